Context: an optimization exercise on an open-source flow, tuned for a short achievable clock period and few clock cycles. The choices shown serve that exercise and are no tape-out recipe. RTL that was checked went through simulation tests only; none was proved equivalent to the original. The runs stand in the order in which they began. Some may have run side by side, so a run need not build on the results above it, and the first need not be the original design. The series may have gaps, and a smaller design here may also do less where the tests do not look. For runs 1 and 3, only the layout was checked, not whether the RTL still works. No activity file was given, so power comes from the tool's default toggle rates.

File: design/flow/run.sh
#!/bin/bash
# synth_recipe.tcl (not shown) runs the flow's synth.tcl, then flattens the netlist and writes it again
# the make line also repeats each setting of config.mk as NAME=value (left out here)
make -C /OpenROAD-flow-scripts/flow DESIGN_CONFIG=/design/flow/config.mk WORK_HOME=/design/flow/orfs CLKGATE_MAP_FILE= SYNTH_SCRIPT=/design/flow/synth_recipe.tcl finish
File: design/flow/constraint.sdc
create_clock -name core_clock -period 14.0 [get_ports {CLK}]
set_input_delay 2.8000 -clock core_clock [delete_from_list [all_inputs] [get_ports {CLK}]]
set_output_delay 2.8000 -clock core_clock [all_outputs]
set_load 0.01 [all_outputs]
File: design/flow/config.mk
export PLATFORM = sky130hd
export DESIGN_NAME = CPU
export DESIGN_NICKNAME = CPU
export VERILOG_FILES = /design/flow/design.v
export SDC_FILE = /design/flow/constraint.sdc
export NUM_CORES = 4
export LEC_CHECK = 0
export CAP_MARGIN = 20
export CORE_MARGIN = 2
export CORE_UTILIZATION = 40
export SLEW_MARGIN = 20
File: design/flow/design.v
module ALU (
   	FOUT, C, Z, S, V,
   	ABUS, BBUS, FSEL, CIN
   	) ;
   	input  [15:0] ABUS,BBUS;           
   	input [3:0] 	 FSEL;	              
   	input         CIN;                 
   	output [15:0] FOUT;                
   	output 	 C,Z,S,V;             
   	reg [15:0] 	 FOUT;
   	reg 		 C,Z,S,V;
	reg [16:0]	 TMP;
	always@(*)
	begin
		case (FSEL)
			4'b0000 : 	begin
						TMP = ABUS;					 
						C = 1'b0; V = 1'b0;
					end
			4'b0001 : 	begin
						TMP = ABUS + 1;					 
						if (ABUS == 16'hFFFF) begin
							C = 1'b1; 
							V = 1'b0;
						end
						else if (ABUS == 16'h7FFF) begin
							V = 1'b1;
							C = 1'b0;
						end
						else begin
							V = 1'b0;
							C = 1'b0;
						end
					end
			4'b0010 : 	begin
						TMP = ABUS - 1;					 
						if (ABUS == 16'h0000) begin
							C = 1'b1;
							V = 1'b0;
						end
						else if (ABUS == 16'h8000) begin
							V = 1'b1;
							C = 1'b0;
						end
						else begin
							V = 1'b0;
							C = 1'b0;
						end
					end
			4'b0011 : 	begin
						TMP = ABUS + BBUS + CIN;			 
						C = TMP[16];
						V = ((!(ABUS[15]^BBUS[15])) && (TMP[15]^BBUS[15]));
					end
			4'b0100 : 	begin
						TMP = ABUS - BBUS - CIN; 			 
						C = TMP[16];
						V = ((!(ABUS[15]^!BBUS[15])) && (TMP[15]^!BBUS[15]));
					end
			4'b0101 : 	begin
						TMP = ABUS & BBUS;				 
						V = 1'b0; C = 1'b0;
					end
			4'b0110 : 	begin
						TMP = ABUS | BBUS;				 
						V = 1'b0; C = 1'b0;
					end
			4'b0111 : 	begin
						TMP = ABUS ^ BBUS;				 
						V = 1'b0; C = 1'b0;
					end
			4'b1000 : 	begin
						TMP = ~ABUS;					 
						V = 1'b0; C = 1'b0;
					end
			4'b1001 : 	begin
						C = ABUS[15]; TMP = {ABUS[14:0],1'b0};		 
						if (ABUS[15] ^ ABUS[14])
							V = 1'b1;
						else
							V = 1'b0;
					end
			4'b1010 : 	begin
						C = ABUS[0]; TMP = ABUS[15:1];			 
						if (ABUS[15] == 1'b1)
							V = 1'b1;
						else
							V = 1'b0;
					end
			4'b1011 : 	begin
						if (ABUS == 16'hFFFF) 				 
							TMP = 16'h0000;
						else
							TMP = {ABUS[15],ABUS[15:1]};
						C = ABUS[0]; V = 1'b0;
					end
			4'b1100 : 	begin
						TMP = {ABUS[14:0],CIN}; C = ABUS[15];		 
						if (ABUS[15] ^ ABUS[14])
							V = 1'b1;
						else
							V = 1'b0;
					end
			4'b1101 : 	begin
						TMP = {CIN,ABUS[15:1]}; C = ABUS[0];		 
						if (ABUS[15] ^ CIN)
							V = 1'b1;
						else
							V = 1'b0;
					end
			4'b1110 : 	begin
						TMP = {ABUS[7:0],ABUS[15:8]};			 
						C = 1'b0; V = 1'b0;
					end
			4'b1111 :	begin
						TMP = BBUS;					 
						C = 1'b0; V = 1'b0;
					end
		endcase
		if (TMP[15:0] == 16'h0000) begin
			Z = 1'b1;
			S = 1'b0;
		end
		else if (TMP[15] == 1'b1) begin
			S = 1'b1;
			Z = 1'b0;
		end
		else begin
			S = 1'b0;
			Z = 1'b0;
		end
		FOUT = TMP[15:0];
	end
endmodule  
module REGFILE (
   ABUS, BBUS,
   ASEL, BSEL, DSEL, DIN, RIN, CLK, RST
   );
   input [2:0]   ASEL,BSEL,DSEL;
   input [15:0]  DIN,RIN;
   output [15:0] ABUS,BBUS;
   input 	 CLK;
   input 	 RST;
reg [15:0] ABUS, BBUS;	
reg [15:0] R [1:7];		 
integer i;			 
always @(posedge CLK or negedge RST)
begin
	if (RST == 1'b0) begin
		for(i = 1; i < 8; i = i + 1)
			R[i] <= 16'h0000;
	end
	else if(DSEL != 0)
		R[DSEL] <= RIN;
end
always @(*)
begin
	if(ASEL == 0)
		ABUS = DIN;
	else
		ABUS = R[ASEL];
	if(BSEL == 0)
		BBUS = DIN;
	else
		BBUS = R[BSEL];
end
endmodule  
module MICROCODE_ROM (ADDR_in,ROM_out);
   input  [10:0] ADDR_in;
   output [44:0] ROM_out;
   reg    [44:0] ROM_out_r;
   assign ROM_out = ROM_out_r;
   always @(ADDR_in)
     begin
        case(ADDR_in)
          11'h0: ROM_out_r = 45'b111_000_111_0001_0000_0_0000_0000000000000000_0000100;  
          11'h1: ROM_out_r = 45'b000_000_000_0000_0000_0_0000_0000000000000000_0000001;  
          11'h2: ROM_out_r = 45'b000_000_000_0000_0000_0_0000_0000000000000000_0001001;  
          11'h3: ROM_out_r = 45'b000_000_000_0000_0000_1_0001_0000000000000000_0000000;  
          11'h8: ROM_out_r = 45'b000_000_000_0000_1111_0_0001_0000000000000000_0010000;  
          11'h10: ROM_out_r = 45'b000_000_000_0001_1111_0_0001_0000000000000000_0010000;  
          11'h18: ROM_out_r = 45'b000_000_000_0010_1111_0_0001_0000000000000000_0010000;  
          11'h20: ROM_out_r = 45'b000_000_000_0011_1111_0_0001_0000000000000000_0010000;  
          11'h28: ROM_out_r = 45'b000_000_000_0100_1111_0_0001_0000000000000000_0010000;  
          11'h30: ROM_out_r = 45'b000_000_000_0101_1111_0_0001_0000000000000000_0010000;  
          11'h38: ROM_out_r = 45'b000_000_000_0110_1111_0_0001_0000000000000000_0010000;  
          11'h40: ROM_out_r = 45'b000_000_000_0111_1111_0_0001_0000000000000000_0010000;  
          11'h48: ROM_out_r = 45'b000_000_000_1000_1111_0_0001_0000000000000000_0010000;  
          11'h50: ROM_out_r = 45'b000_000_000_1001_1111_0_0001_0000000000000000_0010000;  
          11'h58: ROM_out_r = 45'b000_000_000_1010_1111_0_0001_0000000000000000_0010000;  
          11'h60: ROM_out_r = 45'b000_000_000_1011_1111_0_0001_0000000000000000_0010000;  
          11'h68: ROM_out_r = 45'b000_000_000_1100_1111_0_0001_0000000000000000_0010000;  
          11'h70: ROM_out_r = 45'b000_000_000_1101_1111_0_0001_0000000000000000_0010000;  
          11'h78: ROM_out_r = 45'b000_000_000_1110_1111_0_0001_0000000000000000_0010000;  
          11'h80: ROM_out_r = 45'b000_000_000_1111_1111_0_0001_0000000000000000_0010000;  
          11'h88: ROM_out_r = 45'b111_000_111_0001_0000_0_0000_0000000000000000_0000100;  
          11'h89: ROM_out_r = 45'b000_000_000_0000_0000_0_0000_0000000000000000_0000001;  
          11'h8a: ROM_out_r = 45'b000_000_000_1111_0000_0_0001_0000000000000000_0010000;  
          11'h90: ROM_out_r = 45'b000_000_000_0000_0000_0_0000_0000000000000000_0010100;  
          11'h91: ROM_out_r = 45'b000_000_000_0000_0000_0_0000_0000000000000000_0000001;  
          11'h92: ROM_out_r = 45'b000_000_000_1111_0000_0_0001_0000000000000000_0010000;  
          11'h98: ROM_out_r = 45'b000_000_000_0000_0000_0_0000_0000000000000000_0010100;  
          11'h99: ROM_out_r = 45'b000_000_000_1111_0000_0_0001_0000000000000000_0010010;  
          11'ha0: ROM_out_r = 45'b111_000_111_0001_0000_0_0000_0000000000000000_0000100;  
          11'ha1: ROM_out_r = 45'b000_000_000_0000_0000_0_0000_0000000000000000_0000001;  
          11'ha2: ROM_out_r = 45'b000_000_111_0000_0000_0_0001_0000000000000000_0000000;  
          11'ha8: ROM_out_r = 45'b111_000_111_0001_0000_0_0000_0000000000000000_0000100;  
          11'ha9: ROM_out_r = 45'b000_000_000_0000_0000_0_0010_0000000010101011_0000001;  
          11'haa: ROM_out_r = 45'b000_000_000_0000_0000_0_0001_0000000000000000_0000000;  
          11'hab: ROM_out_r = 45'b000_000_111_0000_0000_0_0001_0000000000000000_0000000;  
          11'hb0: ROM_out_r = 45'b111_000_111_0001_0000_0_0000_0000000000000000_0000100;  
          11'hb1: ROM_out_r = 45'b000_000_000_0000_0000_0_0011_0000000010110011_0000001;  
          11'hb2: ROM_out_r = 45'b000_000_000_0000_0000_0_0001_0000000000000000_0000000;  
          11'hb3: ROM_out_r = 45'b000_000_111_0000_0000_0_0001_0000000000000000_0000000;  
          11'hb8: ROM_out_r = 45'b111_000_111_0001_0000_0_0000_0000000000000000_0000100;  
          11'hb9: ROM_out_r = 45'b000_000_000_0000_0000_0_0100_0000000010111011_0000001;  
          11'hba: ROM_out_r = 45'b000_000_000_0000_0000_0_0001_0000000000000000_0000000;  
          11'hbb: ROM_out_r = 45'b000_000_111_0000_0000_0_0001_0000000000000000_0000000;  
          11'hc0: ROM_out_r = 45'b111_000_111_0001_0000_0_0000_0000000000000000_0000100;  
          11'hc1: ROM_out_r = 45'b000_000_000_0000_0000_0_0101_0000000011000011_0000001;  
          11'hc2: ROM_out_r = 45'b000_000_000_0000_0000_0_0001_0000000000000000_0000000;  
          11'hc3: ROM_out_r = 45'b000_000_111_0000_0000_0_0001_0000000000000000_0000000;  
          11'hc8: ROM_out_r = 45'b111_000_111_0001_0000_0_0000_0000000000000000_0000100;  
          11'hc9: ROM_out_r = 45'b000_000_000_0000_0000_0_0110_0000000011001011_0000001;  
          11'hca: ROM_out_r = 45'b000_000_000_0000_0000_0_0001_0000000000000000_0000000;  
          11'hcb: ROM_out_r = 45'b000_000_111_0000_0000_0_0001_0000000000000000_0000000;  
          11'hd0: ROM_out_r = 45'b111_000_111_0001_0000_0_0000_0000000000000000_0000100;  
          11'hd1: ROM_out_r = 45'b000_000_000_0000_0000_0_0111_0000000011010011_0000001;  
          11'hd2: ROM_out_r = 45'b000_000_000_0000_0000_0_0001_0000000000000000_0000000;  
          11'hd3: ROM_out_r = 45'b000_000_111_0000_0000_0_0001_0000000000000000_0000000;  
          11'hd8: ROM_out_r = 45'b111_000_111_0001_0000_0_0000_0000000000000000_0000100;  
          11'hd9: ROM_out_r = 45'b000_000_000_0000_0000_0_1000_0000000011011011_0000001;  
          11'hda: ROM_out_r = 45'b000_000_000_0000_0000_0_0001_0000000000000000_0000000;  
          11'hdb: ROM_out_r = 45'b000_000_111_0000_0000_0_0001_0000000000000000_0000000;  
          11'he0: ROM_out_r = 45'b111_000_111_0001_0000_0_0000_0000000000000000_0000100;  
          11'he1: ROM_out_r = 45'b000_000_000_0000_0000_0_1001_0000000011100011_0000001;  
          11'he2: ROM_out_r = 45'b000_000_000_0000_0000_0_0001_0000000000000000_0000000;  
          11'he3: ROM_out_r = 45'b000_000_111_0000_0000_0_0001_0000000000000000_0000000;  
          11'he8: ROM_out_r = 45'b111_000_111_0001_0000_0_0000_0000000000000000_0000100;  
          11'he9: ROM_out_r = 45'b000_000_000_0000_0000_0_1010_0000000011101011_0000001;  
          11'hea: ROM_out_r = 45'b000_000_000_0000_0000_0_0001_0000000000000000_0000000;  
          11'heb: ROM_out_r = 45'b000_000_111_0000_0000_0_0001_0000000000000000_0000000;  
          11'hf0: ROM_out_r = 45'b111_000_111_0001_0000_0_0000_0000000000000000_0000100;  
          11'hf1: ROM_out_r = 45'b000_000_000_0000_0000_0_1011_0000000011110011_0000001;  
          11'hf2: ROM_out_r = 45'b000_000_000_0000_0000_0_0001_0000000000000000_0000000;  
          11'hf3: ROM_out_r = 45'b000_000_111_0000_0000_0_0001_0000000000000000_0000000;  
          11'h3f8: ROM_out_r = 45'b000_000_000_0000_0000_0_0001_0000001111111000_0000000;  
          default: ROM_out_r = 45'b0;
       endcase
     end
endmodule
module CPU( 
   DATA_O, ADDR, RD, WR,
   DATA_I, CLK, RST
   );
   input [15:0]  DATA_I;
   output [15:0] DATA_O;
   output [15:0] ADDR;
   output 	 RD;
   output 	 WR;
   input 	 CLK;
   input 	 RST;
   reg [15:0] 	 IR;
   reg [15:0] 	 MAR;
   reg [10:0] 	 CAR,CAR_next;
   wire [10:0] 	 EXT_ADRS;
   wire [15:0] 	 ABUS,BBUS,FOUT;
   wire 	 LDMAR,LDIR,RFMUX,DMUX;
   reg 		 Z,S,C,V;
   wire 	 ZOUT,SOUT,COUT,VOUT;
   wire          UPZ,UPS,UPC,UPV;
   assign ADDR = MAR;
   assign DATA_O = FOUT;
   wire [44:0]  ROM_out;
   MICROCODE_ROM MICROCODE_ROM1(
      .ADDR_in(CAR),
      .ROM_out(ROM_out));
   wire [ 2:0]  ASEL;
   wire [ 2:0]  BSEL;
   wire [ 2:0]  DSEL;
   wire [ 3:0]  FSEL;
   wire [ 3:0]  UPDF;
   wire         MUX1;
   wire [ 3:0]  MUX2;
   wire [15:0]  DATA;
   wire [ 6:0]  MISC;
   assign                 ASEL = ROM_out[44:42];     
   assign                 BSEL = ROM_out[41:39];     
   assign                 DSEL = ROM_out[38:36];     
   assign                 FSEL = ROM_out[35:32];     
   assign                 UPDF = ROM_out[31:28];     
   assign                 MUX1 = ROM_out[27];        
   assign                 MUX2 = ROM_out[26:23];     
   assign                 DATA = ROM_out[22: 7];     
   assign                 MISC = ROM_out[ 6: 0];     
   assign RD    = 1'b1;        
   assign WR    = MISC[1];
   assign LDMAR = MISC[2];
   assign LDIR  = MISC[3];
   assign RFMUX = MISC[4];
   assign DMUX  = MISC[5];
   assign UPZ   = UPDF[3];
   assign UPS   = UPDF[2];
   assign UPC   = UPDF[1];
   assign UPV   = UPDF[0];
   REGFILE REGFILE1(    
		       .ABUS(ABUS),
		       .BBUS(BBUS),
	   	       .DSEL(RFMUX ? IR[2:0] : DSEL),
		       .BSEL(RFMUX ? IR[5:3] : BSEL),
	   	       .ASEL(RFMUX ? IR[8:6] : ASEL),
		       .DIN(DMUX ? DATA    : DATA_I),
		       .RIN(FOUT),
		       .CLK(CLK),
		       .RST(RST));
   ALU ALU1( 
	    .FOUT(FOUT),
	    .C(COUT), .Z(ZOUT), .S(SOUT), .V(VOUT),
	    .ABUS(ABUS),
	    .BBUS(BBUS),
	    .FSEL(FSEL),
	    .CIN(C));
   always @(posedge CLK or negedge RST)
     if(RST==1'b0) begin
	Z <= 0;
	S <= 0;
	C <= 0;
	V <= 0;
	MAR <= 0;
	IR <= 0;
     end else begin
	if(UPZ) begin
	   Z <= ZOUT;
	end
	if(UPS) begin
	   S <= SOUT;
	end
	if(UPC) begin
	   C <= COUT;
	end
	if(UPV) begin
	   V <= VOUT;
	end
	if(LDMAR) begin
		MAR <= ABUS;
	end
	if(LDIR) begin
		IR <= DATA_I;
	end
     end
   reg [10:0] MUX1_OUT;
   reg MUX2_OUT;
   assign EXT_ADRS = {1'b0, IR[15:9], 3'b000};
	always@(posedge CLK or negedge RST )   
	begin
		if (RST == 1'b0)
			CAR <= 11'b00000000000;
		else if (MUX2_OUT == 1'b0)
			CAR <= CAR + 1;
		else
			CAR <= MUX1_OUT;
	end 
   	always@(*)
	begin
		case (MUX1)
			1'b0:	MUX1_OUT = DATA[10:0];
			1'b1:	MUX1_OUT = EXT_ADRS;
		endcase
		case (MUX2)
			4'b0000:	MUX2_OUT = 1'b0;
			4'b0001:	MUX2_OUT = 1'b1;
			4'b0010:	MUX2_OUT = C;
			4'b0011:	MUX2_OUT = !C;
			4'b0100:	MUX2_OUT = Z;
			4'b0101:	MUX2_OUT = !Z;
			4'b0110:	MUX2_OUT = S;
			4'b0111:	MUX2_OUT = !S;
			4'b1000:	MUX2_OUT = V;
			4'b1001:	MUX2_OUT = !V;
			4'b1010:	begin
						if (S ^ V)
							MUX2_OUT = 1'b1;
						else
							MUX2_OUT = 1'b0;
					end
			4'b1011:	begin
						if ((S ^ V == 0) & (Z == 0))
							MUX2_OUT = 1'b1;
						else
							MUX2_OUT = 1'b0;
					end
			default:	MUX2_OUT = 1'b0;
		endcase
	end
endmodule
==> metrics.yaml, run 1 <==
stdcell_area_um2: 15310
cp_data_arrival_time_ns: 8.94
crit_path_end_kind: "primary output"
gp_congestion: 0.9686
clkLatencyLatePin_ns: 0.46
antenna_found_initial: 0
gr-usage-all-layers: 0.3012
core.rowCount: 68
grt_overflow: 0
status: "no timing/DRC/antenna violations"
netlist-cell-type-count: 94
cp.required_ns: 11.20
cts-root-buf: "clkbuf_16"
area_growth_pct: 10.94
grt_pass1_vias: 13250
die_w_um: 189.8
syn_inst: 1691
setup_ws_ns: 2.260
drv_cap: 0
cts.path.max_buffers: 2
dr_total_vias: 13790
period_share: 0.8386
ant_nets: 0
cts_hold_buf: 0
cp-start-kind: "flop"
grt_max_degree: 98
cts.sinks: 159
cpPeakStageDelay_ns: 1.03
cts_buffers: 17
synth_top_area_frac: 0.2882
clkSlewWorstSetupHoldPaths_ns: 0.06
slew_violations: 0
crit_buf_inv: 3
crit_chain: "nor4_1 > or3_4 > o211a_2 > nand2_1 > a222oi_1 > or2_2 > inv_1 > fa_1 > nand2b_1 > a2111oi_0 > o31ai_1 > a31o_2 > a21o_1 > a21o_1 > mux2i_1 > a2111oi_0 > o2111ai_1 > nand3_1 > inv_1 > clkdlybuf4s50_1"
hold_violations: 0
fp.dieArea_um2: 36010
placed_cell_area_um2: 14750
synth_seq_cells: 159
numPortBuffers: 50
tritoncts: "built"
synth.area.mux_share: 0.09753
yosys.area.top_type: "dfrtp_1"
dpl.hpwl_um: 38210
max_slew_margin: 0.2244
place_ws_ns: 2.734
yosys_most_used_dff: "dfrtp_1"
synth_compound_area_frac: 0.2489
drive_gt1_frac: 0.1143
synth_area_per_cell_um2: 8.164
yosys.area_share.adder: 0.07795
setup.worst_path.class: "reg2out"
synth_top_family_by_area: "compound AO/OA/AOI/OAI gates"
die_h_um: 189.8
rsz0062_at_grt: "no"
first_pass_iters: 6
drcViolationCount: 0
syn_area_um2: 13800
nNetsFinal: 1786
synth_nets: 1792
clock.fmax_mhz: 85.18
start_util: 0.4026
yosys_warnings: 5
antenna_cells: 0
design.core.area_um2: 34290
io_pins: 52
drt-total-wl_um: 54160
yosys.area_share.xor_xnor: 0.02538
synth.area.top_cells: "dfrtp_1 (29%), ha_1 (7.1%), mux2_2 (6.7%)"
post-cts-setup-buffers: 0
async_reset_ff_frac: 1.000
ctsResizeCount: 0
fin_skew_ns: 0.02113
worstMarginPinSlew_ns: 1.163
yosys.area_share.simple: 0.1996
critical_path.max_fanout: 26
grt_pass1_wl_um: 82410
ys_seq_area_frac: 0.2882
finalSetupViolations: 0
wl_per_cell_um: 25.15
vias_per_cell: 6.406
cp_top_family: "compound AO/OA/AOI/OAI gates"
worstHoldPathType: "reg2reg"
tns_ns: 0
drtIter0Drc: 1543
reg2reg_slack_ns: 4.40
fin_crit_ns: 11.74
slowest_stage: "a222oi_1"
synth_edf_count: 0
cts_max_level: 4
## registers in the layout (all words and copies together) (netlist names)
signal      count
C               1
CAR            11
IR             16
MAR            16
REGFILE1.R    112
S               1
V               1
Z               1
## final cells by class
class | count | area, um2
fill | 3431 | 18970
multi-input combinational | 1319 | 9009
sequential | 159 | 3980
timing repair buffer | 95 | 839.6
tap | 455 | 569.3
clock buffer | 22 | 454.2
inverter | 93 | 349.1
clock inverter | 10 | 113.9
## Yosys cell counts, types with 15 or more instances
cell	n
mux2i_1	34
a21oi_1	99
nand3_1	52
o22ai_1	43
a211oi_1	26
clkbuf_1	91
nor3_1	27
o31ai_1	15
o21ai_0	105
nand2_1	239
nor2_1	96
ha_1	78
a221oi_1	18
xnor2_1	28
nand2b_1	21
a22oi_1	19
nand4_1	19
dfrtp_1	159
inv_1	92
o221ai_1	16
a31oi_1	15
nor2b_1	20
mux2_2	82
## stage by stage
stage / utilization / hold slack (ns) / instances
CTS: 0.4467 / 0.4852 / 2153
finish: 0.4467 / 0.4809 / 2153
global route: 0.4467 / 0.5185 / 2153
floorplan: - / 0.4498 / 1691
global placement: 0.4301 / 0.4690 / 2121
detailed placement: 0.4301 / 0.4709 / 2121
## final timing paths
check | start | to | cells past startpoint
max | CAR[6] | DATA_O[12] | 20
min | MAR[7] | MAR[7] | 2
max reg2reg | CAR[6] | Z | 23
min reg2reg | MAR[7] | MAR[7] | 2
max in group asynchronous | RST | IR[3] | 2
min in group asynchronous | RST | REGFILE1.R[6][14] | 1
## cell usage in the layout, fill, tap and decap left out, types with 11 or more instances in the layout
cell type,n
nand2_1,239
o21ai_0,105
nand4_1,19
nand2b_1,21
o31ai_1,15
mux2i_1,34
dfrtp_1,158
o22ai_1,43
a21o_1,12
nor2b_1,20
o221ai_1,16
nand3_1,52
a31oi_1,15
a22oi_1,19
mux2_2,82
clkdlybuf4s50_1,49
and2_1,12
nor3_1,27
a2111oi_0,13
and3_1,12
a32oi_1,11
xor2_1,12
a211oi_1,26
xnor2_1,28
nor2_1,96
clkbuf_16,17
ha_1,78
a21oi_1,98
a221oi_1,17
or3_1,13
buf_4,45
inv_1,92
## logic make-up after synthesis
kind of cell | after synthesis
multiplexers | 120
adder cells (fa/ha/maj) | 83
XOR/XNOR | 40
buffers and inverters | 213
AND/OR/NAND/NOR | 571
other | 1
flip-flops | 159
AO/OA/AOI/OAI | 504
## tightest hold or removal path: stages (launching register included)
cell and delay (ns):
dfrtp_1 0.34, nand2_1 0.04, o21ai_0 0.06
## routing by layer
metal | part of all wire | track usage
met5 | 0 | 0
met4 | 0.051 | 0.1452
met3 | 0.093 | 0.04852
met2 | 0.44 | 0.4660
met1 | 0.41 | 0.4106
Power of run 1 is left out: the tool's default activity adds up to more than one toggle a clock period on the data nets, which glitch-free logic cannot reach.
==> inputs of run 2 (changes only) <==
==> design/flow/design.v (replaced) <==
module ALU (
   input  [15:0] A,
   input  [15:0] B,
   input  [3:0]  F,
   input         CIN,
   output reg [15:0] R,
   output        Z,
   output        S,
   output reg    C,
   output reg    V
   );
   reg [15:0] X;
   reg        ci;
   always @(*) begin
      case (F[1:0])
        2'b01:   begin X = 16'h0000; ci = 1'b1; end    
        2'b10:   begin X = 16'hFFFF; ci = 1'b0; end    
        2'b11:   begin X = B;        ci = CIN;  end    
        default: begin X = ~B;       ci = ~CIN; end    
      endcase
   end
   wire [16:0] sum = {1'b0, A} + {1'b0, X} + {16'b0, ci};
   wire        ainv = (F == 4'd2) || (F == 4'd4);    
   wire        add_c = sum[16] ^ ainv;
   wire        add_v = (A[15] == X[15]) && (sum[15] != A[15]);
   always @(*) begin
      C = 1'b0; V = 1'b0;
      case (F)
        4'd0:  R = A;
        4'd1, 4'd2, 4'd3, 4'd4: begin R = sum[15:0]; C = add_c; V = add_v; end
        4'd5:  R = A & B;
        4'd6:  R = A | B;
        4'd7:  R = A ^ B;
        4'd8:  R = ~A;
        4'd9:  begin R = {A[14:0], 1'b0}; C = A[15]; V = A[15] ^ A[14]; end
        4'd10: begin R = {1'b0, A[15:1]}; C = A[0];  V = A[15]; end
        4'd11: begin R = (&A) ? 16'h0000 : {A[15], A[15:1]}; C = A[0]; end
        4'd12: begin R = {A[14:0], CIN};  C = A[15]; V = A[15] ^ A[14]; end
        4'd13: begin R = {CIN, A[15:1]};  C = A[0];  V = A[15] ^ CIN; end
        4'd14: R = {A[7:0], A[15:8]};
        default: R = B;                                   
      endcase
   end
   assign Z = (R == 16'h0000);
   assign S = R[15];
endmodule
module REGFILE (
   input             CLK,
   input             RST,
   input             WE,
   input      [2:0]  WSEL,
   input      [15:0] WDATA,
   input      [7:1]  ASEL,    
   input      [7:1]  BSEL,
   input      [15:0] PC,
   output reg [15:0] ABUS,
   output reg [15:0] BBUS
   );
   reg [15:0] R [1:6];
   integer i;
   always @(posedge CLK or negedge RST)
     if (!RST) begin
        for (i = 1; i < 7; i = i + 1) R[i] <= 16'h0000;
     end else if (WE) begin
        for (i = 1; i < 7; i = i + 1)
          if (WSEL == i) R[i] <= WDATA;
     end
   always @(*) begin
      ABUS = {16{ASEL[7]}} & PC;
      BBUS = {16{BSEL[7]}} & PC;
      for (i = 1; i < 7; i = i + 1) begin
         ABUS = ABUS | ({16{ASEL[i]}} & R[i]);
         BBUS = BBUS | ({16{BSEL[i]}} & R[i]);
      end
   end
endmodule
module DECODE (
   input  [15:0] W,
   output        ALU,     
   output        LDI,     
   output        LD,      
   output        ST,      
   output        BR,      
   output        HALT,    
   output [7:1]  ASEL,    
   output [7:1]  BSEL
   );
   wire [6:0] op = W[15:9];
   assign ALU  = (op >= 7'd1) && (op <= 7'd16);
   assign LDI  = (op == 7'd17);
   assign LD   = (op == 7'd18);
   assign ST   = (op == 7'd19);
   assign BR   = (op >= 7'd20) && (op <= 7'd30);
   assign HALT = (op == 7'd127);
   genvar i;
   generate for (i = 1; i < 8; i = i + 1) begin : g
      assign ASEL[i] = (W[8:6] == i);
      assign BSEL[i] = (W[5:3] == i);
   end endgenerate
endmodule
module CPU (
   input  [15:0] DATA_I,
   output [15:0] DATA_O,
   output [15:0] ADDR,
   output        RD,
   output        WR,
   input         CLK,
   input         RST
   );
   assign RD = 1'b1;
   reg [15:0] FA;        
   reg        DV;        
   reg        LW;        
   reg [2:0]  LDD;
   reg        EV;        
   reg [15:0] IR;
   reg [15:0] EPC;       
   reg        I_ALU, I_LDI, I_LD, I_ST, I_BR, I_HALT;
   reg [7:1]  ASEL, BSEL;
   reg        Z, S, C, V;
   wire [15:0] ABUS, BBUS, FOUT;
   wire        ZOUT, SOUT, COUT, VOUT;
   reg         rf_we;
   reg  [2:0]  rf_wsel;
   reg  [15:0] rf_wdata;
   REGFILE REGFILE1 (.CLK(CLK), .RST(RST), .WE(rf_we), .WSEL(rf_wsel),
                     .WDATA(rf_wdata), .ASEL(ASEL), .BSEL(BSEL), .PC(EPC),
                     .ABUS(ABUS), .BBUS(BBUS));
   ALU ALU1 (.A(ABUS), .B(BBUS), .F(IR[12:9] - 4'd1), .CIN(C),
             .R(FOUT), .Z(ZOUT), .S(SOUT), .C(COUT), .V(VOUT));
   reg cond;
   always @(*)
     case (IR[13:9])
       5'd20:   cond = 1'b1;
       5'd21:   cond = C;
       5'd22:   cond = ~C;
       5'd23:   cond = Z;
       5'd24:   cond = ~Z;
       5'd25:   cond = S;
       5'd26:   cond = ~S;
       5'd27:   cond = V;
       5'd28:   cond = ~V;
       5'd29:   cond = S ^ V;
       5'd30:   cond = (S == V) & ~Z;
       default: cond = 1'b0;
     endcase
   wire ex     = EV & ~LW;                 
   wire mem_op = ex & (I_LD | I_ST);       
   wire need_imm = I_LDI | I_BR;
   wire stall  = LW | (EV & need_imm & ~DV) | (EV & I_HALT);
   wire taken  = ex & I_BR & DV & cond;
   wire fetch  = ~mem_op & ~taken & ~(EV & I_HALT);
   assign ADDR   = mem_op ? ABUS : FA;
   assign DATA_O = BBUS;
   assign WR     = ex & I_ST;
   always @(*) begin
      rf_we = 1'b0; rf_wsel = IR[2:0]; rf_wdata = FOUT;
      if (LW) begin
         rf_we = 1'b1; rf_wsel = LDD; rf_wdata = DATA_I;
      end else if (EV & I_ALU) begin
         rf_we = 1'b1;
      end else if (EV & I_LDI & DV) begin
         rf_we = 1'b1; rf_wdata = DATA_I;
      end
   end
   wire        d_alu, d_ldi, d_ld, d_st, d_br, d_halt;
   wire [7:1]  d_asel, d_bsel;
   DECODE DECODE1 (.W(DATA_I), .ALU(d_alu), .LDI(d_ldi), .LD(d_ld), .ST(d_st),
                   .BR(d_br), .HALT(d_halt), .ASEL(d_asel), .BSEL(d_bsel));
   wire ir_free = ~EV | (ex & ~need_imm & ~I_HALT);
   wire ir_load = DV & ir_free;
   always @(posedge CLK or negedge RST)
     if (!RST) begin
        FA <= 16'h0000; DV <= 1'b0; LW <= 1'b0; LDD <= 3'd0;
        EV <= 1'b0; IR <= 16'h0000; EPC <= 16'h0000;
        I_ALU <= 1'b0; I_LDI <= 1'b0; I_LD <= 1'b0; I_ST <= 1'b0;
        I_BR <= 1'b0; I_HALT <= 1'b0; ASEL <= 7'd0; BSEL <= 7'd0;
        Z <= 1'b0; S <= 1'b0; C <= 1'b0; V <= 1'b0;
     end else begin
        if (taken)      FA <= DATA_I;
        else if (fetch) FA <= FA + 16'd1;
        DV <= fetch;
        LW <= mem_op & I_LD;
        if (mem_op & I_LD) LDD <= IR[2:0];
        if (ex & I_ALU) begin
           Z <= ZOUT; S <= SOUT; C <= COUT; V <= VOUT;
        end
        if (ir_load) begin
           IR <= DATA_I; EPC <= FA;
           I_ALU <= d_alu; I_LDI <= d_ldi; I_LD <= d_ld; I_ST <= d_st;
           I_BR <= d_br; I_HALT <= d_halt; ASEL <= d_asel; BSEL <= d_bsel;
        end
        if (ir_load) EV <= 1'b1;
        else if (~stall) EV <= 1'b0;
     end
endmodule
==> metrics.yaml, run 2 <==
status: "no timing/DRC/antenna violations"
hold_depth: 1
crit_path_end_kind: "primary output"
dpl.hpwl_um: 28410
die_h_um: 173.9
ys_seq_area_frac: 0.3596
gp_congestion: 0.9548
clock.fmax_mhz: 169.5
worstHoldPathType: "reg2reg"
p_leak_nw: 5.284
nNetsFinal: 1320
slew_violations: 0
hold_violations: 0
dr_total_vias: 10760
largestRegisters: "REGFILE1.R (96), EPC (16), FA (16)"
clkSlewWorstSetupHoldPaths_ns: 0.07
async_reset_ff_frac: 1.000
start_util: 0.4047
yosys-top-cells-count: "dfrtp_1 (166), nor2_1 (136), a21oi_1 (122)"
top_register: "REGFILE1.R"
cts.sinks: 166
io_pins: 52
ir_drop_mv: 0.08576
r2r_cells: 16
numPortBuffers: 50
slowest_stage: "dfrtp_1"
grt_max_degree: 103
drv_cap: 0
first_pass_iters: 9
vias_per_cell: 6.555
tns_ns: 0
cp-start-kind: "flop"
multi_input_area_um2: 6753
core.rowCount: 62
rsz0062_at_grt: "no"
crit_chain: "a222oi_1 > nand4_1 > inv_1 > a21oi_1 > clkdlybuf4s50_1"
synth_nets: 1325
netlist-cell-type-count: 88
ant_nets: 0
synth_top_area_frac: 0.3596
layout.cells.most_common: "dfrtp_1"
die_w_um: 173.9
syn_area_um2: 11550
tritoncts: "built"
synth_edf_count: 0
fill_cells: 2835
cts_hold_buf: 0
max_slew_margin: 0.3461
cp_data_arrival_time_ns: 3.10
grt_overflow: 0
design.core.area_um2: 28550
cpPeakStageDelay_ns: 0.68
syn_inst: 1249
antenna_found_initial: 1
cp.depth: 5
final_cell_mix: "dfrtp_1 (166), nor2_1 (131), a21oi_1 (122), nand2_1 (89), mux2_2 (68)"
area_growth_pct: 10.69
synth_area_per_cell_um2: 9.249
largest_reg_flops: 96
fp.dieArea_um2: 30260
cts-root-buf: "clkbuf_16"
drive_gt1_frac: 0.1376
worstMarginPinSlew_ns: 0.9808
critical_path.max_fanout: 17
yosys.area.top_type: "dfrtp_1"
cts.path.max_buffers: 2
synth_seq_cells: 166
period_share: 0.4213
synth_most_common_cell: "dfrtp_1"
clkLatencyLatePin_ns: 0.44
drtIter0Drc: 1635
cp_top_family: "buffers and inverters"
placed_cell_area_um2: 12200
fin_crit_ns: 5.898
drcViolationCount: 0
stdcell_area_um2: 12790
yosys_warnings: 4
cp.required_ns: 11.20
cts_buffers: 17
post-cts-setup-buffers: 0
drt-total-wl_um: 41500
grt_pass1_wl_um: 63180
grt_pass1_vias: 10390
gr-usage-all-layers: 0.2725
finalSetupViolations: 0
crit_buf_inv: 2
yosys_most_used_dff: "dfrtp_1"
synth.area.top_cells: "dfrtp_1 (36%), mux2_2 (6.6%), ha_1 (6.1%)"
ctsResizeCount: 0
antenna_cells: 0
setup.worst_path.class: "reg2out"
wl_per_cell_um: 25.29
setup_ws_ns: 8.102
place_ws_ns: 8.517
fin_skew_ns: 0.01335
cts_max_level: 4
seq_area_um2: 4154
p_per_area_nw_per_um2: 219.4
## run 2: cell count changes after synthesis, moves of 15 or more
cell / change
ha_1: -22
o221ai_1: -15
a222oi_1: +28
o22ai_1: -36
o41ai_1: +16
a22oi_1: +45
nand2_1: -149
clkbuf_1: -38
nor2_1: +40
nor3_1: -18
o21ai_0: -71
a21oi_1: +23
a211oi_1: -20
inv_1: -40
## run 2: layout make-up
type	instances	share of cell area
Multi-Input combinational cell	941	0.5281
Clock inverter	12	0.009295
Tap cell	384	0.03757
Sequential cell	166	0.3249
Timing Repair Buffer	66	0.04922
Clock buffer	20	0.03571
Inverter	52	0.01526
## run 2: path summary, 6_finish.rpt
check,from,end,slack [ns]
setup reg to reg,BSEL[4],Z,8.65
max in group asynchronous,RST,LDD[1],10.15
min in group asynchronous,RST,REGFILE1.R[1][5],2.45
setup / recovery,ASEL[1],ADDR[3],8.10
hold reg to reg,LDD[2],LDD[2],0.52
hold / removal,LDD[2],LDD[2],0.52
## run 2: where the power goes
group,leakage [nW],total [W],switching (W),internal (W)
Combinational,3.06,0.00144,0.000862,0.000575
Sequential,1.95,0.000906,0.000240,0.000666
Clock,0.274,0.000463,0.000206,0.000257
## run 2: metal layers
layer,vias up,share of wire,global-route usage
met5,-,0,0
met4,0,0.040,0.1120
li1,4679,-,-
met2,691,0.45,0.4248
met3,133,0.11,0.06584
met1,5254,0.41,0.3638
## run 2: cell families (layout without fill, tap and decap cells)
| kind of cell | count (synthesis) | count (layout) | synth area share |
|---|---|---|---|
| AO/OA/AOI/OAI | 391 | 391 | 0.2436 |
| AND/OR/NAND/NOR | 360 | 360 | 0.1523 |
| flip-flops | 166 | 166 | 0.3596 |
| buffers and inverters | 142 | 150 | 0.05784 |
| multiplexers | 102 | 102 | 0.09964 |
| adder cells (fa/ha/maj) | 58 | 58 | 0.06412 |
| XOR/XNOR | 29 | 29 | 0.02264 |
| other | 1 | 1 | 0.0003246 |
## run 2: worst register-to-register path, delay by kind of cell (launching register included)
kind | cells | cell delay, ns
compound gates | 8 | 1.88
simple gates | 5 | 1.56
flops | 1 | 0.71
xor+xnor | 1 | 0.13
fa+ha+maj | 2 | 1.03
## run 2: per-stage QoR
| stage | util | std cells | power, W | hold WS, ns |
|---|---|---|---|---|
| floorplan | - | 1249 | 0.001768 | 0.4648 |
| global placement | 0.4272 | 1608 | 0.002278 | 0.4968 |
| detailed placement | 0.4272 | 1608 | 0.002293 | 0.5021 |
| CTS | 0.4474 | 1640 | 0.002765 | 0.5181 |
| global route | 0.4479 | 1641 | 0.002964 | 0.5460 |
| finish | 0.4479 | 1641 | 0.002805 | 0.5195 |
Testbench counts for the RTL of run 2, summed over its fixed seeds: cycles 34,580.
==> inputs of run 3 (changes only) <==
--- a/design/flow/design.v
+++ b/design/flow/design.v
@@ -50,11 +50,11 @@
    input             WE,
    input      [2:0]  WSEL,
    input      [15:0] WDATA,
-   input      [7:1]  ASEL,    
-   input      [7:1]  BSEL,
-   input      [15:0] PC,
-   output reg [15:0] ABUS,
-   output reg [15:0] BBUS
+   input      [2:0]  NA,
+   input      [2:0]  NB,
+   input      [15:0] NPC,
+   output reg [15:0] NABUS,
+   output reg [15:0] NBBUS
    );
    reg [15:0] R [1:6];
    integer i;
@@ -65,13 +65,16 @@
         for (i = 1; i < 7; i = i + 1)
           if (WSEL == i) R[i] <= WDATA;
      end
-   always @(*) begin
-      ABUS = {16{ASEL[7]}} & PC;
-      BBUS = {16{BSEL[7]}} & PC;
+   reg [15:0] ra, rb;
+   always @(*) begin
+      ra = NPC;
+      rb = NPC;
       for (i = 1; i < 7; i = i + 1) begin
-         ABUS = ABUS | ({16{ASEL[i]}} & R[i]);
-         BBUS = BBUS | ({16{BSEL[i]}} & R[i]);
+         if (NA == i) ra = R[i];
+         if (NB == i) rb = R[i];
       end
+      NABUS = (WE && WSEL == NA) ? WDATA : ra;
+      NBBUS = (WE && WSEL == NB) ? WDATA : rb;
    end
 endmodule
 module DECODE (
@@ -81,9 +84,7 @@
    output        LD,      
    output        ST,      
    output        BR,      
-   output        HALT,    
-   output [7:1]  ASEL,    
-   output [7:1]  BSEL
+   output        HALT     
    );
    wire [6:0] op = W[15:9];
    assign ALU  = (op >= 7'd1) && (op <= 7'd16);
@@ -92,11 +93,6 @@
    assign ST   = (op == 7'd19);
    assign BR   = (op >= 7'd20) && (op <= 7'd30);
    assign HALT = (op == 7'd127);
-   genvar i;
-   generate for (i = 1; i < 8; i = i + 1) begin : g
-      assign ASEL[i] = (W[8:6] == i);
-      assign BSEL[i] = (W[5:3] == i);
-   end endgenerate
 endmodule
 module CPU (
    input  [15:0] DATA_I,
@@ -116,17 +112,27 @@
    reg [15:0] IR;
    reg [15:0] EPC;       
    reg        I_ALU, I_LDI, I_LD, I_ST, I_BR, I_HALT;
-   reg [7:1]  ASEL, BSEL;
-   reg        Z, S, C, V;
-   wire [15:0] ABUS, BBUS, FOUT;
+   reg [15:0] OPA, OPB;  
+   reg [15:0] RES;       
+   reg        S, C, V;
+   reg [15:0] ADDR_R, DOUT_R;
+   reg        WR_R;
+   reg        MEMOP;     
+   assign ADDR   = ADDR_R;
+   assign DATA_O = DOUT_R;
+   assign WR     = WR_R;
+   wire Z = (RES == 16'h0000);
+   wire [15:0] NABUS, NBBUS, FOUT;
    wire        ZOUT, SOUT, COUT, VOUT;
    reg         rf_we;
    reg  [2:0]  rf_wsel;
    reg  [15:0] rf_wdata;
+   wire [2:0]  na, nb;
+   wire [15:0] npc;
    REGFILE REGFILE1 (.CLK(CLK), .RST(RST), .WE(rf_we), .WSEL(rf_wsel),
-                     .WDATA(rf_wdata), .ASEL(ASEL), .BSEL(BSEL), .PC(EPC),
-                     .ABUS(ABUS), .BBUS(BBUS));
-   ALU ALU1 (.A(ABUS), .B(BBUS), .F(IR[12:9] - 4'd1), .CIN(C),
+                     .WDATA(rf_wdata), .NA(na), .NB(nb), .NPC(npc),
+                     .NABUS(NABUS), .NBBUS(NBBUS));
+   ALU ALU1 (.A(OPA), .B(OPB), .F(IR[12:9] - 4'd1), .CIN(C),
              .R(FOUT), .Z(ZOUT), .S(SOUT), .C(COUT), .V(VOUT));
    reg cond;
    always @(*)
@@ -145,14 +151,10 @@
        default: cond = 1'b0;
      endcase
    wire ex     = EV & ~LW;                 
-   wire mem_op = ex & (I_LD | I_ST);       
    wire need_imm = I_LDI | I_BR;
    wire stall  = LW | (EV & need_imm & ~DV) | (EV & I_HALT);
    wire taken  = ex & I_BR & DV & cond;
-   wire fetch  = ~mem_op & ~taken & ~(EV & I_HALT);
-   assign ADDR   = mem_op ? ABUS : FA;
-   assign DATA_O = BBUS;
-   assign WR     = ex & I_ST;
+   wire fetch  = ~MEMOP & ~taken & ~(EV & I_HALT);
    always @(*) begin
       rf_we = 1'b0; rf_wsel = IR[2:0]; rf_wdata = FOUT;
       if (LW) begin
@@ -164,31 +166,45 @@
       end
    end
    wire        d_alu, d_ldi, d_ld, d_st, d_br, d_halt;
-   wire [7:1]  d_asel, d_bsel;
    DECODE DECODE1 (.W(DATA_I), .ALU(d_alu), .LDI(d_ldi), .LD(d_ld), .ST(d_st),
-                   .BR(d_br), .HALT(d_halt), .ASEL(d_asel), .BSEL(d_bsel));
+                   .BR(d_br), .HALT(d_halt));
    wire ir_free = ~EV | (ex & ~need_imm & ~I_HALT);
    wire ir_load = DV & ir_free;
+   wire lw_next = MEMOP & I_LD;
+   assign na  = ir_load ? DATA_I[8:6] : IR[8:6];
+   assign nb  = ir_load ? DATA_I[5:3] : IR[5:3];
+   assign npc = ir_load ? FA : EPC;
+   wire memop_next = LW ? (EV & (I_LD | I_ST))
+                        : (ir_load & ~lw_next & (d_ld | d_st));
+   wire st_next    = LW ? I_ST : d_st;
+   wire [15:0] fa_next = taken ? DATA_I : fetch ? FA + 16'd1 : FA;
    always @(posedge CLK or negedge RST)
      if (!RST) begin
         FA <= 16'h0000; DV <= 1'b0; LW <= 1'b0; LDD <= 3'd0;
         EV <= 1'b0; IR <= 16'h0000; EPC <= 16'h0000;
         I_ALU <= 1'b0; I_LDI <= 1'b0; I_LD <= 1'b0; I_ST <= 1'b0;
-        I_BR <= 1'b0; I_HALT <= 1'b0; ASEL <= 7'd0; BSEL <= 7'd0;
-        Z <= 1'b0; S <= 1'b0; C <= 1'b0; V <= 1'b0;
+        I_BR <= 1'b0; I_HALT <= 1'b0;
+        OPA <= 16'h0000; OPB <= 16'h0000;
+        RES <= 16'h0001; S <= 1'b0; C <= 1'b0; V <= 1'b0;
+        ADDR_R <= 16'h0000; DOUT_R <= 16'h0000; WR_R <= 1'b0; MEMOP <= 1'b0;
      end else begin
-        if (taken)      FA <= DATA_I;
-        else if (fetch) FA <= FA + 16'd1;
-        DV <= fetch;
-        LW <= mem_op & I_LD;
-        if (mem_op & I_LD) LDD <= IR[2:0];
+        FA     <= fa_next;
+        DV     <= fetch;
+        MEMOP  <= memop_next;
+        ADDR_R <= memop_next ? NABUS : fa_next;
+        DOUT_R <= NBBUS;
+        WR_R   <= memop_next & st_next;
+        LW     <= lw_next;
+        if (lw_next) LDD <= IR[2:0];
+        OPA <= NABUS;
+        OPB <= NBBUS;
         if (ex & I_ALU) begin
-           Z <= ZOUT; S <= SOUT; C <= COUT; V <= VOUT;
+           RES <= FOUT; S <= SOUT; C <= COUT; V <= VOUT;
         end
         if (ir_load) begin
            IR <= DATA_I; EPC <= FA;
            I_ALU <= d_alu; I_LDI <= d_ldi; I_LD <= d_ld; I_ST <= d_st;
-           I_BR <= d_br; I_HALT <= d_halt; ASEL <= d_asel; BSEL <= d_bsel;
+           I_BR <= d_br; I_HALT <= d_halt;
         end
         if (ir_load) EV <= 1'b1;
         else if (~stall) EV <= 1'b0;
==> design/flow/flow/run.sh (new file) <==
#!/bin/bash
set -euo pipefail
export SETUP_SLACK_MARGIN=${FLOW_SETUP_MARGIN:-10}
bash standard.sh > standard.log 2>&1
==> design/flow/standard.sh (new file) <==
#!/bin/bash
# synth_recipe.tcl (not shown) runs the flow's synth.tcl, then flattens the netlist and writes it again
# the make line also repeats each setting of config.mk as NAME=value (left out here)
make -C /OpenROAD-flow-scripts/flow DESIGN_CONFIG=/design/flow/config.mk WORK_HOME=/design/flow/orfs CLKGATE_MAP_FILE= SYNTH_SCRIPT=/design/flow/synth_recipe.tcl "${@:-finish}"
removed: design/flow/run.sh
==> metrics.yaml, run 3 <==
status: "no timing/DRC/antenna violations"
p_per_area_nw_per_um2: 221.2
drt-total-wl_um: 64990
synth.area.top_cells: "dfrtp_1 (38%), a21oi_1 (5.5%), ha_1 (4.8%)"
max_slew_margin: 0.07640
final_cell_mix: "dfrtp_1 (203), nand2_1 (167), a21oi_1 (146), buf_4 (141), nor2_1 (138)"
clkLatencyLatePin_ns: 0.55
yosys-top-cells-count: "dfrtp_1 (221), nand2_1 (175), nor2_1 (168)"
finalSetupViolations: 0
r2r_cells: 15
yosys_warnings: 4
synth_area_per_cell_um2: 8.652
yosys.area_share.adder: 0.05036
fp.dieArea_um2: 38320
ir_drop_mv: 0.1091
synth_top_area_frac: 0.3760
worstHoldPathType: "reg2reg"
design.core.area_um2: 36430
nNetsFinal: 1925
cts_hold_buf: 0
largest_reg_flops: 96
clkSlewWorstSetupHoldPaths_ns: 0.06
period_share: 0.3048
syn_inst: 1700
critical_path.max_fanout: 7
yosys.area_share.xor_xnor: 0.02442
grt_overflow: 0
vias_per_cell: 6.626
drv_cap: 0
cts_buffers: 24
tns_ns: 0
wl_per_cell_um: 27.86
drive_gt1_frac: 0.2901
min_from: "RES[3]"
antenna_found_initial: 0
io_pins: 52
cts_max_level: 1
cts.sinks: 222
antenna_cells: 0
die_w_um: 195.8
synth_seq_cells: 222
die_h_um: 195.8
hold_depth: 2
clock.fmax_mhz: 234.4
cts-root-buf: "clkbuf_16"
power_w: 0.004251
top_register: "REGFILE1.R"
setup.worst_path.class: "in2reg"
yosys.area.top_type: "dfrtp_1"
synth_most_common_cell: "dfrtp_1"
netlist-cell-type-count: 97
async_reset_ff_frac: 1.000
yosys_most_used_dff: "dfrtp_1"
synth.area.mux_share: 0.06482
r2r_end: "OPB[12]"
reg2reg_slack_ns: 10.02
grt_pass1_vias: 14400
cts.path.max_buffers: 3
first_pass_iters: 8
rsz0062_at_grt: "yes"
drcViolationCount: 0
cp_data_arrival_time_ns: 4.68
yosys.area_share.simple: 0.1677
tritoncts: "built"
worstMarginPinSlew_ns: 1.347
crit_path_end_kind: "flop"
syn_area_um2: 14710
grt_pass1_wl_um: 94130
synth_edf_count: 0
hold_violations: 0
dpl.hpwl_um: 44070
min_to: "RES[3]"
gr-usage-all-layers: 0.3269
synth_compound_area_frac: 0.2614
ant_nets: 0
layout.cells.most_common: "dfrtp_1"
fin_skew_ns: 0.01984
drtIter0Drc: 1983
p_leak_nw: 8.005
slew_violations: 0
fin_crit_ns: 4.267
dr_total_vias: 15460
grt_max_degree: 80
rr_startpoint: "IR[9]"
synth_nets: 1776
cp.required_ns: 14.41
start_util: 0.4037
area_growth_pct: 30.63
ys_seq_area_frac: 0.3778
gp_congestion: 0.9628
cp-start-kind: "input pin"
synth_top_family_by_area: "compound AO/OA/AOI/OAI gates"
core.rowCount: 70
numPortBuffers: 50
-- run 3: routing by layer --
metal / global-route usage / share of wire / vias up
li1: - / - / 6591
met5: 0 / 0 / -
met2: 0.4765 / 0.41 / 1096
met1: 0.4545 / 0.41 / 7486
met3: 0.07478 / 0.11 / 285
met4: 0.1669 / 0.067 / 0
-- run 3: kinds of logic after synthesis --
| kind of cell | count (synthesis) |
|---|---|
| AOI/OAI and AO/OA | 561 |
| adders and majority gates | 58 |
| and+or+nand+nor | 532 |
| buffers and inverters | 196 |
| muxes | 89 |
| xor gates and xnor gates | 41 |
| other | 1 |
| DFF | 222 |
-- run 3: final cells by class --
class	instances	area [um2]
clock buffer	34	739.5
clock inverter	8	76.32
tap	468	585.6
timing repair buffer	237	2195
fill	3301	17220
timing repair inverter	2	17.52
sequential	222	5579
multi-input combinational	1289	9689
inverter	73	330.3
-- run 3: power breakdown --
group / internal (W) / switching (W) / leakage, nW
Sequential: 0.000906 / 0.000445 / 2.48
Clock: 0.000385 / 0.000273 / 0.409
Combinational: 0.000926 / 0.00132 / 5.11
Total: 0.00222 / 0.00203 / 8.01
-- run 3: how the worst max path moves through the flow --
stage,slack (ns),endpoint,depth (start not counted),startpoint
final,9.73,ADDR_R[7],13,DATA_I[6]
after global routing,9.72,ADDR_R[8],9,DATA_I[7]
after CTS,9.79,ADDR_R[7],12,DATA_I[7]
after detailed placement,7.93,ADDR_R[4],9,DATA_I[6]
after global placement,8.04,ADDR_R[11],8,DATA_I[6]
after floorplan,9.59,ADDR_R[4],9,DATA_I[6]
-- run 3: repair_timing --
action / CTS / global route
buffers inserted: 114 / 42
pin swaps: 59 / 64
endpoints found under the setup margin: 200 / 103
cloned: 12 / 1
gates resized for setup: 356 / 125
-- run 3: critical path, stage by stage --
cell and delay, ns:
buf_12 0.11, nand2_4 0.07, nor2_4 0.05, a21oi_4 0.22, buf_6 0.19, inv_12 0.05, buf_4 0.14, nand2_1 0.08
a21oi_1 0.09, a2111oi_1 0.47, buf_4 0.22, o31a_1 0.11, o21ai_1 0.06
-- run 3: metrics by stage --
stage	util	std cells	hold slack [ns]	instance area [um2]	worst slack, ns
6_report	0.5273	2333	0.4793	19210	9.733
4_1_cts	0.5018	2289	0.4844	18280	9.786
5_1_grt	0.5273	2333	0.5155	19210	9.724
3_5_place_dp	0.4315	2121	0.4706	15720	7.934
3_3_place_gp	0.4312	2121	0.4653	15710	8.038
2_1_floorplan	-	1700	0.4494	15050	9.595
==> inputs of run 4 (changes only) <==
==> design/flow/design.v (replaced) <==
module ALU (
   input  [15:0] A,
   input  [15:0] B,
   input  [3:0]  F,
   input         CIN,
   output reg [15:0] R,
   output        Z,
   output        S,
   output reg    C,
   output reg    V
   );
   reg [15:0] X;
   reg        ci;
   always @(*) begin
      case (F[1:0])
        2'b01:   begin X = 16'h0000; ci = 1'b1; end    
        2'b10:   begin X = 16'hFFFF; ci = 1'b0; end    
        2'b11:   begin X = B;        ci = CIN;  end    
        default: begin X = ~B;       ci = ~CIN; end    
      endcase
   end
   wire [16:0] sum = {1'b0, A} + {1'b0, X} + {16'b0, ci};
   wire        ainv = (F == 4'd2) || (F == 4'd4);    
   wire        add_c = sum[16] ^ ainv;
   wire        add_v = (A[15] == X[15]) && (sum[15] != A[15]);
   always @(*) begin
      C = 1'b0; V = 1'b0;
      case (F)
        4'd0:  R = A;
        4'd1, 4'd2, 4'd3, 4'd4: begin R = sum[15:0]; C = add_c; V = add_v; end
        4'd5:  R = A & B;
        4'd6:  R = A | B;
        4'd7:  R = A ^ B;
        4'd8:  R = ~A;
        4'd9:  begin R = {A[14:0], 1'b0}; C = A[15]; V = A[15] ^ A[14]; end
        4'd10: begin R = {1'b0, A[15:1]}; C = A[0];  V = A[15]; end
        4'd11: begin R = (&A) ? 16'h0000 : {A[15], A[15:1]}; C = A[0]; end
        4'd12: begin R = {A[14:0], CIN};  C = A[15]; V = A[15] ^ A[14]; end
        4'd13: begin R = {CIN, A[15:1]};  C = A[0];  V = A[15] ^ CIN; end
        4'd14: R = {A[7:0], A[15:8]};
        default: R = B;                                   
      endcase
   end
   assign Z = (R == 16'h0000);
   assign S = R[15];
endmodule
module REGFILE (
   input             CLK,
   input             RST,
   input      [6:1]  W1SEL,
   input      [15:0] W1DATA,
   input      [6:1]  W2SEL,
   input      [15:0] W2DATA,
   input      [7:1]  ASEL,
   input      [7:1]  BSEL,
   input      [15:0] PC,
   output reg [15:0] ABUS,
   output reg [15:0] BBUS
   );
   reg [15:0] R [1:6];
   integer i;
   always @(posedge CLK or negedge RST)
     if (!RST) begin
        for (i = 1; i < 7; i = i + 1) R[i] <= 16'h0000;
     end else begin
        for (i = 1; i < 7; i = i + 1)
          if (W1SEL[i])      R[i] <= W1DATA;
          else if (W2SEL[i]) R[i] <= W2DATA;
     end
   always @(*) begin
      ABUS = {16{ASEL[7]}} & PC;
      BBUS = {16{BSEL[7]}} & PC;
      for (i = 1; i < 7; i = i + 1) begin
         ABUS = ABUS | ({16{ASEL[i]}} & R[i]);
         BBUS = BBUS | ({16{BSEL[i]}} & R[i]);
      end
   end
endmodule
module DECODE (
   input  [15:0] W,
   output [7:1]  ASEL,    
   output [7:1]  BSEL,
   output [6:1]  DSEL
   );
   genvar i;
   generate for (i = 1; i < 8; i = i + 1) begin : g
      assign ASEL[i] = (W[8:6] == i);
      assign BSEL[i] = (W[5:3] == i);
      if (i < 7) begin : gd
         assign DSEL[i] = (W[2:0] == i);
      end
   end endgenerate
endmodule
module CLASSIFY (
   input  [6:0] OP,
   output       ALU,     
   output       LDI,     
   output       LD,      
   output       ST,      
   output       BR,      
   output       HALT     
   );
   assign ALU  = (OP >= 7'd1) && (OP <= 7'd16);
   assign LDI  = (OP == 7'd17);
   assign LD   = (OP == 7'd18);
   assign ST   = (OP == 7'd19);
   assign BR   = (OP >= 7'd20) && (OP <= 7'd30);
   assign HALT = (OP == 7'd127);
endmodule
module CPU (
   input  [15:0] DATA_I,
   output [15:0] DATA_O,
   output [15:0] ADDR,
   output        RD,
   output        WR,
   input         CLK,
   input         RST
   );
   localparam N = 4;                  
   assign RD = 1'b1;
   reg [15:0] ADDR_R, DOUT_R;
   reg        WR_R;
   reg        PF;                     
   reg        PL;                     
   reg [6:1]  PLD;                    
   reg        DV;                     
   reg        LW;                     
   reg [6:1]  LWD;                    
   reg [15:0] FA;                     
   reg [15:0] HPC;                    
   reg        RDR;                    
   reg [2:0]  QV;                     
   reg [15:0] QW   [0:N-1];           
   reg [7:1]  QA   [0:N-1];
   reg [7:1]  QB   [0:N-1];
   reg [6:1]  QD   [0:N-1];
   reg [15:0] RES;                    
   reg        S, C, V;
   assign ADDR   = ADDR_R;
   assign DATA_O = DOUT_R;
   assign WR     = WR_R;
   wire Z = (RES == 16'h0000);
   wire [15:0] IW   = QW[0];
   wire        HAVE = (QV != 3'd0);
   wire        I_ALU, I_LDI, I_LD, I_ST, I_BR, I_HALT;
   CLASSIFY CLASSIFY1 (.OP(IW[15:9]), .ALU(I_ALU), .LDI(I_LDI), .LD(I_LD),
                       .ST(I_ST), .BR(I_BR), .HALT(I_HALT));
   wire        need_imm = I_LDI | I_BR;
   wire        imm_q    = (QV >= 3'd2);                
   wire        imm_ok   = imm_q | DV;
   wire [15:0] IMM      = imm_q ? QW[1] : DATA_I;
   wire [6:1]  pend     = ({6{PL}} & PLD) | ({6{LW}} & LWD);
   wire        hazard   = |((QA[0][6:1] | QB[0][6:1] | QD[0]) & pend);
   wire        go       = HAVE & ~I_HALT & ~hazard & (~need_imm | imm_ok);
   wire        halted   = HAVE & I_HALT;
   wire [15:0] ABUS, BBUS, FOUT;
   wire        ZOUT, SOUT, COUT, VOUT;
   wire        w1  = go & (I_ALU | I_LDI);
   wire [15:0] w1d = I_LDI ? IMM : FOUT;
   REGFILE REGFILE1 (.CLK(CLK), .RST(RST),
                     .W1SEL({6{w1}} & QD[0]), .W1DATA(w1d),
                     .W2SEL({6{LW}} & LWD), .W2DATA(DATA_I),
                     .ASEL(QA[0]), .BSEL(QB[0]), .PC(HPC),
                     .ABUS(ABUS), .BBUS(BBUS));
   ALU ALU1 (.A(ABUS), .B(BBUS), .F(IW[12:9] - 4'd1), .CIN(C),
             .R(FOUT), .Z(ZOUT), .S(SOUT), .C(COUT), .V(VOUT));
   reg cond;
   always @(*)
     case (IW[13:9])
       5'd20:   cond = 1'b1;
       5'd21:   cond = C;
       5'd22:   cond = ~C;
       5'd23:   cond = Z;
       5'd24:   cond = ~Z;
       5'd25:   cond = S;
       5'd26:   cond = ~S;
       5'd27:   cond = V;
       5'd28:   cond = ~V;
       5'd29:   cond = S ^ V;
       5'd30:   cond = (S == V) & ~Z;
       default: cond = 1'b0;
     endcase
   wire redirect = go & I_BR & cond;
   wire memop    = go & (I_LD | I_ST);
   wire [1:0] used = ~go ? 2'd0 : need_imm ? 2'd2 : 2'd1;
   wire [2:0]  qv_next = redirect ? 3'd0 : QV + {2'b0, DV} - {1'b0, used};
   wire [7:1]  d_asel, d_bsel;
   wire [6:1]  d_dsel;
   DECODE DECODE1 (.W(DATA_I), .ASEL(d_asel), .BSEL(d_bsel), .DSEL(d_dsel));
   reg [15:0] shw [0:N-1];
   reg [7:1]  sha [0:N-1];
   reg [7:1]  shb [0:N-1];
   reg [6:1]  shd [0:N-1];
   reg        tak [0:N-1];
   integer j;
   always @(*)
     for (j = 0; j < N; j = j + 1) begin
        shw[j] = QW[j]; sha[j] = QA[j]; shb[j] = QB[j]; shd[j] = QD[j];
        if (used == 2'd1 && j + 1 < N) begin
           shw[j] = QW[j+1]; sha[j] = QA[j+1]; shb[j] = QB[j+1]; shd[j] = QD[j+1];
        end
        if (used == 2'd2 && j + 2 < N) begin
           shw[j] = QW[j+2]; sha[j] = QA[j+2]; shb[j] = QB[j+2]; shd[j] = QD[j+2];
        end
        tak[j] = ({1'b0, j[2:0]} + {2'b0, used}) >= {1'b0, QV};
     end
   wire fetch = ~halted & ({1'b0, qv_next} + {3'b0, PF} < N);
   wire [15:0] fa_inc = FA + 16'd1;
   always @(posedge CLK or negedge RST)
     if (!RST) begin
        ADDR_R <= 16'h0000; DOUT_R <= 16'h0000; WR_R <= 1'b0;
        PF <= 1'b1; PL <= 1'b0; PLD <= 6'd0; DV <= 1'b0; LW <= 1'b0; LWD <= 6'd0;
        FA <= 16'h0000; HPC <= 16'h0001; RDR <= 1'b0; QV <= 3'd0;
        for (j = 0; j < N; j = j + 1) begin
           QW[j] <= 16'h0000; QA[j] <= 7'd0; QB[j] <= 7'd0; QD[j] <= 6'd0;
        end
        RES <= 16'h0001; S <= 1'b0; C <= 1'b0; V <= 1'b0;
     end else begin
        DV  <= PF & ~redirect;
        LW  <= PL;
        LWD <= PLD;
        DOUT_R <= BBUS;
        WR_R   <= memop & I_ST;
        PL     <= memop & I_LD;
        PLD    <= QD[0];
        if (memop) begin
           ADDR_R <= ABUS; PF <= 1'b0;
        end else if (redirect) begin
           ADDR_R <= IMM; FA <= IMM; PF <= 1'b1;
        end else if (fetch) begin
           ADDR_R <= fa_inc; FA <= fa_inc; PF <= 1'b1;
        end else
           PF <= 1'b0;
        QV <= qv_next;
        for (j = 0; j < N; j = j + 1) begin
           QW[j] <= tak[j] ? DATA_I : shw[j];
           QA[j] <= tak[j] ? d_asel : sha[j];
           QB[j] <= tak[j] ? d_bsel : shb[j];
           QD[j] <= tak[j] ? d_dsel : shd[j];
        end
        RDR <= redirect;
        if (RDR)  HPC <= fa_inc;
        else      HPC <= HPC + {14'b0, used};
        if (go & I_ALU) begin
           RES <= FOUT; S <= SOUT; C <= COUT; V <= VOUT;
        end
     end
endmodule
==> metrics.yaml, run 4 <==
grt_util_met3: 0.06533
dpl.hpwl_um: 51060
cts.path.max_buffers: 3
vias_per_cell: 6.419
place_inst: 2815
slowest_stage: "fa_2"
fin_cells: 2996
max_slew_margin: 0.2799
cp-start-kind: "flop"
synth_area_per_cell_um2: 9.280
yosys.area.top_type: "dfrtp_1"
use_met2: 0.4438
synth_top_area_frac: 0.4013
yosys-top-cells-count: "dfrtp_1 (331), nand2_1 (266), o21ai_0 (169)"
area_growth_pct: 20.22
die_w_um: 231.2
critical_path.max_fanout: 17
hold_violations: 0
grt_pass1_wl_um: 118400
drcViolationCount: 0
period_share: 0.2933
gp_congestion: 0.9410
r2r_end: "REGFILE1.R[5][12]"
place_ws_ns: 7.881
drive_gt1_frac: 0.1957
cts_buffers: 40
numPortBuffers: 50
clock.fmax_mhz: 243.5
die_h_um: 231.2
yosys_most_used_dff: "dfrtp_1"
syn_inst: 2224
cp_top_family: "compound AO/OA/AOI/OAI gates"
synth_edf_count: 0
layout.cells.most_common: "dfrtp_1"
synth_seq_cells: 334
netlist-cell-type-count: 86
wl_per_cell_um: 26.89
status: "no timing/DRC/antenna violations"
grt_overflow: 0
clkSlewWorstSetupHoldPaths_ns: 0.06
reg2reg_slack_ns: 9.89
crit_buf_inv: 3
cpPeakStageDelay_ns: 0.44
met1_usage: 0.3886
min_to: "LWD[2]"
ant_nets: 0
largestRegisters: "REGFILE1.R (96), QW (55)"
yosys_warnings: 22
synth_most_common_cell: "dfrtp_1"
dr_total_vias: 19230
core.rowCount: 83
worstHoldPathType: "reg2reg"
grt_max_degree: 151
fp.dieArea_um2: 53430
grt_pass1_vias: 18440
gr-usage-all-layers: 0.2936
busiest_layer: "met2"
synth_nets: 2318
hold_depth: 0
cts-root-buf: "clkbuf_16"
cts_hold_buf: 0
slew_violations: 0
ys_seq_area_frac: 0.4052
drv_cap: 0
tns_ns: 0
min_from: "PLD[2]"
crit_chain: "buf_4 > a22oi_1 > nand3_2 > buf_4 > a21oi_2 > fa_2 > fa_2 > a21oi_4 > o211a_1 > o211ai_1 > a21oi_1 > xor2_1 > o211ai_1 > a31oi_2 > buf_6 > a21oi_2"
antenna_found_initial: 0
r2r_cells: 16
async_reset_ff_frac: 1.000
rr_startpoint: "QB[0][1]"
rsz0062_at_grt: "yes"
drtIter0Drc: 2570
start_util: 0.4031
clkLatencyLatePin_ns: 0.60
io_pins: 52
largest_reg_flops: 96
fin_crit_ns: 4.107
fin_skew_ns: 0.02953
synth.area.top_cells: "dfrtp_1 (40%), mux2i_1 (7.8%), nand2_1 (4.8%)"
fin_util: 0.4846
crit_path_end_kind: "flop"
cp_data_arrival_time_ns: 4.54
final_cell_mix: "dfrtp_1 (321), nand2_1 (263), o21ai_0 (149), mux2i_1 (147), buf_4 (117)"
drt-total-wl_um: 80550
finalSetupViolations: 0
nNetsFinal: 2378
tritoncts: "built"
top_register: "REGFILE1.R"
first_pass_iters: 13
setup.worst_path.class: "reg2reg"
design.core.area_um2: 51200
worstMarginPinSlew_ns: 1.080
setup_ws_ns: 9.893
syn_area_um2: 20640
cts.sinks: 334
cts_max_level: 2
cp.required_ns: 14.43
run 4: how the worst max path moves through the flow:
| stage | to | slack [ns] | start | cells past startpoint |
|---|---|---|---|---|
| floorplan | FA[10] | 9.79 | QW[0][10] | 22 |
| CTS | FA[2] | 9.96 | QW[0][9] | 18 |
| finish | REGFILE1.R[5][12] | 9.89 | QB[0][1] | 16 |
| detailed placement | QB[1][3] | 7.88 | QW[0][9] | 16 |
| global placement | QB[1][3] | 7.99 | QW[0][9] | 16 |
| global route | REGFILE1.R[5][12] | 9.77 | QB[0][7] | 16 |
run 4: per-stage QoR:
stage / area [um2] / hold WS, ns
floorplan: 20800 / 0.3535
global placement: 21670 / 0.3614
detailed placement: 21670 / 0.3647
CTS: 24110 / 0.3748
global route: 24810 / 0.3841
finish: 24810 / 0.3640
run 4: layout make-up:
cell class	instances	area, um2
clock inverters	14	162.7
flip-flops and latches	334	8384
repair buffers	205	1946
fillers	4689	26390
inverters	63	257.7
multi-input cells	1640	12060
diodes	1	2.502
clock buffers	59	1152
well taps	680	850.8
run 4: cells by family (layout without fill, tap and decap cells):
kind of cell / after synthesis / in the layout / share of synthesized area
AO/OA/AOI/OAI: 663 / 663 / 0.2173
AND/OR/NAND/NOR: 639 / 641 / 0.1505
flip-flops: 334 / 334 / 0.4052
buffers and inverters: 252 / 341 / 0.05311
multiplexers: 215 / 215 / 0.1075
adder cells (fa/ha/maj): 76 / 76 / 0.04753
XOR/XNOR: 44 / 44 / 0.01867
other: 1 / 2 / 0.0001817
run 4: timing repair:
item | CTS | global route
resized for setup | 221 | 101
pin swaps | 33 | 47
gates cloned | 7 | 2
endpoints found under the hold margin | 0 | 0
buffers inserted | 55 | 41
setup endpoints to repair | 335 | 263
run 4: metal layers:
layer / vias up / part of all wire
li1: 8368 / -
met2: 1175 / 0.44
met3: 268 / 0.098
met1: 9421 / 0.40
met5: - / 0
met4: 0 / 0.060
Testbench counts for the RTL of run 4, summed over its fixed seeds: cycles 34,293.
Power of run 4 is left out: the tool's default activity adds up to more than one toggle a clock period on the data nets, which glitch-free logic cannot reach.
==> inputs of run 5 (changes only) <==
--- a/design/flow/design.v
+++ b/design/flow/design.v
@@ -1,48 +1,60 @@
 module ALU (
    input  [15:0] A,
    input  [15:0] B,
-   input  [3:0]  F,
+   input  [15:0] FS,
    input         CIN,
-   output reg [15:0] R,
-   output        Z,
+   output [15:0] R,
    output        S,
-   output reg    C,
-   output reg    V
-   );
-   reg [15:0] X;
-   reg        ci;
-   always @(*) begin
-      case (F[1:0])
-        2'b01:   begin X = 16'h0000; ci = 1'b1; end    
-        2'b10:   begin X = 16'hFFFF; ci = 1'b0; end    
-        2'b11:   begin X = B;        ci = CIN;  end    
-        default: begin X = ~B;       ci = ~CIN; end    
-      endcase
-   end
-   wire [16:0] sum = {1'b0, A} + {1'b0, X} + {16'b0, ci};
-   wire        ainv = (F == 4'd2) || (F == 4'd4);    
-   wire        add_c = sum[16] ^ ainv;
-   wire        add_v = (A[15] == X[15]) && (sum[15] != A[15]);
-   always @(*) begin
-      C = 1'b0; V = 1'b0;
-      case (F)
-        4'd0:  R = A;
-        4'd1, 4'd2, 4'd3, 4'd4: begin R = sum[15:0]; C = add_c; V = add_v; end
-        4'd5:  R = A & B;
-        4'd6:  R = A | B;
-        4'd7:  R = A ^ B;
-        4'd8:  R = ~A;
-        4'd9:  begin R = {A[14:0], 1'b0}; C = A[15]; V = A[15] ^ A[14]; end
-        4'd10: begin R = {1'b0, A[15:1]}; C = A[0];  V = A[15]; end
-        4'd11: begin R = (&A) ? 16'h0000 : {A[15], A[15:1]}; C = A[0]; end
-        4'd12: begin R = {A[14:0], CIN};  C = A[15]; V = A[15] ^ A[14]; end
-        4'd13: begin R = {CIN, A[15:1]};  C = A[0];  V = A[15] ^ CIN; end
-        4'd14: R = {A[7:0], A[15:8]};
-        default: R = B;                                   
-      endcase
-   end
-   assign Z = (R == 16'h0000);
+   output        C,
+   output        V
+   );
+   wire [15:0] X  = ({16{FS[3]}} & B) | ({16{FS[4]}} & ~B) | {16{FS[2]}};
+   wire        ci = FS[1] | (FS[3] & CIN) | (FS[4] & ~CIN);
+   wire [15:0] g0 = A & X;
+   wire [15:0] p0 = A ^ X;
+   wire [16:0] gi = {g0, ci};             
+   wire [16:0] pi = {p0, 1'b0};
+   wire [16:0] g1, p1, g2, p2, g3, p3, g4, p4, g5;
+   genvar i;
+   generate for (i = 0; i < 17; i = i + 1) begin : pf
+      if (i >= 1)  begin : l1a assign g1[i] = gi[i] | (pi[i] & gi[i-1]);  assign p1[i] = pi[i] & pi[i-1]; end
+      else         begin : l1b assign g1[i] = gi[i]; assign p1[i] = pi[i]; end
+      if (i >= 2)  begin : l2a assign g2[i] = g1[i] | (p1[i] & g1[i-2]);  assign p2[i] = p1[i] & p1[i-2]; end
+      else         begin : l2b assign g2[i] = g1[i]; assign p2[i] = p1[i]; end
+      if (i >= 4)  begin : l3a assign g3[i] = g2[i] | (p2[i] & g2[i-4]);  assign p3[i] = p2[i] & p2[i-4]; end
+      else         begin : l3b assign g3[i] = g2[i]; assign p3[i] = p2[i]; end
+      if (i >= 8)  begin : l4a assign g4[i] = g3[i] | (p3[i] & g3[i-8]);  assign p4[i] = p3[i] & p3[i-8]; end
+      else         begin : l4b assign g4[i] = g3[i]; assign p4[i] = p3[i]; end
+      if (i >= 16) begin : l5a assign g5[i] = g4[i] | (p4[i] & g4[i-16]); end
+      else         begin : l5b assign g5[i] = g4[i]; end
+   end endgenerate
+   wire [15:0] carry = g5[15:0];          
+   wire        cout  = g5[16];
+   wire [15:0] sum   = p0 ^ carry;
+   wire        add_c = cout ^ (FS[2] | FS[4]);    
+   wire        add_v = (A[15] == X[15]) & (sum[15] != A[15]);
+   wire        arith = FS[1] | FS[2] | FS[3] | FS[4];
+   assign R = ({16{FS[0]}}  & A)
+            | ({16{arith}}  & sum)
+            | ({16{FS[5]}}  & (A & B))
+            | ({16{FS[6]}}  & (A | B))
+            | ({16{FS[7]}}  & (A ^ B))
+            | ({16{FS[8]}}  & ~A)
+            | ({16{FS[9]}}  & {A[14:0], 1'b0})
+            | ({16{FS[10]}} & {1'b0, A[15:1]})
+            | ({16{FS[11]}} & ((&A) ? 16'h0000 : {A[15], A[15:1]}))
+            | ({16{FS[12]}} & {A[14:0], CIN})
+            | ({16{FS[13]}} & {CIN, A[15:1]})
+            | ({16{FS[14]}} & {A[7:0], A[15:8]})
+            | ({16{FS[15]}} & B);
    assign S = R[15];
+   assign C = (arith & add_c)
+            | ((FS[9] | FS[12]) & A[15])
+            | ((FS[10] | FS[11] | FS[13]) & A[0]);
+   assign V = (arith & add_v)
+            | ((FS[9] | FS[12]) & (A[15] ^ A[14]))
+            | (FS[10] & A[15])
+            | (FS[13] & (A[15] ^ CIN));
 endmodule
 module REGFILE (
    input             CLK,
@@ -98,8 +110,13 @@
    output       LD,      
    output       ST,      
    output       BR,      
-   output       HALT     
-   );
+   output       HALT,    
+   output [15:0] FS      
+   );
+   genvar f;
+   generate for (f = 0; f < 16; f = f + 1) begin : gf
+      assign FS[f] = (OP == f + 1);
+   end endgenerate
    assign ALU  = (OP >= 7'd1) && (OP <= 7'd16);
    assign LDI  = (OP == 7'd17);
    assign LD   = (OP == 7'd18);
@@ -134,6 +151,8 @@
    reg [7:1]  QA   [0:N-1];
    reg [7:1]  QB   [0:N-1];
    reg [6:1]  QD   [0:N-1];
+   reg [5:0]  QK   [0:N-1];           
+   reg [15:0] QF   [0:N-1];           
    reg [15:0] RES;                    
    reg        S, C, V;
    assign ADDR   = ADDR_R;
@@ -142,9 +161,8 @@
    wire Z = (RES == 16'h0000);
    wire [15:0] IW   = QW[0];
    wire        HAVE = (QV != 3'd0);
-   wire        I_ALU, I_LDI, I_LD, I_ST, I_BR, I_HALT;
-   CLASSIFY CLASSIFY1 (.OP(IW[15:9]), .ALU(I_ALU), .LDI(I_LDI), .LD(I_LD),
-                       .ST(I_ST), .BR(I_BR), .HALT(I_HALT));
+   wire        I_ALU = QK[0][0], I_LDI = QK[0][1], I_LD = QK[0][2],
+               I_ST = QK[0][3], I_BR = QK[0][4], I_HALT = QK[0][5];
    wire        need_imm = I_LDI | I_BR;
    wire        imm_q    = (QV >= 3'd2);                
    wire        imm_ok   = imm_q | DV;
@@ -154,16 +172,17 @@
    wire        go       = HAVE & ~I_HALT & ~hazard & (~need_imm | imm_ok);
    wire        halted   = HAVE & I_HALT;
    wire [15:0] ABUS, BBUS, FOUT;
-   wire        ZOUT, SOUT, COUT, VOUT;
-   wire        w1  = go & (I_ALU | I_LDI);
-   wire [15:0] w1d = I_LDI ? IMM : FOUT;
+   wire        SOUT, COUT, VOUT;
+   wire        w1  = go & (I_ALU | (I_LDI & imm_q));
+   wire [15:0] w1d = I_LDI ? QW[1] : FOUT;
+   wire [6:1]  w2sel = LW ? LWD : ({6{go & I_LDI & ~imm_q}} & QD[0]);
    REGFILE REGFILE1 (.CLK(CLK), .RST(RST),
                      .W1SEL({6{w1}} & QD[0]), .W1DATA(w1d),
-                     .W2SEL({6{LW}} & LWD), .W2DATA(DATA_I),
+                     .W2SEL(w2sel), .W2DATA(DATA_I),
                      .ASEL(QA[0]), .BSEL(QB[0]), .PC(HPC),
                      .ABUS(ABUS), .BBUS(BBUS));
-   ALU ALU1 (.A(ABUS), .B(BBUS), .F(IW[12:9] - 4'd1), .CIN(C),
-             .R(FOUT), .Z(ZOUT), .S(SOUT), .C(COUT), .V(VOUT));
+   ALU ALU1 (.A(ABUS), .B(BBUS), .FS(QF[0]), .CIN(C),
+             .R(FOUT), .S(SOUT), .C(COUT), .V(VOUT));
    reg cond;
    always @(*)
      case (IW[13:9])
@@ -186,25 +205,36 @@
    wire [2:0]  qv_next = redirect ? 3'd0 : QV + {2'b0, DV} - {1'b0, used};
    wire [7:1]  d_asel, d_bsel;
    wire [6:1]  d_dsel;
+   wire [5:0]  d_cls;
+   wire [15:0] d_fs;
    DECODE DECODE1 (.W(DATA_I), .ASEL(d_asel), .BSEL(d_bsel), .DSEL(d_dsel));
+   CLASSIFY CLASSIFY1 (.OP(DATA_I[15:9]), .ALU(d_cls[0]), .LDI(d_cls[1]),
+                       .LD(d_cls[2]), .ST(d_cls[3]), .BR(d_cls[4]),
+                       .HALT(d_cls[5]), .FS(d_fs));
    reg [15:0] shw [0:N-1];
    reg [7:1]  sha [0:N-1];
    reg [7:1]  shb [0:N-1];
    reg [6:1]  shd [0:N-1];
+   reg [5:0]  shk [0:N-1];
+   reg [15:0] shf [0:N-1];
    reg        tak [0:N-1];
    integer j;
    always @(*)
      for (j = 0; j < N; j = j + 1) begin
-        shw[j] = QW[j]; sha[j] = QA[j]; shb[j] = QB[j]; shd[j] = QD[j];
+        shw[j] = QW[j]; sha[j] = QA[j]; shb[j] = QB[j]; shd[j] = QD[j]; shk[j] = QK[j]; shf[j] = QF[j];
         if (used == 2'd1 && j + 1 < N) begin
            shw[j] = QW[j+1]; sha[j] = QA[j+1]; shb[j] = QB[j+1]; shd[j] = QD[j+1];
+           shk[j] = QK[j+1]; shf[j] = QF[j+1];
         end
         if (used == 2'd2 && j + 2 < N) begin
            shw[j] = QW[j+2]; sha[j] = QA[j+2]; shb[j] = QB[j+2]; shd[j] = QD[j+2];
+           shk[j] = QK[j+2]; shf[j] = QF[j+2];
         end
         tak[j] = ({1'b0, j[2:0]} + {2'b0, used}) >= {1'b0, QV};
      end
-   wire fetch = ~halted & ({1'b0, qv_next} + {3'b0, PF} < N);
+   wire [3:0] occ = {1'b0, QV} + {3'b0, DV} + {3'b0, PF};
+   wire fetch = ~halted & ((occ < N) | ((occ < N + 1) & go) |
+                           ((occ < N + 2) & go & need_imm) | redirect);
    wire [15:0] fa_inc = FA + 16'd1;
    always @(posedge CLK or negedge RST)
      if (!RST) begin
@@ -213,6 +243,7 @@
         FA <= 16'h0000; HPC <= 16'h0001; RDR <= 1'b0; QV <= 3'd0;
         for (j = 0; j < N; j = j + 1) begin
            QW[j] <= 16'h0000; QA[j] <= 7'd0; QB[j] <= 7'd0; QD[j] <= 6'd0;
+           QK[j] <= 6'd0; QF[j] <= 16'd0;
         end
         RES <= 16'h0001; S <= 1'b0; C <= 1'b0; V <= 1'b0;
      end else begin
@@ -237,6 +268,8 @@
            QA[j] <= tak[j] ? d_asel : sha[j];
            QB[j] <= tak[j] ? d_bsel : shb[j];
            QD[j] <= tak[j] ? d_dsel : shd[j];
+           QK[j] <= tak[j] ? d_cls  : shk[j];
+           QF[j] <= tak[j] ? d_fs   : shf[j];
         end
         RDR <= redirect;
         if (RDR)  HPC <= fa_inc;
==> design/flow/flow/run.sh (replaced) <==
#!/bin/bash
# Standard ORFS layout (standard.sh: its synthesis, floorplan, power
# grid, placement, CTS and routing), with three changes to how the timing
# repair works; the clock, the SDC and the design are the design's:
#  - the repair aims for a larger setup margin, so it sizes for speed;
#  - sizing may swap cells of different footprints;
#  - the port buffers are buf_4 cells instead of delay buffers.
set -euo pipefail
export SETUP_SLACK_MARGIN=${FLOW_SETUP_MARGIN:-11}
bash standard.sh MATCH_CELL_FOOTPRINT=0 \
  "BUFFER_PORTS_ARGS=-inputs -outputs -buffer_cell sky130_fd_sc_hd__buf_4" \
  finish > standard.log 2>&1
==> metrics.yaml, run 5 <==
status: "no timing/DRC/antenna violations"
yosys.area.top_type: "dfrtp_1"
tritoncts: "built"
cts-root-buf: "clkbuf_16"
syn_area_um2: 24710
rsz0062_at_grt: "yes"
critical_path.max_fanout: 2
synth.area.top_cells: "dfrtp_1 (42%), o21ai_0 (8.0%), mux2_2 (7.7%)"
antenna_found_initial: 5
dr_total_vias: 26640
synth_top_area_frac: 0.4223
nNetsFinal: 3147
io_pins: 52
grt_overflow: 0
final_cell_mix: "dfrtp_1 (405), nand2_1 (321), buf_4 (188), o21ai_2 (159), mux2_4 (129)"
grt_pass1_wl_um: 169500
dpl.hpwl_um: 57530
synth_seq_cells: 420
numPortBuffers: 50
drive_gt1_frac: 0.4227
largest_reg_flops: 96
place_ws_ns: 8.757
drt-total-wl_um: 126500
wl_per_cell_um: 32.54
core.rowCount: 91
start_util: 0.4026
drv_cap: 0
setup.worst_path.class: "reg2out"
die_w_um: 252.5
fp.dieArea_um2: 63780
setup_ws_ns: 10.01
worstHoldPathType: "reg2reg"
cp.required_ns: 11.20
cts_buffers: 48
cp_data_arrival_time_ns: 1.19
finalSetupViolations: 0
synth_nets: 2857
synth_area_per_cell_um2: 8.927
syn_inst: 2768
hold_violations: 0
ant_nets: 0
fin_util: 0.5984
area_growth_pct: 48.63
grt_pass1_vias: 25300
tns_ns: 0
cts.sinks: 420
vias_per_cell: 6.853
clkSlewWorstSetupHoldPaths_ns: 0.07
cpPeakStageDelay_ns: 0.42
crit_chain: "buf_6"
max_slew_margin: 0.1808
fin_crit_ns: 3.988
clock.fmax_mhz: 250.8
async_reset_ff_frac: 1.000
yosys_most_used_dff: "dfrtp_1"
gr-usage-all-layers: 0.3568
period_share: 0.2848
cts_max_level: 2
drcViolationCount: 0
cts_hold_buf: 0
yosys_warnings: 29
synth_edf_count: 0
first_pass_iters: 9
cp-start-kind: "flop"
layout.cells.most_common: "dfrtp_1"
fin_cells: 3888
ys_seq_area_frac: 0.4255
place_inst: 3430
design.core.area_um2: 61370
netlist-cell-type-count: 72
top_register: "REGFILE1.R"
fin_skew_ns: 0.03893
crit_buf_inv: 1
clkLatencyLatePin_ns: 0.64
slowest_stage: "dfrtp_1"
grt_max_degree: 84
die_h_um: 252.5
cts.path.max_buffers: 3
worstMarginPinSlew_ns: 1.224
largestRegisters: "REGFILE1.R (96), QF (64), QW (48)"
yosys-top-cells-count: "dfrtp_1 (417), nand2_1 (417), o21ai_0 (393)"
gp_congestion: 0.9362
cp_top_family: "flip-flops"
crit_path_end_kind: "primary output"
drtIter0Drc: 4256
slew_violations: 0
run 5: cell type report:
| cell class | instances | area (um2) |
|---|---|---|
| fill | 4717 | 24640 |
| multi-input combinational | 2061 | 17000 |
| sequential | 420 | 10540 |
| timing repair buffer | 465 | 6260 |
| clock buffer | 71 | 1439 |
| tap | 790 | 988.4 |
| inverter | 62 | 260.3 |
| clock inverter | 18 | 242.7 |
| antenna | 1 | 2.502 |
run 5: cell families after synthesis:
| group | count (synthesis) | share of synthesized area |
|---|---|---|
| AO/OA/AOI/OAI | 885 | 0.2268 |
| buffers and inverters | 300 | 0.05033 |
| adder cells (fa/ha/maj) | 71 | 0.03717 |
| other | 1 | 0.0001518 |
| multiplexers | 210 | 0.09368 |
| flip-flops | 420 | 0.4255 |
| AND/OR/NAND/NOR | 845 | 0.1536 |
| XOR/XNOR | 36 | 0.01276 |
run 5: repair_timing:
item                                    in CTS  in global routing
gates resized for setup                    582                447
pin swaps                                  151                264
endpoints found under the setup margin     758                700
gates cloned                                65                 25
setup buffers                              201                 77
run 5: per-layer routing:
layer,share of wire,GRT usage,up-vias
met2,0.42,0.5341,2170
met5,0.00032,0,-
met3,0.13,0.09166,709
met1,0.34,0.4473,13060
met4,0.098,0.2565,6
li1,-,-,10700
run 5: worst paths after layout:
path,slack [ns],cells after the start,to,from
worst max-delay path,10.01,1,ADDR[1],ADDR_R[1]
worst min-delay path,0.39,0,LWD[2],PLD[2]
worst max register to register,10.06,15,REGFILE1.R[5][15],QB[0][1]
worst min register to register,0.39,0,LWD[2],PLD[2]
max in group asynchronous,11.08,3,QF[2][9],RST
min in group asynchronous,2.05,1,REGFILE1.R[2][5],RST
run 5: through the flow:
stage,hold slack [ns],area (um2)
2_1_floorplan,0.3540,26480
3_3_place_gp,0.3592,26800
3_5_place_dp,0.3702,26800
4_1_cts,0.3784,33880
5_1_grt,0.4060,36720
6_report,0.3921,36730
Testbench counts for the RTL of run 5, summed over its fixed seeds: cycles 34,293.
Power of run 5 is left out for the same reason.
==> inputs of run 6 (changes only) <==
--- a/design/flow/design.v
+++ b/design/flow/design.v
@@ -133,7 +133,9 @@
    input         CLK,
    input         RST
    );
-   localparam N = 4;                  
+   localparam N  = 4;                 
+   localparam NB = 4;                 
+   localparam EW = 16 + 7 + 7 + 6 + 6 + 16 + 16 + 1 + 1 + 16 + 2;
    assign RD = 1'b1;
    reg [15:0] ADDR_R, DOUT_R;
    reg        WR_R;
@@ -144,44 +146,61 @@
    reg        LW;                     
    reg [6:1]  LWD;                    
    reg [15:0] FA;                     
-   reg [15:0] HPC;                    
-   reg        RDR;                    
+   reg [15:0] NXT;                    
+   reg [15:0] D_PC1;                  
+   reg        D_PR, D_PT;             
+   reg [15:0] D_ALT;                  
+   reg [1:0]  D_IX;                   
    reg [2:0]  QV;                     
-   reg [15:0] QW   [0:N-1];           
-   reg [7:1]  QA   [0:N-1];
-   reg [7:1]  QB   [0:N-1];
-   reg [6:1]  QD   [0:N-1];
-   reg [5:0]  QK   [0:N-1];           
-   reg [15:0] QF   [0:N-1];           
+   reg [EW-1:0] Q [0:N-1];
    reg [15:0] RES;                    
    reg        S, C, V;
+   reg        BV  [0:NB-1];
+   reg [15:0] BTAG[0:NB-1];
+   reg [15:0] BTGT[0:NB-1];
+   reg        BPT [0:NB-1];
+   reg [1:0]  BRP;                    
    assign ADDR   = ADDR_R;
    assign DATA_O = DOUT_R;
    assign WR     = WR_R;
    wire Z = (RES == 16'h0000);
-   wire [15:0] IW   = QW[0];
+   wire [15:0] IW, F0, P0, ALT0, W1, P1;
+   wire [7:1]  A0, B0;
+   wire [6:1]  D0;
+   wire [5:0]  K0;
+   wire        PR0, PT0, PR1;
+   wire [1:0]  IX0;
+   assign {IW, A0, B0, D0, K0, F0, P0, PR0, PT0, ALT0, IX0} = Q[0];
+   assign W1  = Q[1][EW-1 -: 16];
+   assign P1  = Q[1][2+16+1+1 +: 16];
+   assign PR1 = Q[1][2+16+1];
    wire        HAVE = (QV != 3'd0);
-   wire        I_ALU = QK[0][0], I_LDI = QK[0][1], I_LD = QK[0][2],
-               I_ST = QK[0][3], I_BR = QK[0][4], I_HALT = QK[0][5];
-   wire        need_imm = I_LDI | I_BR;
-   wire        imm_q    = (QV >= 3'd2);                
+   wire        I_ALU = K0[0], I_LDI = K0[1], I_LD = K0[2],
+               I_ST = K0[3], I_BR = K0[4], I_HALT = K0[5];
+   wire        bad_head = HAVE & PR0 & ~I_BR;    
+   wire        pbr      = PR0 & I_BR;            
+   wire        need_imm = I_LDI | (I_BR & ~PR0);
+   wire        imm_q    = (QV >= 3'd2);          
    wire        imm_ok   = imm_q | DV;
-   wire [15:0] IMM      = imm_q ? QW[1] : DATA_I;
+   wire [15:0] IMM      = imm_q ? W1 : DATA_I;
+   wire        IMM_PR   = imm_q ? PR1 : D_PR;
+   wire [15:0] IMM_P1   = imm_q ? P1 : D_PC1;
    wire [6:1]  pend     = ({6{PL}} & PLD) | ({6{LW}} & LWD);
-   wire        hazard   = |((QA[0][6:1] | QB[0][6:1] | QD[0]) & pend);
-   wire        go       = HAVE & ~I_HALT & ~hazard & (~need_imm | imm_ok);
-   wire        halted   = HAVE & I_HALT;
+   wire        hazard   = |((A0[6:1] | B0[6:1] | D0) & pend);
+   wire        go       = HAVE & ~I_HALT & ~bad_head & ~hazard &
+                          (~need_imm | imm_ok);
+   wire        halted   = HAVE & I_HALT & ~PR0;
    wire [15:0] ABUS, BBUS, FOUT;
    wire        SOUT, COUT, VOUT;
    wire        w1  = go & (I_ALU | (I_LDI & imm_q));
-   wire [15:0] w1d = I_LDI ? QW[1] : FOUT;
-   wire [6:1]  w2sel = LW ? LWD : ({6{go & I_LDI & ~imm_q}} & QD[0]);
+   wire [15:0] w1d = I_LDI ? W1 : FOUT;
+   wire [6:1]  w2sel = LW ? LWD : ({6{go & I_LDI & ~imm_q}} & D0);
    REGFILE REGFILE1 (.CLK(CLK), .RST(RST),
-                     .W1SEL({6{w1}} & QD[0]), .W1DATA(w1d),
+                     .W1SEL({6{w1}} & D0), .W1DATA(w1d),
                      .W2SEL(w2sel), .W2DATA(DATA_I),
-                     .ASEL(QA[0]), .BSEL(QB[0]), .PC(HPC),
+                     .ASEL(A0), .BSEL(B0), .PC(P0),
                      .ABUS(ABUS), .BBUS(BBUS));
-   ALU ALU1 (.A(ABUS), .B(BBUS), .FS(QF[0]), .CIN(C),
+   ALU ALU1 (.A(ABUS), .B(BBUS), .FS(F0), .CIN(C),
              .R(FOUT), .S(SOUT), .C(COUT), .V(VOUT));
    reg cond;
    always @(*)
@@ -199,7 +218,12 @@
        5'd30:   cond = (S == V) & ~Z;
        default: cond = 1'b0;
      endcase
-   wire redirect = go & I_BR & cond;
+   wire taken_u  = go & I_BR & ~PR0 & cond;           
+   wire mis_p    = go & pbr & (cond != PT0);          
+   wire bad_imm  = go & need_imm & IMM_PR & ~taken_u;  
+   wire redirect = taken_u | mis_p | bad_imm | bad_head;
+   wire [15:0] rtarget = taken_u ? IMM : mis_p ? ALT0 : bad_imm ? IMM_P1
+                                                     : P0 - 16'd1;
    wire memop    = go & (I_LD | I_ST);
    wire [1:0] used = ~go ? 2'd0 : need_imm ? 2'd2 : 2'd1;
    wire [2:0]  qv_next = redirect ? 3'd0 : QV + {2'b0, DV} - {1'b0, used};
@@ -211,41 +235,50 @@
    CLASSIFY CLASSIFY1 (.OP(DATA_I[15:9]), .ALU(d_cls[0]), .LDI(d_cls[1]),
                        .LD(d_cls[2]), .ST(d_cls[3]), .BR(d_cls[4]),
                        .HALT(d_cls[5]), .FS(d_fs));
-   reg [15:0] shw [0:N-1];
-   reg [7:1]  sha [0:N-1];
-   reg [7:1]  shb [0:N-1];
-   reg [6:1]  shd [0:N-1];
-   reg [5:0]  shk [0:N-1];
-   reg [15:0] shf [0:N-1];
-   reg        tak [0:N-1];
+   wire [EW-1:0] d_entry = {DATA_I, d_asel, d_bsel, d_dsel, d_cls, d_fs,
+                            D_PC1, D_PR, D_PT, D_ALT, D_IX};
+   reg [EW-1:0] shq [0:N-1];
+   reg          tak [0:N-1];
    integer j;
    always @(*)
      for (j = 0; j < N; j = j + 1) begin
-        shw[j] = QW[j]; sha[j] = QA[j]; shb[j] = QB[j]; shd[j] = QD[j]; shk[j] = QK[j]; shf[j] = QF[j];
-        if (used == 2'd1 && j + 1 < N) begin
-           shw[j] = QW[j+1]; sha[j] = QA[j+1]; shb[j] = QB[j+1]; shd[j] = QD[j+1];
-           shk[j] = QK[j+1]; shf[j] = QF[j+1];
-        end
-        if (used == 2'd2 && j + 2 < N) begin
-           shw[j] = QW[j+2]; sha[j] = QA[j+2]; shb[j] = QB[j+2]; shd[j] = QD[j+2];
-           shk[j] = QK[j+2]; shf[j] = QF[j+2];
-        end
+        shq[j] = Q[j];
+        if (used == 2'd1 && j + 1 < N) shq[j] = Q[j+1];
+        if (used == 2'd2 && j + 2 < N) shq[j] = Q[j+2];
         tak[j] = ({1'b0, j[2:0]} + {2'b0, used}) >= {1'b0, QV};
      end
    wire [3:0] occ = {1'b0, QV} + {3'b0, DV} + {3'b0, PF};
    wire fetch = ~halted & ((occ < N) | ((occ < N + 1) & go) |
-                           ((occ < N + 2) & go & need_imm) | redirect);
+                           ((occ < N + 2) & go & need_imm));
    wire [15:0] fa_inc = FA + 16'd1;
+   wire [15:0] fa_2   = FA + 16'd2;
+   reg        hit, hpt;
+   reg [15:0] htgt;
+   reg [1:0]  hix;
+   integer k;
+   always @(*) begin
+      hit = 1'b0; hpt = 1'b0; htgt = 16'h0000; hix = 2'd0;
+      for (k = 0; k < NB; k = k + 1)
+        if (BV[k] && BTAG[k] == FA) begin
+           hit = 1'b1; hpt = hpt | BPT[k]; htgt = htgt | BTGT[k];
+           hix = hix | k[1:0];
+        end
+   end
+   wire [15:0] succ_new = ~hit ? fa_inc : hpt ? htgt : fa_2;
+   wire [15:0] succ     = PF ? succ_new : NXT;
    always @(posedge CLK or negedge RST)
      if (!RST) begin
         ADDR_R <= 16'h0000; DOUT_R <= 16'h0000; WR_R <= 1'b0;
         PF <= 1'b1; PL <= 1'b0; PLD <= 6'd0; DV <= 1'b0; LW <= 1'b0; LWD <= 6'd0;
-        FA <= 16'h0000; HPC <= 16'h0001; RDR <= 1'b0; QV <= 3'd0;
-        for (j = 0; j < N; j = j + 1) begin
-           QW[j] <= 16'h0000; QA[j] <= 7'd0; QB[j] <= 7'd0; QD[j] <= 6'd0;
-           QK[j] <= 6'd0; QF[j] <= 16'd0;
+        FA <= 16'h0000; NXT <= 16'h0000;
+        D_PC1 <= 16'h0000; D_PR <= 1'b0; D_PT <= 1'b0; D_ALT <= 16'h0000; D_IX <= 2'd0;
+        QV <= 3'd0;
+        for (j = 0; j < N; j = j + 1) Q[j] <= {EW{1'b0}};
+        RES <= 16'h0001; S <= 1'b0; C <= 1'b0; V <= 1'b0;
+        for (k = 0; k < NB; k = k + 1) begin
+           BV[k] <= 1'b0; BTAG[k] <= 16'h0000; BTGT[k] <= 16'h0000; BPT[k] <= 1'b0;
         end
-        RES <= 16'h0001; S <= 1'b0; C <= 1'b0; V <= 1'b0;
+        BRP <= 2'd0;
      end else begin
         DV  <= PF & ~redirect;
         LW  <= PL;
@@ -253,29 +286,32 @@
         DOUT_R <= BBUS;
         WR_R   <= memop & I_ST;
         PL     <= memop & I_LD;
-        PLD    <= QD[0];
+        PLD    <= D0;
         if (memop) begin
            ADDR_R <= ABUS; PF <= 1'b0;
         end else if (redirect) begin
-           ADDR_R <= IMM; FA <= IMM; PF <= 1'b1;
+           ADDR_R <= rtarget; FA <= rtarget; PF <= 1'b1;
         end else if (fetch) begin
-           ADDR_R <= fa_inc; FA <= fa_inc; PF <= 1'b1;
+           ADDR_R <= succ; FA <= succ; PF <= 1'b1;
         end else
            PF <= 1'b0;
+        if (PF) begin
+           NXT <= succ_new;
+           D_PC1 <= fa_inc; D_PR <= hit; D_PT <= hpt;
+           D_ALT <= hpt ? fa_2 : htgt; D_IX <= hix;
+        end
         QV <= qv_next;
-        for (j = 0; j < N; j = j + 1) begin
-           QW[j] <= tak[j] ? DATA_I : shw[j];
-           QA[j] <= tak[j] ? d_asel : sha[j];
-           QB[j] <= tak[j] ? d_bsel : shb[j];
-           QD[j] <= tak[j] ? d_dsel : shd[j];
-           QK[j] <= tak[j] ? d_cls  : shk[j];
-           QF[j] <= tak[j] ? d_fs   : shf[j];
-        end
-        RDR <= redirect;
-        if (RDR)  HPC <= fa_inc;
-        else      HPC <= HPC + {14'b0, used};
+        for (j = 0; j < N; j = j + 1)
+           Q[j] <= tak[j] ? d_entry : shq[j];
         if (go & I_ALU) begin
            RES <= FOUT; S <= SOUT; C <= COUT; V <= VOUT;
         end
+        if (go & I_BR & ~PR0) begin
+           BV[BRP] <= 1'b1; BTAG[BRP] <= P0 - 16'd1; BTGT[BRP] <= IMM;
+           BPT[BRP] <= cond; BRP <= BRP + 2'd1;
+        end else if (go & pbr)
+           BPT[IX0] <= cond;
+        else if (bad_head)
+           BV[IX0] <= 1'b0;
      end
 endmodule
==> metrics.yaml, run 6 <==
nNetsFinal: 4971
dr_total_vias: 41460
cts.sinks: 737
grt_pass1_wl_um: 276800
clock.fmax_mhz: 237.8
grt_pass1_vias: 39320
cp_data_arrival_time_ns: 4.74
synth_most_common_cell: "nand2_1"
yosys-top-cells-count: "nand2_1 (775), dfrtp_1 (735), o21ai_0 (608)"
fin_cells: 6240
yosys_most_used_dff: "dfrtp_1"
ant_nets: 0
fin_skew_ns: 0.04225
drcViolationCount: 0
first_pass_iters: 10
wl_per_cell_um: 30.80
largest_reg_flops: 365
gp_congestion: 0.9472
slew_violations: 0
drv_cap: 0
hold_violations: 0
async_reset_ff_frac: 1.000
max_slew_margin: 0.2041
fin_crit_ns: 4.205
clkSlewWorstSetupHoldPaths_ns: 0.07
fill_cells: 8472
clkLatencyLatePin_ns: 0.68
yosys_warnings: 10
layout.cells.most_common: "dfrtp_1"
placed_cell_area_um2: 42170
place_inst: 5671
synth_top_area_frac: 0.4566
top_register: "Q"
stdcell_area_um2: 53630
cts.path.max_buffers: 3
die_h_um: 321.3
met2_length_um: 79240
synth_edf_count: 0
design.core.area_um2: 100000
ys_seq_area_frac: 0.4579
io_pins: 52
core.rowCount: 116
cts_max_level: 3
tritoncts: "built"
synth_nets: 4743
status: "no timing/DRC/antenna violations"
cts_buffers: 80
cts_hold_buf: 0
cp.required_ns: 14.54
netlist-cell-type-count: 82
synth.area.top_cells: "dfrtp_1 (46%), o21ai_0 (7.6%), nand2_1 (7.2%)"
final_cell_mix: "dfrtp_1 (701), nand2_1 (695), nor2_1 (303), o21ai_1 (293), a21oi_1 (283)"
routed.top_layer: "met5"
fp.dieArea_um2: 103300
numPortBuffers: 50
route.met3.wl_um: 27510
rsz0062_at_grt: "yes"
die_w_um: 321.3
worstHoldPathType: "reg2reg"
met1_length_um: 68960
drtIter0Drc: 6286
cts-root-buf: "clkbuf_16"
yosys.area.top_type: "dfrtp_1"
crit_path_end_kind: "flop"
largestRegisters: "Q (365), REGFILE1.R (96)"
grt_max_degree: 79
finalSetupViolations: 0
synth_seq_cells: 737
grt_overflow: 0
setup.worst_path.class: "reg2reg"
start_util: 0.4028
syn_area_um2: 40280
cp-start-kind: "flop"
syn_inst: 4651
area_growth_pct: 33.13
gr-usage-all-layers: 0.3627
antenna_found_initial: 8
drt-total-wl_um: 192200
synth_area_per_cell_um2: 8.661
period_share: 0.3003
drive_gt1_frac: 0.2523
vias_per_cell: 6.645
critical_path.max_fanout: 6
tns_ns: 0
worstMarginPinSlew_ns: 1.185
dpl.hpwl_um: 95710
## run 6: what timing repair did
item                                    in CTS  in global routing
resized for setup                          803                148
cloned                                     136                 10
buffers inserted                           228                 50
endpoints found under the setup margin    1347                995
pin swaps                                  167                 59
## run 6: per-stage QoR
stage / util / hold slack [ns] / worst slack, ns
final: 0.5363 / 0.3712 / 9.795
after global routing: 0.5362 / 0.3885 / 9.704
after CTS: 0.5235 / 0.3746 / 9.936
after detailed placement: 0.4217 / 0.3628 / 8.404
after global placement: 0.4216 / 0.3602 / 8.465
after floorplan: - / 0.3540 / 10.20
## run 6: layout make-up
type,count,area [um2],share of cell area
Tap cell,1298,1624,0.03028
Sequential cell,737,18520,0.3454
Clock inverter,26,281.5,0.005250
Multi-Input combinational cell,3469,23140,0.4315
Clock buffer,112,2273,0.04239
Inverter,76,337.8,0.006300
Timing Repair Buffer,513,7418,0.1383
Timing Repair inverter,2,15.01,0.0002800
Antenna cell,7,17.52,0.0003266
## run 6: final timing paths
| path | start | end | slack (ns) | depth (start not counted) |
|---|---|---|---|---|
| worst max-delay path | Q[0][28] | REGFILE1.R[2][15] | 9.80 | 16 |
| worst min-delay path | PLD[6] | LWD[6] | 0.37 | 0 |
| worst max register to register | Q[0][28] | REGFILE1.R[2][15] | 9.80 | 16 |
| worst min register to register | PLD[6] | LWD[6] | 0.37 | 0 |
| max in group asynchronous | RST | FA[15] | 11.11 | 3 |
| min in group asynchronous | RST | Q[2][80] | 1.99 | 1 |
## run 6: logic make-up after synthesis
group                    after synthesis  share of synthesized area
flip-flops                           737                     0.4579
AO/OA/AOI/OAI                       1477                     0.2224
adder cells (fa/ha/maj)               74                    0.02354
buffers and inverters                471                    0.04752
other                                  1                 0.00009309
XOR/XNOR                             125                    0.02718
AND/OR/NAND/NOR                     1563                     0.1695
multiplexers                         203                    0.05190
## run 6: layer usage
| layer | global-route usage | vias to the layer above |
|---|---|---|
| li1 | - | 17090 |
| met1 | 0.4633 | 20090 |
| met2 | 0.5236 | 3319 |
| met5 | 0 | - |
| met4 | 0.2385 | 4 |
| met3 | 0.1192 | 952 |
## run 6: worst max-delay path: stages (launching register included)
cell and delay [ns]:
dfrtp_2 0.52, a222oi_1 0.49, nand3_2 0.20, and2_1 0.20
a211o_1 0.30, ha_4 0.28, a21o_1 0.19, a21o_1 0.19
a21oi_1 0.17, o21ai_2 0.11, o211ai_1 0.33, a32oi_2 0.15
buf_4 0.17, nor3b_4 0.16, o41ai_4 0.35, buf_6 0.19
o21ai_2 0.06
Testbench counts for the RTL of run 6, summed over its fixed seeds: cycles 32,186.
Power of run 6 is left out for the same reason.
==> inputs of run 7 (changes only) <==
--- a/design/flow/design.v
+++ b/design/flow/design.v
@@ -135,11 +135,16 @@
    );
    localparam N  = 4;                 
    localparam NB = 4;                 
+   localparam NC = 32;                
    localparam EW = 16 + 7 + 7 + 6 + 6 + 16 + 16 + 1 + 1 + 16 + 2;
    assign RD = 1'b1;
    reg [15:0] ADDR_R, DOUT_R;
    reg        WR_R;
    reg        PF;                     
+   reg        CF;                     
+   reg        DSRC;                   
+   reg [15:0] CDR;                    
+   reg [15:0] DA;                     
    reg        PL;                     
    reg [6:1]  PLD;                    
    reg        DV;                     
@@ -160,6 +165,9 @@
    reg [15:0] BTGT[0:NB-1];
    reg        BPT [0:NB-1];
    reg [1:0]  BRP;                    
+   reg        CV  [0:NC-1];
+   reg [10:0] CTAG[0:NC-1];
+   reg [15:0] CDAT[0:NC-1];
    assign ADDR   = ADDR_R;
    assign DATA_O = DOUT_R;
    assign WR     = WR_R;
@@ -182,13 +190,14 @@
    wire        need_imm = I_LDI | (I_BR & ~PR0);
    wire        imm_q    = (QV >= 3'd2);          
    wire        imm_ok   = imm_q | DV;
-   wire [15:0] IMM      = imm_q ? W1 : DATA_I;
+   wire [15:0] DIN      = DSRC ? CDR : DATA_I;       
+   wire [15:0] IMM      = imm_q ? W1 : DIN;
    wire        IMM_PR   = imm_q ? PR1 : D_PR;
    wire [15:0] IMM_P1   = imm_q ? P1 : D_PC1;
    wire [6:1]  pend     = ({6{PL}} & PLD) | ({6{LW}} & LWD);
    wire        hazard   = |((A0[6:1] | B0[6:1] | D0) & pend);
    wire        go       = HAVE & ~I_HALT & ~bad_head & ~hazard &
-                          (~need_imm | imm_ok);
+                          (~need_imm | imm_ok) & ~(I_LDI & ~imm_q & LW);
    wire        halted   = HAVE & I_HALT & ~PR0;
    wire [15:0] ABUS, BBUS, FOUT;
    wire        SOUT, COUT, VOUT;
@@ -197,7 +206,7 @@
    wire [6:1]  w2sel = LW ? LWD : ({6{go & I_LDI & ~imm_q}} & D0);
    REGFILE REGFILE1 (.CLK(CLK), .RST(RST),
                      .W1SEL({6{w1}} & D0), .W1DATA(w1d),
-                     .W2SEL(w2sel), .W2DATA(DATA_I),
+                     .W2SEL(w2sel), .W2DATA((DSRC & ~LW) ? CDR : DATA_I),
                      .ASEL(A0), .BSEL(B0), .PC(P0),
                      .ABUS(ABUS), .BBUS(BBUS));
    ALU ALU1 (.A(ABUS), .B(BBUS), .FS(F0), .CIN(C),
@@ -231,11 +240,11 @@
    wire [6:1]  d_dsel;
    wire [5:0]  d_cls;
    wire [15:0] d_fs;
-   DECODE DECODE1 (.W(DATA_I), .ASEL(d_asel), .BSEL(d_bsel), .DSEL(d_dsel));
-   CLASSIFY CLASSIFY1 (.OP(DATA_I[15:9]), .ALU(d_cls[0]), .LDI(d_cls[1]),
+   DECODE DECODE1 (.W(DIN), .ASEL(d_asel), .BSEL(d_bsel), .DSEL(d_dsel));
+   CLASSIFY CLASSIFY1 (.OP(DIN[15:9]), .ALU(d_cls[0]), .LDI(d_cls[1]),
                        .LD(d_cls[2]), .ST(d_cls[3]), .BR(d_cls[4]),
                        .HALT(d_cls[5]), .FS(d_fs));
-   wire [EW-1:0] d_entry = {DATA_I, d_asel, d_bsel, d_dsel, d_cls, d_fs,
+   wire [EW-1:0] d_entry = {DIN, d_asel, d_bsel, d_dsel, d_cls, d_fs,
                             D_PC1, D_PR, D_PT, D_ALT, D_IX};
    reg [EW-1:0] shq [0:N-1];
    reg          tak [0:N-1];
@@ -247,7 +256,7 @@
         if (used == 2'd2 && j + 2 < N) shq[j] = Q[j+2];
         tak[j] = ({1'b0, j[2:0]} + {2'b0, used}) >= {1'b0, QV};
      end
-   wire [3:0] occ = {1'b0, QV} + {3'b0, DV} + {3'b0, PF};
+   wire [3:0] occ = {1'b0, QV} + {3'b0, DV} + {3'b0, PF | CF};
    wire fetch = ~halted & ((occ < N) | ((occ < N + 1) & go) |
                            ((occ < N + 2) & go & need_imm));
    wire [15:0] fa_inc = FA + 16'd1;
@@ -265,11 +274,14 @@
         end
    end
    wire [15:0] succ_new = ~hit ? fa_inc : hpt ? htgt : fa_2;
-   wire [15:0] succ     = PF ? succ_new : NXT;
+   wire        chit     = CF & CV[FA[4:0]] & (CTAG[FA[4:0]] == FA[15:5]);
+   wire        fetched  = PF | chit;
+   wire [15:0] succ     = fetched ? succ_new : CF ? FA : NXT;
    always @(posedge CLK or negedge RST)
      if (!RST) begin
         ADDR_R <= 16'h0000; DOUT_R <= 16'h0000; WR_R <= 1'b0;
-        PF <= 1'b1; PL <= 1'b0; PLD <= 6'd0; DV <= 1'b0; LW <= 1'b0; LWD <= 6'd0;
+        PF <= 1'b1; CF <= 1'b0; DSRC <= 1'b0; CDR <= 16'h0000; DA <= 16'h0000;
+        PL <= 1'b0; PLD <= 6'd0; DV <= 1'b0; LW <= 1'b0; LWD <= 6'd0;
         FA <= 16'h0000; NXT <= 16'h0000;
         D_PC1 <= 16'h0000; D_PR <= 1'b0; D_PT <= 1'b0; D_ALT <= 16'h0000; D_IX <= 2'd0;
         QV <= 3'd0;
@@ -279,8 +291,13 @@
            BV[k] <= 1'b0; BTAG[k] <= 16'h0000; BTGT[k] <= 16'h0000; BPT[k] <= 1'b0;
         end
         BRP <= 2'd0;
+        for (k = 0; k < NC; k = k + 1) begin
+           CV[k] <= 1'b0; CTAG[k] <= 11'd0; CDAT[k] <= 16'h0000;
+        end
      end else begin
-        DV  <= PF & ~redirect;
+        DV  <= fetched & ~redirect;
+        DSRC <= chit;
+        CDR  <= CDAT[FA[4:0]];
         LW  <= PL;
         LWD <= PLD;
         DOUT_R <= BBUS;
@@ -288,21 +305,27 @@
         PL     <= memop & I_LD;
         PLD    <= D0;
         if (memop) begin
-           ADDR_R <= ABUS; PF <= 1'b0;
+           ADDR_R <= ABUS; PF <= 1'b0; CF <= fetch;
+           if (fetch) FA <= succ;
         end else if (redirect) begin
-           ADDR_R <= rtarget; FA <= rtarget; PF <= 1'b1;
+           ADDR_R <= rtarget; FA <= rtarget; PF <= 1'b1; CF <= 1'b0;
         end else if (fetch) begin
-           ADDR_R <= succ; FA <= succ; PF <= 1'b1;
-        end else
-           PF <= 1'b0;
-        if (PF) begin
-           NXT <= succ_new;
+           ADDR_R <= succ; FA <= succ; PF <= 1'b1; CF <= 1'b0;
+        end else begin
+           PF <= 1'b0; CF <= 1'b0;
+        end
+        if (fetched) begin
+           NXT <= succ_new; DA <= FA;
            D_PC1 <= fa_inc; D_PR <= hit; D_PT <= hpt;
            D_ALT <= hpt ? fa_2 : htgt; D_IX <= hix;
         end
         QV <= qv_next;
         for (j = 0; j < N; j = j + 1)
            Q[j] <= tak[j] ? d_entry : shq[j];
+        if (DV & ~DSRC) begin
+           CV[DA[4:0]] <= 1'b1; CTAG[DA[4:0]] <= DA[15:5]; CDAT[DA[4:0]] <= DATA_I;
+        end
+        if (memop & I_ST) CV[ABUS[4:0]] <= 1'b0;
         if (go & I_ALU) begin
            RES <= FOUT; S <= SOUT; C <= COUT; V <= VOUT;
         end
==> metrics.yaml, run 7 <==
die_w_um: 456.0
layout.cells.most_common: "dfrtp_1"
final_cell_mix: "dfrtp_1 (1622), nand2_1 (984), mux2_2 (640), a21oi_1 (351), mux2_4 (338)"
cp_top_family: "compound AO/OA/AOI/OAI gates"
critical_path.max_fanout: 8
setup.worst_path.class: "reg2reg"
slew_violations: 0
fin_cells: 10980
drt-total-wl_um: 362800
fin_skew_ns: 0.05566
cts_hold_buf: 0
grt_overflow: 0
cpPeakStageDelay_ns: 0.42
crit_path_end_kind: "flop"
netlist-cell-type-count: 92
place_inst: 10110
worstHoldPathType: "reg2reg"
cp_data_arrival_time_ns: 5.46
grt_pass1_wl_um: 506600
clkSlewWorstSetupHoldPaths_ns: 0.06
ys_seq_area_frac: 0.5106
synth_nets: 7947
start_util: 0.4034
synth_area_per_cell_um2: 10.41
yosys-top-cells-count: "dfrtp_1 (1665), nand2_1 (1189), mux2_2 (955)"
slowest_stage: "a2111oi_2"
clkLatencyLatePin_ns: 0.88
syn_inst: 7850
cts-root-buf: "clkbuf_16"
fin_crit_ns: 4.732
top_register: "CDAT"
dr_total_vias: 72000
largest_reg_flops: 512
syn_area_um2: 81710
crit_chain: "buf_12 > ha_4 > buf_12 > and3_4 > ha_4 > buf_4 > a22oi_1 > o31ai_1 > a2111oi_2 > nand4_1 > o211ai_1 > o2111ai_1 > or3_4 > o41a_4 > buf_4 > buf_12 > clkbuf_16 > o211a_1 > o311ai_1"
numPortBuffers: 50
grt_pass1_vias: 69190
finalSetupViolations: 0
cts.sinks: 1667
worstMarginPinSlew_ns: 1.217
rsz0062_at_grt: "yes"
ant_nets: 0
yosys.area.top_type: "dfrtp_1"
hold_violations: 0
cts.path.max_buffers: 3
cts_max_level: 4
area_growth_pct: 29.93
synth.area.top_cells: "dfrtp_1 (51%), mux2_2 (13%), nand2_1 (5.5%)"
grt_util_met3: 0.08562
synth_edf_count: 0
max_slew_margin: 0.1828
yosys_warnings: 13
wl_per_cell_um: 33.04
synth_seq_cells: 1667
dpl.hpwl_um: 188600
io_pins: 52
first_pass_iters: 8
critPathMostFrequentCell: "buf_12"
tns_ns: 0
drive_gt1_frac: 0.3618
clock.fmax_mhz: 211.3
cp-start-kind: "flop"
design.core.area_um2: 202500
period_share: 0.3380
fill_cells: 16940
tritoncts: "built"
cp.required_ns: 14.72
largestRegisters: "CDAT (512), Q (365), CTAG (352)"
vias_per_cell: 6.556
gp_congestion: 0.9439
antenna_found_initial: 6
synth_top_area_frac: 0.5099
fp.dieArea_um2: 207900
core.rowCount: 165
use_met2: 0.4885
drcViolationCount: 0
nNetsFinal: 8253
met1_usage: 0.4322
crit_buf_inv: 6
busiest_layer: "met2"
drv_cap: 0
die_h_um: 456.0
cts_buffers: 181
async_reset_ff_frac: 1.000
grt_max_degree: 86
gr-usage-all-layers: 0.3307
synth_most_common_cell: "dfrtp_1"
status: "no timing/DRC/antenna violations"
drtIter0Drc: 10070
yosys_most_used_dff: "dfrtp_1"
run 7: cells by family after synthesis:
| logic type | Yosys count | synth area share |
|---|---|---|
| xor+xnor | 121 | 0.01297 |
| flops | 1667 | 0.5106 |
| mux | 1116 | 0.1536 |
| simple gates | 2206 | 0.1210 |
| fa+ha+maj | 79 | 0.01237 |
| buf+inv | 766 | 0.03715 |
| compound gates | 1894 | 0.1523 |
| other cells | 1 | 0.00004590 |
run 7: worst paths after layout:
path / start / end / slack (ns) / cells past startpoint
worst min register to register: PLD[2] / LWD[2] / 0.39 / 0
worst max-delay path: FA[1] / ADDR_R[2] / 9.27 / 19
worst min-delay path: PLD[2] / LWD[2] / 0.39 / 0
max in group asynchronous: RST / CDAT[4][7] / 11.09 / 3
worst max register to register: FA[1] / ADDR_R[2] / 9.27 / 19
min in group asynchronous: RST / Q[2][50] / 1.79 / 1
run 7: metrics by stage:
step	cell area (um2)	utilization	hold WS, ns	setup slack [ns]
2_1_floorplan	84890	-	0.3519	9.730
3_3_place_gp	87030	0.4297	0.3570	7.720
3_5_place_dp	87050	0.4298	0.3708	7.573
4_1_cts	102500	0.5059	0.3773	9.444
5_1_grt	106200	0.5241	0.3909	9.249
6_report	106200	0.5242	0.3851	9.268
run 7: repair_timing:
action                                  4_1_cts  5_1_grt
gates cloned                                151       31
endpoints found under the setup margin     2838     1595
pin swaps                                   208      289
setup buffers                               286       68
gates resized for setup                     942      639
run 7: area by class of cell:
cell class	count	area, um2	area share
antenna	5	12.51	0.0001179
clock buffer	271	5308	0.04999
clock inverter	61	854.6	0.008050
inverter	108	461.7	0.004349
multi-input combinational	5429	43680	0.4114
sequential	1667	41810	0.3938
tap	2672	3343	0.03149
timing repair buffer	767	10680	0.1006
timing repair inverter	2	22.52	0.0002121
run 7: routing by layer:
layer / vias to the layer above / routed length, um
li1: 29060 / -
met1: 36450 / 135600
met2: 5061 / 155800
met3: 1422 / 42900
met4: 2 / 28430
met5: - / 11
Testbench counts for the RTL of run 7, summed over its fixed seeds: cycles 31,501.
Power of run 7 is not shown: the default activity estimate is doubtful for this run.
==> inputs of run 8 (changes only) <==
--- a/design/flow/design.v
+++ b/design/flow/design.v
@@ -1,6 +1,7 @@
 module ALU (
    input  [15:0] A,
    input  [15:0] B,
+   input  [15:0] X,       
    input  [15:0] FS,
    input         CIN,
    output [15:0] R,
@@ -8,7 +9,6 @@
    output        C,
    output        V
    );
-   wire [15:0] X  = ({16{FS[3]}} & B) | ({16{FS[4]}} & ~B) | {16{FS[2]}};
    wire        ci = FS[1] | (FS[3] & CIN) | (FS[4] & ~CIN);
    wire [15:0] g0 = A & X;
    wire [15:0] p0 = A ^ X;
@@ -65,9 +65,13 @@
    input      [15:0] W2DATA,
    input      [7:1]  ASEL,
    input      [7:1]  BSEL,
+   input      [7:1]  XPSEL,   
+   input      [7:1]  XNSEL,   
+   input             XONES,   
    input      [15:0] PC,
    output reg [15:0] ABUS,
-   output reg [15:0] BBUS
+   output reg [15:0] BBUS,
+   output reg [15:0] XBUS
    );
    reg [15:0] R [1:6];
    integer i;
@@ -82,9 +86,11 @@
    always @(*) begin
       ABUS = {16{ASEL[7]}} & PC;
       BBUS = {16{BSEL[7]}} & PC;
+      XBUS = ({16{XPSEL[7]}} & PC) | ({16{XNSEL[7]}} & ~PC) | {16{XONES}};
       for (i = 1; i < 7; i = i + 1) begin
          ABUS = ABUS | ({16{ASEL[i]}} & R[i]);
          BBUS = BBUS | ({16{BSEL[i]}} & R[i]);
+         XBUS = XBUS | ({16{XPSEL[i]}} & R[i]) | ({16{XNSEL[i]}} & ~R[i]);
       end
    end
 endmodule
@@ -92,12 +98,19 @@
    input  [15:0] W,
    output [7:1]  ASEL,    
    output [7:1]  BSEL,
-   output [6:1]  DSEL
+   output [6:1]  DSEL,
+   output [7:1]  XPSEL,   
+   output [7:1]  XNSEL,
+   output        XONES    
    );
+   wire [6:0] op = W[15:9];
+   assign XONES = (op == 7'd3);
    genvar i;
    generate for (i = 1; i < 8; i = i + 1) begin : g
       assign ASEL[i] = (W[8:6] == i);
       assign BSEL[i] = (W[5:3] == i);
+      assign XPSEL[i] = (W[5:3] == i) && (op == 7'd4);
+      assign XNSEL[i] = (W[5:3] == i) && (op == 7'd5);
       if (i < 7) begin : gd
          assign DSEL[i] = (W[2:0] == i);
       end
@@ -135,16 +148,11 @@
    );
    localparam N  = 4;                 
    localparam NB = 4;                 
-   localparam NC = 32;                
-   localparam EW = 16 + 7 + 7 + 6 + 6 + 16 + 16 + 1 + 1 + 16 + 2;
+   localparam EW = 15 + 16 + 7 + 7 + 6 + 6 + 16 + 16 + 1 + 1 + 16 + 2;
    assign RD = 1'b1;
    reg [15:0] ADDR_R, DOUT_R;
    reg        WR_R;
    reg        PF;                     
-   reg        CF;                     
-   reg        DSRC;                   
-   reg [15:0] CDR;                    
-   reg [15:0] DA;                     
    reg        PL;                     
    reg [6:1]  PLD;                    
    reg        DV;                     
@@ -165,9 +173,6 @@
    reg [15:0] BTGT[0:NB-1];
    reg        BPT [0:NB-1];
    reg [1:0]  BRP;                    
-   reg        CV  [0:NC-1];
-   reg [10:0] CTAG[0:NC-1];
-   reg [15:0] CDAT[0:NC-1];
    assign ADDR   = ADDR_R;
    assign DATA_O = DOUT_R;
    assign WR     = WR_R;
@@ -178,8 +183,10 @@
    wire [5:0]  K0;
    wire        PR0, PT0, PR1;
    wire [1:0]  IX0;
-   assign {IW, A0, B0, D0, K0, F0, P0, PR0, PT0, ALT0, IX0} = Q[0];
-   assign W1  = Q[1][EW-1 -: 16];
+   wire [7:1]  XP0, XN0;
+   wire        XO0;
+   assign {XP0, XN0, XO0, IW, A0, B0, D0, K0, F0, P0, PR0, PT0, ALT0, IX0} = Q[0];
+   assign W1  = Q[1][EW-16 -: 16];
    assign P1  = Q[1][2+16+1+1 +: 16];
    assign PR1 = Q[1][2+16+1];
    wire        HAVE = (QV != 3'd0);
@@ -190,26 +197,26 @@
    wire        need_imm = I_LDI | (I_BR & ~PR0);
    wire        imm_q    = (QV >= 3'd2);          
    wire        imm_ok   = imm_q | DV;
-   wire [15:0] DIN      = DSRC ? CDR : DATA_I;       
-   wire [15:0] IMM      = imm_q ? W1 : DIN;
+   wire [15:0] IMM      = imm_q ? W1 : DATA_I;
    wire        IMM_PR   = imm_q ? PR1 : D_PR;
    wire [15:0] IMM_P1   = imm_q ? P1 : D_PC1;
    wire [6:1]  pend     = ({6{PL}} & PLD) | ({6{LW}} & LWD);
    wire        hazard   = |((A0[6:1] | B0[6:1] | D0) & pend);
    wire        go       = HAVE & ~I_HALT & ~bad_head & ~hazard &
-                          (~need_imm | imm_ok) & ~(I_LDI & ~imm_q & LW);
+                          (~need_imm | imm_ok);
    wire        halted   = HAVE & I_HALT & ~PR0;
-   wire [15:0] ABUS, BBUS, FOUT;
+   wire [15:0] ABUS, BBUS, XBUS, FOUT;
    wire        SOUT, COUT, VOUT;
    wire        w1  = go & (I_ALU | (I_LDI & imm_q));
    wire [15:0] w1d = I_LDI ? W1 : FOUT;
    wire [6:1]  w2sel = LW ? LWD : ({6{go & I_LDI & ~imm_q}} & D0);
    REGFILE REGFILE1 (.CLK(CLK), .RST(RST),
                      .W1SEL({6{w1}} & D0), .W1DATA(w1d),
-                     .W2SEL(w2sel), .W2DATA((DSRC & ~LW) ? CDR : DATA_I),
+                     .W2SEL(w2sel), .W2DATA(DATA_I),
                      .ASEL(A0), .BSEL(B0), .PC(P0),
-                     .ABUS(ABUS), .BBUS(BBUS));
-   ALU ALU1 (.A(ABUS), .B(BBUS), .FS(F0), .CIN(C),
+                     .XPSEL(XP0), .XNSEL(XN0), .XONES(XO0),
+                     .ABUS(ABUS), .BBUS(BBUS), .XBUS(XBUS));
+   ALU ALU1 (.A(ABUS), .B(BBUS), .X(XBUS), .FS(F0), .CIN(C),
              .R(FOUT), .S(SOUT), .C(COUT), .V(VOUT));
    reg cond;
    always @(*)
@@ -238,13 +245,16 @@
    wire [2:0]  qv_next = redirect ? 3'd0 : QV + {2'b0, DV} - {1'b0, used};
    wire [7:1]  d_asel, d_bsel;
    wire [6:1]  d_dsel;
+   wire [7:1]  d_xp, d_xn;
+   wire        d_xo;
    wire [5:0]  d_cls;
    wire [15:0] d_fs;
-   DECODE DECODE1 (.W(DIN), .ASEL(d_asel), .BSEL(d_bsel), .DSEL(d_dsel));
-   CLASSIFY CLASSIFY1 (.OP(DIN[15:9]), .ALU(d_cls[0]), .LDI(d_cls[1]),
+   DECODE DECODE1 (.W(DATA_I), .ASEL(d_asel), .BSEL(d_bsel), .DSEL(d_dsel),
+                   .XPSEL(d_xp), .XNSEL(d_xn), .XONES(d_xo));
+   CLASSIFY CLASSIFY1 (.OP(DATA_I[15:9]), .ALU(d_cls[0]), .LDI(d_cls[1]),
                        .LD(d_cls[2]), .ST(d_cls[3]), .BR(d_cls[4]),
                        .HALT(d_cls[5]), .FS(d_fs));
-   wire [EW-1:0] d_entry = {DIN, d_asel, d_bsel, d_dsel, d_cls, d_fs,
+   wire [EW-1:0] d_entry = {d_xp, d_xn, d_xo, DATA_I, d_asel, d_bsel, d_dsel, d_cls, d_fs,
                             D_PC1, D_PR, D_PT, D_ALT, D_IX};
    reg [EW-1:0] shq [0:N-1];
    reg          tak [0:N-1];
@@ -256,7 +266,7 @@
         if (used == 2'd2 && j + 2 < N) shq[j] = Q[j+2];
         tak[j] = ({1'b0, j[2:0]} + {2'b0, used}) >= {1'b0, QV};
      end
-   wire [3:0] occ = {1'b0, QV} + {3'b0, DV} + {3'b0, PF | CF};
+   wire [3:0] occ = {1'b0, QV} + {3'b0, DV} + {3'b0, PF};
    wire fetch = ~halted & ((occ < N) | ((occ < N + 1) & go) |
                            ((occ < N + 2) & go & need_imm));
    wire [15:0] fa_inc = FA + 16'd1;
@@ -274,14 +284,11 @@
         end
    end
    wire [15:0] succ_new = ~hit ? fa_inc : hpt ? htgt : fa_2;
-   wire        chit     = CF & CV[FA[4:0]] & (CTAG[FA[4:0]] == FA[15:5]);
-   wire        fetched  = PF | chit;
-   wire [15:0] succ     = fetched ? succ_new : CF ? FA : NXT;
+   wire [15:0] succ     = PF ? succ_new : NXT;
    always @(posedge CLK or negedge RST)
      if (!RST) begin
         ADDR_R <= 16'h0000; DOUT_R <= 16'h0000; WR_R <= 1'b0;
-        PF <= 1'b1; CF <= 1'b0; DSRC <= 1'b0; CDR <= 16'h0000; DA <= 16'h0000;
-        PL <= 1'b0; PLD <= 6'd0; DV <= 1'b0; LW <= 1'b0; LWD <= 6'd0;
+        PF <= 1'b1; PL <= 1'b0; PLD <= 6'd0; DV <= 1'b0; LW <= 1'b0; LWD <= 6'd0;
         FA <= 16'h0000; NXT <= 16'h0000;
         D_PC1 <= 16'h0000; D_PR <= 1'b0; D_PT <= 1'b0; D_ALT <= 16'h0000; D_IX <= 2'd0;
         QV <= 3'd0;
@@ -291,13 +298,8 @@
            BV[k] <= 1'b0; BTAG[k] <= 16'h0000; BTGT[k] <= 16'h0000; BPT[k] <= 1'b0;
         end
         BRP <= 2'd0;
-        for (k = 0; k < NC; k = k + 1) begin
-           CV[k] <= 1'b0; CTAG[k] <= 11'd0; CDAT[k] <= 16'h0000;
-        end
      end else begin
-        DV  <= fetched & ~redirect;
-        DSRC <= chit;
-        CDR  <= CDAT[FA[4:0]];
+        DV  <= PF & ~redirect;
         LW  <= PL;
         LWD <= PLD;
         DOUT_R <= BBUS;
@@ -305,27 +307,21 @@
         PL     <= memop & I_LD;
         PLD    <= D0;
         if (memop) begin
-           ADDR_R <= ABUS; PF <= 1'b0; CF <= fetch;
-           if (fetch) FA <= succ;
+           ADDR_R <= ABUS; PF <= 1'b0;
         end else if (redirect) begin
-           ADDR_R <= rtarget; FA <= rtarget; PF <= 1'b1; CF <= 1'b0;
+           ADDR_R <= rtarget; FA <= rtarget; PF <= 1'b1;
         end else if (fetch) begin
-           ADDR_R <= succ; FA <= succ; PF <= 1'b1; CF <= 1'b0;
-        end else begin
-           PF <= 1'b0; CF <= 1'b0;
-        end
-        if (fetched) begin
-           NXT <= succ_new; DA <= FA;
+           ADDR_R <= succ; FA <= succ; PF <= 1'b1;
+        end else
+           PF <= 1'b0;
+        if (PF) begin
+           NXT <= succ_new;
            D_PC1 <= fa_inc; D_PR <= hit; D_PT <= hpt;
            D_ALT <= hpt ? fa_2 : htgt; D_IX <= hix;
         end
         QV <= qv_next;
         for (j = 0; j < N; j = j + 1)
            Q[j] <= tak[j] ? d_entry : shq[j];
-        if (DV & ~DSRC) begin
-           CV[DA[4:0]] <= 1'b1; CTAG[DA[4:0]] <= DA[15:5]; CDAT[DA[4:0]] <= DATA_I;
-        end
-        if (memop & I_ST) CV[ABUS[4:0]] <= 1'b0;
         if (go & I_ALU) begin
            RES <= FOUT; S <= SOUT; C <= COUT; V <= VOUT;
         end
==> metrics.yaml, run 8 <==
cp_data_arrival_time_ns: 4.88
worstMarginPinSlew_ns: 1.286
fin_util: 0.5733
finalSetupViolations: 0
die_w_um: 341.7
first_pass_iters: 14
cp.required_ns: 14.58
fin_skew_ns: 0.05308
cts-root-buf: "clkbuf_16"
rsz0062_at_grt: "yes"
area_growth_pct: 41.74
tns_ns: 0
r2r_cells: 21
cpPeakStageDelay_ns: 0.52
largestRegisters: "Q (421), REGFILE1.R (96)"
hold_slack_ns: 0.3867
yosys-top-cells-count: "nand2_1 (933), dfrtp_1 (791), o21ai_0 (634)"
gr-usage-all-layers: 0.3965
cts_max_level: 3
gp_congestion: 0.9349
r2r_end: "Q[0][18]"
dpl.hpwl_um: 108700
syn_area_um2: 45630
ant_nets: 0
grt_pass1_wl_um: 336600
core.rowCount: 123
status: "no timing/DRC/antenna violations"
fp.dieArea_um2: 116800
antenna_found_initial: 17
crit_path_end_kind: "flop"
start_util: 0.4045
grt_max_degree: 83
cts_hold_buf: 0
yosys_most_used_dff: "dfrtp_1"
numPortBuffers: 50
grt_overflow: 0
stdcell_area_um2: 64670
worstHoldPathType: "reg2reg"
min_from: "PLD[5]"
yosys_warnings: 10
synth.area.top_cells: "dfrtp_1 (43%), nand2_1 (7.7%), o21ai_0 (7.0%)"
period_share: 0.3071
top_register: "Q"
hold_violations: 0
final_cell_mix: "dfrtp_1 (745), nand2_1 (650), a21oi_1 (399), buf_4 (286), mux2i_1 (273)"
vias_per_cell: 6.884
drt-total-wl_um: 247800
critPathMostFrequentCell: "buf_6"
clkLatencyLatePin_ns: 0.75
grt_pass1_vias: 46160
cts.path.max_buffers: 3
setup.worst_path.class: "reg2reg"
syn_inst: 5243
synth_most_common_cell: "nand2_1"
min_to: "LWD[5]"
hold_depth: 0
tritoncts: "built"
design.core.area_um2: 112800
drcViolationCount: 0
cts_buffers: 89
dr_total_vias: 49640
cts.sinks: 793
yosys.area.top_type: "dfrtp_1"
synth_area_per_cell_um2: 8.703
wl_per_cell_um: 34.37
clock.fmax_mhz: 232.6
synth_seq_cells: 793
die_h_um: 341.7
critical_path.max_fanout: 24
synth_top_area_frac: 0.4338
slowest_stage: "a21oi_2"
io_pins: 52
layout.cells.most_common: "dfrtp_1"
rr_startpoint: "QV[0]"
crit_chain: "nor3_4 > nor3b_4 > buf_6 > nor4_4 > buf_4 > buf_6 > buf_6 > nand3_4 > buf_6 > buf_6 > buf_6 > ha_2 > a21oi_4 > nor2_2 > nor2_4 > buf_6 > buf_4 > clkbuf_16 > a21oi_1 > a21oi_2 > o21ai_1"
reg2reg_slack_ns: 9.70
cp-start-kind: "flop"
drtIter0Drc: 8730
largest_reg_flops: 421
fin_crit_ns: 4.299
synth_nets: 5335
nNetsFinal: 5719
async_reset_ff_frac: 1.000
drive_gt1_frac: 0.3534
clkSlewWorstSetupHoldPaths_ns: 0.06
drv_cap: 0
netlist-cell-type-count: 104
slew_violations: 0
synth_edf_count: 0
ys_seq_area_frac: 0.4350
max_slew_margin: 0.1393
placed_cell_area_um2: 47540
-- run 8: cell types whose count changed after synthesis, moves of 164 or more --
cell	before	now
dfrtp_1	1665	791
nand2_1	1189	933
mux2_2	955	129
clkbuf_1	579	310
a22oi_1	272	92
mux2i_1	133	297
-- run 8: cells by family (layout without fill, tap and decap cells) --
logic type / after synthesis / after routing / share of synthesized area
AND/OR/NAND/NOR: 1752 / 1765 / 0.1721
AO/OA/AOI/OAI: 1559 / 1565 / 0.2023
flip-flops: 793 / 793 / 0.4350
buffers and inverters: 529 / 963 / 0.05191
multiplexers: 426 / 426 / 0.09699
XOR/XNOR: 109 / 109 / 0.02092
adder cells (fa/ha/maj): 74 / 74 / 0.02079
other: 1 / 16 / 0.00008219
-- run 8: metal layers --
metal | GRT usage | share of wire
met4 | 0.2931 | 0.10
met2 | 0.5503 | 0.39
met3 | 0.1783 | 0.17
met1 | 0.4807 | 0.34
met5 | 0.008170 | 0.0024
-- run 8: worst max-delay path: cells and delay by family (launching register included) --
| family | cells | cell delay [ns] |
|---|---|---|
| AND/OR/NAND/NOR | 6 | 0.98 |
| buffers and inverters | 10 | 1.51 |
| flip-flops | 1 | 0.44 |
| adder cells (fa/ha/maj) | 1 | 0.24 |
| AO/OA/AOI/OAI | 4 | 0.93 |
-- run 8: worst max path at each step --
stage	depth (start not counted)	slack, ns	to	startpoint
floorplan	7	10.0	Q[0][102]	DATA_I[13]
global placement	14	7.21	Q[1][98]	QV[2]
detailed placement	15	7.01	Q[1][69]	QV[2]
CTS	1	9.93	ADDR[15]	ADDR_R[15]
global route	20	9.70	Q[0][18]	Q[0][76]
finish	21	9.70	Q[0][18]	QV[0]
-- run 8: repair_timing --
item                                     CTS  global route
pin swaps                                343           260
setup buffers                            314            89
endpoints found under the setup margin  1467           954
resized for setup                       1253           665
gates cloned                             189            11
-- run 8: final cells by class --
class / instances / area [um2]
Fill cell: 8935 / 48130
Sequential cell: 793 / 19950
Clock buffer: 128 / 2586
Inverter: 78 / 332.8
Clock inverter: 32 / 326.6
Multi-Input combinational cell: 3940 / 29160
Antenna cell: 15 / 37.54
Timing Repair Buffer: 724 / 10400
Timing Repair inverter: 1 / 11.26
Tap cell: 1500 / 1877
-- run 8: per-stage QoR --
step                      instances  worst slack [ns]
after global placement         6432             7.206
after detailed placement       6432             7.012
after floorplan                5243             9.999
after CTS                      7095             9.926
after global routing           7197             9.697
final                          7211             9.701
Testbench counts for the RTL of run 8, summed over its fixed seeds: cycles 32,186.
Power of run 8 is not shown: default switching activity piles up to over one toggle a cycle in this logic, so the estimate is an artifact.
==> inputs of run 9 (changes only) <==
--- a/design/flow/design.v
+++ b/design/flow/design.v
@@ -148,7 +148,7 @@
    );
    localparam N  = 4;                 
    localparam NB = 4;                 
-   localparam EW = 15 + 16 + 7 + 7 + 6 + 6 + 16 + 16 + 1 + 1 + 16 + 2;
+   localparam EW = 15 + 16 + 7 + 7 + 6 + 6 + 16 + 1 + 1 + 16 + 2;
    assign RD = 1'b1;
    reg [15:0] ADDR_R, DOUT_R;
    reg        WR_R;
@@ -185,7 +185,11 @@
    wire [1:0]  IX0;
    wire [7:1]  XP0, XN0;
    wire        XO0;
-   assign {XP0, XN0, XO0, IW, A0, B0, D0, K0, F0, P0, PR0, PT0, ALT0, IX0} = Q[0];
+   assign {XP0, XN0, XO0, IW, A0, B0, D0, K0, P0, PR0, PT0, ALT0, IX0} = Q[0];
+   genvar gf;
+   generate for (gf = 0; gf < 16; gf = gf + 1) begin : gfs
+      assign F0[gf] = (IW[15:9] == gf + 1);
+   end endgenerate
    assign W1  = Q[1][EW-16 -: 16];
    assign P1  = Q[1][2+16+1+1 +: 16];
    assign PR1 = Q[1][2+16+1];
@@ -248,13 +252,12 @@
    wire [7:1]  d_xp, d_xn;
    wire        d_xo;
    wire [5:0]  d_cls;
-   wire [15:0] d_fs;
    DECODE DECODE1 (.W(DATA_I), .ASEL(d_asel), .BSEL(d_bsel), .DSEL(d_dsel),
                    .XPSEL(d_xp), .XNSEL(d_xn), .XONES(d_xo));
    CLASSIFY CLASSIFY1 (.OP(DATA_I[15:9]), .ALU(d_cls[0]), .LDI(d_cls[1]),
                        .LD(d_cls[2]), .ST(d_cls[3]), .BR(d_cls[4]),
-                       .HALT(d_cls[5]), .FS(d_fs));
-   wire [EW-1:0] d_entry = {d_xp, d_xn, d_xo, DATA_I, d_asel, d_bsel, d_dsel, d_cls, d_fs,
+                       .HALT(d_cls[5]), .FS());
+   wire [EW-1:0] d_entry = {d_xp, d_xn, d_xo, DATA_I, d_asel, d_bsel, d_dsel, d_cls,
                             D_PC1, D_PR, D_PT, D_ALT, D_IX};
    reg [EW-1:0] shq [0:N-1];
    reg          tak [0:N-1];
==> metrics.yaml, run 9 <==
fin_skew_ns: 0.04166
rsz0062_at_grt: "yes"
area_growth_pct: 36.72
grt_pass1_wl_um: 257900
cts_max_level: 3
status: "no timing/DRC/antenna violations"
drive_gt1_frac: 0.2977
cp_data_arrival_time_ns: 1.24
start_util: 0.4037
largest_reg_flops: 363
gr-usage-all-layers: 0.3199
synth_nets: 4854
period_share: 0.2886
die_h_um: 327.4
cts.path.max_buffers: 3
r2r_cells: 15
hold_depth: 0
dpl.hpwl_um: 99600
min_to: "LWD[5]"
yosys-top-cells-count: "nand2_1 (974), dfrtp_1 (733), o21ai_0 (518)"
reg2reg_slack_ns: 10.00
crit_path_end_kind: "primary output"
hold_violations: 0
syn_area_um2: 41840
first_pass_iters: 9
crit_buf_inv: 1
clock.fmax_mhz: 247.5
drcViolationCount: 0
clkLatencyLatePin_ns: 0.66
cp_top_family: "flip-flops"
slowest_stage: "dfrtp_2"
cts.sinks: 735
synth_top_area_frac: 0.4384
drv_cap: 0
largestRegisters: "Q (363), REGFILE1.R (96)"
grt_overflow: 0
cpPeakStageDelay_ns: 0.45
worstMarginPinSlew_ns: 1.113
tritoncts: "built"
ant_nets: 0
yosys.area.top_type: "dfrtp_1"
final_cell_mix: "nand2_1 (943), dfrtp_1 (669), buf_4 (286), o21ai_1 (250), mux2i_1 (202)"
grt_max_degree: 97
rr_startpoint: "Q[0][57]"
cts-root-buf: "clkbuf_16"
antenna_found_initial: 7
drtIter0Drc: 6711
syn_inst: 4762
die_w_um: 327.4
synth_area_per_cell_um2: 8.787
hold_slack_ns: 0.3909
slew_violations: 0
design.core.area_um2: 103600
top_register: "Q"
cp-start-kind: "flop"
fp.dieArea_um2: 107200
clkSlewWorstSetupHoldPaths_ns: 0.06
max_slew_margin: 0.2533
async_reset_ff_frac: 1.000
critical_path.max_fanout: 2
layout.cells.most_common: "nand2_1"
finalSetupViolations: 0
gp_congestion: 0.9429
worstHoldPathType: "reg2reg"
tns_ns: 0
core.rowCount: 118
synth_seq_cells: 735
wl_per_cell_um: 30.41
netlist-cell-type-count: 85
cp.required_ns: 11.20
fin_crit_ns: 4.040
min_from: "PLD[5]"
setup.worst_path.class: "reg2out"
ys_seq_area_frac: 0.4396
cts_buffers: 80
synth_edf_count: 0
setup.worst_path.start: "ADDR_R[15]"
synth.area.top_cells: "dfrtp_1 (44%), nand2_1 (8.7%), o21ai_0 (6.2%)"
grt_pass1_vias: 37850
yosys_warnings: 10
nNetsFinal: 5181
drt-total-wl_um: 198700
vias_per_cell: 6.512
r2r_end: "REGFILE1.R[1][12]"
dr_total_vias: 42540
synth_most_common_cell: "nand2_1"
io_pins: 52
yosys_most_used_dff: "dfrtp_1"
crit_chain: "buf_6"
numPortBuffers: 50
run 9: changes by cell type after synthesis, sizes merged, moves of 20 or more:
cell and delta:
o22ai -21, a2111oi +21, nor2 -91, inv +21, a21oi -222, a22oi -21, nand2 +40, mux2 +32
mux2i -55, buf -61, dfrtp -58, nand4 -20, xnor2 +21, o21ai -123
run 9: timing repair:
action                     in CTS  in global routing
resized for setup             612                585
setup endpoints to repair    1377                815
setup buffers                 198                190
pin swaps                     100                172
hold buffers                    0                  0
gates cloned                   44                 82
run 9: worst max path at each step:
stage,end,depth (start not counted)
after floorplan,ADDR_R[10],6
after global placement,Q[2][87],13
after detailed placement,Q[2][90],13
after CTS,ADDR[15],1
after global routing,ADDR[15],1
final,ADDR[15],1
run 9: cell families after synthesis:
| kind of cell | synth area share |
|---|---|
| compound gates | 0.1824 |
| xor+xnor | 0.02700 |
| fa+ha+maj | 0.02267 |
| buf+inv | 0.04766 |
| flops | 0.4396 |
| mux | 0.1012 |
| other cells | 0.00008962 |
| simple gates | 0.1794 |
run 9: layer usage:
metal / vias to the layer above / part of all wire / GRT usage
met1: 20690 / 0.36 / 0.4186
li1: 17570 / - / -
met3: 1017 / 0.13 / 0.07654
met4: 8 / 0.084 / 0.1912
met5: - / 0.00041 / 0
met2: 3258 / 0.42 / 0.4807
run 9: area by class of cell:
type,instances,area [um2]
Clock inverter,21,207.7
Timing Repair Buffer,615,7919
Sequential cell,735,18540
Antenna cell,3,7.507
Tap cell,1380,1727
Clock buffer,122,2412
Timing Repair inverter,1,8.758
Inverter,99,390.4
Multi-Input combinational cell,3557,25990
Fill cell,8758,46440
run 9: stage by stage:
step / cells / setup WS, ns / cell area (um2) / util
CTS: 6258 / 9.940 / 51860 / 0.5004
floorplan: 4762 / 10.23 / 43440 / -
global route: 6530 / 9.946 / 57200 / 0.5519
global placement: 5873 / 8.496 / 44190 / 0.4263
detailed placement: 5873 / 8.302 / 44190 / 0.4263
finish: 6533 / 9.960 / 57210 / 0.5520
Testbench counts for the RTL of run 9, summed over its fixed seeds: cycles 32,186.
Power of run 9 is left out for the same reason.
==> inputs of run 10 (changes only) <==
--- a/design/flow/design.v
+++ b/design/flow/design.v
@@ -146,7 +146,7 @@
    input         CLK,
    input         RST
    );
-   localparam N  = 4;                 
+   localparam N  = 3;                 
    localparam NB = 4;                 
    localparam EW = 15 + 16 + 7 + 7 + 6 + 6 + 16 + 1 + 1 + 16 + 2;
    assign RD = 1'b1;
@@ -207,16 +207,17 @@
    wire [6:1]  pend     = ({6{PL}} & PLD) | ({6{LW}} & LWD);
    wire        hazard   = |((A0[6:1] | B0[6:1] | D0) & pend);
    wire        go       = HAVE & ~I_HALT & ~bad_head & ~hazard &
-                          (~need_imm | imm_ok);
+                          (~need_imm | imm_ok) & ~(I_LDI & LW);
    wire        halted   = HAVE & I_HALT & ~PR0;
    wire [15:0] ABUS, BBUS, XBUS, FOUT;
    wire        SOUT, COUT, VOUT;
-   wire        w1  = go & (I_ALU | (I_LDI & imm_q));
-   wire [15:0] w1d = I_LDI ? W1 : FOUT;
-   wire [6:1]  w2sel = LW ? LWD : ({6{go & I_LDI & ~imm_q}} & D0);
+   wire        w1  = go & I_ALU;
+   wire [15:0] w1d = FOUT;
+   wire [6:1]  w2sel = LW ? LWD : ({6{go & I_LDI}} & D0);
+   wire [15:0] w2d = (LW | ~imm_q) ? DATA_I : W1;
    REGFILE REGFILE1 (.CLK(CLK), .RST(RST),
                      .W1SEL({6{w1}} & D0), .W1DATA(w1d),
-                     .W2SEL(w2sel), .W2DATA(DATA_I),
+                     .W2SEL(w2sel), .W2DATA(w2d),
                      .ASEL(A0), .BSEL(B0), .PC(P0),
                      .XPSEL(XP0), .XNSEL(XN0), .XONES(XO0),
                      .ABUS(ABUS), .BBUS(BBUS), .XBUS(XBUS));
@@ -288,9 +289,17 @@
    end
    wire [15:0] succ_new = ~hit ? fa_inc : hpt ? htgt : fa_2;
    wire [15:0] succ     = PF ? succ_new : NXT;
-   always @(posedge CLK or negedge RST)
+   wire [15:0] addr_next = memop ? ABUS : redirect ? rtarget : succ;
+   always @(posedge CLK)
      if (!RST) begin
         ADDR_R <= 16'h0000; DOUT_R <= 16'h0000; WR_R <= 1'b0;
+     end else begin
+        if (memop | redirect | fetch) ADDR_R <= addr_next;
+        DOUT_R <= BBUS;
+        WR_R   <= memop & I_ST;
+     end
+   always @(posedge CLK or negedge RST)
+     if (!RST) begin
         PF <= 1'b1; PL <= 1'b0; PLD <= 6'd0; DV <= 1'b0; LW <= 1'b0; LWD <= 6'd0;
         FA <= 16'h0000; NXT <= 16'h0000;
         D_PC1 <= 16'h0000; D_PR <= 1'b0; D_PT <= 1'b0; D_ALT <= 16'h0000; D_IX <= 2'd0;
@@ -305,16 +314,14 @@
         DV  <= PF & ~redirect;
         LW  <= PL;
         LWD <= PLD;
-        DOUT_R <= BBUS;
-        WR_R   <= memop & I_ST;
         PL     <= memop & I_LD;
         PLD    <= D0;
         if (memop) begin
-           ADDR_R <= ABUS; PF <= 1'b0;
+           PF <= 1'b0;
         end else if (redirect) begin
-           ADDR_R <= rtarget; FA <= rtarget; PF <= 1'b1;
+           FA <= rtarget; PF <= 1'b1;
         end else if (fetch) begin
-           ADDR_R <= succ; FA <= succ; PF <= 1'b1;
+           FA <= succ; PF <= 1'b1;
         end else
            PF <= 1'b0;
         if (PF) begin
==> metrics.yaml, run 10 <==
grt_pass1_wl_um: 238700
met2_length_um: 70840
worstHoldPathType: "reg2reg"
tns_ns: 0
critical_path.max_fanout: 3
hold_violations: 0
fp.dieArea_um2: 93740
fin_skew_ns: 0.03318
synth_most_common_cell: "nand2_1"
min_to: "LWD[3]"
synth_area_per_cell_um2: 9.060
route.met3.wl_um: 25780
clkLatencyLatePin_ns: 0.67
clock.fmax_mhz: 253.6
ys_seq_area_frac: 0.4354
met1_length_um: 65310
die_h_um: 306.2
r2r_cells: 16
largest_reg_flops: 270
antenna_found_initial: 5
tritoncts: "built"
worstMarginPinSlew_ns: 1.160
fin_crit_ns: 3.943
cts.sinks: 642
period_share: 0.2816
vias_per_cell: 6.627
slew_violations: 0
finalSetupViolations: 0
setup.worst_path.class: "reg2reg"
synth_seq_cells: 642
cp.required_ns: 14.55
grt_overflow: 0
synth.area.top_cells: "dfrtp_1 (42%), o21ai_0 (7.1%), nand2_1 (6.3%)"
crit_path_end_kind: "flop"
first_pass_iters: 13
io_pins: 52
reg2reg_slack_ns: 10.06
rsz0062_at_grt: "yes"
max_slew_margin: 0.2212
cts_max_level: 3
drv_cap: 0
r2r_end: "REGFILE1.R[3][13]"
wl_per_cell_um: 30.92
die_w_um: 306.2
clkSlewWorstSetupHoldPaths_ns: 0.07
core.rowCount: 110
synth_edf_count: 0
numPortBuffers: 50
top_register: "Q"
yosys.area.top_type: "dfrtp_1"
gr-usage-all-layers: 0.3419
synth_top_area_frac: 0.4159
routed.top_layer: "met5"
cts.path.max_buffers: 3
grt_pass1_vias: 34640
syn_area_um2: 36520
cp-start-kind: "flop"
yosys-top-cells-count: "nand2_1 (609), dfrtp_1 (607), o21ai_0 (515)"
async_reset_ff_frac: 0.9486
dr_total_vias: 37260
hold_depth: 0
fin_util: 0.5739
synth_nets: 4119
yosys_most_used_dff: "dfrtp_1"
start_util: 0.4045
rr_startpoint: "Q[0][85]"
cts_buffers: 74
cp_data_arrival_time_ns: 4.49
syn_inst: 4031
min_from: "PLD[3]"
area_growth_pct: 41.88
final_cell_mix: "dfrtp_1 (551), nand2_1 (446), buf_4 (253), o21ai_1 (183), o21ai_0 (164)"
design.core.area_um2: 90290
drtIter0Drc: 5385
nNetsFinal: 4473
drt-total-wl_um: 173800
drive_gt1_frac: 0.3703
drcViolationCount: 0
cts-root-buf: "clkbuf_16"
layout.cells.most_common: "dfrtp_1"
cts_hold_buf: 0
status: "no timing/DRC/antenna violations"
ant_nets: 0
yosys_warnings: 10
grt_max_degree: 83
largestRegisters: "Q (270), REGFILE1.R (96)"
dpl.hpwl_um: 88820
netlist-cell-type-count: 83
gp_congestion: 0.9478
==> run 10: cell families after synthesis <==
kind of cell / share of synthesized area
buffers and inverters: 0.04906
and+or+nand+nor: 0.1764
other: 0.0002056
xor gates and xnor gates: 0.03022
adders and majority gates: 0.02460
muxes: 0.08249
DFF: 0.4354
AOI/OAI and AO/OA: 0.2016
==> run 10: layer usage <==
metal,vias up,track usage
met5,-,0
met4,10,0.1700
met3,846,0.1232
met2,2952,0.4847
met1,18160,0.4591
li1,15290,-
==> run 10: final cells by class <==
type / count / area, um2
fillers: 7222 / 38470
diodes: 1 / 2.502
repair inverters: 2 / 20.02
clock buffers: 108 / 2192
repair buffers: 596 / 7692
flip-flops and latches: 642 / 16070
multi-input cells: 2985 / 23740
clock inverters: 28 / 260.3
inverters: 84 / 374.1
well taps: 1176 / 1471
==> run 10: how the worst max path moves through the flow <==
stage	start	endpoint	slack, ns	cells after the start
after global placement	Q[0][19]	Q[2][56]	7.48	14
after global routing	Q[0][85]	REGFILE1.R[3][13]	10.01	16
after detailed placement	Q[0][19]	Q[2][45]	7.35	14
after CTS	ADDR_R[14]	ADDR[14]	10.09	1
after floorplan	RST	ADDR_R[12]	10.20	6
final	Q[0][85]	REGFILE1.R[3][13]	10.06	16
==> run 10: critical path, cell delays in order, from the launching register on <==
cell and delay [ns]:
dfrtp_4 0.53, buf_12 0.15, mux2_4 0.28, a2111oi_4 0.30
nand4_1 0.30, ha_4 0.40, nor2b_4 0.18, o2111ai_4 0.17
a31oi_4 0.21, o2111a_2 0.28, o21ai_4 0.07, buf_6 0.13
xnor2_4 0.12, a221oi_4 0.31, buf_12 0.18, a21oi_4 0.05
a21o_1 0.15
==> run 10: repair_timing <==
action / in CTS / in global routing
cloned: 90 / 22
buffers inserted: 312 / 82
pin swaps: 239 / 201
setup endpoints to repair: 1166 / 724
gates resized for setup: 786 / 462
==> run 10: metrics by stage <==
stage,instances,worst slack (ns),hold slack (ns),cell area (um2)
3_3_place_gp,4979,7.481,0.3603,38700
2_1_floorplan,4031,10.20,0.3540,38400
5_1_grt,5621,10.01,0.3834,51820
6_report,5622,10.06,0.3814,51820
4_1_cts,5517,10.09,0.3759,48650
3_5_place_dp,4979,7.352,0.3667,38700
Testbench counts for the RTL of run 10, summed over its fixed seeds: cycles 32,384.
Power of run 10 is not shown: the default activity estimate is doubtful for this run.
==> inputs of run 11 (changes only) <==
--- a/design/flow/design.v
+++ b/design/flow/design.v
@@ -146,7 +146,7 @@
    input         CLK,
    input         RST
    );
-   localparam N  = 3;                 
+   localparam N  = 4;                 
    localparam NB = 4;                 
    localparam EW = 15 + 16 + 7 + 7 + 6 + 6 + 16 + 1 + 1 + 16 + 2;
    assign RD = 1'b1;
==> metrics.yaml, run 11 <==
tritoncts: "built"
final_cell_mix: "nand2_1 (704), dfrtp_1 (650), buf_4 (317), a21oi_1 (286), nor2_1 (212)"
die_w_um: 325.5
grt_pass1_vias: 38900
async_reset_ff_frac: 0.9551
route.met3.wl_um: 31000
routed.top_layer: "met5"
slew_violations: 0
syn_inst: 4673
drv_cap: 0
stdcell_area_um2: 58220
rsz0062_at_grt: "yes"
max_slew_margin: 0.1232
antenna_found_initial: 4
clkLatencyLatePin_ns: 0.69
fin_crit_ns: 4.087
worstMarginPinSlew_ns: 1.306
synth_most_common_cell: "nand2_1"
drive_gt1_frac: 0.3494
numPortBuffers: 50
yosys_most_used_dff: "dfrtp_1"
synth_area_per_cell_um2: 8.846
met2_length_um: 80460
setup.worst_path.class: "reg2reg"
area_growth_pct: 40.85
synth_top_area_frac: 0.4238
yosys-top-cells-count: "nand2_1 (859), dfrtp_1 (700), o21ai_0 (444)"
io_pins: 52
hold_violations: 0
cts-root-buf: "clkbuf_16"
grt_max_degree: 92
ant_nets: 0
critical_path.max_fanout: 5
clock.fmax_mhz: 244.7
drcViolationCount: 0
placed_cell_area_um2: 43580
dpl.hpwl_um: 95950
place_ws_ns: 7.092
die_h_um: 325.5
slowest_stage: "dfrtp_2"
crit_chain: "mux2_4 > a2111oi_4 > nand4_1 > ha_4 > buf_4 > buf_6 > buf_6 > buf_6 > o21a_1 > o21ai_2 > o31a_1 > buf_4 > buf_4 > xnor2_2 > a221oi_2 > buf_4 > mux2_4 > o21ai_1"
fin_skew_ns: 0.04294
cts.path.max_buffers: 3
synth.area.top_cells: "dfrtp_1 (42%), nand2_1 (7.8%), mux2i_1 (5.5%)"
syn_area_um2: 41340
cp_data_arrival_time_ns: 4.63
cts.sinks: 735
fill_cells: 8265
layout.cells.most_common: "nand2_1"
netlist-cell-type-count: 106
ys_seq_area_frac: 0.4410
setup_ws_ns: 9.913
largestRegisters: "Q (363), REGFILE1.R (96)"
nNetsFinal: 5162
cts_buffers: 83
cts_max_level: 3
grt_pass1_wl_um: 270400
gr-usage-all-layers: 0.3402
status: "no timing/DRC/antenna violations"
cp-start-kind: "flop"
fin_cells: 6508
design.core.area_um2: 102200
synth_edf_count: 0
drt-total-wl_um: 199300
synth_nets: 4765
yosys.area.top_type: "dfrtp_1"
first_pass_iters: 11
cp.required_ns: 14.54
grt_overflow: 0
largest_reg_flops: 363
vias_per_cell: 6.610
yosys_warnings: 10
cpPeakStageDelay_ns: 0.49
gp_congestion: 0.9566
fp.dieArea_um2: 105900
core.rowCount: 117
tns_ns: 0
wl_per_cell_um: 30.63
place_inst: 5779
dr_total_vias: 43020
finalSetupViolations: 0
critPathMostFrequentCell: "buf_4"
worstHoldPathType: "reg2reg"
drtIter0Drc: 7337
synth_seq_cells: 735
clkSlewWorstSetupHoldPaths_ns: 0.07
top_register: "Q"
start_util: 0.4045
met1_length_um: 73790
crit_path_end_kind: "flop"
period_share: 0.2919
run 11: cell count changes in the layout (fill, tap and decap cells not counted), moves of 31 or more:
cell / previous run / this run
nor2_1: 148 / 212
dfrtp_1: 551 / 650
o21ai_0: 164 / 71
and3_1: 49 / 13
nand2b_1: 94 / 5
nand2_1: 446 / 704
a311o_1: 36 / 1
o21ai_2: 163 / 211
nor2_4: 16 / 47
nand3_1: 149 / 196
buf_4: 253 / 317
mux2i_1: 161 / 193
o211ai_1: 88 / 178
a21oi_1: 56 / 286
run 11: worst paths after layout:
| check | startpoint | to | slack [ns] | cells after the start |
|---|---|---|---|---|
| worst max register to register | Q[0][21] | REGFILE1.R[4][6] | 9.91 | 18 |
| max in group asynchronous | RST | Q[0][54] | 11.06 | 5 |
| min in group asynchronous | RST | FA[2] | 1.97 | 1 |
| worst max-delay path | Q[0][21] | REGFILE1.R[4][6] | 9.91 | 18 |
| worst min-delay path | PLD[2] | LWD[2] | 0.38 | 0 |
| worst min register to register | PLD[2] | LWD[2] | 0.38 | 0 |
run 11: logic make-up (layout without fill, tap and decap cells):
logic type,count (synthesis),after routing,share of synthesized area
AO/OA/AOI/OAI,1307,1313,0.2004
XOR/XNOR,129,129,0.02733
adder cells (fa/ha/maj),74,74,0.02294
buffers and inverters,464,900,0.04710
flip-flops,735,735,0.4410
multiplexers,341,341,0.08624
other,1,4,0.00009072
AND/OR/NAND/NOR,1622,1644,0.1749
run 11: layout make-up:
| class | instances | area (um2) | area share |
|---|---|---|---|
| timing repair inverter | 1 | 7.507 | 0.0001289 |
| timing repair buffer | 671 | 8740 | 0.1501 |
| multi-input combinational | 3502 | 26210 | 0.4501 |
| clock inverter | 27 | 400.4 | 0.006877 |
| clock buffer | 125 | 2427 | 0.04169 |
| tap | 1368 | 1712 | 0.02940 |
| sequential | 735 | 18400 | 0.3160 |
| inverter | 76 | 325.3 | 0.005587 |
| antenna | 3 | 7.507 | 0.0001289 |
run 11: stage by stage:
step	hold WS (ns)	util
floorplan	0.3540	-
global route	0.3980	0.5697
finish	0.3799	0.5698
global placement	0.3692	0.4264
detailed placement	0.3699	0.4265
CTS	0.3803	0.5352
run 11: metal layers:
layer | track usage | vias up
met5 | 0.0009058 | -
met4 | 0.1670 | 6
met3 | 0.1234 | 969
met2 | 0.4765 | 3495
met1 | 0.4616 | 20910
li1 | - | 17640
run 11: worst max-delay path, delay by kind of cell (launching register included):
family          cells  cell delay [ns]
xor+xnor            1             0.13
fa+ha+maj           1             0.40
buf+inv             7             0.84
mux                 2             0.47
simple gates        1             0.34
flops               1             0.49
compound gates      6             1.24
run 11: timing repair:
item,CTS,global route
gates cloned,99,35
hold buffers,0,0
buffers inserted,336,104
setup endpoints to repair,1350,747
pin swaps,234,251
gates resized for setup,885,496
Testbench counts for the RTL of run 11, summed over its fixed seeds: cycles 32,186.
Power of run 11 is not shown: default switching activity piles up to over one toggle a cycle in this logic, so the estimate is an artifact.
==> inputs of run 12 (changes only) <==
--- a/design/flow/design.v
+++ b/design/flow/design.v
@@ -146,7 +146,7 @@
    input         CLK,
    input         RST
    );
-   localparam N  = 4;                 
+   localparam N  = 3;                 
    localparam NB = 4;                 
    localparam EW = 15 + 16 + 7 + 7 + 6 + 6 + 16 + 1 + 1 + 16 + 2;
    assign RD = 1'b1;
@@ -300,22 +300,18 @@
      end
    always @(posedge CLK or negedge RST)
      if (!RST) begin
-        PF <= 1'b1; PL <= 1'b0; PLD <= 6'd0; DV <= 1'b0; LW <= 1'b0; LWD <= 6'd0;
-        FA <= 16'h0000; NXT <= 16'h0000;
-        D_PC1 <= 16'h0000; D_PR <= 1'b0; D_PT <= 1'b0; D_ALT <= 16'h0000; D_IX <= 2'd0;
+        PF <= 1'b1; PL <= 1'b0; DV <= 1'b0; LW <= 1'b0;
+        FA <= 16'h0000;
         QV <= 3'd0;
-        for (j = 0; j < N; j = j + 1) Q[j] <= {EW{1'b0}};
         RES <= 16'h0001; S <= 1'b0; C <= 1'b0; V <= 1'b0;
         for (k = 0; k < NB; k = k + 1) begin
-           BV[k] <= 1'b0; BTAG[k] <= 16'h0000; BTGT[k] <= 16'h0000; BPT[k] <= 1'b0;
+           BV[k] <= 1'b0;
         end
         BRP <= 2'd0;
      end else begin
         DV  <= PF & ~redirect;
         LW  <= PL;
-        LWD <= PLD;
         PL     <= memop & I_LD;
-        PLD    <= D0;
         if (memop) begin
            PF <= 1'b0;
         end else if (redirect) begin
@@ -324,23 +320,28 @@
            FA <= succ; PF <= 1'b1;
         end else
            PF <= 1'b0;
-        if (PF) begin
-           NXT <= succ_new;
-           D_PC1 <= fa_inc; D_PR <= hit; D_PT <= hpt;
-           D_ALT <= hpt ? fa_2 : htgt; D_IX <= hix;
-        end
         QV <= qv_next;
-        for (j = 0; j < N; j = j + 1)
-           Q[j] <= tak[j] ? d_entry : shq[j];
         if (go & I_ALU) begin
            RES <= FOUT; S <= SOUT; C <= COUT; V <= VOUT;
         end
         if (go & I_BR & ~PR0) begin
-           BV[BRP] <= 1'b1; BTAG[BRP] <= P0 - 16'd1; BTGT[BRP] <= IMM;
-           BPT[BRP] <= cond; BRP <= BRP + 2'd1;
-        end else if (go & pbr)
-           BPT[IX0] <= cond;
-        else if (bad_head)
+           BV[BRP] <= 1'b1; BRP <= BRP + 2'd1;
+        end else if (bad_head)
            BV[IX0] <= 1'b0;
      end
+   always @(posedge CLK) begin
+      LWD <= PLD;
+      PLD <= D0;
+      if (PF) begin
+         NXT <= succ_new;
+         D_PC1 <= fa_inc; D_PR <= hit; D_PT <= hpt;
+         D_ALT <= hpt ? fa_2 : htgt; D_IX <= hix;
+      end
+      for (j = 0; j < N; j = j + 1)
+         Q[j] <= tak[j] ? d_entry : shq[j];
+      if (go & I_BR & ~PR0) begin
+         BTAG[BRP] <= P0 - 16'd1; BTGT[BRP] <= IMM; BPT[BRP] <= cond;
+      end else if (go & pbr)
+         BPT[IX0] <= cond;
+   end
 endmodule
==> metrics.yaml, run 12 <==
status: "no timing/DRC/antenna violations"
yosys_warnings: 7
grt_overflow: 0
synth_edf_count: 438
crit_buf_inv: 2
crit_chain: "buf_4 > mux2i_1 > nand2_1 > a2111oi_4 > nand4_1 > ha_4 > nand3_4 > or3b_4 > a21oi_4 > o41ai_4 > or2_1 > mux2i_2 > a221oi_4 > buf_6 > o21ai_2"
final_cell_mix: "edfxtp_1 (438), buf_4 (237), mux2i_1 (179), buf_6 (178), nand2_1 (146)"
drtIter0Drc: 4798
cts_max_level: 3
cp.required_ns: 14.51
design.core.area_um2: 85280
tritoncts: "built"
vias_per_cell: 6.576
layout.cells.most_common: "edfxtp_1"
clkLatencyLatePin_ns: 0.67
synth_top_area_frac: 0.3812
grt_pass1_vias: 29980
setup.worst_path.class: "reg2reg"
stdcell_area_um2: 49240
largestRegisters: "Q (270), REGFILE1.R (96)"
crit_path_end_kind: "flop"
r2r_end: "REGFILE1.R[3][14]"
synth_area_per_cell_um2: 11.07
drt-total-wl_um: 154100
cts-root-buf: "clkbuf_16"
cts_hold_buf: 0
drcViolationCount: 0
fp.dieArea_um2: 88630
fin_crit_ns: 4.065
rr_startpoint: "Q[0][90]"
critical_path.max_fanout: 6
die_w_um: 297.7
finalSetupViolations: 0
first_pass_iters: 14
die_h_um: 297.7
slew_violations: 0
cp.depth: 15
period_share: 0.2903
worstHoldPathType: "reg2reg"
syn_inst: 3116
place_inst: 4144
io_pins: 52
cts.sinks: 642
cp_data_arrival_time_ns: 4.58
fin_skew_ns: 0.04197
setup.worst_path.start: "Q[0][90]"
dpl.hpwl_um: 79410
met1_usage: 0.4253
start_util: 0.4046
area_growth_pct: 42.71
ant_nets: 0
ys_seq_area_frac: 0.5204
max_slew_margin: 0.3021
cts.path.max_buffers: 3
largest_reg_flops: 270
slowest_stage: "edfxtp_1"
grt_pass1_wl_um: 211400
fin_cells: 4788
cp-start-kind: "flop"
core.rowCount: 107
gp_congestion: 0.9442
reg2reg_slack_ns: 9.94
min_from: "PLD[4]"
worstMarginPinSlew_ns: 1.047
crit_path_end: "REGFILE1.R[3][14]"
clock.fmax_mhz: 246.0
fill_cells: 6411
yosys_most_used_dff: "edfxtp_1"
synth_nets: 3204
seq_area_um2: 18040
syn_area_um2: 34500
grt_util_met3: 0.09509
nNetsFinal: 3672
wl_per_cell_um: 32.19
synth_seq_cells: 642
cp_top_family: "simple AND/OR/NAND/NOR gates"
gr-usage-all-layers: 0.3238
use_met2: 0.4898
drive_gt1_frac: 0.4043
antenna_found_initial: 3
hold_violations: 0
clkSlewWorstSetupHoldPaths_ns: 0.06
r2r_cells: 15
synth_most_common_cell: "edfxtp_1"
grt_max_degree: 59
top_register: "Q"
yosys-top-cells-count: "edfxtp_1 (438), nand2_1 (248), o21ai_0 (210)"
busiest_layer: "met2"
async_reset_ff_frac: 0.2227
yosys.area.top_type: "edfxtp_1"
numPortBuffers: 50
dr_total_vias: 31480
cts_buffers: 72
drv_cap: 0
synth.area.top_cells: "edfxtp_1 (38%), dfrtp_1 (10%), mux2i_1 (5.4%)"
multi_input_area_um2: 19410
placed_cell_area_um2: 36610
netlist-cell-type-count: 99
rsz0062_at_grt: "yes"
tns_ns: 0
cpPeakStageDelay_ns: 0.55
==> run 12: cell types whose count changed in the layout (fill, tap and decap cells not counted), moves of 70 or more <==
cell / before / now
o211ai_1: 178 / 101
buf_4: 317 / 237
mux2_4: 62 / 132
o21ai_1: 155 / 74
nor2_1: 212 / 89
nand3_1: 196 / 121
o21ai_2: 211 / 136
a21oi_1: 286 / 41
nand2_1: 704 / 146
edfxtp_1: 0 / 438
dfrtp_1: 650 / 124
nand2b_1: 5 / 111
==> run 12: layer usage <==
layer / share of wire / routed length [um]
met1: 0.38 / 57840
met2: 0.43 / 66610
met3: 0.12 / 19210
met4: 0.068 / 10410
met5: 0.00029 / 45
==> run 12: worst reg2reg max path: cells and delay by family (launching register included) <==
kind | cells | cell delay (ns)
DFF | 1 | 0.55
buffers and inverters | 2 | 0.41
and+or+nand+nor | 5 | 1.27
adders and majority gates | 1 | 0.44
muxes | 2 | 0.33
AOI/OAI and AO/OA | 5 | 0.93
==> run 12: layout make-up <==
type                       count  area share
sequential                   642      0.3664
multi-input combinational   2175      0.3942
clock inverter                27    0.006556
inverter                      91    0.007978
timing repair buffer         599      0.1542
timing repair inverter         3   0.0009147
clock buffer                 106     0.04060
tap                         1144     0.02907
antenna                        1  0.00005082
==> run 12: worst min path at each step <==
stage | to | slack, ns | cells past startpoint
after floorplan | LWD[1] | 0.33 | 0
after global placement | LWD[1] | 0.35 | 0
after detailed placement | LWD[4] | 0.34 | 0
after CTS | LWD[4] | 0.35 | 0
after global routing | LWD[4] | 0.37 | 0
final | LWD[4] | 0.36 | 0
==> run 12: cell families after synthesis <==
group | count (synthesis) | synth area share
AO/OA/AOI/OAI | 741 | 0.1476
other | 2 | 0.0002177
XOR/XNOR | 121 | 0.03071
buffers and inverters | 324 | 0.04032
multiplexers | 338 | 0.1044
AND/OR/NAND/NOR | 878 | 0.1303
adder cells (fa/ha/maj) | 70 | 0.02604
flip-flops | 642 | 0.5204
==> run 12: timing repair <==
action | in CTS | in global routing
buffers inserted | 302 | 103
setup endpoints to repair | 930 | 887
pin swaps | 206 | 147
gates resized for setup | 829 | 375
cloned | 94 | 11
==> run 12: metrics by stage <==
stage | util | hold WS [ns] | setup slack (ns)
global placement | 0.4293 | 0.3467 | 8.083
floorplan | - | 0.3311 | 10.01
finish | 0.5774 | 0.3591 | 9.935
global route | 0.5774 | 0.3700 | 9.892
CTS | 0.5469 | 0.3520 | 10.04
detailed placement | 0.4293 | 0.3393 | 8.061
Testbench counts for the RTL of run 12, summed over its fixed seeds: cycles 32,384.
Power of run 12 is left out for the same reason.

## afterwards: timing with drivers on the ports
In the flow no input, the clock included, has a driving cell. The finished layouts below were timed again as built, in two steps.
Step 1 sets driving cells, clkbuf_16 on the clock port and buf_2 on the other inputs (assumed; they add their load-dependent delay and slew).
Step 2 also shifts input and output timing later by t, the mid clock arrival at the registers, as if the neighbouring blocks saw the same clock.
Slacks: ideal / step 1 / step 2; pairs: ideal / step 1.
| run | t (ns) | setup WS [ns] | clock arrival spread, ns |
|---|---|---|---|
| run 1 | 0.502 | 2.260 / 2.208 / 2.609 | 0.021 / 0.022 |
| run 2 | 0.475 | 8.102 / 8.055 / 8.531 | 0.014 / 0.013 |
| run 3 | 0.587 | 9.733 / 9.737 / 9.150 | 0.020 / 0.020 |
| run 4 | 0.647 | 9.893 / 9.893 / 9.382 | 0.030 / 0.029 |
| run 5 | 0.686 | 10.012 / 9.945 / 9.759 | 0.040 / 0.040 |
| run 6 | 0.728 | 9.795 / 9.795 / 9.695 | 0.043 / 0.044 |
| run 7 | 0.942 | 9.268 / 9.268 / 9.268 | 0.057 / 0.057 |
| run 8 | 0.793 | 9.701 / 9.701 / 9.230 | 0.053 / 0.053 |
| run 9 | 0.712 | 9.960 / 9.890 / 9.802 | 0.042 / 0.041 |
| run 10 | 0.725 | 10.057 / 10.015 / 9.473 | 0.034 / 0.034 |
| run 11 | 0.744 | 9.913 / 9.913 / 9.733 | 0.045 / 0.045 |
| run 12 | 0.716 | 9.935 / 9.935 / 9.859 | 0.042 / 0.042 |
After both steps every run listed still meets setup and hold. The setup slack of run 10, which loses most, moves by -0.042 ns with the drivers and by -0.584 ns with both steps.
